From an optimization exercise on the open Yosys and OpenROAD flow, aimed at small area, a short achievable clock period and few clock cycles; shortcuts taken in it are not production practice.
RTL that was checked went through simulation tests only; none was proved equivalent to the original.
Order is by start time. A run may have started before the one above it ended, and the first run may already hold edits.
Not every run is shown, and edits may drop behaviour that the tests do not exercise.
Function not checked in runs 3 to 5, 7 and 8: the RTL went through the layout flow alone.

`run.sh`:
```
#!/bin/bash
# synth_recipe.tcl (not shown) runs the flow's synth.tcl, then flattens the netlist and writes it again
# the make line also repeats each setting of config.mk as NAME=value (left out here)
make -C /OpenROAD-flow-scripts/flow DESIGN_CONFIG=/design/flow/config.mk WORK_HOME=/design/flow/orfs CLKGATE_MAP_FILE= SYNTH_SCRIPT=/design/flow/synth_recipe.tcl finish
```
`config.mk`:
```
export PLATFORM = sky130hd
export DESIGN_NAME = solver
export DESIGN_NICKNAME = solver
export VERILOG_FILES = /design/flow/design.v
export SDC_FILE = /design/flow/constraint.sdc
export NUM_CORES = 4
export LEC_CHECK = 0
export CAP_MARGIN = 20
export CORE_MARGIN = 2
export CORE_UTILIZATION = 40
export SLEW_MARGIN = 20
```
`constraint.sdc`:
```
create_clock -name core_clock -period 22.0 [get_ports {clk}]
set_input_delay 4.4000 -clock core_clock [delete_from_list [all_inputs] [get_ports {clk}]]
set_output_delay 4.4000 -clock core_clock [all_outputs]
set_load 0.01 [all_outputs]
```
`design.v`:
```
module solver (
    input  logic        clk,
    input  logic        resetN,
    input  logic        start_enable,
    input  logic [31:0]  seq1_in,                     
    input  logic [31:0]  seq2_in,                     
    input  logic [127:0] above_row_score,             
    input  logic [127:0] left_col_score,              
    input  logic [3:0]   tile_row,                    
    input  logic [3:0]   tile_col,
    output logic         solver_done,
    output logic [511:0] arrow_matrix,                
    output logic [127:0] last_row_score,              
    output logic [127:0] last_col_score,              
    output logic [7:0]   max_score,                   
    output logic [7:0]   max_pos,                     
    output logic [3:0]   out_tile_row,                
    output logic [3:0]   out_tile_col                 
);
    logic [2047:0] score_matrix;        
    logic [511:0]  temp_arrow_matrix;   
    logic [7:0] current_max_score;
    logic [3:0] max_score_row, max_score_col;
    logic [4:0] current_diag;
    logic [1:0] seq1_chars [15:0];
    logic [1:0] seq2_chars [15:0];
    typedef enum logic [2:0] {IDLE, INIT, PROCESS_DIAG, UPDATE_SCORES, FINALIZE} state_t;
    state_t current_state, next_state;
    always_comb begin
        for(int i = 0; i < 16; i++) begin
            seq1_chars[i] = seq1_in[2*i +: 2];
            seq2_chars[i] = seq2_in[2*i +: 2];
        end
    end
    always_ff @(posedge clk or negedge resetN) begin
        if (!resetN)
            current_state <= IDLE;
        else
            current_state <= next_state;
    end
    always_comb begin
        next_state = current_state;
        case (current_state)
            IDLE: begin
                if (start_enable)
                    next_state = INIT;
            end
            INIT: begin
                next_state = PROCESS_DIAG;
            end
            PROCESS_DIAG: begin
                if (current_diag == 30)  
                    next_state = FINALIZE;
            end
            FINALIZE: begin
                next_state = IDLE;
            end
            default: next_state = IDLE;
        endcase
    end
    logic [15:0]  cell_valid;
    logic [63:0]  cell_col;      
    logic [127:0] cell_val;      
    logic [31:0]  cell_arrow;    
    logic [7:0]   diag_max;
    logic [3:0]   diag_max_row;
    logic [135:0] ext_row [16:0];    
    always_comb begin
        ext_row[0] = {above_row_score, 8'd0};
        for (int r = 0; r < 16; r++)
            ext_row[r+1] = {score_matrix[16*8*r +: 128], left_col_score[8*r +: 8]};
    end
    logic [127:0] lvl0_v;
    logic [63:0]  lvl0_r;
    logic [63:0]  lvl1_v;
    logic [31:0]  lvl1_r;
    logic [31:0]  lvl2_v;
    logic [15:0]  lvl2_r;
    logic [15:0]  lvl3_v;
    logic [7:0]   lvl3_r;
    always_comb begin
        for (int i = 0; i < 16; i++) begin
            logic [4:0] col;
            logic [7:0] h_diag, h_up, h_left;
            logic signed [9:0] diag_score, up_score, left_score;
            logic signed [9:0] max_val;
            logic [1:0] arrow;
            col = current_diag - 5'(i);
            cell_valid[i] = (current_diag >= 5'(i)) && (col < 5'd16);
            cell_col[4*i +: 4] = col[3:0];
            h_left = ext_row[i+1][8*col[3:0] +: 8];
            h_diag = ext_row[i][8*col[3:0] +: 8];
            h_up   = ext_row[i][8*({1'b0, col[3:0]} + 5'd1) +: 8];
            diag_score = $signed({2'b00, h_diag}) + ((seq1_chars[i] == seq2_chars[col[3:0]]) ? 10'sd1 : -10'sd1);
            up_score   = $signed({2'b00, h_up})   - 10'sd2;
            left_score = $signed({2'b00, h_left}) - 10'sd2;
            if (diag_score >= up_score && diag_score >= left_score && diag_score > 0) begin
                max_val = diag_score;
                arrow = 2'b01;  
            end
            else if (up_score >= left_score && up_score > 0) begin
                max_val = up_score;
                arrow = 2'b10;  
            end
            else if (left_score > 0) begin
                max_val = left_score;
                arrow = 2'b11;  
            end
            else begin
                max_val = '0;
                arrow = 2'b00;  
            end
            if (max_val > 10'sd255)
                max_val = 10'sd255;
            cell_val[8*i +: 8] = max_val[7:0];
            cell_arrow[2*i +: 2] = arrow;
        end
        for (int i = 0; i < 16; i++) begin
            lvl0_v[8*i +: 8] = cell_valid[i] ? cell_val[8*i +: 8] : 8'd0;
            lvl0_r[4*i +: 4] = 4'(i);
        end
        for (int i = 0; i < 8; i++) begin
            if (lvl0_v[16*i+8 +: 8] > lvl0_v[16*i +: 8]) begin
                lvl1_v[8*i +: 8] = lvl0_v[16*i+8 +: 8]; lvl1_r[4*i +: 4] = lvl0_r[8*i+4 +: 4];
            end else begin
                lvl1_v[8*i +: 8] = lvl0_v[16*i +: 8];   lvl1_r[4*i +: 4] = lvl0_r[8*i +: 4];
            end
        end
        for (int i = 0; i < 4; i++) begin
            if (lvl1_v[16*i+8 +: 8] > lvl1_v[16*i +: 8]) begin
                lvl2_v[8*i +: 8] = lvl1_v[16*i+8 +: 8]; lvl2_r[4*i +: 4] = lvl1_r[8*i+4 +: 4];
            end else begin
                lvl2_v[8*i +: 8] = lvl1_v[16*i +: 8];   lvl2_r[4*i +: 4] = lvl1_r[8*i +: 4];
            end
        end
        for (int i = 0; i < 2; i++) begin
            if (lvl2_v[16*i+8 +: 8] > lvl2_v[16*i +: 8]) begin
                lvl3_v[8*i +: 8] = lvl2_v[16*i+8 +: 8]; lvl3_r[4*i +: 4] = lvl2_r[8*i+4 +: 4];
            end else begin
                lvl3_v[8*i +: 8] = lvl2_v[16*i +: 8];   lvl3_r[4*i +: 4] = lvl2_r[8*i +: 4];
            end
        end
        if (lvl3_v[15:8] > lvl3_v[7:0]) begin
            diag_max = lvl3_v[15:8]; diag_max_row = lvl3_r[7:4];
        end else begin
            diag_max = lvl3_v[7:0];  diag_max_row = lvl3_r[3:0];
        end
    end
    always_ff @(posedge clk or negedge resetN) begin
        if (!resetN) begin
            current_diag <= '0;
            solver_done <= 0;
            max_score <= '0;
            max_pos <= '0;
            current_max_score <= '0;
            max_score_row <= '0;
            max_score_col <= '0;
            out_tile_row <= '0;
            out_tile_col <= '0;
            score_matrix <= '0;
            temp_arrow_matrix <= '0;
            arrow_matrix <= '0;
            last_row_score <= '0;
            last_col_score <= '0;
        end
        else begin
            case (current_state)
                IDLE: begin
                    if (start_enable)
                        solver_done <= 0;
                end
                INIT: begin
                    current_diag <= '0;
                    current_max_score <= '0;
                    max_score_row <= '0;
                    max_score_col <= '0;
                end
                PROCESS_DIAG: begin
                    for (int i = 0; i < 16; i++) begin
                        for (int j = 0; j < 16; j++) begin
                            if (cell_valid[i] && cell_col[4*i +: 4] == 4'(j)) begin
                                score_matrix[(16*i+j)*8 +: 8] <= cell_val[8*i +: 8];
                                temp_arrow_matrix[(16*i+j)*2 +: 2] <= cell_arrow[2*i +: 2];
                            end
                        end
                    end
                    if (diag_max > current_max_score) begin
                        current_max_score <= diag_max;
                        max_score_row <= diag_max_row;
                        max_score_col <= cell_col[4*diag_max_row +: 4];
                    end
                    current_diag <= current_diag + 1;
                end
                FINALIZE: begin
                    for (int i = 0; i < 16; i++) begin
                        for (int j = 0; j < 16; j++) begin
                            arrow_matrix[32*i + 2*j +: 2] <= temp_arrow_matrix[(16*i+j)*2 +: 2];
                        end
                        last_row_score[8*i +: 8] <= score_matrix[(16*15+i)*8 +: 8];
                        last_col_score[8*i +: 8] <= score_matrix[(16*i+15)*8 +: 8];
                    end
                    max_score <= current_max_score;
                    max_pos <= {max_score_row, max_score_col};
                    out_tile_row <= tile_row;
                    out_tile_col <= tile_col;
                    solver_done <= 1;
                end
                default: ;
            endcase
        end
    end
endmodule
```
==> results by group, run 1 <==
Outcome
  – Status: timing/DRC/antenna clean

Global route
  – GRT Total Usage: a little under a third
  – GRT Residual Overflow: 0
  – Initial antenna violation count: ~150
  – First-pass GRT wire length: between 1,000,000 and 1,500,000 um
  – Pin count of the biggest net entering global routing: 178
  – Vias in the first global route: ~160k

Logic synthesis
  – Syn Inst Count: between 15k and 20k
  – Area share of the largest cell type after synthesis: around two fifths
  – Net count after synthesis: between 15k and 20k
  – Most used standard cell by instance count after synthesis: dfrtp_1
  – #FFs+latches synth: ~3.4k
  – FFs w/ async S/R, synth: 100%
  – Synth cell count leaders: dfrtp_1 (3,369), nand2_1 (2,042), mux2_2 (1,880)
  – Netlist cell types: 158
  – Leading area contributor after synthesis: dfrtp_1
  – Synth top area cells: dfrtp_1 (40%), mux4_2 (16%), mux2_2 (10%)
  – Post-synth design cell area: between 0.2 and 0.25 mm^2
  – Post-synth top flop: dfrtp_1
  – Post-synth EDFFs: 0
  – Synth warn: 4
  – Seq/Total Area, Yosys: between 40% and 50%
  – Syn avg cell area: between 10 and 15 um^2

Clock network
  – Clock tree root buffer cell: clkbuf_16
  – H-tree lvl count: 5
  – Max clock buf depth: 4
  – Clock Latency Late Sink: 1.10 ns
  – CTS Sinks: ~3.4k
  – Clk slew on worst S/H paths: roughly 0.06 ns
  – CTS tree: yes
  – Number of clock buffers inserted by TritonCTS: 380

Route
  – Wire per inst: around 31 um
  – Total routed wirelength: a little over 800,000 um
  – Met2 routed WL: 358,000 um
  – Highest routing layer actually used: met5
  – Wl on met1: approximately 330,000 um
  – Pre-antenna DRT Iters: 7
  – Routed Antenna Nets: 0
  – DRC: 0
  – Iter 0 DRT Violations: ~18k
  – DR vias: 164k
  – DR vias/cell: 6.19
  – Routed wire length on met3: roughly 80,000 um

Worst setup path
  – R2R Setup Slk: 1.93 ns
  – WP data required: about 23 ns
  – CP max FO: 18
  – Worst path top cell family by delay: compound AO/OA/AOI/OAI gates
  – Critical path arrival: between 20 and 25 ns
  – Startpoint Class: primary input
  – Worst path slowest cell: clkdlybuf4s50_1
  – Crit end category: flop
  – CP Class: in2reg
  – Crit-path most repeated cell: o21a_1
  – Critical path's largest stage delay: about 0.83 ns
  – Critical path buffers and inverters: 6

Final layout
  – Share of cells above drive strength 1: between 20% and 30%
  – Final net count: between 20k and 25k
  – Util after Layout: a little under half
  – Fillers: roughly 48k
  – Layout area overhead: 15.6%

Place
  – HPWL after DPL: 596,000 um
  – Final estimated routing congestion in global placement: approximately 0.97
  – Port Buffers: ~1.1k

STA
  – TNS Setup: 0 ns
  – Final Skew: between 0.1 and 0.15 ns
  – Max Slew Vio Count: 0
  – Final hold violation count: 0
  – Final period utilization: between 90 and 100%
  – Slew @ Worst Pin: 1.35 ns
  – Final setup vio count: 0
  – Unrepaired setup endpoints after global routing: false
  – F_max: around 0.047 GHz
  – Slew headroom: around 8.8%
  – Min Tclk post-route: 21.15 ns

Die
  – Row cnt: 266
  – I/O pins: roughly 1.1k
  – Die Width: 730 um
  – Die height: around 730 um
  – Core area: roughly 0.52 mm^2
  – Die ar.: ~0.53 mm^2
  – Starting Density: ~40%

Min path
  – Hold WC Path Type: reg2reg

Job
  – Max-cap viol count: 0
metal layers:
metal | global-route usage, % | vias up
li1 | - | 70100
met1 | 40.8 | 84000
met2 | 44.7 | 8050
met3 | 8.10 | 1604
met4 | 14.2 | 76
met5 | 0 | -
cell usage in the layout (no fill, tap or decap), types with 114 or more instances in the layout:
master	instances
a21oi_1	802
o21ai_0	1340
ha_1	779
nor2b_1	137
dfrtp_1	3364
nor3_1	159
inv_1	448
nand2b_1	116
a21o_1	142
nand2_1	2040
mux2i_1	538
buf_4	530
xnor2_1	162
mux2_2	1880
nand3_1	300
a22oi_1	114
clkdlybuf4s50_1	1122
nor2_1	1068
mux4_2	1539
clkbuf_16	382
xor2_1	114
worst reg2reg max path: cells and delay by family (launching register included):
kind,cells,cell delay [ns]
xor+xnor,2,1.12
buf+inv,9,2.90
flops,1,0.99
compound gates,39,7.27
mux,1,0.66
simple gates,19,4.00
fa+ha+maj,8,3.01
logic make-up (layout without fill, tap and decap cells):
logic type	count (synthesis)	after routing	synth area share [%]
AOI/OAI and AO/OA	3567	3567	10.6
xor gates and xnor gates	296	296	1.30
adders and majority gates	804	804	4.83
buffers and inverters	1725	2838	3.80
DFF	3369	3369	40.0
muxes	4043	4043	29.9
other	0	95	0
and+or+nand+nor	4480	4480	9.60
per-stage QoR:
step	area, um^2	hold WS (ns)	worst slack, ns	std cells
6_report	244000	0.457	0.845	26500
5_1_grt	243000	0.477	0.0216	26400
4_1_cts	243000	0.461	1.41	26400
3_5_place_dp	230000	0.458	0.402	25700
3_3_place_gp	230000	0.456	0.395	25700
2_1_floorplan	211000	0.430	1.94	18300
state kept, by name (all words and copies together), names as in the netlist:
| register | flops |
|---|---|
| max_score_col | 4 |
| solver_done | 1 |
| max_score_row | 4 |
| arrow_matrix | 512 |
| current_diag | 5 |
| max_score | 8 |
| temp_arrow_matrix | 512 |
| max_pos | 8 |
| out_tile_row | 4 |
| score_matrix | 2048 |
| last_col_score | 120 |
| out_tile_col | 4 |
| last_row_score | 128 |
| current_state | 3 |
| current_max_score | 8 |
cell type report:
cell class                      instances  area (um^2)  area share [%]
Inverter                              460         1740           0.713
Antenna cell                           95          238          0.0976
Timing Repair Buffer                 1688        15900            6.53
Multi-Input combinational cell      13200       119000            49.0
Clock inverter                        162         2380           0.977
Clock buffer                          528        11000            4.52
Tap cell                             6968         8720            3.58
Sequential cell                      3369        84300            34.6
worst paths after layout:
| path | startpoint | endpoint | depth (start not counted) |
|---|---|---|---|
| min in group asynchronous | resetN | temp_arrow_matrix[131] | 1 |
| worst max-delay path | seq2_in[24] | current_max_score[1] | 75 |
| worst min register to register | temp_arrow_matrix[425] | arrow_matrix[425] | 1 |
| worst min-delay path | temp_arrow_matrix[425] | arrow_matrix[425] | 1 |
| worst max register to register | current_diag[1] | current_max_score[1] | 78 |
| max in group asynchronous | resetN | score_matrix[898] | 6 |
timing repair:
| item | CTS | global route |
|---|---|---|
| endpoints found under the setup margin | 0 | 2 |
| buffers inserted | 0 | 2 |
| resized for setup | 0 | 4 |
| hold buffers | 0 | 0 |
Testbench counts, summed over its fixed seeds: cycles 26,112.
Power of run 1 is left out: the tool's default activity adds up to more than one toggle a clock period on the data nets, which glitch-free logic cannot reach.
==> run 2, diff against run 1 <==
==> design.v (replaced) <==
module solver (
    input  logic         clk,
    input  logic         resetN,
    input  logic         start_enable,
    input  logic [31:0]  seq1_in,
    input  logic [31:0]  seq2_in,
    input  logic [127:0] above_row_score,
    input  logic [127:0] left_col_score,
    input  logic [3:0]   tile_row,
    input  logic [3:0]   tile_col,
    output logic         solver_done,
    output logic [511:0] arrow_matrix,
    output logic [127:0] last_row_score,
    output logic [127:0] last_col_score,
    output logic [7:0]   max_score,
    output logic [7:0]   max_pos,
    output logic [3:0]   out_tile_row,
    output logic [3:0]   out_tile_col
);
    logic       busy;
    logic [3:0] tc;                      
    logic [15:0] oh;                     
    always_ff @(posedge clk or negedge resetN) begin
        if (!resetN) begin
            busy        <= 1'b0;
            tc          <= '0;
            solver_done <= 1'b0;
        end else if (!busy) begin
            if (start_enable) begin
                busy        <= 1'b1;
                solver_done <= 1'b0;
            end
        end else begin
            tc <= tc + 4'd1;
            if (tc == 4'd15) begin
                busy        <= 1'b0;
                solver_done <= 1'b1;
            end
        end
    end
    always_comb
        for (int t = 0; t < 16; t++) oh[t] = busy && (tc == 4'(t));
    always_ff @(posedge clk) begin
        if (start_enable) begin
            out_tile_row <= tile_row;
            out_tile_col <= tile_col;
        end
    end
    logic [31:0]  s1;                    
    logic [33:0]  cq;                    
    logic [23:0]  w;                     
    logic [127:0] p1;                    
    logic [127:0] p2;                    
    logic [1:0] nq_hi, nq_lo;
    logic [7:0] na_hi, na_lo;
    always_comb begin
        nq_hi = 2'b00; nq_lo = 2'b00; na_hi = 8'd0; na_lo = 8'd0;
        for (int u = 0; u < 7; u++) begin
            if (tc == 4'(u)) begin
                nq_hi = seq2_in[2*(2*u+3) +: 2];
                nq_lo = seq2_in[2*(2*u+2) +: 2];
                na_hi = above_row_score[8*(2*u+3) +: 8];
                na_lo = above_row_score[8*(2*u+2) +: 8];
            end
        end
    end
    always_ff @(posedge clk) begin
        if (!busy) begin
            s1 <= seq1_in;
            cq[3:0] <= {seq2_in[1:0], seq2_in[3:2]};
            w <= {above_row_score[15:0], 8'd0};
        end else begin
            cq[3:0] <= {nq_lo, nq_hi};
            w <= {na_hi, na_lo, w[23:16]};
        end
        cq[33:4] <= cq[29:0];
    end
    logic [255:0] hv;                    
    logic [63:0]  av;                    
    function automatic logic ge8(input logic [7:0] a, input logic [7:0] b);
        logic [7:0] g, p;
        logic [3:0] g1, p1;
        logic [1:0] g2, p2;
        g = a & ~b;
        p = a | ~b;
        for (int n = 0; n < 4; n++) begin
            g1[n] = g[2*n+1] | (p[2*n+1] & g[2*n]);
            p1[n] = p[2*n+1] & p[2*n];
        end
        for (int n = 0; n < 2; n++) begin
            g2[n] = g1[2*n+1] | (p1[2*n+1] & g1[2*n]);
            p2[n] = p1[2*n+1] & p1[2*n];
        end
        ge8 = g2[1] | (p2[1] & (g2[0] | p2[0]));
    endfunction
    function automatic logic [7:0] pand8(input logic [7:0] v);
        logic [7:0] a1, a2;
        for (int n = 0; n < 8; n++) a1[n] = (n >= 1) ? v[n] & v[n-1] : v[n];
        for (int n = 0; n < 8; n++) a2[n] = (n >= 2) ? a1[n] & a1[n-2] : a1[n];
        for (int n = 0; n < 8; n++) pand8[n] = (n >= 4) ? a2[n] & a2[n-4] : a2[n];
    endfunction
    function automatic logic [9:0] sw_cell(input logic [7:0] hd, input logic [7:0] hu,
                                           input logic [7:0] hl, input logic match);
        logic [8:0] x;
        logic [7:0] d, u, l, pd1, pd0, pu, pl, ph;
        logic       c2, dpos, upos, lpos, c_du, c_dl, c_ul, diag;
        pd1 = pand8(hd);                         
        pd0 = pand8(~hd);                        
        pu  = pand8(~{hu[7:1], 1'b0});           
        pl  = pand8(~{hl[7:1], 1'b0});
        ph  = pand8({hd[7:2], 2'b11});           
        x[0] = ~hd[0];
        x[1] = hd[1] ^ hd[0] ^ match;
        c2   = match ? (hd[1] | hd[0]) : (hd[1] & hd[0]);
        x[2] = hd[2] ^ c2;
        for (int n = 3; n < 8; n++) x[n] = hd[n] ^ (c2 & ph[n-1]);
        x[8] = c2 & ph[7];
        d[0] = ~hd[0];
        for (int n = 1; n < 8; n++) d[n] = hd[n] ^ (match ? pd1[n-1] : pd0[n-1]);
        if (match && pd1[7]) d = 8'd255;
        u[0] = hu[0];
        l[0] = hl[0];
        u[1] = ~hu[1];
        l[1] = ~hl[1];
        for (int n = 2; n < 8; n++) begin
            u[n] = hu[n] ^ pu[n-1];
            l[n] = hl[n] ^ pl[n-1];
        end
        dpos = match | (|hd[7:1]);
        upos = (|hu[7:2]) | (&hu[1:0]);
        lpos = (|hl[7:2]) | (&hl[1:0]);
        c_du = x[8] | ge8(x[7:0], hu);
        c_dl = x[8] | ge8(x[7:0], hl);
        c_ul = !lpos | ge8(hu, hl);           
        diag = dpos & c_du & c_dl;
        if (diag)              sw_cell = {2'b01, d};
        else if (!c_ul)        sw_cell = {2'b11, l};
        else if (upos)         sw_cell = {2'b10, u};
        else                   sw_cell = {2'b00, 8'd0};
    endfunction
    genvar gi, gk;
    generate
        for (gi = 0; gi < 16; gi++) begin : pe
            for (gk = 0; gk < 2; gk++) begin : ce
                logic [7:0] hl, hu, hd;
                logic       mt, force_l;
                logic [9:0] r;
                if (gk == 0) assign hl = p1[8*gi +: 8];
                else         assign hl = hv[(2*gi)*8 +: 8];
                if (gi == 0) begin
                    assign hu = w[8*(gk+1) +: 8];
                    assign hd = w[8*gk +: 8];
                end else if (gk == 0) begin
                    assign hu = p1[8*(gi-1) +: 8];
                    assign hd = p2[8*(gi-1) +: 8];
                end else begin
                    assign hu = hv[(2*gi-2)*8 +: 8];
                    assign hd = p1[8*(gi-1) +: 8];
                end
                assign mt = (s1[2*gi +: 2] == cq[2*(gi-gk+1) +: 2]);
                if (gi >= 1 && ((gi-1) % 2) == gk)
                    assign force_l = (tc == 4'((gi-1) / 2));
                else
                    assign force_l = 1'b0;
                assign r = sw_cell(hd, hu, hl, mt);
                assign hv[(2*gi+gk)*8 +: 8] = force_l ? p1[8*gi +: 8] : r[7:0];
                assign av[(2*gi+gk)*2 +: 2] = r[9:8];
            end
        end
    endgenerate
    logic [15:0] lc_02;
    always_ff @(posedge clk) begin
        for (int i = 0; i < 16; i++) begin
            if (i <= 2 ? !busy : oh[(i-1)/2 - 1])
                p1[8*i +: 8] <= left_col_score[8*i +: 8];
            else if (i % 2 == 1 || i <= 2 || (busy && tc <= 4'((15+i)/2)))
                p1[8*i +: 8] <= hv[(2*i+1)*8 +: 8];
            if (i % 2 == 0 || (busy && tc <= 4'((15+i)/2)))
                p2[8*i +: 8] <= hv[(2*i)*8 +: 8];
        end
        if (oh[7]) lc_02[7:0]  <= hv[(2*0+1)*8 +: 8];
        if (oh[8]) lc_02[15:8] <= hv[(2*2+1)*8 +: 8];
    end
    always_comb begin
        for (int i = 0; i < 16; i++) begin
            if (i == 0)          last_col_score[8*i +: 8] = lc_02[7:0];
            else if (i == 2)     last_col_score[8*i +: 8] = lc_02[15:8];
            else if (i % 2 == 1) last_col_score[8*i +: 8] = p2[8*i +: 8];
            else                 last_col_score[8*i +: 8] = p1[8*i +: 8];
        end
    end
    always_ff @(posedge clk) begin
        for (int i = 0; i < 16; i++) begin
            for (int j = 0; j < 16; j++) begin
                if (oh[(i+j) / 2])
                    arrow_matrix[32*i + 2*j +: 2] <= av[(2*i + (i+j) % 2)*2 +: 2];
            end
            if (oh[(15+i) / 2])
                last_row_score[8*i +: 8] <= hv[(2*15 + (15+i) % 2)*8 +: 8];
        end
    end
    logic [31:0] c_v;                    
    logic [15:0] c_r, c_c;               
    logic [31:0] n_v;
    logic [15:0] n_r, n_c;
    logic [31:0] cval;
    always_comb
        for (int i = 0; i < 16; i++)
            for (int k = 0; k < 2; k++) begin
                cval[2*i+k] = 1'b0;
                for (int t = 0; t < 16; t++)
                    if (2*t + k - i >= 0 && 2*t + k - i <= 15 && t + 1 < 16)
                        cval[2*i+k] = cval[2*i+k] | oh[t+1];
            end
    always_comb begin
        for (int k = 0; k < 2; k++) begin
            for (int h = 0; h < 2; h++) begin
                logic [7:0] v0 [8];
                logic [2:0] r0 [8];
                logic [7:0] v1 [4];
                logic [2:0] r1 [4];
                logic [7:0] v2 [2];
                logic [2:0] r2 [2];
                logic [7:0] v3;
                logic [2:0] r3;
                for (int q = 0; q < 8; q++) begin
                    v0[q] = cval[2*(8*h+q)+k] ? (k == 1 ? p1[8*(8*h+q) +: 8] : p2[8*(8*h+q) +: 8]) : 8'd0;
                    r0[q] = 3'(q);
                end
                for (int q = 0; q < 4; q++) begin
                    if (ge8(v0[2*q], v0[2*q+1])) begin v1[q] = v0[2*q];   r1[q] = r0[2*q];   end
                    else                         begin v1[q] = v0[2*q+1]; r1[q] = r0[2*q+1]; end
                end
                for (int q = 0; q < 2; q++) begin
                    if (ge8(v1[2*q], v1[2*q+1])) begin v2[q] = v1[2*q];   r2[q] = r1[2*q];   end
                    else                         begin v2[q] = v1[2*q+1]; r2[q] = r1[2*q+1]; end
                end
                if (ge8(v2[0], v2[1])) begin v3 = v2[0]; r3 = r2[0]; end
                else                   begin v3 = v2[1]; r3 = r2[1]; end
                n_v[(2*k+h)*8 +: 8] = v3;
                n_r[(2*k+h)*4 +: 4] = {1'(h), r3};
                n_c[(2*k+h)*4 +: 4] = {tc[2:0] - 3'd1, 1'(k)} - {1'(h), r3};
            end
        end
    end
    always_ff @(posedge clk) begin
        c_v <= n_v;
        c_r <= n_r;
        c_c <= n_c;
    end
    logic [7:0] m_v, m_p;
    always_comb begin
        logic [7:0] a_v, a_p, b_v, b_p, s_v, s_p;
        logic [7:0] t_v [5];
        logic [7:0] t_p [5];
        logic [7:0] u_v, u_p, x_v, x_p, y_v, y_p;
        if (ge8(c_v[7:0], c_v[15:8])) begin a_v = c_v[7:0];   a_p = {c_r[3:0], c_c[3:0]};   end
        else                          begin a_v = c_v[15:8];  a_p = {c_r[7:4], c_c[7:4]};   end
        if (ge8(c_v[23:16], c_v[31:24])) begin b_v = c_v[23:16]; b_p = {c_r[11:8], c_c[11:8]};   end
        else                             begin b_v = c_v[31:24]; b_p = {c_r[15:12], c_c[15:12]}; end
        if (ge8(a_v, b_v)) begin s_v = a_v; s_p = a_p; end
        else               begin s_v = b_v; s_p = b_p; end
        if (ge8(max_score, s_v)) begin m_v = max_score; m_p = max_pos; end
        else                     begin m_v = s_v;       m_p = s_p;     end
        t_v[0] = p2[8*13 +: 8]; t_p[0] = {4'd13, 4'd15};
        t_v[1] = p2[8*14 +: 8]; t_p[1] = {4'd14, 4'd14};
        t_v[2] = p2[8*15 +: 8]; t_p[2] = {4'd15, 4'd13};
        t_v[3] = p1[8*14 +: 8]; t_p[3] = {4'd14, 4'd15};
        t_v[4] = p1[8*15 +: 8]; t_p[4] = {4'd15, 4'd14};
        if (ge8(t_v[0], t_v[1])) begin u_v = t_v[0]; u_p = t_p[0]; end
        else                     begin u_v = t_v[1]; u_p = t_p[1]; end
        if (ge8(t_v[2], t_v[3])) begin x_v = t_v[2]; x_p = t_p[2]; end
        else                     begin x_v = t_v[3]; x_p = t_p[3]; end
        if (ge8(u_v, x_v)) begin y_v = u_v; y_p = u_p; end
        else               begin y_v = x_v; y_p = x_p; end
        if (!ge8(y_v, t_v[4])) begin y_v = t_v[4]; y_p = t_p[4]; end
        if (tc == 4'd15) begin
            if (!ge8(m_v, y_v)) begin m_v = y_v; m_p = y_p; end
            if (!ge8(m_v, hv[(2*15)*8 +: 8])) begin m_v = hv[(2*15)*8 +: 8]; m_p = 8'hFF; end
        end
    end
    always_ff @(posedge clk) begin
        if (busy) begin
            if (tc == 4'd0) begin
                max_score <= '0;
                max_pos   <= '0;
            end else begin
                max_score <= m_v;
                max_pos   <= m_p;
            end
        end
    end
endmodule
==> results by group, run 2 <==
Min path
  – Hold WC Path Type: reg2reg

Route
  – Iter 0 DRT Violations: 10.1k (-44%)
  – Pre-antenna DRT Iters: 9 (+2)
  – Total routed wirelength: 363,000 um (-56%)
  – DRC: 0 (unchanged)
  – Wire per inst: 27.4 um (-11%)
  – DR vias/cell: 6.29 (+1.6%)
  – Routed Antenna Nets: 0 (unchanged)
  – DR vias: 83.3k (-49%)

Final layout
  – Sequential cell area: 0.0301 mm^2 (-64%)
  – Top reg by flops: arrow_matrix
  – Most frequent cells in the layout: clkdlybuf4s50_1 (1,123), nor2_1 (935), nand2_1 (884)
  – Layout area overhead: 21.4%
  – Final net count: 10.9k (-46%)
  – Fillers: 19.6k (-59%)
  – Area occupied by multi-input gates: 0.0480 mm^2 (-60%)
  – Share of cells above drive strength 1: 8.07% (-18 points)
  – Max reg flops: 512 (-75%)
  – Commonest non-fill, non-tap cell in the layout: clkdlybuf4s50_1

STA
  – Final hold violation count: 0 (unchanged)
  – Slew @ Worst Pin: 1.12 ns (-0.228 ns)
  – Slew headroom: 23.0% (+14 points)
  – Min Tclk post-route: 9.41 ns (-11.75 ns)
  – F_max: 0.106 GHz (+120%)
  – Unrepaired setup endpoints after global routing: false
  – Final period utilization: 42.8% (-53 points)
  – Final setup vio count: 0 (unchanged)
  – Max Slew Vio Count: 0 (unchanged)
  – TNS Setup: 0 ns (unchanged)
  – Final Skew: 0.0258 ns (-0.0925 ns)

Die
  – Row cnt: 167 (-37%)
  – Core area: 0.207 mm^2 (-61%)
  – I/O pins: 1,124 (unchanged)
  – Die Width: 459 um (-37%)
  – Die height: 459 um (-37%)
  – Die ar.: 0.211 mm^2 (-60%)
  – Starting Density: 40.1% (about the same)

Worst setup path
  – Crit end category: flop
  – Reg-to-reg endpoint: c_c[3]
  – Reg-to-Reg Start: busy
  – CP Class: reg2reg
  – Critical path's largest stage delay: 0.74 ns (-0.09 ns)
  – Crit. path cell count: 26 (-65%)
  – WP data required: 22.77 ns (-0.17 ns)
  – Startpoint Class: flop
  – Worst path slowest cell: or3_1
  – Critical path buffers and inverters: 4 (-2)
  – Worst path top cell family by delay: compound AO/OA/AOI/OAI gates
  – CP max FO: 33 (+15)
  – CP endpoint: c_c[3]
  – Critical path arrival: 10.18 ns (-11.91 ns)
  – CP Launch Point: busy
  – Cells on worst reg2reg path: 26 (-67%)
  – R2R Setup Slk: 12.59 ns (+10.66 ns)

Place
  – Final estimated routing congestion in global placement: 0.982 (+1.0%)
  – Port Buffers: 1,123 (unchanged)
  – HPWL after DPL: 274,000 um (-54%)

Global route
  – Global route hottest layer: met2
  – Met2 Usage GRT: 51.4% (+6.7 points)
  – Pin count of the biggest net entering global routing: 84 (-53%)
  – Initial antenna violation count: 4 (-97%)
  – First-pass GRT wire length: 522,000 um (-55%)
  – GRT Residual Overflow: 0 (unchanged)
  – GRT Total Usage: 32.6% (+2.6 points)
  – Met1 Use GR: 43.0% (+2.2 points)
  – Met3 Usage GRT: 7.55% (-0.55 points)
  – Vias in the first global route: 78.2k (-50%)

Logic synthesis
  – Syn Inst Count: 9,646 (-47%)
  – Net count after synthesis: 10.1k (-48%)
  – #FFs+latches synth: 1,090 (-68%)
  – Netlist cell types: 142 (-10%)
  – Syn avg cell area: 8.60 um^2 (-25%)
  – Seq/Total Area, Yosys: 36.3% (-3.7 points)
  – Most used standard cell by instance count after synthesis: nor2_1
  – Synth top area cells: edfxtp_1 (30%), dfxtp_1 (6.3%), xnor2_1 (4.5%)
  – Leading area contributor after synthesis: edfxtp_1
  – Post-synth EDFFs: 824 (+824)
  – FFs w/ async S/R, synth: 0.550% (-99 points)
  – Synth cell count leaders: nor2_1 (945), nand2_1 (885), edfxtp_1 (824)
  – Post-synth top flop: edfxtp_1
  – Area share of the largest cell type after synthesis: 29.8% (-10 points)
  – Synth warn: 27 (+23)
  – Post-synth design cell area: 0.0830 mm^2 (-61%)

Clock network
  – Number of clock buffers inserted by TritonCTS: 134 (-65%)
  – H-tree lvl count: 4 (-1)
  – Clk slew on worst S/H paths: 0.06 ns (about the same)
  – Clock tree root buffer cell: clkbuf_16
  – Post CTS Setup Buffer Count: 0 (unchanged)
  – CTS Sinks: 1,090 (-68%)
  – Max clock buf depth: 3 (-1)
  – CTS resizes: 0 (unchanged)
  – CTS tree: yes
  – Clock Latency Late Sink: 0.84 ns (-0.26 ns)
  – Hold buffers post-CTS: 0 (unchanged)

Outcome
  – Status: timing/DRC/antenna clean

Job
  – Max-cap viol count: 0 (unchanged)
[run 2: cell count changes in the layout (fill, tap and decap cells not counted), sizes merged, moves of 308 or more]
cell | before | now
nand2 | 2047 | 892
mux2 | 1885 | 113
buf | 566 | 203
mux2i | 573 | 265
ha | 788 | 157
dfrtp | 3369 | 6
clkbuf | 528 | 167
edfxtp | 0 | 824
mux4 | 1585 | 0
o21ai | 1374 | 566
[run 2: worst min-delay path by stage]
stage	to	cells after the start	startpoint
2_1_floorplan	cq[4]	0	cq[0]
3_5_place_dp	cq[31]	0	cq[27]
6_report	cq[31]	0	cq[27]
3_3_place_gp	cq[4]	0	cq[0]
5_1_grt	cq[31]	0	cq[27]
4_1_cts	cq[31]	0	cq[27]
[run 2: cell families after synthesis]
group	synth area share [%]
AO/OA/AOI/OAI	23.9
XOR/XNOR	5.84
adder cells (fa/ha/maj)	4.68
buffers and inverters	6.10
flip-flops	36.3
multiplexers	4.80
AND/OR/NAND/NOR	18.4
[run 2: final cells by class]
type	count	share of cell area, %
Tap cell	2704	3.36
Clock buffer	167	3.56
Clock inverter	78	1.05
Inverter	481	1.80
Antenna cell	4	0.00994
Sequential cell	1090	29.9
Timing Repair Buffer	1326	12.7
Multi-Input combinational cell	7384	47.6
[run 2: metrics by stage]
stage	cells	hold WS [ns]	instance area [um^2]	util [%]	setup slack (ns)
after floorplan	9646	0.350	83000	-	11.98
after global placement	13000	0.400	96000	46.4	12.70
after detailed placement	13000	0.392	96000	46.5	12.75
after CTS	13200	0.403	101000	48.7	12.71
after global routing	13200	0.406	101000	48.7	11.99
final	13200	0.401	101000	48.7	12.59
[run 2: per-layer routing]
metal / wire, um / vias up
li1: - / 37600
met1: 149000 / 40300
met2: 162000 / 4664
met3: 36500 / 765
met4: 15500 / 2
met5: 13 / -
Testbench counts for the RTL of run 2, summed over its fixed seeds: cycles 13,056.
Power of run 2 is left out for the same reason.
==> run 3, diff against run 2 <==
--- a/design.v
+++ b/design.v
@@ -47,7 +47,9 @@
         end
     end
     logic [31:0]  s1;                    
-    logic [33:0]  cq;                    
+    logic [37:0]  cq;                    
+    logic [37:0]  cqn;                   
+    logic [31:0]  mr;                    
     logic [23:0]  w;                     
     logic [127:0] p1;                    
     logic [127:0] p2;                    
@@ -57,23 +59,33 @@
         nq_hi = 2'b00; nq_lo = 2'b00; na_hi = 8'd0; na_lo = 8'd0;
         for (int u = 0; u < 7; u++) begin
             if (tc == 4'(u)) begin
-                nq_hi = seq2_in[2*(2*u+3) +: 2];
-                nq_lo = seq2_in[2*(2*u+2) +: 2];
                 na_hi = above_row_score[8*(2*u+3) +: 8];
                 na_lo = above_row_score[8*(2*u+2) +: 8];
             end
+            if (tc == 4'(u) && u < 6) begin
+                nq_hi = seq2_in[2*(2*u+5) +: 2];
+                nq_lo = seq2_in[2*(2*u+4) +: 2];
+            end
         end
     end
+    always_comb begin
+        if (!busy)
+            cqn[7:0] = {seq2_in[1:0], seq2_in[3:2], seq2_in[5:4], seq2_in[7:6]};
+        else
+            cqn[7:0] = {cq[3:0], nq_lo, nq_hi};
+        cqn[37:8] = cq[33:4];
+    end
     always_ff @(posedge clk) begin
         if (!busy) begin
             s1 <= seq1_in;
-            cq[3:0] <= {seq2_in[1:0], seq2_in[3:2]};
             w <= {above_row_score[15:0], 8'd0};
         end else begin
-            cq[3:0] <= {nq_lo, nq_hi};
             w <= {na_hi, na_lo, w[23:16]};
         end
-        cq[33:4] <= cq[29:0];
+        cq <= cqn;
+        for (int i = 0; i < 16; i++)
+            for (int k = 0; k < 2; k++)
+                mr[2*i+k] <= ((busy ? s1[2*i +: 2] : seq1_in[2*i +: 2]) == cqn[2*(i-k+3) +: 2]);
     end
     logic [255:0] hv;                    
     logic [63:0]  av;                    
@@ -143,10 +155,13 @@
         for (gi = 0; gi < 16; gi++) begin : pe
             for (gk = 0; gk < 2; gk++) begin : ce
                 logic [7:0] hl, hu, hd;
-                logic       mt, force_l;
                 logic [9:0] r;
-                if (gk == 0) assign hl = p1[8*gi +: 8];
-                else         assign hl = hv[(2*gi)*8 +: 8];
+                if (gk == 0)
+                    assign hl = p1[8*gi +: 8];
+                else if (gi % 2 == 1)
+                    assign hl = (tc == 4'((gi-1) / 2)) ? p1[8*gi +: 8] : hv[(2*gi)*8 +: 8];
+                else
+                    assign hl = hv[(2*gi)*8 +: 8];
                 if (gi == 0) begin
                     assign hu = w[8*(gk+1) +: 8];
                     assign hd = w[8*gk +: 8];
@@ -157,34 +172,31 @@
                     assign hu = hv[(2*gi-2)*8 +: 8];
                     assign hd = p1[8*(gi-1) +: 8];
                 end
-                assign mt = (s1[2*gi +: 2] == cq[2*(gi-gk+1) +: 2]);
-                if (gi >= 1 && ((gi-1) % 2) == gk)
-                    assign force_l = (tc == 4'((gi-1) / 2));
-                else
-                    assign force_l = 1'b0;
-                assign r = sw_cell(hd, hu, hl, mt);
-                assign hv[(2*gi+gk)*8 +: 8] = force_l ? p1[8*gi +: 8] : r[7:0];
+                assign r = sw_cell(hd, hu, hl, mr[2*gi+gk]);
+                assign hv[(2*gi+gk)*8 +: 8] = r[7:0];
                 assign av[(2*gi+gk)*2 +: 2] = r[9:8];
             end
         end
     endgenerate
-    logic [15:0] lc_02;
+    logic [7:0] lc0;
     always_ff @(posedge clk) begin
         for (int i = 0; i < 16; i++) begin
-            if (i <= 2 ? !busy : oh[(i-1)/2 - 1])
+            if (i == 0 ? !busy :
+                i % 2 == 1 ? ((i-1)/2 == 0 ? !busy : oh[(i-1)/2 - 1]) :
+                             oh[(i-2)/2])
                 p1[8*i +: 8] <= left_col_score[8*i +: 8];
-            else if (i % 2 == 1 || i <= 2 || (busy && tc <= 4'((15+i)/2)))
+            else if (i % 2 == 1 || i == 0 || (busy && tc <= 4'((15+i)/2)))
                 p1[8*i +: 8] <= hv[(2*i+1)*8 +: 8];
-            if (i % 2 == 0 || (busy && tc <= 4'((15+i)/2)))
+            if (i % 2 == 1 && oh[(i-1)/2])
+                p2[8*i +: 8] <= p1[8*i +: 8];
+            else if (i % 2 == 0 || (busy && tc <= 4'((15+i)/2)))
                 p2[8*i +: 8] <= hv[(2*i)*8 +: 8];
         end
-        if (oh[7]) lc_02[7:0]  <= hv[(2*0+1)*8 +: 8];
-        if (oh[8]) lc_02[15:8] <= hv[(2*2+1)*8 +: 8];
+        if (oh[7]) lc0 <= hv[(2*0+1)*8 +: 8];
     end
     always_comb begin
         for (int i = 0; i < 16; i++) begin
-            if (i == 0)          last_col_score[8*i +: 8] = lc_02[7:0];
-            else if (i == 2)     last_col_score[8*i +: 8] = lc_02[15:8];
+            if (i == 0)          last_col_score[8*i +: 8] = lc0;
             else if (i % 2 == 1) last_col_score[8*i +: 8] = p2[8*i +: 8];
             else                 last_col_score[8*i +: 8] = p1[8*i +: 8];
         end
@@ -199,69 +211,91 @@
                 last_row_score[8*i +: 8] <= hv[(2*15 + (15+i) % 2)*8 +: 8];
         end
     end
-    logic [31:0] c_v;                    
-    logic [15:0] c_r, c_c;               
-    logic [31:0] n_v;
-    logic [15:0] n_r, n_c;
-    logic [31:0] cval;
-    always_comb
+    logic [31:0] vr;
+    always_ff @(posedge clk)
         for (int i = 0; i < 16; i++)
             for (int k = 0; k < 2; k++) begin
-                cval[2*i+k] = 1'b0;
+                vr[2*i+k] <= 1'b0;
                 for (int t = 0; t < 16; t++)
-                    if (2*t + k - i >= 0 && 2*t + k - i <= 15 && t + 1 < 16)
-                        cval[2*i+k] = cval[2*i+k] | oh[t+1];
+                    if (2*t + k - i >= 0 && 2*t + k - i <= 15 && oh[t])
+                        vr[2*i+k] <= 1'b1;
             end
+    logic [3:0]  c_ok;                   
+    logic [31:0] c_v;                    
+    logic [15:0] c_r;                    
+    logic [2:0]  c_b;                    
+    logic [3:0]  n_ok;
+    logic [31:0] n_v;
+    logic [15:0] n_r;
+    logic [3:0]  tcd;                    
+    always_ff @(posedge clk) tcd <= tc;
     always_comb begin
         for (int k = 0; k < 2; k++) begin
             for (int h = 0; h < 2; h++) begin
+                logic       o0 [8];
                 logic [7:0] v0 [8];
                 logic [2:0] r0 [8];
+                logic       o1 [4];
                 logic [7:0] v1 [4];
                 logic [2:0] r1 [4];
+                logic       o2 [2];
                 logic [7:0] v2 [2];
                 logic [2:0] r2 [2];
-                logic [7:0] v3;
-                logic [2:0] r3;
                 for (int q = 0; q < 8; q++) begin
-                    v0[q] = cval[2*(8*h+q)+k] ? (k == 1 ? p1[8*(8*h+q) +: 8] : p2[8*(8*h+q) +: 8]) : 8'd0;
+                    o0[q] = vr[2*(8*h+q)+k];
+                    v0[q] = (k == 1) ? p1[8*(8*h+q) +: 8] : p2[8*(8*h+q) +: 8];
                     r0[q] = 3'(q);
                 end
                 for (int q = 0; q < 4; q++) begin
-                    if (ge8(v0[2*q], v0[2*q+1])) begin v1[q] = v0[2*q];   r1[q] = r0[2*q];   end
-                    else                         begin v1[q] = v0[2*q+1]; r1[q] = r0[2*q+1]; end
+                    if (o0[2*q+1] && (!o0[2*q] || !ge8(v0[2*q], v0[2*q+1])))
+                         begin v1[q] = v0[2*q+1]; r1[q] = r0[2*q+1]; end
+                    else begin v1[q] = v0[2*q];   r1[q] = r0[2*q];   end
+                    o1[q] = o0[2*q] | o0[2*q+1];
                 end
                 for (int q = 0; q < 2; q++) begin
-                    if (ge8(v1[2*q], v1[2*q+1])) begin v2[q] = v1[2*q];   r2[q] = r1[2*q];   end
-                    else                         begin v2[q] = v1[2*q+1]; r2[q] = r1[2*q+1]; end
+                    if (o1[2*q+1] && (!o1[2*q] || !ge8(v1[2*q], v1[2*q+1])))
+                         begin v2[q] = v1[2*q+1]; r2[q] = r1[2*q+1]; end
+                    else begin v2[q] = v1[2*q];   r2[q] = r1[2*q];   end
+                    o2[q] = o1[2*q] | o1[2*q+1];
                 end
-                if (ge8(v2[0], v2[1])) begin v3 = v2[0]; r3 = r2[0]; end
-                else                   begin v3 = v2[1]; r3 = r2[1]; end
-                n_v[(2*k+h)*8 +: 8] = v3;
-                n_r[(2*k+h)*4 +: 4] = {1'(h), r3};
-                n_c[(2*k+h)*4 +: 4] = {tc[2:0] - 3'd1, 1'(k)} - {1'(h), r3};
+                if (o2[1] && (!o2[0] || !ge8(v2[0], v2[1])))
+                     begin n_v[(2*k+h)*8 +: 8] = v2[1]; n_r[(2*k+h)*4 +: 4] = {1'(h), r2[1]}; end
+                else begin n_v[(2*k+h)*8 +: 8] = v2[0]; n_r[(2*k+h)*4 +: 4] = {1'(h), r2[0]}; end
+                n_ok[2*k+h] = o2[0] | o2[1];
             end
         end
     end
     always_ff @(posedge clk) begin
+        c_ok <= n_ok;
         c_v <= n_v;
         c_r <= n_r;
-        c_c <= n_c;
+        c_b <= tcd[2:0];
     end
     logic [7:0] m_v, m_p;
     always_comb begin
         logic [7:0] a_v, a_p, b_v, b_p, s_v, s_p;
+        logic       a_ok, b_ok, s_ok;
         logic [7:0] t_v [5];
         logic [7:0] t_p [5];
-        logic [7:0] u_v, u_p, x_v, x_p, y_v, y_p;
-        if (ge8(c_v[7:0], c_v[15:8])) begin a_v = c_v[7:0];   a_p = {c_r[3:0], c_c[3:0]};   end
-        else                          begin a_v = c_v[15:8];  a_p = {c_r[7:4], c_c[7:4]};   end
-        if (ge8(c_v[23:16], c_v[31:24])) begin b_v = c_v[23:16]; b_p = {c_r[11:8], c_c[11:8]};   end
-        else                             begin b_v = c_v[31:24]; b_p = {c_r[15:12], c_c[15:12]}; end
-        if (ge8(a_v, b_v)) begin s_v = a_v; s_p = a_p; end
-        else               begin s_v = b_v; s_p = b_p; end
-        if (ge8(max_score, s_v)) begin m_v = max_score; m_p = max_pos; end
-        else                     begin m_v = s_v;       m_p = s_p;     end
+        logic [7:0] u_v, u_p, x_v, x_p, y_v, y_p, d15;
+        logic [15:0] c_c;
+        for (int c = 0; c < 4; c++)
+            c_c[4*c +: 4] = {c_b, 1'(c / 2)} - c_r[4*c +: 4];
+        if (c_ok[1] && (!c_ok[0] || !ge8(c_v[7:0], c_v[15:8])))
+             begin a_v = c_v[15:8];  a_p = {c_r[7:4], c_c[7:4]};   end
+        else begin a_v = c_v[7:0];   a_p = {c_r[3:0], c_c[3:0]};   end
+        a_ok = c_ok[0] | c_ok[1];
+        if (c_ok[3] && (!c_ok[2] || !ge8(c_v[23:16], c_v[31:24])))
+             begin b_v = c_v[31:24]; b_p = {c_r[15:12], c_c[15:12]}; end
+        else begin b_v = c_v[23:16]; b_p = {c_r[11:8], c_c[11:8]};   end
+        b_ok = c_ok[2] | c_ok[3];
+        if (b_ok && (!a_ok || !ge8(a_v, b_v)))
+             begin s_v = b_v; s_p = b_p; end
+        else begin s_v = a_v; s_p = a_p; end
+        s_ok = a_ok | b_ok;
+        if (s_ok && !ge8(max_score, s_v))
+             begin m_v = s_v;       m_p = s_p;     end
+        else begin m_v = max_score; m_p = max_pos; end
         t_v[0] = p2[8*13 +: 8]; t_p[0] = {4'd13, 4'd15};
         t_v[1] = p2[8*14 +: 8]; t_p[1] = {4'd14, 4'd14};
         t_v[2] = p2[8*15 +: 8]; t_p[2] = {4'd15, 4'd13};
@@ -274,9 +308,12 @@
         if (ge8(u_v, x_v)) begin y_v = u_v; y_p = u_p; end
         else               begin y_v = x_v; y_p = x_p; end
         if (!ge8(y_v, t_v[4])) begin y_v = t_v[4]; y_p = t_p[4]; end
+        d15 = p2[8*14 +: 8] + 8'd1;
         if (tc == 4'd15) begin
             if (!ge8(m_v, y_v)) begin m_v = y_v; m_p = y_p; end
-            if (!ge8(m_v, hv[(2*15)*8 +: 8])) begin m_v = hv[(2*15)*8 +: 8]; m_p = 8'hFF; end
+            if (mr[30] && m_v == p2[8*14 +: 8] && m_v != 8'd255) begin
+                m_v = d15; m_p = 8'hFF;
+            end
         end
     end
     always_ff @(posedge clk) begin
==> flow/run.sh (new file) <==
#!/bin/bash
# The standard layout (standard.sh, unchanged synthesis) with two
# changes to how it is optimised:
#  - timing repair after CTS and global routing aims for 16 ns of setup
#    slack at the design's clock period, so it upsizes and buffers the
#    critical paths instead of stopping at 0 ns of slack;
set -o pipefail
export SETUP_SLACK_MARGIN=16
export BUFFER_PORTS_ARGS="-buffer_cell sky130_fd_sc_hd__buf_4"
bash standard.sh finish > standard.log 2>&1
==> standard.sh (new file) <==
#!/bin/bash
# synth_recipe.tcl (not shown) runs the flow's synth.tcl, then flattens the netlist and writes it again
# the make line also repeats each setting of config.mk as NAME=value (left out here)
make -C /OpenROAD-flow-scripts/flow DESIGN_CONFIG=/design/flow/config.mk WORK_HOME=/design/flow/orfs CLKGATE_MAP_FILE= SYNTH_SCRIPT=/design/flow/synth_recipe.tcl "${@:-finish}"
removed: run.sh
==> results by group, run 3 <==
Logic synthesis
  – Syn avg cell area: 8.67 um^2 (+0.85%)
  – Seq/Total Area, Yosys: 37.3% (+1.0 points)
  – Area share of the largest cell type after synthesis: 30.1% (+0.28 points)
  – Synth cell count leaders: nor2_1 (998), nand2_1 (826), edfxtp_1 (824)
  – #FFs+latches synth: 1,119 (+2.7%)
  – Synth warn: 41 (+52%)
  – Net count after synthesis: 9,970 (-1.7%)
  – Post-synth EDFFs: 824 (unchanged)
  – Netlist cell types: 120 (-15%)
  – Most used standard cell by instance count after synthesis: nor2_1
  – Syn Inst Count: 9,477 (-1.8%)
  – Synth top area cells: edfxtp_1 (30%), dfxtp_1 (7.0%), xnor2_1 (5.2%)
  – Post-synth design cell area: 0.0822 mm^2 (-0.91%)
  – Leading area contributor after synthesis: edfxtp_1
  – Post-synth top flop: edfxtp_1
  – FFs w/ async S/R, synth: 0.536% (-0.014 points)

STA
  – TNS Setup: 0 ns (unchanged)
  – Max Slew Vio Count: 0 (unchanged)
  – Final setup vio count: 0 (unchanged)
  – Slew @ Worst Pin: 1.30 ns (+0.175 ns)
  – Final hold violation count: 0 (unchanged)
  – F_max: 0.151 GHz (+42%)
  – Slew headroom: 13.3% (-9.8 points)
  – Final period utilization: 30.2% (-13 points)
  – Worst hold slack: 0.331 ns (-0.0700 ns)
  – Final Skew: 0.0364 ns (+0.0106 ns)
  – Unrepaired setup endpoints after global routing: true
  – Min Tclk post-route: 6.64 ns (-2.77 ns)

Route
  – Routed Antenna Nets: 0 (unchanged)
  – DRC: 0 (unchanged)
  – DR vias: 86.8k (+4.2%)
  – DR vias/cell: 6.18 (-1.8%)
  – Iter 0 DRT Violations: 10.4k (+3.1%)
  – Total routed wirelength: 377,000 um (+3.9%)
  – Wire per inst: 26.9 um (-2.1%)
  – Pre-antenna DRT Iters: 10 (+1)

Place
  – Port Buffers: 1,123 (unchanged)
  – Post-Place Cells: 12.8k (-1.7%)
  – HPWL after DPL: 261,000 um (-4.5%)
  – Final estimated routing congestion in global placement: 0.990 (+0.87%)

Die
  – Starting Density: 40.2% (+0.076 points)
  – I/O pins: 1,124 (unchanged)
  – Row cnt: 166 (-0.60%)
  – Die height: 457 um (-0.45%)
  – Core area: 0.204 mm^2 (-1.1%)
  – Die ar.: 0.209 mm^2 (-0.91%)
  – Die Width: 457 um (-0.45%)

Final layout
  – Top reg by flops: arrow_matrix
  – Finished Layout Cells: 14.0k (+6.1%)
  – Util after Layout: 55.9% (+7.1 points)
  – Commonest non-fill, non-tap cell in the layout: buf_4
  – Most frequent cells in the layout: buf_4 (1,981), nor2_1 (914), edfxtp_1 (824)
  – Layout area overhead: 39.0%
  – Share of cells above drive strength 1: 35.5% (+27 points)
  – Final net count: 11.7k (+7.4%)
  – Max reg flops: 512 (unchanged)

Outcome
  – Status: timing/DRC/antenna clean

Worst setup path
  – CP Launch Point: p2[119]
  – Reg-to-Reg Start: p2[119]
  – Startpoint Class: flop
  – Reg-to-reg endpoint: max_score[4]
  – CP endpoint: max_score[4]
  – R2R Setup Slk: 15.36 ns (+2.77 ns)
  – Crit end category: flop
  – Critical path arrival: 7.15 ns (-3.03 ns)
  – CP Class: reg2reg
  – WP data required: 22.51 ns (-0.26 ns)
  – CP max FO: 16 (-52%)
  – Cells on worst reg2reg path: 25 (-3.8%)

Clock network
  – H-tree lvl count: 4 (unchanged)
  – Clock tree root buffer cell: clkbuf_16
  – Hold buffers post-CTS: 0 (unchanged)
  – CTS tree: yes
  – Number of clock buffers inserted by TritonCTS: 134 (unchanged)
  – CTS Sinks: 1,119 (+2.7%)
  – Max clock buf depth: 3 (unchanged)
  – Clock Latency Late Sink: 0.85 ns (about the same)
  – Clk slew on worst S/H paths: 0.06 ns (about the same)

Min path
  – Hold WC Path Type: reg2reg

Global route
  – Pin count of the biggest net entering global routing: 50 (-40%)
  – Vias in the first global route: 80.5k (+2.9%)
  – First-pass GRT wire length: 532,000 um (+1.9%)
  – GRT Total Usage: 33.5% (+0.89 points)
  – Initial antenna violation count: 18 (+14)
  – GRT Residual Overflow: 0 (unchanged)

Job
  – Max-cap viol count: 0 (unchanged)
run 3: changes by cell type after synthesis, sizes merged, moves of 50 or more:
cell | before | now
a21oi | 634 | 568
buf | 263 | 202
clkbuf | 428 | 506
maj3 | 181 | 249
nor2 | 949 | 999
nor3 | 292 | 227
mux2i | 265 | 325
xnor2 | 429 | 491
nand2 | 892 | 829
run 3: per-stage QoR:
step                      worst slack [ns]  area, um^2
after floorplan                      15.85       83000
after global placement               13.25       93000
after detailed placement             13.18       93000
after CTS                            15.58      108000
after global routing                 15.08      114000
final                                15.36      114000
run 3: cell type report:
class | instances | area (um^2)
well taps | 2688 | 3360
clock inverters | 76 | 982
clock buffers | 171 | 3660
multi-input cells | 7190 | 54200
diodes | 26 | 65.1
repair buffers | 2296 | 19200
flip-flops and latches | 1119 | 30800
inverters | 479 | 1970
fillers | 18100 | 90200
run 3: how the worst min path moves through the flow:
stage / depth (start not counted) / start / slack [ns] / endpoint
global placement: 0 / tcd[1] / 0.32 / c_b[1]
finish: 0 / tcd[2] / 0.33 / c_b[2]
CTS: 0 / tcd[1] / 0.33 / c_b[1]
global route: 0 / tcd[2] / 0.34 / c_b[2]
detailed placement: 0 / tcd[2] / 0.32 / c_b[2]
floorplan: 0 / tcd[0] / 0.31 / c_b[0]
run 3: repair_timing:
action | CTS | global route
pin swaps | 344 | 393
resized for setup | 1168 | 778
endpoints found under the setup margin | 638 | 557
buffers inserted | 704 | 273
gates cloned | 22 | 7
run 3: worst max-delay path, stage by stage (launching register included):
cell	delay (ns)
dfxtp_2	0.48
nand2b_1	0.26
a31oi_2	0.29
o21ai_1	0.15
o41ai_4	0.21
buf_4	0.25
mux2i_4	0.32
a31oi_2	0.15
o311a_1	0.42
or3_1	0.32
o2111a_1	0.17
a211oi_2	0.28
a22oi_2	0.10
maj3_4	0.46
mux2_4	0.36
a32o_1	0.22
o21a_1	0.21
o211a_4	0.28
a211oi_2	0.21
o211ai_1	0.18
a2111oi_4	0.21
buf_4	0.20
nand4_1	0.19
buf_6	0.21
nor2_4	0.10
a2111oi_2	0.05
run 3: logic make-up after synthesis:
| logic type | count (synthesis) | synth area share, % |
|---|---|---|
| compound gates | 2513 | 20.6 |
| flops | 1119 | 37.3 |
| fa+ha+maj | 411 | 5.53 |
| buf+inv | 1187 | 6.08 |
| mux | 469 | 5.94 |
| simple gates | 3177 | 18.1 |
| xor+xnor | 601 | 6.40 |
run 3: layer usage:
metal	share of wire [%]	routed length, um	track usage [%]	vias up
met4	5.7	21400	16.5	14
met5	0.097	366	0	-
met2	45	170000	52.8	5086
met1	39	147000	42.6	42000
li1	-	-	-	38500
met3	10	38800	8.65	1122
Power of run 3 is left out for the same reason.
==> run 4, diff against run 3 <==
==> design.v (replaced) <==
module solver (
    input  logic         clk,
    input  logic         resetN,
    input  logic         start_enable,
    input  logic [31:0]  seq1_in,
    input  logic [31:0]  seq2_in,
    input  logic [127:0] above_row_score,
    input  logic [127:0] left_col_score,
    input  logic [3:0]   tile_row,
    input  logic [3:0]   tile_col,
    output logic         solver_done,
    output logic [511:0] arrow_matrix,
    output logic [127:0] last_row_score,
    output logic [127:0] last_col_score,
    output logic [7:0]   max_score,
    output logic [7:0]   max_pos,
    output logic [3:0]   out_tile_row,
    output logic [3:0]   out_tile_col
);
    logic        busy;
    logic [4:0]  tc;                     
    logic [30:0] oh;                     
    always_ff @(posedge clk or negedge resetN) begin
        if (!resetN) begin
            busy        <= 1'b0;
            tc          <= '0;
            solver_done <= 1'b0;
        end else if (!busy) begin
            if (start_enable) begin
                busy        <= 1'b1;
                solver_done <= 1'b0;
            end
        end else if (tc == 5'd30) begin
            busy        <= 1'b0;
            tc          <= '0;
            solver_done <= 1'b1;
        end else begin
            tc <= tc + 5'd1;
        end
    end
    always_comb
        for (int t = 0; t < 31; t++) oh[t] = busy && (tc == 5'(t));
    always_ff @(posedge clk) begin
        if (start_enable) begin
            out_tile_row <= tile_row;
            out_tile_col <= tile_col;
        end
    end
    logic [31:0]  s1;                    
    logic [33:0]  cq;                    
    logic [33:0]  cqn;                   
    logic [15:0]  mr;                    
    logic [15:0]  w;                     
    logic [127:0] p1;                    
    logic [127:0] p2;                    
    logic [1:0] nq;
    logic [7:0] na;
    always_comb begin
        nq = 2'b00; na = 8'd0;
        for (int u = 0; u < 15; u++) begin
            if (tc == 5'(u)) na = above_row_score[8*(u+1) +: 8];
            if (tc == 5'(u) && u < 14) nq = seq2_in[2*(u+2) +: 2];
        end
    end
    always_comb begin
        if (!busy)
            cqn[3:0] = {seq2_in[1:0], seq2_in[3:2]};
        else
            cqn[3:0] = {cq[1:0], nq};
        cqn[33:4] = cq[31:2];
    end
    always_ff @(posedge clk) begin
        if (!busy) begin
            s1 <= seq1_in;
            w <= {above_row_score[7:0], 8'd0};
        end else begin
            w <= {na, w[15:8]};
        end
        cq <= cqn;
        for (int i = 0; i < 16; i++)
            mr[i] <= ((busy ? s1[2*i +: 2] : seq1_in[2*i +: 2]) == cqn[2*(i+1) +: 2]);
    end
    logic [127:0] hv;                    
    logic [31:0]  av;                    
    function automatic logic ge8(input logic [7:0] a, input logic [7:0] b);
        logic [7:0] g, p;
        logic [3:0] g1, p1;
        logic [1:0] g2, p2;
        g = a & ~b;
        p = a | ~b;
        for (int n = 0; n < 4; n++) begin
            g1[n] = g[2*n+1] | (p[2*n+1] & g[2*n]);
            p1[n] = p[2*n+1] & p[2*n];
        end
        for (int n = 0; n < 2; n++) begin
            g2[n] = g1[2*n+1] | (p1[2*n+1] & g1[2*n]);
            p2[n] = p1[2*n+1] & p1[2*n];
        end
        ge8 = g2[1] | (p2[1] & (g2[0] | p2[0]));
    endfunction
    function automatic logic [7:0] pand8(input logic [7:0] v);
        logic [7:0] a1, a2;
        for (int n = 0; n < 8; n++) a1[n] = (n >= 1) ? v[n] & v[n-1] : v[n];
        for (int n = 0; n < 8; n++) a2[n] = (n >= 2) ? a1[n] & a1[n-2] : a1[n];
        for (int n = 0; n < 8; n++) pand8[n] = (n >= 4) ? a2[n] & a2[n-4] : a2[n];
    endfunction
    function automatic logic [9:0] sw_cell(input logic [7:0] hd, input logic [7:0] hu,
                                           input logic [7:0] hl, input logic match);
        logic [8:0] x;
        logic [7:0] d, u, l, pd1, pd0, pu, pl, ph;
        logic       c2, dpos, upos, lpos, c_du, c_dl, c_ul, diag;
        pd1 = pand8(hd);                         
        pd0 = pand8(~hd);                        
        pu  = pand8(~{hu[7:1], 1'b0});           
        pl  = pand8(~{hl[7:1], 1'b0});
        ph  = pand8({hd[7:2], 2'b11});           
        x[0] = ~hd[0];
        x[1] = hd[1] ^ hd[0] ^ match;
        c2   = match ? (hd[1] | hd[0]) : (hd[1] & hd[0]);
        x[2] = hd[2] ^ c2;
        for (int n = 3; n < 8; n++) x[n] = hd[n] ^ (c2 & ph[n-1]);
        x[8] = c2 & ph[7];
        d[0] = ~hd[0];
        for (int n = 1; n < 8; n++) d[n] = hd[n] ^ (match ? pd1[n-1] : pd0[n-1]);
        if (match && pd1[7]) d = 8'd255;
        u[0] = hu[0];
        l[0] = hl[0];
        u[1] = ~hu[1];
        l[1] = ~hl[1];
        for (int n = 2; n < 8; n++) begin
            u[n] = hu[n] ^ pu[n-1];
            l[n] = hl[n] ^ pl[n-1];
        end
        dpos = match | (|hd[7:1]);
        upos = (|hu[7:2]) | (&hu[1:0]);
        lpos = (|hl[7:2]) | (&hl[1:0]);
        c_du = x[8] | ge8(x[7:0], hu);
        c_dl = x[8] | ge8(x[7:0], hl);
        c_ul = !lpos | ge8(hu, hl);           
        diag = dpos & c_du & c_dl;
        if (diag)              sw_cell = {2'b01, d};
        else if (!c_ul)        sw_cell = {2'b11, l};
        else if (upos)         sw_cell = {2'b10, u};
        else                   sw_cell = {2'b00, 8'd0};
    endfunction
    genvar gi;
    generate
        for (gi = 0; gi < 16; gi++) begin : pe
            logic [7:0] hl, hu, hd;
            logic [9:0] r;
            assign hl = p1[8*gi +: 8];
            if (gi == 0) begin
                assign hu = w[15:8];
                assign hd = w[7:0];
            end else begin
                assign hu = p1[8*(gi-1) +: 8];
                assign hd = p2[8*(gi-1) +: 8];
            end
            assign r = sw_cell(hd, hu, hl, mr[gi]);
            assign hv[8*gi +: 8] = r[7:0];
            assign av[2*gi +: 2] = r[9:8];
        end
    endgenerate
    logic [7:0] lc0;
    always_ff @(posedge clk) begin
        for (int i = 0; i < 16; i++) begin
            if (i == 0 ? !busy : oh[i-1])
                p1[8*i +: 8] <= left_col_score[8*i +: 8];
            else if (i == 0 || (busy && tc <= 5'(i+15)))
                p1[8*i +: 8] <= hv[8*i +: 8];
        end
        p2 <= p1;
        if (oh[15]) lc0 <= hv[7:0];
    end
    always_comb begin
        last_col_score = p1;
        last_col_score[7:0] = lc0;
    end
    always_ff @(posedge clk) begin
        for (int i = 0; i < 16; i++) begin
            for (int j = 0; j < 16; j++) begin
                if (oh[i+j])
                    arrow_matrix[32*i + 2*j +: 2] <= av[2*i +: 2];
            end
            if (oh[15+i])
                last_row_score[8*i +: 8] <= hv[8*15 +: 8];
        end
    end
    logic [15:0] vr;
    always_ff @(posedge clk)
        for (int i = 0; i < 16; i++) begin
            vr[i] <= 1'b0;
            for (int t = 0; t < 31; t++)
                if (t - i >= 0 && t - i <= 15 && oh[t]) vr[i] <= 1'b1;
        end
    logic [1:0]  c_ok;                   
    logic [15:0] c_v;                    
    logic [7:0]  c_r;                    
    logic [3:0]  c_b;                    
    logic [4:0]  tcd;                    
    logic [1:0]  n_ok;
    logic [15:0] n_v;
    logic [7:0]  n_r;
    always_ff @(posedge clk) tcd <= tc;
    always_comb begin
        for (int h = 0; h < 2; h++) begin
            logic       o0 [8];
            logic [7:0] v0 [8];
            logic [2:0] r0 [8];
            logic       o1 [4];
            logic [7:0] v1 [4];
            logic [2:0] r1 [4];
            logic       o2 [2];
            logic [7:0] v2 [2];
            logic [2:0] r2 [2];
            for (int q = 0; q < 8; q++) begin
                o0[q] = vr[8*h+q];
                v0[q] = p1[8*(8*h+q) +: 8];
                r0[q] = 3'(q);
            end
            for (int q = 0; q < 4; q++) begin
                if (o0[2*q+1] && (!o0[2*q] || !ge8(v0[2*q], v0[2*q+1])))
                     begin v1[q] = v0[2*q+1]; r1[q] = r0[2*q+1]; end
                else begin v1[q] = v0[2*q];   r1[q] = r0[2*q];   end
                o1[q] = o0[2*q] | o0[2*q+1];
            end
            for (int q = 0; q < 2; q++) begin
                if (o1[2*q+1] && (!o1[2*q] || !ge8(v1[2*q], v1[2*q+1])))
                     begin v2[q] = v1[2*q+1]; r2[q] = r1[2*q+1]; end
                else begin v2[q] = v1[2*q];   r2[q] = r1[2*q];   end
                o2[q] = o1[2*q] | o1[2*q+1];
            end
            if (o2[1] && (!o2[0] || !ge8(v2[0], v2[1])))
                 begin n_v[8*h +: 8] = v2[1]; n_r[4*h +: 4] = {1'(h), r2[1]}; end
            else begin n_v[8*h +: 8] = v2[0]; n_r[4*h +: 4] = {1'(h), r2[0]}; end
            n_ok[h] = o2[0] | o2[1];
        end
    end
    always_ff @(posedge clk) begin
        c_ok <= n_ok;
        c_v <= n_v;
        c_r <= n_r;
        c_b <= tcd[3:0];
    end
    logic [7:0] m_v, m_p;
    always_comb begin
        logic [7:0] s_v, s_p, y_v, y_p, d15;
        logic [3:0] c0, c1;
        c0 = c_b - c_r[3:0];
        c1 = c_b - c_r[7:4];
        if (c_ok[1] && (!c_ok[0] || !ge8(c_v[7:0], c_v[15:8])))
             begin s_v = c_v[15:8]; s_p = {c_r[7:4], c1}; end
        else begin s_v = c_v[7:0];  s_p = {c_r[3:0], c0}; end
        if ((c_ok[0] | c_ok[1]) && !ge8(max_score, s_v))
             begin m_v = s_v;       m_p = s_p;     end
        else begin m_v = max_score; m_p = max_pos; end
        if (ge8(p1[8*14 +: 8], p1[8*15 +: 8])) begin y_v = p1[8*14 +: 8]; y_p = {4'd14, 4'd15}; end
        else                                    begin y_v = p1[8*15 +: 8]; y_p = {4'd15, 4'd14}; end
        d15 = p2[8*14 +: 8] + 8'd1;
        if (tc == 5'd30) begin
            if (!ge8(m_v, y_v)) begin m_v = y_v; m_p = y_p; end
            if (mr[15] && m_v == p2[8*14 +: 8] && m_v != 8'd255) begin
                m_v = d15; m_p = 8'hFF;
            end
        end
    end
    always_ff @(posedge clk) begin
        if (busy) begin
            if (tc == 5'd0) begin
                max_score <= '0;
                max_pos   <= '0;
            end else begin
                max_score <= m_v;
                max_pos   <= m_p;
            end
        end
    end
endmodule
==> flow/run.sh (replaced) <==
#!/bin/bash
# The standard layout (standard.sh, unchanged synthesis) with two
# changes to how it is optimised:
#  - timing repair after CTS and global routing aims for 16.5 ns of setup
#    slack at the design's clock period, so it upsizes and buffers the
#    critical paths instead of stopping at 0 ns of slack;
set -o pipefail
export SETUP_SLACK_MARGIN=16.5
export BUFFER_PORTS_ARGS="-buffer_cell sky130_fd_sc_hd__buf_4"
bash standard.sh finish > standard.log 2>&1
==> results by group, run 4 <==
Outcome
  – Status: timing/DRC/antenna clean

Logic synthesis
  – Simple-gate area share of the yosys netlist: 13.9% (-4.3 points)
  – Syn Inst Count: 5,549 (-41%)
  – Post-synth design cell area: 0.0566 mm^2 (-31%)
  – Synth Area in XOR/XNOR: 4.51% (-1.9 points)
  – Seq/Total Area, Yosys: 52.6% (+15 points)
  – Post-synth EDFFs: 824 (unchanged)
  – Post-synth top flop: edfxtp_1
  – FFs w/ async S/R, synth: 0.654% (+0.12 points)
  – Leading area contributor after synthesis: edfxtp_1
  – Syn avg cell area: 10.2 um^2 (+18%)
  – Most used standard cell by instance count after synthesis: edfxtp_1
  – Netlist cell types: 103 (-14%)
  – Synth cell count leaders: edfxtp_1 (824), nand2_1 (542), o21ai_0 (467)
  – Largest family of logic cells by synthesized area: compound AO/OA/AOI/OAI gates
  – Compound-Gate Fraction of Synth Area: 15.6% (-5.0 points)
  – Net count after synthesis: 5,954 (-40%)
  – Area share of the largest cell type after synthesis: 43.7% (+14 points)
  – Post-synthesis mux area share: 3.42% (-2.5 points)
  – Synth top area cells: edfxtp_1 (44%), dfxtp_1 (8.5%), o21ai_0 (4.1%)
  – Synth warn: 20 (-51%)
  – #FFs+latches synth: 1,071 (-4.3%)
  – Adder-cell share of the synthesized area: 4.61% (-0.92 points)

STA
  – Max Slew Vio Count: 0 (unchanged)
  – Final period utilization: 26.7% (-3.5 points)
  – Slew headroom: 24.0% (+11 points)
  – Final Skew: 0.0409 ns (+0.00445 ns)
  – Slew @ Worst Pin: 1.14 ns (-0.158 ns)
  – F_max: 0.170 GHz (+13%)
  – TNS Setup: 0 ns (unchanged)
  – Min Tclk post-route: 5.87 ns (-0.770 ns)
  – Final setup vio count: 0 (unchanged)
  – Final hold violation count: 0 (unchanged)
  – Worst hold slack: 0.358 ns (+0.0269 ns)
  – Unrepaired setup endpoints after global routing: true

Final layout
  – Final net count: 7,134 (-39%)
  – Top reg by flops: arrow_matrix
  – Share of cells above drive strength 1: 28.8% (-6.6 points)
  – Layout area overhead: 34.3%
  – Commonest non-fill, non-tap cell in the layout: edfxtp_1
  – Top Registers: arrow_matrix: 512 flops, last_row_score: 128 flops, p1: 128 flops
  – Most frequent cells in the layout: edfxtp_1 (824), buf_4 (757), buf_6 (739)
  – Max reg flops: 512 (unchanged)

Global route
  – Vias in the first global route: 46.5k (-42%)
  – Pin count of the biggest net entering global routing: 65 (+30%)
  – First-pass GRT wire length: 328,000 um (-38%)
  – GRT Residual Overflow: 0 (unchanged)
  – GRT Total Usage: 30.7% (-2.9 points)
  – Initial antenna violation count: 18 (unchanged)

Route
  – Routed Antenna Nets: 0 (unchanged)
  – Pre-antenna DRT Iters: 6 (-4)
  – Wire per inst: 26.8 um (-0.42%)
  – Iter 0 DRT Violations: 5,324 (-49%)
  – DR vias: 49.4k (-43%)
  – Total routed wirelength: 233,000 um (-38%)
  – DRC: 0 (unchanged)
  – DR vias/cell: 5.67 (-8.2%)

Die
  – I/O pins: 1,124 (unchanged)
  – Starting Density: 40.4% (+0.22 points)
  – Core area: 0.140 mm^2 (-32%)
  – Die ar.: 0.144 mm^2 (-31%)
  – Die Width: 380 um (-17%)
  – Die height: 380 um (-17%)
  – Row cnt: 137 (-17%)

Clock network
  – Clk slew on worst S/H paths: 0.06 ns (about the same)
  – Hold buffers post-CTS: 0 (unchanged)
  – Max clock buf depth: 3 (unchanged)
  – CTS tree: yes
  – H-tree lvl count: 3 (-1)
  – Clock tree root buffer cell: clkbuf_16
  – CTS Sinks: 1,071 (-4.3%)
  – Number of clock buffers inserted by TritonCTS: 113 (-16%)
  – Clock Latency Late Sink: 0.76 ns (-0.09 ns)

Min path
  – Hold WC Path Type: reg2reg

Worst setup path
  – CP max FO: 2 (-14)
  – Worst path cell trace: buf_6
  – Startpoint Class: flop
  – Critical path's largest stage delay: 0.53 ns (+0.05 ns)
  – CP Class: reg2out
  – Worst path top cell family by delay: flip-flops
  – Critical path arrival: 1.47 ns (-5.68 ns)
  – Crit end category: output pin
  – Critical path buffers and inverters: 1 (-2)
  – WP data required: 17.60 ns (-4.91 ns)
  – Worst path slowest cell: edfxtp_1

Place
  – HPWL after DPL: 168,000 um (-36%)
  – Port Buffers: 1,123 (unchanged)
  – Final estimated routing congestion in global placement: 0.965 (-2.5%)

Job
  – Max-cap viol count: 0 (unchanged)
run 4: per-stage QoR:
step	instance area, um^2	setup WS, ns	util, %	std cells
final	76000	16.13	54.3	8712
after global routing	76000	16.05	54.3	8712
after CTS	74000	16.09	52.9	8619
after detailed placement	66000	15.17	47.2	8176
after global placement	65900	15.11	47.1	8175
after floorplan	56600	16.07	-	5549
run 4: layer usage:
metal | wire length, um | vias up | share of wire, % | GRT usage [%]
met5 | 27 | - | 0.012 | 0
met4 | 9520 | 4 | 4.1 | 12.4
met3 | 18300 | 397 | 7.9 | 5.73
met2 | 114000 | 2288 | 49 | 52.0
met1 | 91400 | 24200 | 39 | 38.4
li1 | - | 22600 | - | -
run 4: final cells by class:
cell class	count	area [um^2]
Multi-Input combinational cell	3798	24800
Clock buffer	143	3070
Clock inverter	70	825
Fill cell	12200	63900
Sequential cell	1071	29700
Tap cell	1876	2350
Inverter	232	876
Timing Repair Buffer	1513	14300
Antenna cell	9	22.5
run 4: final timing paths:
check / cells after the start / start / slack, ns / to
setup / recovery: 1 / p1[64] / 16.13 / last_col_score[64]
hold / removal: 0 / tcd[0] / 0.36 / c_b[0]
setup reg to reg: 25 / p1[68] / 16.57 / c_v[14]
hold reg to reg: 0 / tcd[0] / 0.36 / c_b[0]
max in group asynchronous: 1 / resetN / 18.30 / busy
min in group asynchronous: 1 / resetN / 3.51 / solver_done
run 4: repair_timing:
| action | CTS | global route |
|---|---|---|
| gates resized for setup | 625 | 285 |
| buffers inserted | 229 | 81 |
| pin swaps | 28 | 53 |
| endpoints found under the setup margin | 987 | 996 |
| cloned | 1 | 1 |
run 4: cell families (layout without fill, tap and decap cells):
| group | after synthesis | after routing |
|---|---|---|
| muxes | 187 | 187 |
| xor gates and xnor gates | 291 | 291 |
| other | 0 | 9 |
| adders and majority gates | 241 | 241 |
| buffers and inverters | 682 | 1958 |
| DFF | 1071 | 1071 |
| and+or+nand+nor | 1689 | 1691 |
| AOI/OAI and AO/OA | 1388 | 1388 |
Power of run 4 is not shown: the default activity estimate is doubtful for this run.
==> run 5, diff against run 4 <==
==> design.v (replaced) <==
module solver (
    input  logic         clk,
    input  logic         resetN,
    input  logic         start_enable,
    input  logic [31:0]  seq1_in,
    input  logic [31:0]  seq2_in,
    input  logic [127:0] above_row_score,
    input  logic [127:0] left_col_score,
    input  logic [3:0]   tile_row,
    input  logic [3:0]   tile_col,
    output logic         solver_done,
    output logic [511:0] arrow_matrix,
    output logic [127:0] last_row_score,
    output logic [127:0] last_col_score,
    output logic [7:0]   max_score,
    output logic [7:0]   max_pos,
    output logic [3:0]   out_tile_row,
    output logic [3:0]   out_tile_col
);
    logic        busy;
    logic [3:0]  tc;                     
    logic [14:0] oh;                     
    always_ff @(posedge clk or negedge resetN) begin
        if (!resetN) begin
            busy        <= 1'b0;
            tc          <= '0;
            solver_done <= 1'b0;
        end else if (!busy) begin
            if (start_enable) begin
                busy        <= 1'b1;
                solver_done <= 1'b0;
            end
        end else if (tc == 4'd14) begin
            busy        <= 1'b0;
            tc          <= '0;
            solver_done <= 1'b1;
        end else begin
            tc <= tc + 4'd1;
        end
    end
    always_comb
        for (int t = 0; t < 15; t++) oh[t] = busy && (tc == 4'(t));
    always_ff @(posedge clk) begin
        if (start_enable) begin
            out_tile_row <= tile_row;
            out_tile_col <= tile_col;
        end
    end
    function automatic logic ge8(input logic [7:0] a, input logic [7:0] b);
        logic [7:0] g, p;
        logic [3:0] g1, p1;
        logic [1:0] g2, p2;
        g = a & ~b;
        p = a | ~b;
        for (int n = 0; n < 4; n++) begin
            g1[n] = g[2*n+1] | (p[2*n+1] & g[2*n]);
            p1[n] = p[2*n+1] & p[2*n];
        end
        for (int n = 0; n < 2; n++) begin
            g2[n] = g1[2*n+1] | (p1[2*n+1] & g1[2*n]);
            p2[n] = p1[2*n+1] & p1[2*n];
        end
        ge8 = g2[1] | (p2[1] & (g2[0] | p2[0]));
    endfunction
    function automatic logic [7:0] pand8(input logic [7:0] v);
        logic [7:0] a1, a2;
        for (int n = 0; n < 8; n++) a1[n] = (n >= 1) ? v[n] & v[n-1] : v[n];
        for (int n = 0; n < 8; n++) a2[n] = (n >= 2) ? a1[n] & a1[n-2] : a1[n];
        for (int n = 0; n < 8; n++) pand8[n] = (n >= 4) ? a2[n] & a2[n-4] : a2[n];
    endfunction
    function automatic logic [9:0] sw_cell(input logic [7:0] hd, input logic [7:0] hu,
                                           input logic [7:0] hl, input logic match);
        logic [8:0] x;
        logic [7:0] d, u, l, pd1, pd0, pu, pl, ph;
        logic       c2, dpos, upos, lpos, c_du, c_dl, c_ul, diag;
        pd1 = pand8(hd);                         
        pd0 = pand8(~hd);                        
        pu  = pand8(~{hu[7:1], 1'b0});           
        pl  = pand8(~{hl[7:1], 1'b0});
        ph  = pand8({hd[7:2], 2'b11});           
        x[0] = ~hd[0];
        x[1] = hd[1] ^ hd[0] ^ match;
        c2   = match ? (hd[1] | hd[0]) : (hd[1] & hd[0]);
        x[2] = hd[2] ^ c2;
        for (int n = 3; n < 8; n++) x[n] = hd[n] ^ (c2 & ph[n-1]);
        x[8] = c2 & ph[7];
        d[0] = ~hd[0];
        for (int n = 1; n < 8; n++) d[n] = hd[n] ^ (match ? pd1[n-1] : pd0[n-1]);
        if (match && pd1[7]) d = 8'd255;
        u[0] = hu[0];
        l[0] = hl[0];
        u[1] = ~hu[1];
        l[1] = ~hl[1];
        for (int n = 2; n < 8; n++) begin
            u[n] = hu[n] ^ pu[n-1];
            l[n] = hl[n] ^ pl[n-1];
        end
        dpos = match | (|hd[7:1]);
        upos = (|hu[7:2]) | (&hu[1:0]);
        lpos = (|hl[7:2]) | (&hl[1:0]);
        c_du = x[8] | ge8(x[7:0], hu);
        c_dl = x[8] | ge8(x[7:0], hl);
        c_ul = !lpos | ge8(hu, hl);           
        diag = dpos & c_du & c_dl;
        if (diag)              sw_cell = {2'b01, d};
        else if (!c_ul)        sw_cell = {2'b11, l};
        else if (upos)         sw_cell = {2'b10, u};
        else                   sw_cell = {2'b00, 8'd0};
    endfunction
    function automatic logic [8:0] xinc(input logic [7:0] h, input logic match);
        logic [7:0] ph;
        logic       c2;
        ph = pand8({h[7:2], 2'b11});           
        xinc[0] = ~h[0];
        xinc[1] = h[1] ^ h[0] ^ match;
        c2 = match ? (h[1] | h[0]) : (h[1] & h[0]);
        xinc[2] = h[2] ^ c2;
        for (int n = 3; n < 8; n++) xinc[n] = h[n] ^ (c2 & ph[n-1]);
        xinc[8] = c2 & ph[7];
    endfunction
    function automatic logic [9:0] sw_cell_x(input logic [8:0] x, input logic [7:0] hu,
                                             input logic [7:0] hl);
        logic [7:0] d, u, l, px, pu, pl;
        logic       dpos, upos, lpos, c_du, c_dl, c_ul, diag;
        px = pand8(~{x[7:1], 1'b0});             
        d[0] = x[0];
        d[1] = ~x[1];
        for (int n = 2; n < 8; n++) d[n] = x[n] ^ px[n-1];
        if (x[8] && x[1]) d = 8'd255;
        pu = pand8(~{hu[7:1], 1'b0});
        pl = pand8(~{hl[7:1], 1'b0});
        u[0] = hu[0];
        l[0] = hl[0];
        u[1] = ~hu[1];
        l[1] = ~hl[1];
        for (int n = 2; n < 8; n++) begin
            u[n] = hu[n] ^ pu[n-1];
            l[n] = hl[n] ^ pl[n-1];
        end
        dpos = (|x[8:2]) | (&x[1:0]);
        upos = (|hu[7:2]) | (&hu[1:0]);
        lpos = (|hl[7:2]) | (&hl[1:0]);
        c_du = x[8] | ge8(x[7:0], hu);
        c_dl = x[8] | ge8(x[7:0], hl);
        c_ul = !lpos | ge8(hu, hl);
        diag = dpos & c_du & c_dl;
        if (diag)              sw_cell_x = {2'b01, d};
        else if (!c_ul)        sw_cell_x = {2'b11, l};
        else if (upos)         sw_cell_x = {2'b10, u};
        else                   sw_cell_x = {2'b00, 8'd0};
    endfunction
    logic [37:0]  cq;                    
    logic [37:0]  cqn;                   
    logic [31:0]  mr;                    
    logic [23:0]  w;                     
    logic [127:0] p1;                    
    logic [127:0] p2;                    
    logic [143:0] xr;                    
    logic [31:0]  mrn;                   
    logic [23:0]  wn;                    
    logic [127:0] p2n;                   
    logic [7:0]   h00;                   
    logic [1:0]   a00;                   
    logic [1:0] nq_hi, nq_lo;
    logic [7:0] na_hi, na_lo;
    always_comb begin
        nq_hi = 2'b00; nq_lo = 2'b00; na_hi = 8'd0; na_lo = 8'd0;
        for (int u = 0; u < 7; u++) begin
            if (2*u+4 < 16) na_hi = na_hi | ({8{tc == 4'(u)}} & above_row_score[8*(2*u+4) +: 8]);
            na_lo = na_lo | ({8{tc == 4'(u)}} & above_row_score[8*(2*u+3) +: 8]);
            if (2*u+6 < 16) nq_hi = nq_hi | ({2{tc == 4'(u)}} & seq2_in[2*(2*u+6) +: 2]);
            if (2*u+5 < 16) nq_lo = nq_lo | ({2{tc == 4'(u)}} & seq2_in[2*(2*u+5) +: 2]);
        end
    end
    always_comb begin
        if (!busy)
            cqn[9:0] = {seq2_in[1:0], seq2_in[3:2], seq2_in[5:4], seq2_in[7:6], seq2_in[9:8]};
        else
            cqn[9:0] = {cq[5:0], nq_lo, nq_hi};
        cqn[37:10] = cq[33:6];
    end
    logic [9:0] r00;
    assign r00 = sw_cell(8'd0, above_row_score[7:0], left_col_score[7:0],
                         seq1_in[1:0] == seq2_in[1:0]);
    always_comb begin
        wn = busy ? {na_hi, na_lo, w[23:16]} : above_row_score[23:0];
        for (int i = 0; i < 16; i++)
            for (int k = 0; k < 2; k++)
                mrn[2*i+k] = (seq1_in[2*i +: 2] == cqn[2*(i-k+3) +: 2]);
    end
    always_ff @(posedge clk) begin
        if (!busy) begin
            h00 <= r00[7:0];
            a00 <= r00[9:8];
        end
        w  <= wn;
        cq <= cqn;
        mr <= mrn;
        xr[8:0] <= xinc(wn[7:0], mrn[0]);
        for (int i = 1; i < 16; i++)
            xr[9*i +: 9] <= xinc(p2n[8*(i-1) +: 8], mrn[2*i]);
    end
    logic [255:0] hv;                    
    logic [63:0]  av;                    
    genvar gi, gk;
    generate
        for (gi = 0; gi < 16; gi++) begin : pe
            for (gk = 0; gk < 2; gk++) begin : ce
                logic [7:0] hl, hu, hd;
                logic [9:0] r;
                if (gk == 0) begin
                    if (gi == 0)
                        assign hl = (tc == 4'd0) ? h00 : p1[8*gi +: 8];
                    else if (gi % 2 == 1)
                        assign hl = (tc == 4'((gi-1) / 2)) ? p2[8*gi +: 8] : p1[8*gi +: 8];
                    else
                        assign hl = p1[8*gi +: 8];
                end else begin
                    if (gi % 2 == 0 && gi >= 2)
                        assign hl = (tc == 4'((gi-2) / 2)) ? p2[8*gi +: 8] : hv[(2*gi)*8 +: 8];
                    else
                        assign hl = hv[(2*gi)*8 +: 8];
                end
                if (gi == 0) begin
                    assign hu = w[8*(gk+1) +: 8];
                    assign hd = w[8*gk +: 8];
                end else if (gk == 0) begin
                    if (gi == 1)
                        assign hu = (tc == 4'd0) ? h00 : p1[8*(gi-1) +: 8];
                    else
                        assign hu = p1[8*(gi-1) +: 8];
                    assign hd = p2[8*(gi-1) +: 8];
                end else begin
                    assign hu = hv[(2*gi-2)*8 +: 8];
                    if (gi == 1)
                        assign hd = (tc == 4'd0) ? h00 : p1[8*(gi-1) +: 8];
                    else if ((gi-1) % 2 == 1)
                        assign hd = (tc == 4'((gi-2) / 2)) ? p2[8*(gi-1) +: 8] : p1[8*(gi-1) +: 8];
                    else
                        assign hd = p1[8*(gi-1) +: 8];
                end
                if (gk == 0) assign r = sw_cell_x(xr[9*gi +: 9], hu, hl);
                else         assign r = sw_cell(hd, hu, hl, mr[2*gi+gk]);
                assign hv[(2*gi+gk)*8 +: 8] = r[7:0];
                assign av[(2*gi+gk)*2 +: 2] = r[9:8];
            end
        end
    endgenerate
    logic [23:0] lc;
    always_comb begin
        for (int i = 0; i < 16; i++) begin
            p2n[8*i +: 8] = p2[8*i +: 8];
            if (i == 0 ? !busy :
                i % 2 == 1 ? (i == 1 ? !busy : oh[(i-3)/2]) :
                             ((i == 2 ? !busy : oh[(i-4)/2]) || oh[(i-2)/2]))
                p2n[8*i +: 8] = left_col_score[8*i +: 8];
            else if (i <= 2 || (busy && tc <= 4'((14+i)/2)))
                p2n[8*i +: 8] = hv[(2*i)*8 +: 8];
            else if (i % 2 == 1 && busy && tc == 4'((14+i)/2 + 1))
                p2n[8*i +: 8] = p1[8*i +: 8];
        end
    end
    always_ff @(posedge clk) begin
        p1 <= {hv[255:248], hv[239:232], hv[223:216], hv[207:200], hv[191:184], hv[175:168], hv[159:152], hv[143:136],
               hv[127:120], hv[111:104], hv[95:88], hv[79:72], hv[63:56], hv[47:40], hv[31:24], hv[15:8]};
        p2 <= p2n;
        if (oh[7]) lc[7:0]   <= hv[(2*0)*8 +: 8];
        if (oh[7]) lc[15:8]  <= hv[(2*1+1)*8 +: 8];
        if (oh[8]) lc[23:16] <= hv[(2*2)*8 +: 8];
    end
    always_comb begin
        last_col_score = p2;
        last_col_score[23:0] = lc;
        last_col_score[127:120] = last_row_score[127:120];
    end
    always_ff @(posedge clk) begin
        if (oh[0]) arrow_matrix[1:0] <= a00;
        for (int i = 0; i < 16; i++) begin
            for (int j = 0; j < 16; j++) begin
                if (i + j >= 1 && oh[(i+j-1) / 2])
                    arrow_matrix[32*i + 2*j +: 2] <= av[(2*i + (i+j-1) % 2)*2 +: 2];
            end
            if (oh[(14+i) / 2])
                last_row_score[8*i +: 8] <= hv[(2*15 + i % 2)*8 +: 8];
        end
    end
    logic [31:0] vr;
    always_ff @(posedge clk)
        for (int i = 0; i < 16; i++)
            for (int k = 0; k < 2; k++) begin
                vr[2*i+k] <= 1'b0;
                for (int t = 0; t < 15; t++)
                    if (2*t + 1 + k - i >= 0 && 2*t + 1 + k - i <= 15 && oh[t])
                        vr[2*i+k] <= 1'b1;
            end
    logic [3:0]  c_ok;                   
    logic [31:0] c_v;                    
    logic [15:0] c_r;                    
    logic [3:0]  c_b;                    
    logic [3:0]  n_ok;
    logic [31:0] n_v;
    logic [15:0] n_r;
    always_comb begin
        for (int k = 0; k < 2; k++) begin
            for (int h = 0; h < 2; h++) begin
                logic       o0 [8];
                logic [7:0] v0 [8];
                logic [2:0] r0 [8];
                logic       o1 [4];
                logic [7:0] v1 [4];
                logic [2:0] r1 [4];
                logic       o2 [2];
                logic [7:0] v2 [2];
                logic [2:0] r2 [2];
                for (int q = 0; q < 8; q++) begin
                    o0[q] = vr[2*(8*h+q)+k];
                    v0[q] = (k == 1) ? p1[8*(8*h+q) +: 8] : p2[8*(8*h+q) +: 8];
                    r0[q] = 3'(q);
                end
                for (int q = 0; q < 4; q++) begin
                    if (o0[2*q+1] && (!o0[2*q] || !ge8(v0[2*q], v0[2*q+1])))
                         begin v1[q] = v0[2*q+1]; r1[q] = r0[2*q+1]; end
                    else begin v1[q] = v0[2*q];   r1[q] = r0[2*q];   end
                    o1[q] = o0[2*q] | o0[2*q+1];
                end
                for (int q = 0; q < 2; q++) begin
                    if (o1[2*q+1] && (!o1[2*q] || !ge8(v1[2*q], v1[2*q+1])))
                         begin v2[q] = v1[2*q+1]; r2[q] = r1[2*q+1]; end
                    else begin v2[q] = v1[2*q];   r2[q] = r1[2*q];   end
                    o2[q] = o1[2*q] | o1[2*q+1];
                end
                if (o2[1] && (!o2[0] || !ge8(v2[0], v2[1])))
                     begin n_v[(2*k+h)*8 +: 8] = v2[1]; n_r[(2*k+h)*4 +: 4] = {1'(h), r2[1]}; end
                else begin n_v[(2*k+h)*8 +: 8] = v2[0]; n_r[(2*k+h)*4 +: 4] = {1'(h), r2[0]}; end
                n_ok[2*k+h] = o2[0] | o2[1];
            end
        end
    end
    always_ff @(posedge clk) begin
        c_ok <= n_ok;
        c_v <= n_v;
        c_r <= n_r;
        c_b <= {tc[2:0] - 3'd1, 1'b1};       
    end
    logic [7:0] m_v, m_p;
    always_comb begin
        logic [7:0] a_v, a_p, b_v, b_p, s_v, s_p;
        logic       a_ok, b_ok, s_ok;
        logic [7:0] t_v [7];
        logic [7:0] t_p [7];
        logic [7:0] u_v [4];
        logic [7:0] u_p [4];
        logic [7:0] x_v, x_p, y_v, y_p, z_v, z_p;
        logic [15:0] c_c;
        logic q1, q2, q3;
        q1 = 1'b0; q2 = 1'b0; q3 = 1'b0;
        for (int c = 0; c < 4; c++)
            c_c[4*c +: 4] = c_b + 4'(c / 2) - c_r[4*c +: 4];
        if (c_ok[1] && (!c_ok[0] || !ge8(c_v[7:0], c_v[15:8])))
             begin a_v = c_v[15:8];  a_p = {c_r[7:4], c_c[7:4]};   end
        else begin a_v = c_v[7:0];   a_p = {c_r[3:0], c_c[3:0]};   end
        a_ok = c_ok[0] | c_ok[1];
        if (c_ok[3] && (!c_ok[2] || !ge8(c_v[23:16], c_v[31:24])))
             begin b_v = c_v[31:24]; b_p = {c_r[15:12], c_c[15:12]}; end
        else begin b_v = c_v[23:16]; b_p = {c_r[11:8], c_c[11:8]};   end
        b_ok = c_ok[2] | c_ok[3];
        if (b_ok && (!a_ok || !ge8(a_v, b_v)))
             begin s_v = b_v; s_p = b_p; end
        else begin s_v = a_v; s_p = a_p; end
        s_ok = a_ok | b_ok;
        if (s_ok && !ge8(max_score, s_v))
             begin m_v = s_v;       m_p = s_p;     end
        else begin m_v = max_score; m_p = max_pos; end
        t_v[0] = p2[8*12 +: 8]; t_p[0] = {4'd12, 4'd15};
        t_v[1] = p2[8*13 +: 8]; t_p[1] = {4'd13, 4'd14};
        t_v[2] = p2[8*14 +: 8]; t_p[2] = {4'd14, 4'd13};
        t_v[3] = p2[8*15 +: 8]; t_p[3] = {4'd15, 4'd12};
        t_v[4] = p1[8*13 +: 8]; t_p[4] = {4'd13, 4'd15};
        t_v[5] = p1[8*14 +: 8]; t_p[5] = {4'd14, 4'd14};
        t_v[6] = p1[8*15 +: 8]; t_p[6] = {4'd15, 4'd13};
        for (int q = 0; q < 3; q++) begin
            if (ge8(t_v[2*q], t_v[2*q+1])) begin u_v[q] = t_v[2*q];   u_p[q] = t_p[2*q];   end
            else                           begin u_v[q] = t_v[2*q+1]; u_p[q] = t_p[2*q+1]; end
        end
        u_v[3] = t_v[6]; u_p[3] = t_p[6];
        if (ge8(u_v[0], u_v[1])) begin x_v = u_v[0]; x_p = u_p[0]; end
        else                     begin x_v = u_v[1]; x_p = u_p[1]; end
        if (ge8(u_v[2], u_v[3])) begin y_v = u_v[2]; y_p = u_p[2]; end
        else                     begin y_v = u_v[3]; y_p = u_p[3]; end
        if (ge8(x_v, y_v)) begin z_v = x_v; z_p = x_p; end
        else               begin z_v = y_v; z_p = y_p; end
        if (tc == 4'd14) begin
            if (!ge8(m_v, z_v)) begin m_v = z_v; m_p = z_p; end
            q1 = mr[2*14] && m_v == p2[8*13 +: 8] && m_v != 8'd255;       
            q2 = mr[2*15] && m_v == p2[8*14 +: 8] && m_v != 8'd255;       
            q3 = mr[2*15+1] && m_v == p1[8*14 +: 8] && m_v != 8'd255;     
            if (q1)      begin m_v = p2[8*13 +: 8] + 8'd1; m_p = {4'd14, 4'd15}; end
            else if (q2) begin m_v = p2[8*14 +: 8] + 8'd1; m_p = {4'd15, 4'd14}; end
            else if (q3) begin m_v = p1[8*14 +: 8] + 8'd1; m_p = 8'hFF;         end
        end
    end
    always_ff @(posedge clk) begin
        if (busy) begin
            if (tc == 4'd0) begin
                max_score <= h00;
                max_pos   <= '0;
            end else begin
                max_score <= m_v;
                max_pos   <= m_p;
            end
        end
    end
endmodule
==> flow/run.sh (replaced) <==
#!/bin/bash
# The standard layout (standard.sh, unchanged synthesis) with two
# changes to how it is optimised:
#  - timing repair after CTS and global routing aims for 16 ns of setup
#    slack at the design's clock period, so it upsizes and buffers the
#    critical paths instead of stopping at 0 ns of slack;
set -o pipefail
export SETUP_SLACK_MARGIN=16
export BUFFER_PORTS_ARGS="-buffer_cell sky130_fd_sc_hd__buf_4"
bash standard.sh finish > standard.log 2>&1
==> results by group, run 5 <==
STA
  – Max Slew Vio Count: 0 (unchanged)
  – Slew headroom: 21.0% (-3.0 points)
  – Slew @ Worst Pin: 1.15 ns (+0.0119 ns)
  – Final Skew: 0.0595 ns (+0.0187 ns)
  – Final period utilization: 32.4% (+5.7 points)
  – Final hold violation count: 0 (unchanged)
  – Unrepaired setup endpoints after global routing: true
  – F_max: 0.140 GHz (-18%)
  – Min Tclk post-route: 7.13 ns (+1.26 ns)
  – Final setup vio count: 0 (unchanged)
  – TNS Setup: 0 ns (unchanged)

Final layout
  – Finished Layout Cells: 14.5k (+66%)
  – Top Registers: arrow_matrix: 512 flops, xr: 144 flops
  – Commonest non-fill, non-tap cell in the layout: buf_4
  – Top reg by flops: arrow_matrix
  – Share of cells above drive strength 1: 35.5% (+6.6 points)
  – Final net count: 12.1k (+69%)
  – Util after Layout: 56.2% (+1.9 points)
  – Layout area overhead: 39.5%
  – Most frequent cells in the layout: buf_4 (1,930), nor2_1 (922), nand2_1 (874)
  – Max reg flops: 512 (unchanged)

Worst setup path
  – Startpoint Class: flop
  – Worst path slowest cell: a222oi_1
  – Crit end category: flop
  – WP data required: 22.57 ns (+4.97 ns)
  – Cells on worst reg2reg path: 29 (+16%)
  – CP Launch Point: p1[116]
  – CP endpoint: max_pos[1]
  – Critical path arrival: 7.69 ns (+6.22 ns)
  – CP Class: reg2reg
  – R2R Setup Slk: 14.87 ns (-1.70 ns)
  – Crit-path most repeated cell: buf_4
  – Critical path's largest stage delay: 0.40 ns (-0.13 ns)
  – CP max FO: 11 (+9)
  – Reg-to-Reg Start: p1[116]
  – Reg-to-reg endpoint: max_pos[1]

Clock network
  – CTS Sinks: 1,232 (+15%)
  – Clock Latency Late Sink: 0.86 ns (+0.10 ns)
  – Clk slew on worst S/H paths: 0.07 ns (about the same)
  – Max clock buf depth: 3 (unchanged)
  – Number of clock buffers inserted by TritonCTS: 145 (+28%)
  – H-tree lvl count: 4 (+1)
  – Clock tree root buffer cell: clkbuf_16
  – CTS tree: yes

Die
  – Core area: 0.210 mm^2 (+50%)
  – Die height: 463 um (+22%)
  – Row cnt: 168 (+23%)
  – Starting Density: 40.3% (-0.19 points)
  – I/O pins: 1,124 (unchanged)
  – Die ar.: 0.215 mm^2 (+49%)
  – Die Width: 463 um (+22%)

Logic synthesis
  – Syn avg cell area: 8.73 um^2 (-14%)
  – Most used standard cell by instance count after synthesis: nor2_1
  – Synth cell count leaders: nor2_1 (989), nand2_1 (931), edfxtp_1 (706)
  – Netlist cell types: 143 (+39%)
  – Net count after synthesis: 10.2k (+71%)
  – FFs w/ async S/R, synth: 0.487% (-0.17 points)
  – Leading area contributor after synthesis: edfxtp_1
  – Area share of the largest cell type after synthesis: 25.1% (-19 points)
  – Post-synth EDFFs: 706 (-14%)
  – Syn Inst Count: 9,667 (+74%)
  – Synth top area cells: edfxtp_1 (25%), dfxtp_1 (12%), mux2i_1 (4.6%)
  – Post-synth top flop: edfxtp_1
  – Seq/Total Area, Yosys: 37.6% (-15 points)
  – Post-synth design cell area: 0.0844 mm^2 (+49%)
  – #FFs+latches synth: 1,232 (+15%)
  – Synth warn: 42 (+110%)

Route
  – Total routed wirelength: 412,000 um (+77%)
  – Iter 0 DRT Violations: 9,737 (+83%)
  – Pre-antenna DRT Iters: 10 (+4)
  – DR vias: 88.2k (+78%)
  – Wire per inst: 28.4 um (+6.2%)
  – DR vias/cell: 6.08 (+7.2%)
  – DRC: 0 (unchanged)
  – Routed Antenna Nets: 0 (unchanged)

Place
  – HPWL after DPL: 292,000 um (+74%)
  – Final estimated routing congestion in global placement: 1.02 (+5.7%)
  – Post-Place Cells: 13.2k (+62%)
  – Port Buffers: 1,123 (unchanged)

Global route
  – GRT Residual Overflow: 0 (unchanged)
  – Vias in the first global route: 83.7k (+80%)
  – GRT Total Usage: 36.1% (+5.4 points)
  – Initial antenna violation count: 27 (+9)
  – First-pass GRT wire length: 579,000 um (+76%)
  – Pin count of the biggest net entering global routing: 97 (+49%)

Min path
  – Hold depth: 0 (unchanged)
  – Hold WC Path Type: reg2reg

Job
  – Max-cap viol count: 0 (unchanged)

Outcome
  – Status: timing/DRC/antenna clean
## run 5: cell types whose count changed in the layout (fill, tap and decap cells not counted), moves of 147 or more
cell,previous run,this run
nand2_1,538,874
buf_6,739,249
nor2_1,428,922
maj3_2,6,169
buf_4,757,1930
mux2i_1,117,268
a21oi_1,278,454
inv_1,224,494
dfxtp_1,237,384
xnor2_1,209,432
## run 5: worst min-delay path by stage
| stage | from | end | slack (ns) |
|---|---|---|---|
| final | cq[28] | cq[32] | 0.39 |
| after global routing | cq[28] | cq[32] | 0.40 |
| after CTS | cq[28] | cq[32] | 0.39 |
| after detailed placement | cq[28] | cq[32] | 0.38 |
| after global placement | cq[28] | cq[32] | 0.38 |
| after floorplan | cq[12] | cq[16] | 0.37 |
## run 5: worst max-delay path, delay by kind of cell (launching register included)
| kind | cells | cell delay [ns] |
|---|---|---|
| flops | 1 | 0.39 |
| xor+xnor | 1 | 0.18 |
| buf+inv | 7 | 1.05 |
| mux | 2 | 0.56 |
| simple gates | 7 | 1.61 |
| compound gates | 12 | 3.06 |
## run 5: layout make-up
class | instances | area (um^2)
fillers | 18600 | 91900
multi-input cells | 7274 | 54900
flip-flops and latches | 1232 | 32000
repair buffers | 2297 | 19800
clock buffers | 175 | 3910
well taps | 2805 | 3510
inverters | 611 | 2530
clock inverters | 92 | 1080
diodes | 10 | 25.0
## run 5: what timing repair did
action,in CTS,in global routing
buffers inserted,726,239
resized for setup,1417,652
hold buffers,0,0
endpoints found under the setup margin,673,555
pin swaps,430,405
gates cloned,41,2
## run 5: stage by stage
step                      setup slack [ns]  hold slack, ns  area [um^2]
after detailed placement             12.84           0.382        95700
after global routing                 14.63           0.401       118000
final                                14.87           0.388       118000
after floorplan                      15.27           0.373        85200
after CTS                            14.97           0.387       113000
after global placement               13.09           0.381        95700
## run 5: logic make-up (layout without fill, tap and decap cells)
logic type | Yosys count | in the layout | share of synthesized area (%)
AO/OA/AOI/OAI | 2502 | 2518 | 19.8
XOR/XNOR | 639 | 639 | 6.63
adder cells (fa/ha/maj) | 517 | 518 | 6.77
buffers and inverters | 1181 | 3175 | 6.13
flip-flops | 1232 | 1232 | 37.6
multiplexers | 503 | 504 | 6.17
other | 0 | 10 | 0
AND/OR/NAND/NOR | 3093 | 3095 | 16.9
## run 5: routing by layer
layer	up-vias	wire length, um	track usage, %
met4	12	23000	17.0
met3	1098	39000	8.27
met1	43000	165000	46.6
met2	5054	184000	57.0
met5	-	78	0
li1	39000	-	-
Power of run 5 is not shown: default switching activity piles up to over one toggle a cycle in this logic, so the estimate is an artifact.
==> run 6, diff against run 5 <==
--- a/design.v
+++ b/design.v
@@ -149,6 +149,7 @@
         else if (upos)         sw_cell_x = {2'b10, u};
         else                   sw_cell_x = {2'b00, 8'd0};
     endfunction
+    logic [31:0]  s1;                    
     logic [37:0]  cq;                    
     logic [37:0]  cqn;                   
     logic [31:0]  mr;                    
@@ -166,10 +167,14 @@
     always_comb begin
         nq_hi = 2'b00; nq_lo = 2'b00; na_hi = 8'd0; na_lo = 8'd0;
         for (int u = 0; u < 7; u++) begin
-            if (2*u+4 < 16) na_hi = na_hi | ({8{tc == 4'(u)}} & above_row_score[8*(2*u+4) +: 8]);
-            na_lo = na_lo | ({8{tc == 4'(u)}} & above_row_score[8*(2*u+3) +: 8]);
-            if (2*u+6 < 16) nq_hi = nq_hi | ({2{tc == 4'(u)}} & seq2_in[2*(2*u+6) +: 2]);
-            if (2*u+5 < 16) nq_lo = nq_lo | ({2{tc == 4'(u)}} & seq2_in[2*(2*u+5) +: 2]);
+            if (tc == 4'(u)) begin
+                if (2*u+4 < 16) na_hi = above_row_score[8*(2*u+4) +: 8];
+                na_lo = above_row_score[8*(2*u+3) +: 8];
+            end
+            if (tc == 4'(u) && u < 6) begin
+                if (2*u+6 < 16) nq_hi = seq2_in[2*(2*u+6) +: 2];
+                nq_lo = seq2_in[2*(2*u+5) +: 2];
+            end
         end
     end
     always_comb begin
@@ -186,10 +191,11 @@
         wn = busy ? {na_hi, na_lo, w[23:16]} : above_row_score[23:0];
         for (int i = 0; i < 16; i++)
             for (int k = 0; k < 2; k++)
-                mrn[2*i+k] = (seq1_in[2*i +: 2] == cqn[2*(i-k+3) +: 2]);
+                mrn[2*i+k] = ((busy ? s1[2*i +: 2] : seq1_in[2*i +: 2]) == cqn[2*(i-k+3) +: 2]);
     end
     always_ff @(posedge clk) begin
         if (!busy) begin
+            s1  <= seq1_in;
             h00 <= r00[7:0];
             a00 <= r00[9:8];
         end
==> results by group, run 6 <==
Worst setup path
  – Worst path slowest cell: or4b_4
  – Startpoint Class: flop
  – CP Launch Point: p2[123]
  – CP Class: reg2reg
  – CP max FO: 8 (-3)
  – Critical path buffers and inverters: 4 (-3)
  – Critical path's largest stage delay: 0.57 ns (+0.17 ns)
  – Crit end category: flop
  – Reg-to-Reg Start: p2[123]
  – R2R Setup Slk: 15.26 ns (+0.38 ns)
  – WP data required: 22.54 ns (-0.03 ns)
  – Critical path arrival: 7.28 ns (-0.41 ns)
  – Worst path top cell family by delay: compound AO/OA/AOI/OAI gates

STA
  – Final setup vio count: 0 (unchanged)
  – F_max: 0.148 GHz (+5.7%)
  – TNS Setup: 0 ns (unchanged)
  – Final Skew: 0.0365 ns (-0.0231 ns)
  – Final period utilization: 30.6% (-1.7 points)
  – Max Slew Vio Count: 0 (unchanged)
  – Final hold violation count: 0 (unchanged)
  – Unrepaired setup endpoints after global routing: true
  – Min Tclk post-route: 6.74 ns (-0.385 ns)
  – Slew headroom: 15.6% (-5.4 points)
  – Slew @ Worst Pin: 1.26 ns (+0.109 ns)

Clock network
  – CTS tree: yes
  – Max clock buf depth: 3 (unchanged)
  – Clock tree root buffer cell: clkbuf_16
  – Number of clock buffers inserted by TritonCTS: 146 (+0.69%)
  – Clk slew on worst S/H paths: 0.07 ns (about the same)
  – Hold buffers post-CTS: 0 (unchanged)
  – H-tree lvl count: 4 (unchanged)
  – Clock Latency Late Sink: 0.82 ns (-0.04 ns)
  – CTS Sinks: 1,264 (+2.6%)

Die
  – Starting Density: 40.2% (-0.041 points)
  – I/O pins: 1,124 (unchanged)
  – Die ar.: 0.219 mm^2 (+2.3%)
  – Core area: 0.215 mm^2 (+2.4%)
  – Die height: 468 um (+1.1%)
  – Die Width: 468 um (+1.1%)
  – Row cnt: 170 (+1.2%)

Logic synthesis
  – Post-synth EDFFs: 738 (+4.5%)
  – Synth cell count leaders: nor2_1 (1,024), nand2_1 (899), edfxtp_1 (738)
  – Syn avg cell area: 8.81 um^2 (+0.94%)
  – Syn Inst Count: 9,798 (+1.4%)
  – Netlist cell types: 140 (-2.1%)
  – Post-synth design cell area: 0.0863 mm^2 (+2.3%)
  – Area share of the largest cell type after synthesis: 25.7% (+0.55 points)
  – #FFs+latches synth: 1,264 (+2.6%)
  – FFs w/ async S/R, synth: 0.475% (-0.012 points)
  – Synth top area cells: edfxtp_1 (26%), dfxtp_1 (12%), mux2i_1 (5.3%)
  – Net count after synthesis: 10.3k (+1.3%)
  – Synth warn: 43 (+2.4%)
  – Leading area contributor after synthesis: edfxtp_1
  – Most used standard cell by instance count after synthesis: nor2_1
  – Seq/Total Area, Yosys: 37.9% (+0.27 points)
  – Post-synth top flop: edfxtp_1

Global route
  – GRT Total Usage: 35.5% (-0.53 points)
  – Initial antenna violation count: 20 (-26%)
  – First-pass GRT wire length: 579,000 um (about the same)
  – Vias in the first global route: 83.2k (-0.60%)
  – GRT Residual Overflow: 0 (unchanged)
  – Pin count of the biggest net entering global routing: 61 (-37%)

Final layout
  – Finished Layout Cells: 14.5k (+0.24%)
  – Final net count: 12.1k (-0.13%)
  – Max reg flops: 512 (unchanged)
  – Fillers: 19.2k (+3.2%)
  – Top reg by flops: arrow_matrix
  – Layout area overhead: 36.7%
  – Top Registers: arrow_matrix: 512 flops, xr: 144 flops
  – Share of cells above drive strength 1: 33.9% (-1.5 points)
  – Commonest non-fill, non-tap cell in the layout: buf_4
  – Most frequent cells in the layout: buf_4 (1,903), nor2_1 (970), nand2_1 (856)

Place
  – Final estimated routing congestion in global placement: 1.02 (-0.43%)
  – Post-Place Cells: 13.4k (+1.2%)
  – HPWL after DPL: 297,000 um (+1.8%)
  – Port Buffers: 1,123 (unchanged)

Route
  – DR vias: 88.8k (+0.73%)
  – Routed Antenna Nets: 0 (unchanged)
  – Wire per inst: 28.5 um (+0.32%)
  – DR vias/cell: 6.11 (+0.49%)
  – Highest routing layer actually used: met5
  – Total routed wirelength: 414,000 um (+0.57%)
  – Iter 0 DRT Violations: 10.5k (+7.4%)
  – Pre-antenna DRT Iters: 19 (+9)
  – Routed wire length on met3: 42,500 um (+9.1%)
  – Wl on met1: 167,000 um (+0.89%)
  – Met2 routed WL: 183,000 um (-1.0%)
  – DRC: 0 (unchanged)

Outcome
  – Status: timing/DRC/antenna clean

Min path
  – Min-delay src: cq[29]
  – Hold WC Path Type: reg2reg

Job
  – Max-cap viol count: 0 (unchanged)
run 6: cell types whose count changed after synthesis, sizes merged, moves of 32 or more:
cell,previous run,this run
edfxtp,706,738
mux2,108,156
xor2,205,153
mux2i,395,471
nand2,935,903
xnor2,434,477
nor2,992,1030
a221oi,72,105
run 6: path summary, 6_finish.rpt:
path,to,depth (start not counted)
min,cq[33],0
max,max_score[5],26
max in group asynchronous,busy,1
min in group asynchronous,tc[1],1
min reg2reg,cq[33],0
max reg2reg,max_score[5],26
run 6: stage by stage:
step	area [um^2]	hold slack [ns]	util (%)	setup WS, ns
floorplan	87100	0.375	-	15.07
global placement	97700	0.385	45.5	13.68
detailed placement	97800	0.383	45.6	13.62
CTS	114000	0.390	53.1	15.42
global route	118000	0.402	55.0	15.02
finish	118000	0.393	55.0	15.26
run 6: worst register-to-register path: cells and delay by family (launching register included):
kind	cells	cell delay [ns]
flip-flops	1	0.45
AO/OA/AOI/OAI	11	2.50
buffers and inverters	4	0.69
multiplexers	1	0.32
AND/OR/NAND/NOR	9	2.18
adder cells (fa/ha/maj)	1	0.33
run 6: timing repair:
action | in CTS | in global routing
pin swaps | 340 | 367
resized for setup | 1286 | 546
buffers inserted | 623 | 208
gates cloned | 36 | 3
endpoints found under the setup margin | 648 | 539
run 6: cell families after synthesis:
| group | share of synthesized area (%) |
|---|---|
| XOR/XNOR | 6.39 |
| multiplexers | 7.58 |
| flip-flops | 37.9 |
| buffers and inverters | 5.80 |
| AND/OR/NAND/NOR | 16.9 |
| adder cells (fa/ha/maj) | 6.52 |
| AO/OA/AOI/OAI | 18.9 |
run 6: routing by layer:
layer / vias up / track usage [%]
met1: 43400 / 46.9
met4: 12 / 15.9
met5: - / 0
met3: 1098 / 8.66
met2: 5176 / 54.9
li1: 39200 / -
run 6: cell type report:
cell class	count	area, um^2	area share (%)
flip-flops and latches	1264	33000	28.0
repair buffers	2173	18300	15.5
clock buffers	199	4300	3.65
well taps	2838	3550	3.01
clock inverters	70	772	0.654
diodes	27	67.6	0.0573
multi-input cells	7377	55600	47.2
inverters	583	2370	2.01
Testbench counts for the RTL of run 6, summed over its fixed seeds: cycles 12,288.
Power of run 6 is left out for the same reason.
==> run 7, diff against run 6 <==
--- a/design.v
+++ b/design.v
@@ -40,6 +40,10 @@
     end
     always_comb
         for (int t = 0; t < 15; t++) oh[t] = busy && (tc == 4'(t));
+    logic [7:0] sel;
+    always_ff @(posedge clk)
+        for (int u = 0; u < 8; u++)
+            sel[u] <= busy ? (tc + 4'd1 == 4'(u)) : (u == 0);
     always_ff @(posedge clk) begin
         if (start_enable) begin
             out_tile_row <= tile_row;
@@ -149,7 +153,6 @@
         else if (upos)         sw_cell_x = {2'b10, u};
         else                   sw_cell_x = {2'b00, 8'd0};
     endfunction
-    logic [31:0]  s1;                    
     logic [37:0]  cq;                    
     logic [37:0]  cqn;                   
     logic [31:0]  mr;                    
@@ -167,14 +170,10 @@
     always_comb begin
         nq_hi = 2'b00; nq_lo = 2'b00; na_hi = 8'd0; na_lo = 8'd0;
         for (int u = 0; u < 7; u++) begin
-            if (tc == 4'(u)) begin
-                if (2*u+4 < 16) na_hi = above_row_score[8*(2*u+4) +: 8];
-                na_lo = above_row_score[8*(2*u+3) +: 8];
-            end
-            if (tc == 4'(u) && u < 6) begin
-                if (2*u+6 < 16) nq_hi = seq2_in[2*(2*u+6) +: 2];
-                nq_lo = seq2_in[2*(2*u+5) +: 2];
-            end
+            if (2*u+4 < 16) na_hi = na_hi | ({8{tc == 4'(u)}} & above_row_score[8*(2*u+4) +: 8]);
+            na_lo = na_lo | ({8{tc == 4'(u)}} & above_row_score[8*(2*u+3) +: 8]);
+            if (2*u+6 < 16) nq_hi = nq_hi | ({2{tc == 4'(u)}} & seq2_in[2*(2*u+6) +: 2]);
+            if (2*u+5 < 16) nq_lo = nq_lo | ({2{tc == 4'(u)}} & seq2_in[2*(2*u+5) +: 2]);
         end
     end
     always_comb begin
@@ -191,11 +190,10 @@
         wn = busy ? {na_hi, na_lo, w[23:16]} : above_row_score[23:0];
         for (int i = 0; i < 16; i++)
             for (int k = 0; k < 2; k++)
-                mrn[2*i+k] = ((busy ? s1[2*i +: 2] : seq1_in[2*i +: 2]) == cqn[2*(i-k+3) +: 2]);
+                mrn[2*i+k] = (seq1_in[2*i +: 2] == cqn[2*(i-k+3) +: 2]);
     end
     always_ff @(posedge clk) begin
         if (!busy) begin
-            s1  <= seq1_in;
             h00 <= r00[7:0];
             a00 <= r00[9:8];
         end
@@ -216,14 +214,14 @@
                 logic [9:0] r;
                 if (gk == 0) begin
                     if (gi == 0)
-                        assign hl = (tc == 4'd0) ? h00 : p1[8*gi +: 8];
+                        assign hl = sel[0] ? h00 : p1[8*gi +: 8];
                     else if (gi % 2 == 1)
-                        assign hl = (tc == 4'((gi-1) / 2)) ? p2[8*gi +: 8] : p1[8*gi +: 8];
+                        assign hl = sel[(gi-1) / 2] ? p2[8*gi +: 8] : p1[8*gi +: 8];
                     else
                         assign hl = p1[8*gi +: 8];
                 end else begin
                     if (gi % 2 == 0 && gi >= 2)
-                        assign hl = (tc == 4'((gi-2) / 2)) ? p2[8*gi +: 8] : hv[(2*gi)*8 +: 8];
+                        assign hl = sel[(gi-2) / 2] ? p2[8*gi +: 8] : hv[(2*gi)*8 +: 8];
                     else
                         assign hl = hv[(2*gi)*8 +: 8];
                 end
@@ -232,21 +230,21 @@
                     assign hd = w[8*gk +: 8];
                 end else if (gk == 0) begin
                     if (gi == 1)
-                        assign hu = (tc == 4'd0) ? h00 : p1[8*(gi-1) +: 8];
+                        assign hu = sel[0] ? h00 : p1[8*(gi-1) +: 8];
                     else
                         assign hu = p1[8*(gi-1) +: 8];
                     assign hd = p2[8*(gi-1) +: 8];
                 end else begin
                     assign hu = hv[(2*gi-2)*8 +: 8];
                     if (gi == 1)
-                        assign hd = (tc == 4'd0) ? h00 : p1[8*(gi-1) +: 8];
+                        assign hd = sel[0] ? h00 : p1[8*(gi-1) +: 8];
                     else if ((gi-1) % 2 == 1)
-                        assign hd = (tc == 4'((gi-2) / 2)) ? p2[8*(gi-1) +: 8] : p1[8*(gi-1) +: 8];
+                        assign hd = sel[(gi-2) / 2] ? p2[8*(gi-1) +: 8] : p1[8*(gi-1) +: 8];
                     else
                         assign hd = p1[8*(gi-1) +: 8];
                 end
-                if (gk == 0) assign r = sw_cell_x(xr[9*gi +: 9], hu, hl);
-                else         assign r = sw_cell(hd, hu, hl, mr[2*gi+gk]);
+                if (gk == 0) sw_pe_cell_x u_cell (.x(xr[9*gi +: 9]), .hu(hu), .hl(hl), .r(r));
+                else         sw_pe_cell   u_cell (.hd(hd), .hu(hu), .hl(hl), .match(mr[2*gi+gk]), .r(r));
                 assign hv[(2*gi+gk)*8 +: 8] = r[7:0];
                 assign av[(2*gi+gk)*2 +: 2] = r[9:8];
             end
@@ -417,3 +415,226 @@
         end
     end
 endmodule
+module sw_pe_cell (
+    input  logic [7:0] hd,
+    input  logic [7:0] hu,
+    input  logic [7:0] hl,
+    input  logic       match,
+    output logic [9:0] r
+);
+    function automatic logic ge8(input logic [7:0] a, input logic [7:0] b);
+        logic [7:0] g, p;
+        logic [3:0] g1, p1;
+        logic [1:0] g2, p2;
+        g = a & ~b;
+        p = a | ~b;
+        for (int n = 0; n < 4; n++) begin
+            g1[n] = g[2*n+1] | (p[2*n+1] & g[2*n]);
+            p1[n] = p[2*n+1] & p[2*n];
+        end
+        for (int n = 0; n < 2; n++) begin
+            g2[n] = g1[2*n+1] | (p1[2*n+1] & g1[2*n]);
+            p2[n] = p1[2*n+1] & p1[2*n];
+        end
+        ge8 = g2[1] | (p2[1] & (g2[0] | p2[0]));
+    endfunction
+    function automatic logic [7:0] pand8(input logic [7:0] v);
+        logic [7:0] a1, a2;
+        for (int n = 0; n < 8; n++) a1[n] = (n >= 1) ? v[n] & v[n-1] : v[n];
+        for (int n = 0; n < 8; n++) a2[n] = (n >= 2) ? a1[n] & a1[n-2] : a1[n];
+        for (int n = 0; n < 8; n++) pand8[n] = (n >= 4) ? a2[n] & a2[n-4] : a2[n];
+    endfunction
+    function automatic logic [9:0] sw_cell(input logic [7:0] hd, input logic [7:0] hu,
+                                           input logic [7:0] hl, input logic match);
+        logic [8:0] x;
+        logic [7:0] d, u, l, pd1, pd0, pu, pl, ph;
+        logic       c2, dpos, upos, lpos, c_du, c_dl, c_ul, diag;
+        pd1 = pand8(hd);                         
+        pd0 = pand8(~hd);                        
+        pu  = pand8(~{hu[7:1], 1'b0});           
+        pl  = pand8(~{hl[7:1], 1'b0});
+        ph  = pand8({hd[7:2], 2'b11});           
+        x[0] = ~hd[0];
+        x[1] = hd[1] ^ hd[0] ^ match;
+        c2   = match ? (hd[1] | hd[0]) : (hd[1] & hd[0]);
+        x[2] = hd[2] ^ c2;
+        for (int n = 3; n < 8; n++) x[n] = hd[n] ^ (c2 & ph[n-1]);
+        x[8] = c2 & ph[7];
+        d[0] = ~hd[0];
+        for (int n = 1; n < 8; n++) d[n] = hd[n] ^ (match ? pd1[n-1] : pd0[n-1]);
+        if (match && pd1[7]) d = 8'd255;
+        u[0] = hu[0];
+        l[0] = hl[0];
+        u[1] = ~hu[1];
+        l[1] = ~hl[1];
+        for (int n = 2; n < 8; n++) begin
+            u[n] = hu[n] ^ pu[n-1];
+            l[n] = hl[n] ^ pl[n-1];
+        end
+        dpos = match | (|hd[7:1]);
+        upos = (|hu[7:2]) | (&hu[1:0]);
+        lpos = (|hl[7:2]) | (&hl[1:0]);
+        c_du = x[8] | ge8(x[7:0], hu);
+        c_dl = x[8] | ge8(x[7:0], hl);
+        c_ul = !lpos | ge8(hu, hl);           
+        diag = dpos & c_du & c_dl;
+        if (diag)              sw_cell = {2'b01, d};
+        else if (!c_ul)        sw_cell = {2'b11, l};
+        else if (upos)         sw_cell = {2'b10, u};
+        else                   sw_cell = {2'b00, 8'd0};
+    endfunction
+    function automatic logic [8:0] xinc(input logic [7:0] h, input logic match);
+        logic [7:0] ph;
+        logic       c2;
+        ph = pand8({h[7:2], 2'b11});           
+        xinc[0] = ~h[0];
+        xinc[1] = h[1] ^ h[0] ^ match;
+        c2 = match ? (h[1] | h[0]) : (h[1] & h[0]);
+        xinc[2] = h[2] ^ c2;
+        for (int n = 3; n < 8; n++) xinc[n] = h[n] ^ (c2 & ph[n-1]);
+        xinc[8] = c2 & ph[7];
+    endfunction
+    function automatic logic [9:0] sw_cell_x(input logic [8:0] x, input logic [7:0] hu,
+                                             input logic [7:0] hl);
+        logic [7:0] d, u, l, px, pu, pl;
+        logic       dpos, upos, lpos, c_du, c_dl, c_ul, diag;
+        px = pand8(~{x[7:1], 1'b0});             
+        d[0] = x[0];
+        d[1] = ~x[1];
+        for (int n = 2; n < 8; n++) d[n] = x[n] ^ px[n-1];
+        if (x[8] && x[1]) d = 8'd255;
+        pu = pand8(~{hu[7:1], 1'b0});
+        pl = pand8(~{hl[7:1], 1'b0});
+        u[0] = hu[0];
+        l[0] = hl[0];
+        u[1] = ~hu[1];
+        l[1] = ~hl[1];
+        for (int n = 2; n < 8; n++) begin
+            u[n] = hu[n] ^ pu[n-1];
+            l[n] = hl[n] ^ pl[n-1];
+        end
+        dpos = (|x[8:2]) | (&x[1:0]);
+        upos = (|hu[7:2]) | (&hu[1:0]);
+        lpos = (|hl[7:2]) | (&hl[1:0]);
+        c_du = x[8] | ge8(x[7:0], hu);
+        c_dl = x[8] | ge8(x[7:0], hl);
+        c_ul = !lpos | ge8(hu, hl);
+        diag = dpos & c_du & c_dl;
+        if (diag)              sw_cell_x = {2'b01, d};
+        else if (!c_ul)        sw_cell_x = {2'b11, l};
+        else if (upos)         sw_cell_x = {2'b10, u};
+        else                   sw_cell_x = {2'b00, 8'd0};
+    endfunction
+    assign r = sw_cell(hd, hu, hl, match);
+endmodule
+module sw_pe_cell_x (
+    input  logic [8:0] x,
+    input  logic [7:0] hu,
+    input  logic [7:0] hl,
+    output logic [9:0] r
+);
+    function automatic logic ge8(input logic [7:0] a, input logic [7:0] b);
+        logic [7:0] g, p;
+        logic [3:0] g1, p1;
+        logic [1:0] g2, p2;
+        g = a & ~b;
+        p = a | ~b;
+        for (int n = 0; n < 4; n++) begin
+            g1[n] = g[2*n+1] | (p[2*n+1] & g[2*n]);
+            p1[n] = p[2*n+1] & p[2*n];
+        end
+        for (int n = 0; n < 2; n++) begin
+            g2[n] = g1[2*n+1] | (p1[2*n+1] & g1[2*n]);
+            p2[n] = p1[2*n+1] & p1[2*n];
+        end
+        ge8 = g2[1] | (p2[1] & (g2[0] | p2[0]));
+    endfunction
+    function automatic logic [7:0] pand8(input logic [7:0] v);
+        logic [7:0] a1, a2;
+        for (int n = 0; n < 8; n++) a1[n] = (n >= 1) ? v[n] & v[n-1] : v[n];
+        for (int n = 0; n < 8; n++) a2[n] = (n >= 2) ? a1[n] & a1[n-2] : a1[n];
+        for (int n = 0; n < 8; n++) pand8[n] = (n >= 4) ? a2[n] & a2[n-4] : a2[n];
+    endfunction
+    function automatic logic [9:0] sw_cell(input logic [7:0] hd, input logic [7:0] hu,
+                                           input logic [7:0] hl, input logic match);
+        logic [8:0] x;
+        logic [7:0] d, u, l, pd1, pd0, pu, pl, ph;
+        logic       c2, dpos, upos, lpos, c_du, c_dl, c_ul, diag;
+        pd1 = pand8(hd);                         
+        pd0 = pand8(~hd);                        
+        pu  = pand8(~{hu[7:1], 1'b0});           
+        pl  = pand8(~{hl[7:1], 1'b0});
+        ph  = pand8({hd[7:2], 2'b11});           
+        x[0] = ~hd[0];
+        x[1] = hd[1] ^ hd[0] ^ match;
+        c2   = match ? (hd[1] | hd[0]) : (hd[1] & hd[0]);
+        x[2] = hd[2] ^ c2;
+        for (int n = 3; n < 8; n++) x[n] = hd[n] ^ (c2 & ph[n-1]);
+        x[8] = c2 & ph[7];
+        d[0] = ~hd[0];
+        for (int n = 1; n < 8; n++) d[n] = hd[n] ^ (match ? pd1[n-1] : pd0[n-1]);
+        if (match && pd1[7]) d = 8'd255;
+        u[0] = hu[0];
+        l[0] = hl[0];
+        u[1] = ~hu[1];
+        l[1] = ~hl[1];
+        for (int n = 2; n < 8; n++) begin
+            u[n] = hu[n] ^ pu[n-1];
+            l[n] = hl[n] ^ pl[n-1];
+        end
+        dpos = match | (|hd[7:1]);
+        upos = (|hu[7:2]) | (&hu[1:0]);
+        lpos = (|hl[7:2]) | (&hl[1:0]);
+        c_du = x[8] | ge8(x[7:0], hu);
+        c_dl = x[8] | ge8(x[7:0], hl);
+        c_ul = !lpos | ge8(hu, hl);           
+        diag = dpos & c_du & c_dl;
+        if (diag)              sw_cell = {2'b01, d};
+        else if (!c_ul)        sw_cell = {2'b11, l};
+        else if (upos)         sw_cell = {2'b10, u};
+        else                   sw_cell = {2'b00, 8'd0};
+    endfunction
+    function automatic logic [8:0] xinc(input logic [7:0] h, input logic match);
+        logic [7:0] ph;
+        logic       c2;
+        ph = pand8({h[7:2], 2'b11});           
+        xinc[0] = ~h[0];
+        xinc[1] = h[1] ^ h[0] ^ match;
+        c2 = match ? (h[1] | h[0]) : (h[1] & h[0]);
+        xinc[2] = h[2] ^ c2;
+        for (int n = 3; n < 8; n++) xinc[n] = h[n] ^ (c2 & ph[n-1]);
+        xinc[8] = c2 & ph[7];
+    endfunction
+    function automatic logic [9:0] sw_cell_x(input logic [8:0] x, input logic [7:0] hu,
+                                             input logic [7:0] hl);
+        logic [7:0] d, u, l, px, pu, pl;
+        logic       dpos, upos, lpos, c_du, c_dl, c_ul, diag;
+        px = pand8(~{x[7:1], 1'b0});             
+        d[0] = x[0];
+        d[1] = ~x[1];
+        for (int n = 2; n < 8; n++) d[n] = x[n] ^ px[n-1];
+        if (x[8] && x[1]) d = 8'd255;
+        pu = pand8(~{hu[7:1], 1'b0});
+        pl = pand8(~{hl[7:1], 1'b0});
+        u[0] = hu[0];
+        l[0] = hl[0];
+        u[1] = ~hu[1];
+        l[1] = ~hl[1];
+        for (int n = 2; n < 8; n++) begin
+            u[n] = hu[n] ^ pu[n-1];
+            l[n] = hl[n] ^ pl[n-1];
+        end
+        dpos = (|x[8:2]) | (&x[1:0]);
+        upos = (|hu[7:2]) | (&hu[1:0]);
+        lpos = (|hl[7:2]) | (&hl[1:0]);
+        c_du = x[8] | ge8(x[7:0], hu);
+        c_dl = x[8] | ge8(x[7:0], hl);
+        c_ul = !lpos | ge8(hu, hl);
+        diag = dpos & c_du & c_dl;
+        if (diag)              sw_cell_x = {2'b01, d};
+        else if (!c_ul)        sw_cell_x = {2'b11, l};
+        else if (upos)         sw_cell_x = {2'b10, u};
+        else                   sw_cell_x = {2'b00, 8'd0};
+    endfunction
+    assign r = sw_cell_x(x, hu, hl);
+endmodule
--- a/config.mk
+++ b/config.mk
@@ -9,3 +9,4 @@
 export CORE_MARGIN = 2
 export CORE_UTILIZATION = 40
 export SLEW_MARGIN = 20
+export SYNTH_HIERARCHICAL = 1
==> results by group, run 7 <==
Final layout
  – Area occupied by multi-input gates: 0.0575 mm^2 (+3.3%)
  – Sequential cell area: 0.0321 mm^2 (-2.6%)
  – Finished Layout Cells: 14.8k (+2.0%)
  – Top reg by flops: arrow_matrix
  – Fillers: 21.4k (+11%)
  – Layout area overhead: 24.1%
  – Final net count: 12.2k (+1.2%)
  – Most frequent cells in the layout: buf_4 (1,582), nor2_1 (905), edfxtp_1 (706)
  – Top Registers: arrow_matrix: 512 flops, xr: 144 flops
  – Commonest non-fill, non-tap cell in the layout: buf_4
  – Max reg flops: 512 (unchanged)
  – Share of cells above drive strength 1: 26.0% (-7.9 points)

Place
  – Worst slack, placed: 12.74 ns (-0.885 ns)
  – Final estimated routing congestion in global placement: 0.967 (-4.8%)
  – Post-Place Cells: 14.2k (+6.5%)
  – HPWL after DPL: 289,000 um (-2.6%)
  – Port Buffers: 1,123 (unchanged)

Route
  – Wire per inst: 26.4 um (-7.3%)
  – DRC: 0 (unchanged)
  – Total routed wirelength: 391,000 um (-5.5%)
  – Routed Antenna Nets: 0 (unchanged)
  – Pre-antenna DRT Iters: 7 (-12)
  – DR vias/cell: 5.94 (-2.8%)
  – Iter 0 DRT Violations: 8,444 (-19%)
  – DR vias: 88.1k (-0.83%)

Global route
  – GRT Total Usage: 31.7% (-3.9 points)
  – First-pass GRT wire length: 562,000 um (-3.0%)
  – GRT Residual Overflow: 0 (unchanged)
  – Vias in the first global route: 84.0k (+0.98%)
  – Pin count of the biggest net entering global routing: 61 (unchanged)
  – Initial antenna violation count: 29 (+45%)

Logic synthesis
  – Seq/Total Area, Yosys: 34.6% (-3.3 points)
  – Post-synth top flop: edfxtp_1
  – Netlist cell types: 114 (-19%)
  – Synth top area cells: edfxtp_1 (23%), dfxtp_1 (11%), mux2i_1 (6.8%)
  – Leading area contributor after synthesis: edfxtp_1
  – Synth cell count leaders: nor2_1 (920), a21oi_1 (747), edfxtp_1 (706)
  – Net count after synthesis: 11.0k (+6.2%)
  – Syn avg cell area: 8.87 um^2 (+0.71%)
  – Synth warn: 50 (+16%)
  – #FFs+latches synth: 1,240 (-1.9%)
  – FFs w/ async S/R, synth: 0.484% (+0.0092 points)
  – Post-synth design cell area: 0.0923 mm^2 (+6.9%)
  – Syn Inst Count: 10.4k (+6.1%)
  – Area share of the largest cell type after synthesis: 23.0% (-2.7 points)
  – Most used standard cell by instance count after synthesis: nor2_1
  – Post-synth EDFFs: 706 (-4.3%)

Worst setup path
  – CP Class: reg2reg
  – Startpoint Class: flop
  – CP max FO: 8 (unchanged)
  – Crit-path most repeated cell: buf_12
  – Cells on worst reg2reg path: 30 (+15%)
  – Worst path slowest cell: or4_4
  – WP data required: 22.56 ns (+0.02 ns)
  – Critical path's largest stage delay: 0.54 ns (-0.03 ns)
  – Crit end category: flop
  – Critical path arrival: 7.55 ns (+0.27 ns)

Die
  – Die Width: 484 um (+3.4%)
  – Die height: 484 um (+3.4%)
  – Starting Density: 40.2% (-0.047 points)
  – Row cnt: 176 (+3.5%)
  – Die ar.: 0.234 mm^2 (+6.8%)
  – I/O pins: 1,124 (unchanged)
  – Core area: 0.230 mm^2 (+7.0%)

STA
  – Slew @ Worst Pin: 1.15 ns (-0.112 ns)
  – Final period utilization: 31.8% (+1.1 points)
  – F_max: 0.143 GHz (-3.5%)
  – Unrepaired setup endpoints after global routing: true
  – Final setup vio count: 0 (unchanged)
  – Worst hold slack: 0.399 ns (+0.00557 ns)
  – Final worst setup slack: 15.01 ns (-0.247 ns)
  – Final hold violation count: 0 (unchanged)
  – Final Skew: 0.0376 ns (+0.00111 ns)
  – Slew headroom: 23.4% (+7.7 points)
  – Max Slew Vio Count: 0 (unchanged)
  – Min Tclk post-route: 6.99 ns (+0.247 ns)
  – TNS Setup: 0 ns (unchanged)

Clock network
  – Max clock buf depth: 3 (unchanged)
  – CTS tree: yes
  – H-tree lvl count: 4 (unchanged)
  – Number of clock buffers inserted by TritonCTS: 146 (unchanged)
  – Clock Latency Late Sink: 0.84 ns (+0.02 ns)
  – Hold buffers post-CTS: 0 (unchanged)
  – Clk slew on worst S/H paths: 0.07 ns (about the same)
  – Clock tree root buffer cell: clkbuf_16
  – CTS Sinks: 1,240 (-1.9%)

Outcome
  – Status: timing/DRC/antenna clean

Min path
  – Hold depth: 0 (unchanged)
  – Hold WC Path Type: reg2reg

Job
  – Max-cap viol count: 0 (unchanged)
[run 7: critical path, delay by kind of cell (launching register included)]
family	cells	cell delay, ns
buffers and inverters	8	0.99
multiplexers	3	0.82
AND/OR/NAND/NOR	5	1.42
AO/OA/AOI/OAI	13	2.98
XOR/XNOR	1	0.15
flip-flops	1	0.34
[run 7: what timing repair did]
item                       CTS  global route
buffers inserted           210            69
setup endpoints to repair  359           321
resized for setup          467           207
pin swaps                  120           119
cloned                       8             2
[run 7: final timing paths]
path | endpoint | startpoint | slack [ns]
worst max register to register | max_score[6] | c_v[13] | 15.01
max in group asynchronous | busy | resetN | 18.43
min in group asynchronous | tc[3] | resetN | 3.39
worst max-delay path | max_score[6] | c_v[13] | 15.01
worst min-delay path | cq[14] | cq[10] | 0.40
worst min register to register | cq[14] | cq[10] | 0.40
[run 7: layout make-up]
class	count	share of cell area, %
clock inverters	79	0.895
multi-input cells	7859	50.2
repair buffers	1677	11.6
well taps	3026	3.31
diodes	23	0.0503
inverters	726	2.40
clock buffers	190	3.48
flip-flops and latches	1240	28.1
[run 7: Yosys stat by module (local to each module, per instance)]
module        flops+latches  cell area [um^2]  cells
solver                 1240             53000   4480
sw_pe_cell                0              1370    207
sw_pe_cell_x              0              1090    163
[run 7: kinds of logic after synthesis]
| group | synth area share (%) |
|---|---|
| fa+ha+maj | 5.21 |
| flops | 34.6 |
| mux | 9.87 |
| compound gates | 19.6 |
| simple gates | 18.0 |
| xor+xnor | 6.57 |
| buf+inv | 6.10 |
[run 7: routing by layer]
metal / up-vias / GRT usage (%) / part of all wire [%]
met2: 4326 / 51.9 / 46
met4: 10 / 19.2 / 6.7
met5: - / 0 / 0.018
li1: 40300 / - / -
met3: 887 / 6.26 / 7.6
met1: 42500 / 38.3 / 39
[run 7: metrics by stage]
step,instance area [um^2],utilization (%)
after floorplan,92700,-
after global placement,104000,45.4
after detailed placement,104000,45.4
after CTS,113000,49.2
after global routing,114000,49.8
final,114000,49.8
Power of run 7 is left out for the same reason.
==> run 8, diff against run 7 <==
--- a/design.v
+++ b/design.v
@@ -356,7 +356,7 @@
         logic [7:0] u_p [4];
         logic [7:0] x_v, x_p, y_v, y_p, z_v, z_p;
         logic [15:0] c_c;
-        logic q1, q2, q3;
+        logic q1, q2, q3, ga, gb, gc;
         q1 = 1'b0; q2 = 1'b0; q3 = 1'b0;
         for (int c = 0; c < 4; c++)
             c_c[4*c +: 4] = c_b + 4'(c / 2) - c_r[4*c +: 4];
@@ -393,14 +393,25 @@
         else                     begin y_v = u_v[3]; y_p = u_p[3]; end
         if (ge8(x_v, y_v)) begin z_v = x_v; z_p = x_p; end
         else               begin z_v = y_v; z_p = y_p; end
+        ga = 1'b1; gb = 1'b1; gc = 1'b1;
+        for (int c = 0; c < 4; c++) begin
+            ga = ga & (!c_ok[c] | ge8(t_v[1], c_v[8*c +: 8]));
+            gb = gb & (!c_ok[c] | ge8(t_v[2], c_v[8*c +: 8]));
+            gc = gc & (!c_ok[c] | ge8(t_v[5], c_v[8*c +: 8]));
+        end
+        for (int j = 0; j < 7; j++) begin
+            if (j != 1) ga = ga & ge8(t_v[1], t_v[j]);
+            if (j != 2) gb = gb & ge8(t_v[2], t_v[j]);
+            if (j != 5) gc = gc & ge8(t_v[5], t_v[j]);
+        end
+        q1 = mr[2*14]   && ga && ge8(t_v[1], max_score) && t_v[1] != 8'd255;    
+        q2 = mr[2*15]   && gb && ge8(t_v[2], max_score) && t_v[2] != 8'd255;    
+        q3 = mr[2*15+1] && gc && ge8(t_v[5], max_score) && t_v[5] != 8'd255;    
         if (tc == 4'd14) begin
             if (!ge8(m_v, z_v)) begin m_v = z_v; m_p = z_p; end
-            q1 = mr[2*14] && m_v == p2[8*13 +: 8] && m_v != 8'd255;       
-            q2 = mr[2*15] && m_v == p2[8*14 +: 8] && m_v != 8'd255;       
-            q3 = mr[2*15+1] && m_v == p1[8*14 +: 8] && m_v != 8'd255;     
-            if (q1)      begin m_v = p2[8*13 +: 8] + 8'd1; m_p = {4'd14, 4'd15}; end
-            else if (q2) begin m_v = p2[8*14 +: 8] + 8'd1; m_p = {4'd15, 4'd14}; end
-            else if (q3) begin m_v = p1[8*14 +: 8] + 8'd1; m_p = 8'hFF;         end
+            if (q1)      begin m_v = t_v[1] + 8'd1; m_p = {4'd14, 4'd15}; end
+            else if (q2) begin m_v = t_v[2] + 8'd1; m_p = {4'd15, 4'd14}; end
+            else if (q3) begin m_v = t_v[5] + 8'd1; m_p = 8'hFF;         end
         end
     end
     always_ff @(posedge clk) begin
==> results by group, run 8 <==
Logic synthesis
  – Most used standard cell by instance count after synthesis: nor2_1
  – Seq/Total Area, Yosys: 33.8% (-0.85 points)
  – Netlist cell types: 112 (-1.8%)
  – Post-synth top flop: edfxtp_1
  – Synth cell count leaders: nor2_1 (946), a21oi_1 (856), nand2_1 (718)
  – #FFs+latches synth: 1,240 (unchanged)
  – Net count after synthesis: 11.4k (+4.1%)
  – Leading area contributor after synthesis: edfxtp_1
  – Syn avg cell area: 8.71 um^2 (-1.8%)
  – Area share of the largest cell type after synthesis: 22.4% (-0.56 points)
  – Post-synth EDFFs: 706 (unchanged)
  – Post-synth design cell area: 0.0946 mm^2 (+2.5%)
  – Synth warn: 50 (unchanged)
  – Syn Inst Count: 10.9k (+4.3%)
  – FFs w/ async S/R, synth: 0.484% (unchanged)
  – Synth top area cells: edfxtp_1 (22%), dfxtp_1 (11%), mux2i_1 (6.2%)

Die
  – Row cnt: 178 (+1.1%)
  – Starting Density: 40.2% (+0.043 points)
  – Die Width: 490 um (+1.2%)
  – Core area: 0.235 mm^2 (+2.4%)
  – Die height: 490 um (+1.2%)
  – Die ar.: 0.240 mm^2 (+2.5%)
  – I/O pins: 1,124 (unchanged)

Outcome
  – Status: timing/DRC/antenna clean

Worst setup path
  – Worst path cell trace: buf_12, nand2b_4, maj3_2, o21ai_1, o21ai_1, maj3_2, maj3_2, maj3_2, o21ai_2, a21oi_4, and3b_1, or3_1
  – Critical path's largest stage delay: 0.30 ns (-0.24 ns)
  – WP data required: 22.57 ns (about the same)
  – CP Class: in2reg
  – Crit-path most repeated cell: maj3_2
  – Startpoint Class: primary input
  – Critical path arrival: 6.63 ns (-0.92 ns)
  – CP max FO: 4 (-4)
  – Crit end category: flop
  – Worst path slowest cell: maj3_2
  – R2R Setup Slk: 16.03 ns (+1.02 ns)

Place
  – HPWL after DPL: 308,000 um (+6.6%)
  – Port Buffers: 1,123 (unchanged)
  – Final estimated routing congestion in global placement: 1.00 (+3.6%)
  – Post-DP Area: 0.106 mm^2 (+2.0%)

Final layout
  – Most frequent cells in the layout: buf_4 (1,526), nor2_1 (934), a21oi_1 (824)
  – Final net count: 12.5k (+2.7%)
  – Layout area overhead: 22.0%
  – Design area: 0.115 mm^2 (+0.80%)
  – Share of cells above drive strength 1: 23.3% (-2.7 points)
  – Commonest non-fill, non-tap cell in the layout: buf_4
  – Top Registers: arrow_matrix: 512 flops, xr: 144 flops
  – Max reg flops: 512 (unchanged)
  – Top reg by flops: arrow_matrix

STA
  – F_max: 0.165 GHz (+15%)
  – Min Tclk post-route: 6.06 ns (-0.925 ns)
  – Final Skew: 0.0365 ns (-0.00108 ns)
  – Unrepaired setup endpoints after global routing: true
  – Final setup vio count: 0 (unchanged)
  – Slew headroom: 16.3% (-7.1 points)
  – Slew @ Worst Pin: 1.26 ns (+0.106 ns)
  – Final period utilization: 27.6% (-4.2 points)
  – Final hold violation count: 0 (unchanged)
  – TNS Setup: 0 ns (unchanged)
  – Max Slew Vio Count: 0 (unchanged)

Clock network
  – Clock tree root buffer cell: clkbuf_16
  – Max clock buf depth: 3 (unchanged)
  – Hold buffers post-CTS: 0 (unchanged)
  – Clk slew on worst S/H paths: 0.06 ns (about the same)
  – Clock Latency Late Sink: 0.85 ns (about the same)
  – H-tree lvl count: 4 (unchanged)
  – CTS tree: yes
  – Number of clock buffers inserted by TritonCTS: 146 (unchanged)
  – CTS Sinks: 1,240 (unchanged)

Global route
  – Initial antenna violation count: 17 (-41%)
  – First-pass GRT wire length: 599,000 um (+6.5%)
  – GRT Residual Overflow: 0 (unchanged)
  – GRT Total Usage: 32.9% (+1.3 points)
  – Pin count of the biggest net entering global routing: 80 (+31%)
  – Vias in the first global route: 87.0k (+3.5%)

Route
  – Wire per inst: 27.5 um (+4.3%)
  – Total routed wirelength: 420,000 um (+7.3%)
  – DR vias/cell: 6.06 (+2.0%)
  – Routed Antenna Nets: 0 (unchanged)
  – Iter 0 DRT Violations: 10.1k (+20%)
  – Pre-antenna DRT Iters: 9 (+2)
  – DR vias: 92.4k (+4.9%)
  – DRC: 0 (unchanged)

Min path
  – Hold WC Path Type: reg2reg

Job
  – Max-cap viol count: 0 (unchanged)
## run 8: changes by cell type after synthesis, sizes merged, moves of 25 or more
| cell | change |
|---|---|
| a21oi | +108 |
| o21ai | +106 |
| maj3 | +85 |
| nand2 | +50 |
| clkbuf | +46 |
| mux2i | -44 |
| nor2 | +27 |
| o22ai | +25 |
## run 8: final timing paths
path	from	endpoint	depth (start not counted)
worst max-delay path	above_row_score[0]	h00[0]	12
worst max register to register	p1[96]	c_v[25]	23
min in group asynchronous	resetN	solver_done	1
worst min register to register	cq[20]	cq[24]	0
max in group asynchronous	resetN	busy	1
worst min-delay path	cq[20]	cq[24]	0
## run 8: metrics by stage
stage               hold WS, ns  setup WS, ns  utilization [%]  instances
finish                    0.392         15.94             49.0      15300
detailed placement        0.394         14.43             45.2      14800
global route              0.397         15.86             49.0      15300
global placement          0.386         14.43             45.2      14800
CTS                       0.393         15.95             48.3      15200
floorplan                 0.373         15.30                -      10900
## run 8: per-layer routing
layer | track usage [%] | wire length, um
met5 | 0 | 64
met4 | 16.3 | 24700
met3 | 6.78 | 36800
met2 | 53.5 | 192000
met1 | 41.4 | 167000
## run 8: logic make-up (layout without fill, tap and decap cells)
kind of cell	count (synthesis)	count (layout)	share of synthesized area, %
compound gates	2860	2863	20.8
xor+xnor	672	672	6.22
other cells	0	5	0
fa+ha+maj	501	501	5.99
flops	1240	1240	33.8
mux	802	802	8.90
buf+inv	1361	2603	6.16
simple gates	3416	3418	18.2
## run 8: layout make-up
cell class                 instances  area, um^2
fill                           22300      120000
multi-input combinational       8256       58700
sequential                      1240       32100
timing repair buffer            1605       12800
tap                             3150        3940
clock buffer                     183        3930
inverter                         730        2790
clock inverter                    85        1080
antenna                            5        12.5
## run 8: Yosys stat by module (local to each module, per instance)
module / times used / cells inside / cell area [um^2]
solver: 1 / 4932 / 55300
sw_pe_cell: 16 / 207 / 1370
sw_pe_cell_x: 16 / 163 / 1090
## run 8: what timing repair did
item                       in CTS  in global routing
gates resized for setup       287                251
pin swaps                      46                 84
setup endpoints to repair     279                328
buffers inserted              108                 79
cloned                         11                  8
## run 8: worst max-delay path, delay by kind of cell
kind	cells	cell delay (ns)
AO/OA/AOI/OAI	4	0.33
AND/OR/NAND/NOR	3	0.60
buffers and inverters	1	0.11
adder cells (fa/ha/maj)	4	1.16
Power of run 8 is left out for the same reason.
==> run 9, diff against run 8 <==
--- a/design.v
+++ b/design.v
@@ -184,8 +184,8 @@
         cqn[37:10] = cq[33:6];
     end
     logic [9:0] r00;
-    assign r00 = sw_cell(8'd0, above_row_score[7:0], left_col_score[7:0],
-                         seq1_in[1:0] == seq2_in[1:0]);
+    sw_pe_cell00 u_cell00 (.hu(above_row_score[7:0]), .hl(left_col_score[7:0]),
+                           .match(seq1_in[1:0] == seq2_in[1:0]), .r(r00));
     always_comb begin
         wn = busy ? {na_hi, na_lo, w[23:16]} : above_row_score[23:0];
         for (int i = 0; i < 16; i++)
@@ -304,42 +304,24 @@
     logic [3:0]  n_ok;
     logic [31:0] n_v;
     logic [15:0] n_r;
-    always_comb begin
-        for (int k = 0; k < 2; k++) begin
-            for (int h = 0; h < 2; h++) begin
-                logic       o0 [8];
-                logic [7:0] v0 [8];
-                logic [2:0] r0 [8];
-                logic       o1 [4];
-                logic [7:0] v1 [4];
-                logic [2:0] r1 [4];
-                logic       o2 [2];
-                logic [7:0] v2 [2];
-                logic [2:0] r2 [2];
-                for (int q = 0; q < 8; q++) begin
-                    o0[q] = vr[2*(8*h+q)+k];
-                    v0[q] = (k == 1) ? p1[8*(8*h+q) +: 8] : p2[8*(8*h+q) +: 8];
-                    r0[q] = 3'(q);
-                end
-                for (int q = 0; q < 4; q++) begin
-                    if (o0[2*q+1] && (!o0[2*q] || !ge8(v0[2*q], v0[2*q+1])))
-                         begin v1[q] = v0[2*q+1]; r1[q] = r0[2*q+1]; end
-                    else begin v1[q] = v0[2*q];   r1[q] = r0[2*q];   end
-                    o1[q] = o0[2*q] | o0[2*q+1];
-                end
-                for (int q = 0; q < 2; q++) begin
-                    if (o1[2*q+1] && (!o1[2*q] || !ge8(v1[2*q], v1[2*q+1])))
-                         begin v2[q] = v1[2*q+1]; r2[q] = r1[2*q+1]; end
-                    else begin v2[q] = v1[2*q];   r2[q] = r1[2*q];   end
-                    o2[q] = o1[2*q] | o1[2*q+1];
+    genvar gk2, gh2;
+    generate
+        for (gk2 = 0; gk2 < 2; gk2++) begin : s1k
+            for (gh2 = 0; gh2 < 2; gh2++) begin : s1h
+                logic [63:0] vals;
+                logic [7:0]  oks;
+                for (genvar q = 0; q < 8; q++) begin : lf
+                    assign oks[q] = vr[2*(8*gh2+q)+gk2];
+                    if (gk2 == 1) assign vals[8*q +: 8] = p1[8*(8*gh2+q) +: 8];
+                    else          assign vals[8*q +: 8] = p2[8*(8*gh2+q) +: 8];
                 end
-                if (o2[1] && (!o2[0] || !ge8(v2[0], v2[1])))
-                     begin n_v[(2*k+h)*8 +: 8] = v2[1]; n_r[(2*k+h)*4 +: 4] = {1'(h), r2[1]}; end
-                else begin n_v[(2*k+h)*8 +: 8] = v2[0]; n_r[(2*k+h)*4 +: 4] = {1'(h), r2[0]}; end
-                n_ok[2*k+h] = o2[0] | o2[1];
+                sw_max8 u_max (.ok(oks), .v(vals),
+                               .best_ok(n_ok[2*gk2+gh2]), .best_v(n_v[(2*gk2+gh2)*8 +: 8]),
+                               .best_r(n_r[(2*gk2+gh2)*4 +: 3]));
+                assign n_r[(2*gk2+gh2)*4 + 3] = 1'(gh2);
             end
         end
-    end
+    endgenerate
     always_ff @(posedge clk) begin
         c_ok <= n_ok;
         c_v <= n_v;
@@ -649,3 +631,249 @@
     endfunction
     assign r = sw_cell_x(x, hu, hl);
 endmodule
+module sw_pe_cell00 (
+    input  logic [7:0] hu,
+    input  logic [7:0] hl,
+    input  logic       match,
+    output logic [9:0] r
+);
+    function automatic logic ge8(input logic [7:0] a, input logic [7:0] b);
+        logic [7:0] g, p;
+        logic [3:0] g1, p1;
+        logic [1:0] g2, p2;
+        g = a & ~b;
+        p = a | ~b;
+        for (int n = 0; n < 4; n++) begin
+            g1[n] = g[2*n+1] | (p[2*n+1] & g[2*n]);
+            p1[n] = p[2*n+1] & p[2*n];
+        end
+        for (int n = 0; n < 2; n++) begin
+            g2[n] = g1[2*n+1] | (p1[2*n+1] & g1[2*n]);
+            p2[n] = p1[2*n+1] & p1[2*n];
+        end
+        ge8 = g2[1] | (p2[1] & (g2[0] | p2[0]));
+    endfunction
+    function automatic logic [7:0] pand8(input logic [7:0] v);
+        logic [7:0] a1, a2;
+        for (int n = 0; n < 8; n++) a1[n] = (n >= 1) ? v[n] & v[n-1] : v[n];
+        for (int n = 0; n < 8; n++) a2[n] = (n >= 2) ? a1[n] & a1[n-2] : a1[n];
+        for (int n = 0; n < 8; n++) pand8[n] = (n >= 4) ? a2[n] & a2[n-4] : a2[n];
+    endfunction
+    function automatic logic [9:0] sw_cell(input logic [7:0] hd, input logic [7:0] hu,
+                                           input logic [7:0] hl, input logic match);
+        logic [8:0] x;
+        logic [7:0] d, u, l, pd1, pd0, pu, pl, ph;
+        logic       c2, dpos, upos, lpos, c_du, c_dl, c_ul, diag;
+        pd1 = pand8(hd);                         
+        pd0 = pand8(~hd);                        
+        pu  = pand8(~{hu[7:1], 1'b0});           
+        pl  = pand8(~{hl[7:1], 1'b0});
+        ph  = pand8({hd[7:2], 2'b11});           
+        x[0] = ~hd[0];
+        x[1] = hd[1] ^ hd[0] ^ match;
+        c2   = match ? (hd[1] | hd[0]) : (hd[1] & hd[0]);
+        x[2] = hd[2] ^ c2;
+        for (int n = 3; n < 8; n++) x[n] = hd[n] ^ (c2 & ph[n-1]);
+        x[8] = c2 & ph[7];
+        d[0] = ~hd[0];
+        for (int n = 1; n < 8; n++) d[n] = hd[n] ^ (match ? pd1[n-1] : pd0[n-1]);
+        if (match && pd1[7]) d = 8'd255;
+        u[0] = hu[0];
+        l[0] = hl[0];
+        u[1] = ~hu[1];
+        l[1] = ~hl[1];
+        for (int n = 2; n < 8; n++) begin
+            u[n] = hu[n] ^ pu[n-1];
+            l[n] = hl[n] ^ pl[n-1];
+        end
+        dpos = match | (|hd[7:1]);
+        upos = (|hu[7:2]) | (&hu[1:0]);
+        lpos = (|hl[7:2]) | (&hl[1:0]);
+        c_du = x[8] | ge8(x[7:0], hu);
+        c_dl = x[8] | ge8(x[7:0], hl);
+        c_ul = !lpos | ge8(hu, hl);           
+        diag = dpos & c_du & c_dl;
+        if (diag)              sw_cell = {2'b01, d};
+        else if (!c_ul)        sw_cell = {2'b11, l};
+        else if (upos)         sw_cell = {2'b10, u};
+        else                   sw_cell = {2'b00, 8'd0};
+    endfunction
+    function automatic logic [8:0] xinc(input logic [7:0] h, input logic match);
+        logic [7:0] ph;
+        logic       c2;
+        ph = pand8({h[7:2], 2'b11});           
+        xinc[0] = ~h[0];
+        xinc[1] = h[1] ^ h[0] ^ match;
+        c2 = match ? (h[1] | h[0]) : (h[1] & h[0]);
+        xinc[2] = h[2] ^ c2;
+        for (int n = 3; n < 8; n++) xinc[n] = h[n] ^ (c2 & ph[n-1]);
+        xinc[8] = c2 & ph[7];
+    endfunction
+    function automatic logic [9:0] sw_cell_x(input logic [8:0] x, input logic [7:0] hu,
+                                             input logic [7:0] hl);
+        logic [7:0] d, u, l, px, pu, pl;
+        logic       dpos, upos, lpos, c_du, c_dl, c_ul, diag;
+        px = pand8(~{x[7:1], 1'b0});             
+        d[0] = x[0];
+        d[1] = ~x[1];
+        for (int n = 2; n < 8; n++) d[n] = x[n] ^ px[n-1];
+        if (x[8] && x[1]) d = 8'd255;
+        pu = pand8(~{hu[7:1], 1'b0});
+        pl = pand8(~{hl[7:1], 1'b0});
+        u[0] = hu[0];
+        l[0] = hl[0];
+        u[1] = ~hu[1];
+        l[1] = ~hl[1];
+        for (int n = 2; n < 8; n++) begin
+            u[n] = hu[n] ^ pu[n-1];
+            l[n] = hl[n] ^ pl[n-1];
+        end
+        dpos = (|x[8:2]) | (&x[1:0]);
+        upos = (|hu[7:2]) | (&hu[1:0]);
+        lpos = (|hl[7:2]) | (&hl[1:0]);
+        c_du = x[8] | ge8(x[7:0], hu);
+        c_dl = x[8] | ge8(x[7:0], hl);
+        c_ul = !lpos | ge8(hu, hl);
+        diag = dpos & c_du & c_dl;
+        if (diag)              sw_cell_x = {2'b01, d};
+        else if (!c_ul)        sw_cell_x = {2'b11, l};
+        else if (upos)         sw_cell_x = {2'b10, u};
+        else                   sw_cell_x = {2'b00, 8'd0};
+    endfunction
+    assign r = sw_cell(8'd0, hu, hl, match);
+endmodule
+module sw_max8 (
+    input  logic [7:0]  ok,
+    input  logic [63:0] v,
+    output logic        best_ok,
+    output logic [7:0]  best_v,
+    output logic [2:0]  best_r
+);
+    function automatic logic ge8(input logic [7:0] a, input logic [7:0] b);
+        logic [7:0] g, p;
+        logic [3:0] g1, p1;
+        logic [1:0] g2, p2;
+        g = a & ~b;
+        p = a | ~b;
+        for (int n = 0; n < 4; n++) begin
+            g1[n] = g[2*n+1] | (p[2*n+1] & g[2*n]);
+            p1[n] = p[2*n+1] & p[2*n];
+        end
+        for (int n = 0; n < 2; n++) begin
+            g2[n] = g1[2*n+1] | (p1[2*n+1] & g1[2*n]);
+            p2[n] = p1[2*n+1] & p1[2*n];
+        end
+        ge8 = g2[1] | (p2[1] & (g2[0] | p2[0]));
+    endfunction
+    function automatic logic [7:0] pand8(input logic [7:0] v);
+        logic [7:0] a1, a2;
+        for (int n = 0; n < 8; n++) a1[n] = (n >= 1) ? v[n] & v[n-1] : v[n];
+        for (int n = 0; n < 8; n++) a2[n] = (n >= 2) ? a1[n] & a1[n-2] : a1[n];
+        for (int n = 0; n < 8; n++) pand8[n] = (n >= 4) ? a2[n] & a2[n-4] : a2[n];
+    endfunction
+    function automatic logic [9:0] sw_cell(input logic [7:0] hd, input logic [7:0] hu,
+                                           input logic [7:0] hl, input logic match);
+        logic [8:0] x;
+        logic [7:0] d, u, l, pd1, pd0, pu, pl, ph;
+        logic       c2, dpos, upos, lpos, c_du, c_dl, c_ul, diag;
+        pd1 = pand8(hd);                         
+        pd0 = pand8(~hd);                        
+        pu  = pand8(~{hu[7:1], 1'b0});           
+        pl  = pand8(~{hl[7:1], 1'b0});
+        ph  = pand8({hd[7:2], 2'b11});           
+        x[0] = ~hd[0];
+        x[1] = hd[1] ^ hd[0] ^ match;
+        c2   = match ? (hd[1] | hd[0]) : (hd[1] & hd[0]);
+        x[2] = hd[2] ^ c2;
+        for (int n = 3; n < 8; n++) x[n] = hd[n] ^ (c2 & ph[n-1]);
+        x[8] = c2 & ph[7];
+        d[0] = ~hd[0];
+        for (int n = 1; n < 8; n++) d[n] = hd[n] ^ (match ? pd1[n-1] : pd0[n-1]);
+        if (match && pd1[7]) d = 8'd255;
+        u[0] = hu[0];
+        l[0] = hl[0];
+        u[1] = ~hu[1];
+        l[1] = ~hl[1];
+        for (int n = 2; n < 8; n++) begin
+            u[n] = hu[n] ^ pu[n-1];
+            l[n] = hl[n] ^ pl[n-1];
+        end
+        dpos = match | (|hd[7:1]);
+        upos = (|hu[7:2]) | (&hu[1:0]);
+        lpos = (|hl[7:2]) | (&hl[1:0]);
+        c_du = x[8] | ge8(x[7:0], hu);
+        c_dl = x[8] | ge8(x[7:0], hl);
+        c_ul = !lpos | ge8(hu, hl);           
+        diag = dpos & c_du & c_dl;
+        if (diag)              sw_cell = {2'b01, d};
+        else if (!c_ul)        sw_cell = {2'b11, l};
+        else if (upos)         sw_cell = {2'b10, u};
+        else                   sw_cell = {2'b00, 8'd0};
+    endfunction
+    function automatic logic [8:0] xinc(input logic [7:0] h, input logic match);
+        logic [7:0] ph;
+        logic       c2;
+        ph = pand8({h[7:2], 2'b11});           
+        xinc[0] = ~h[0];
+        xinc[1] = h[1] ^ h[0] ^ match;
+        c2 = match ? (h[1] | h[0]) : (h[1] & h[0]);
+        xinc[2] = h[2] ^ c2;
+        for (int n = 3; n < 8; n++) xinc[n] = h[n] ^ (c2 & ph[n-1]);
+        xinc[8] = c2 & ph[7];
+    endfunction
+    function automatic logic [9:0] sw_cell_x(input logic [8:0] x, input logic [7:0] hu,
+                                             input logic [7:0] hl);
+        logic [7:0] d, u, l, px, pu, pl;
+        logic       dpos, upos, lpos, c_du, c_dl, c_ul, diag;
+        px = pand8(~{x[7:1], 1'b0});             
+        d[0] = x[0];
+        d[1] = ~x[1];
+        for (int n = 2; n < 8; n++) d[n] = x[n] ^ px[n-1];
+        if (x[8] && x[1]) d = 8'd255;
+        pu = pand8(~{hu[7:1], 1'b0});
+        pl = pand8(~{hl[7:1], 1'b0});
+        u[0] = hu[0];
+        l[0] = hl[0];
+        u[1] = ~hu[1];
+        l[1] = ~hl[1];
+        for (int n = 2; n < 8; n++) begin
+            u[n] = hu[n] ^ pu[n-1];
+            l[n] = hl[n] ^ pl[n-1];
+        end
+        dpos = (|x[8:2]) | (&x[1:0]);
+        upos = (|hu[7:2]) | (&hu[1:0]);
+        lpos = (|hl[7:2]) | (&hl[1:0]);
+        c_du = x[8] | ge8(x[7:0], hu);
+        c_dl = x[8] | ge8(x[7:0], hl);
+        c_ul = !lpos | ge8(hu, hl);
+        diag = dpos & c_du & c_dl;
+        if (diag)              sw_cell_x = {2'b01, d};
+        else if (!c_ul)        sw_cell_x = {2'b11, l};
+        else if (upos)         sw_cell_x = {2'b10, u};
+        else                   sw_cell_x = {2'b00, 8'd0};
+    endfunction
+    always_comb begin
+        logic       o1 [4];
+        logic [7:0] v1 [4];
+        logic [2:0] r1 [4];
+        logic       o2 [2];
+        logic [7:0] v2 [2];
+        logic [2:0] r2 [2];
+        for (int q = 0; q < 4; q++) begin
+            if (ok[2*q+1] && (!ok[2*q] || !ge8(v[16*q +: 8], v[16*q+8 +: 8])))
+                 begin v1[q] = v[16*q+8 +: 8]; r1[q] = 3'(2*q+1); end
+            else begin v1[q] = v[16*q +: 8];   r1[q] = 3'(2*q);   end
+            o1[q] = ok[2*q] | ok[2*q+1];
+        end
+        for (int q = 0; q < 2; q++) begin
+            if (o1[2*q+1] && (!o1[2*q] || !ge8(v1[2*q], v1[2*q+1])))
+                 begin v2[q] = v1[2*q+1]; r2[q] = r1[2*q+1]; end
+            else begin v2[q] = v1[2*q];   r2[q] = r1[2*q];   end
+            o2[q] = o1[2*q] | o1[2*q+1];
+        end
+        if (o2[1] && (!o2[0] || !ge8(v2[0], v2[1])))
+             begin best_v = v2[1]; best_r = r2[1]; end
+        else begin best_v = v2[0]; best_r = r2[0]; end
+        best_ok = o2[0] | o2[1];
+    end
+endmodule
==> results by group, run 9 <==
Place
  – Port Buffers: 1,123 (unchanged)
  – Post-DP Area: 0.108 mm^2 (+1.7%)
  – HPWL after DPL: 299,000 um (-3.1%)
  – Final estimated routing congestion in global placement: 0.994 (-0.74%)

Worst setup path
  – Cells on worst reg2reg path: 24 (+4.3%)
  – Reg-to-reg endpoint: max_pos[4]
  – CP Class: reg2out
  – R2R Setup Slk: 16.04 ns (about the same)
  – CP max FO: 2 (-2)
  – Startpoint Class: flop
  – CP Launch Point: max_score[1]
  – Critical path's largest stage delay: 0.54 ns (+0.24 ns)
  – Crit end category: output pin
  – CP endpoint: max_score[1]
  – Crit. path cell count: 1 (-11)
  – WP data required: 17.60 ns (-4.97 ns)
  – Worst path slowest cell: edfxtp_1
  – Critical path buffers and inverters: 1 (unchanged)
  – Critical path arrival: 1.61 ns (-5.02 ns)
  – Reg-to-Reg Start: p1[108]
  – Worst path top cell family by delay: flip-flops
  – Worst path cell trace: buf_6

Final layout
  – Max reg flops: 512 (unchanged)
  – Most frequent cells in the layout: buf_4 (1,445), nor2_1 (909), a21oi_1 (799)
  – Share of cells above drive strength 1: 22.3% (-0.94 points)
  – Layout area overhead: 20.1%
  – Final net count: 12.5k (-0.22%)
  – Util after Layout: 48.3% (-0.79 points)
  – Commonest non-fill, non-tap cell in the layout: buf_4
  – Design area: 0.116 mm^2 (+0.53%)
  – Top Registers: arrow_matrix: 512 flops, xr: 144 flops
  – Top reg by flops: arrow_matrix

Clock network
  – Clk slew on worst S/H paths: 0.06 ns (about the same)
  – Clock tree root buffer cell: clkbuf_16
  – Clock Latency Late Sink: 0.86 ns (about the same)
  – Hold buffers post-CTS: 0 (unchanged)
  – Number of clock buffers inserted by TritonCTS: 147 (+0.68%)
  – Max clock buf depth: 3 (unchanged)
  – CTS tree: yes
  – H-tree lvl count: 4 (unchanged)
  – CTS Sinks: 1,240 (unchanged)

STA
  – Final hold violation count: 0 (unchanged)
  – Unrepaired setup endpoints after global routing: true
  – Final Skew: 0.0463 ns (+0.00984 ns)
  – F_max: 0.166 GHz (+0.87%)
  – Max Slew Vio Count: 0 (unchanged)
  – Final period utilization: 27.3% (-0.24 points)
  – Slew @ Worst Pin: 1.13 ns (-0.129 ns)
  – Final setup vio count: 0 (unchanged)
  – Slew headroom: 24.5% (+8.2 points)
  – Min Tclk post-route: 6.01 ns (-0.0520 ns)
  – Worst hold slack: 0.405 ns (+0.0131 ns)
  – TNS Setup: 0 ns (unchanged)

Die
  – I/O pins: 1,124 (unchanged)
  – Die ar.: 0.245 mm^2 (+2.1%)
  – Starting Density: 40.2% (about the same)
  – Die Width: 495 um (+1.1%)
  – Core area: 0.240 mm^2 (+2.2%)
  – Die height: 495 um (+1.1%)
  – Row cnt: 180 (+1.1%)

Logic synthesis
  – Area share of the largest cell type after synthesis: 21.9% (-0.47 points)
  – Syn Inst Count: 10.9k (+0.61%)
  – Largest family of logic cells by synthesized area: compound AO/OA/AOI/OAI gates
  – Syn avg cell area: 8.85 um^2 (+1.5%)
  – Simple-gate area share of the yosys netlist: 18.0% (-0.22 points)
  – Post-synth EDFFs: 706 (unchanged)
  – Synth top area cells: edfxtp_1 (22%), dfxtp_1 (11%), mux2i_1 (6.7%)
  – FFs w/ async S/R, synth: 0.484% (unchanged)
  – Compound-Gate Fraction of Synth Area: 20.8% (+0.048 points)
  – #FFs+latches synth: 1,240 (unchanged)
  – Synth cell count leaders: nor2_1 (917), a21oi_1 (813), inv_1 (720)
  – Most used standard cell by instance count after synthesis: nor2_1
  – Post-synthesis mux area share: 10.2% (+1.3 points)
  – Leading area contributor after synthesis: edfxtp_1
  – Net count after synthesis: 11.5k (+0.57%)
  – Post-synth top flop: edfxtp_1
  – Synth Area in XOR/XNOR: 6.07% (-0.15 points)
  – Netlist cell types: 115 (+2.7%)
  – Synth warn: 22 (-56%)
  – Seq/Total Area, Yosys: 33.0% (-0.71 points)
  – Post-synth design cell area: 0.0966 mm^2 (+2.2%)
  – Adder-cell share of the synthesized area: 5.57% (-0.42 points)

Route
  – DR vias/cell: 6.07 (+0.20%)
  – Wl on met1: 160,000 um (-3.9%)
  – DRC: 0 (unchanged)
  – Routed wire length on met3: 33,600 um (-8.7%)
  – Met2 routed WL: 189,000 um (-1.3%)
  – Pre-antenna DRT Iters: 9 (unchanged)
  – Total routed wirelength: 407,000 um (-3.0%)
  – Routed Antenna Nets: 0 (unchanged)
  – Highest routing layer actually used: met5
  – DR vias: 92.7k (+0.33%)
  – Iter 0 DRT Violations: 9,902 (-2.4%)
  – Wire per inst: 26.7 um (-3.1%)

Job
  – Max-cap viol count: 0 (unchanged)

Global route
  – First-pass GRT wire length: 583,000 um (-2.5%)
  – GRT Total Usage: 31.4% (-1.5 points)
  – Vias in the first global route: 87.4k (+0.54%)
  – Pin count of the biggest net entering global routing: 98 (+23%)
  – Initial antenna violation count: 30 (+13)
  – GRT Residual Overflow: 0 (unchanged)

Outcome
  – Status: timing/DRC/antenna clean

Min path
  – Hold WC Path Type: reg2reg
==> run 9: changes by cell type after synthesis, moves of 34 or more <==
cell	change
a21oi_1	-43
nand2_1	-81
mux2i_1	+60
o21ai_0	-130
maj3_1	-34
nand2b_1	+43
==> run 9: logic make-up after synthesis <==
kind of cell / count (synthesis)
AND/OR/NAND/NOR: 3388
AO/OA/AOI/OAI: 2829
buffers and inverters: 1385
XOR/XNOR: 670
multiplexers: 934
adder cells (fa/ha/maj): 472
flip-flops: 1240
==> run 9: repair_timing <==
action	in CTS	in global routing
pin swaps	5	32
resized for setup	216	159
cloned	4	5
endpoints found under the setup margin	334	306
setup buffers	39	64
==> run 9: layout make-up <==
cell class,instances,area (um^2)
fillers,22700,124000
multi-input cells,8296,59700
flip-flops and latches,1240,32100
repair buffers,1515,11900
well taps,3185,3990
clock buffers,174,3970
inverters,752,2880
clock inverters,101,1400
diodes,10,25.0
==> run 9: layer usage <==
| metal | GRT usage [%] | up-vias |
|---|---|---|
| met5 | 0 | - |
| li1 | - | 42000 |
| met3 | 5.85 | 974 |
| met4 | 16.8 | 20 |
| met1 | 38.9 | 44900 |
| met2 | 51.7 | 4814 |
==> run 9: how the worst min path moves through the flow <==
stage           start  endpoint  cells after the start
2_1_floorplan   cq[6]    cq[10]                      0
3_3_place_gp   cq[23]    cq[27]                      0
3_5_place_dp   cq[22]    cq[26]                      0
4_1_cts        cq[22]    cq[26]                      0
5_1_grt        cq[23]    cq[27]                      0
6_report       cq[22]    cq[26]                      0
==> run 9: per-module statistics from Yosys, one instance, submodules excluded <==
module        cells  cell area, um^2
sw_pe_cell00     87              587
sw_pe_cell_x    163             1090
solver         3743            48500
sw_max8         292             2070
sw_pe_cell      207             1370
==> run 9: per-stage QoR <==
stage,worst slack (ns),instances
after CTS,15.94,15200
after global placement,14.63,14900
final,15.99,15300
after detailed placement,14.60,14900
after floorplan,16.01,10900
after global routing,15.90,15300
Testbench counts for the RTL of run 9, summed over its fixed seeds: cycles 12,288.
Power of run 9 is left out for the same reason.
==> run 10, diff against run 9 <==
--- a/config.mk
+++ b/config.mk
@@ -7,6 +7,6 @@
 export LEC_CHECK = 0
 export CAP_MARGIN = 20
 export CORE_MARGIN = 2
-export CORE_UTILIZATION = 40
+export CORE_UTILIZATION = 55
 export SLEW_MARGIN = 20
 export SYNTH_HIERARCHICAL = 1
==> results by group, run 10 <==
Clock network
  – CTS tree: yes
  – Clock Latency Late Sink: 0.83 ns (-0.03 ns)
  – Clock tree root buffer cell: clkbuf_16
  – Clk slew on worst S/H paths: 0.07 ns (about the same)
  – H-tree lvl count: 4 (unchanged)
  – Number of clock buffers inserted by TritonCTS: 139 (-5.4%)
  – Hold buffers post-CTS: 0 (unchanged)
  – Max clock buf depth: 3 (unchanged)
  – CTS Sinks: 1,240 (unchanged)

Worst setup path
  – Critical path's largest stage delay: 0.58 ns (+0.04 ns)
  – Critical path buffers and inverters: 1 (unchanged)
  – Worst path top cell family by delay: flip-flops
  – Worst path cell trace: buf_6
  – Crit end category: output pin
  – Startpoint Class: flop
  – WP data required: 17.60 ns (about the same)
  – CP Class: reg2out
  – Critical path arrival: 1.63 ns (+0.02 ns)
  – Worst path slowest cell: edfxtp_1
  – CP max FO: 2 (unchanged)

Logic synthesis
  – Post-synth top flop: edfxtp_1
  – Synth top area cells: edfxtp_1 (22%), dfxtp_1 (11%), mux2i_1 (6.7%)
  – Net count after synthesis: 11.5k (unchanged)
  – Largest family of logic cells by synthesized area: compound AO/OA/AOI/OAI gates
  – Syn Inst Count: 10.9k (unchanged)
  – Post-synthesis mux area share: 10.2% (unchanged)
  – Seq/Total Area, Yosys: 33.0% (unchanged)
  – Adder-cell share of the synthesized area: 5.57% (unchanged)
  – Simple-gate area share of the yosys netlist: 18.0% (unchanged)
  – Compound-Gate Fraction of Synth Area: 20.8% (unchanged)
  – Most used standard cell by instance count after synthesis: nor2_1
  – FFs w/ async S/R, synth: 0.484% (unchanged)
  – Post-synth EDFFs: 706 (unchanged)
  – Syn avg cell area: 8.85 um^2 (unchanged)
  – #FFs+latches synth: 1,240 (unchanged)
  – Post-synth design cell area: 0.0966 mm^2 (unchanged)
  – Synth warn: 22 (unchanged)
  – Area share of the largest cell type after synthesis: 21.9% (unchanged)
  – Netlist cell types: 115 (unchanged)
  – Leading area contributor after synthesis: edfxtp_1
  – Synth cell count leaders: nor2_1 (917), a21oi_1 (813), inv_1 (720)
  – Synth Area in XOR/XNOR: 6.07% (unchanged)

Job
  – Max-cap viol count: 0 (unchanged)

Route
  – DR vias: 93.3k (+0.64%)
  – DRC: 0 (unchanged)
  – Pre-antenna DRT Iters: 8 (-1)
  – Wire per inst: 26.6 um (-0.27%)
  – Iter 0 DRT Violations: 11.3k (+14%)
  – Total routed wirelength: 381,000 um (-6.4%)
  – Routed Antenna Nets: 0 (unchanged)
  – DR vias/cell: 6.51 (+7.2%)

STA
  – Final period utilization: 27.4% (+0.085 points)
  – Min Tclk post-route: 6.03 ns (+0.0188 ns)
  – Slew headroom: 13.9% (-11 points)
  – F_max: 0.166 GHz (-0.31%)
  – Unrepaired setup endpoints after global routing: true
  – Final Skew: 0.0347 ns (-0.0116 ns)
  – Final hold violation count: 0 (unchanged)
  – Max Slew Vio Count: 0 (unchanged)
  – Final setup vio count: 0 (unchanged)
  – Slew @ Worst Pin: 1.29 ns (+0.161 ns)
  – TNS Setup: 0 ns (unchanged)

Final layout
  – Share of cells above drive strength 1: 21.4% (-0.92 points)
  – Top reg by flops: arrow_matrix
  – Top Registers: arrow_matrix: 512 flops, xr: 144 flops
  – Max reg flops: 512 (unchanged)
  – Final net count: 12.4k (-0.53%)
  – Fillers: 14.7k (-35%)
  – Most frequent cells in the layout: buf_4 (1,421), nor2_1 (912), a21oi_1 (802)
  – Layout area overhead: 17.1%
  – Commonest non-fill, non-tap cell in the layout: buf_4

Die
  – I/O pins: 1,124 (unchanged)
  – Die ar.: 0.179 mm^2 (-27%)
  – Starting Density: 55.5% (+15 points)
  – Die height: 423 um (-15%)
  – Core area: 0.174 mm^2 (-28%)
  – Row cnt: 153 (-15%)
  – Die Width: 423 um (-15%)

Place
  – HPWL after DPL: 281,000 um (-6.1%)
  – Final estimated routing congestion in global placement: 1.06 (+6.4%)
  – Port Buffers: 1,123 (unchanged)

Global route
  – First-pass GRT wire length: 556,000 um (-4.7%)
  – Pin count of the biggest net entering global routing: 66 (-33%)
  – Vias in the first global route: 87.4k (-0.010%)
  – GRT Total Usage: 40.4% (+8.9 points)
  – Initial antenna violation count: 28 (-6.7%)
  – GRT Residual Overflow: 0 (unchanged)

Min path
  – Hold WC Path Type: reg2reg

Outcome
  – Status: timing/DRC/antenna clean
## run 10: per-stage QoR
step / area, um^2 / worst slack [ns] / hold slack, ns / instances / util (%)
floorplan: 96600 / 16.01 / 0.373 / 10900 / -
global placement: 107000 / 14.97 / 0.389 / 14000 / 61.3
detailed placement: 107000 / 14.88 / 0.389 / 14000 / 61.3
CTS: 112000 / 16.00 / 0.399 / 14300 / 64.4
global route: 113000 / 15.90 / 0.409 / 14300 / 64.9
finish: 113000 / 15.97 / 0.400 / 14300 / 64.9
## run 10: logic make-up (layout without fill, tap and decap cells)
kind of cell               after synthesis  after routing
AOI/OAI and AO/OA                     2829           2830
xor gates and xnor gates               670            670
adders and majority gates              472            472
buffers and inverters                 1385           2470
DFF                                   1240           1240
muxes                                  934            934
other                                    0             12
and+or+nand+nor                       3388           3388
## run 10: area by class of cell
| type | instances | area, um^2 | area share [%] |
|---|---|---|---|
| Tap cell | 2325 | 2910 | 2.57 |
| Sequential cell | 1240 | 32100 | 28.4 |
| Timing Repair Buffer | 1459 | 11200 | 9.92 |
| Antenna cell | 12 | 30.0 | 0.0266 |
| Clock inverter | 73 | 792 | 0.700 |
| Multi-Input combinational cell | 8294 | 59300 | 52.4 |
| Inverter | 752 | 2870 | 2.53 |
| Clock buffer | 186 | 3900 | 3.45 |
## run 10: worst reg2reg max path, delay by kind of cell (launching register included)
family | cells | cell delay (ns)
AO/OA/AOI/OAI | 8 | 2.48
buffers and inverters | 1 | 0.26
flip-flops | 1 | 0.84
multiplexers | 2 | 0.86
AND/OR/NAND/NOR | 5 | 1.34
## run 10: final timing paths
| kind | from | endpoint | slack (ns) | depth (start not counted) |
|---|---|---|---|---|
| max in group asynchronous | resetN | tc[2] | 18.39 | 1 |
| min reg2reg | cq[11] | cq[15] | 0.40 | 0 |
| max | max_pos[1] | max_pos[1] | 15.97 | 1 |
| max reg2reg | p1[58] | arrow_matrix[257] | 16.09 | 16 |
| min | cq[11] | cq[15] | 0.40 | 0 |
| min in group asynchronous | resetN | busy | 3.41 | 1 |
## run 10: layer usage
layer,share of wire (%),track usage (%)
met5,0.028,0
met4,7.3,25.2
met3,9.6,8.30
met2,45,64.6
met1,38,49.7
## run 10: per-module statistics from Yosys, one instance, submodules excluded
module / cell area [um^2] / cells inside / times used / flip-flops and latches
sw_pe_cell00: 587 / 87 / 1 / 0
sw_pe_cell: 1370 / 207 / 16 / 0
solver: 48500 / 3743 / 1 / 1240
sw_max8: 2070 / 292 / 4 / 0
sw_pe_cell_x: 1090 / 163 / 16 / 0
## run 10: repair_timing
action	4_1_cts	5_1_grt
gates cloned	1	2
gates resized for setup	135	144
buffers inserted	29	39
pin swaps	5	23
endpoints found under the setup margin	264	340
Power of run 10 is left out for the same reason.
==> run 11, diff against run 10 <==
--- a/config.mk
+++ b/config.mk
@@ -8,5 +8,7 @@
 export CAP_MARGIN = 20
 export CORE_MARGIN = 2
 export CORE_UTILIZATION = 55
+export CTS_CLUSTER_DIAMETER = 100
+export CTS_CLUSTER_SIZE = 20
 export SLEW_MARGIN = 20
 export SYNTH_HIERARCHICAL = 1
==> results by group, run 11 <==
Die
  – Die ar.: 0.179 mm^2 (unchanged)
  – Row cnt: 153 (unchanged)
  – I/O pins: 1,124 (unchanged)
  – Starting Density: 55.5% (unchanged)
  – Die height: 423 um (unchanged)
  – Die Width: 423 um (unchanged)
  – Core area: 0.174 mm^2 (unchanged)

Clock network
  – Number of clock buffers inserted by TritonCTS: 77 (-45%)
  – Clk slew on worst S/H paths: 0.08 ns (about the same)
  – H-tree lvl count: 3 (-1)
  – Clock Latency Late Sink: 0.76 ns (-0.07 ns)
  – CTS tree: yes
  – Clock tree root buffer cell: clkbuf_16
  – Max clock buf depth: 3 (unchanged)
  – Hold buffers post-CTS: 0 (unchanged)
  – CTS Sinks: 1,240 (unchanged)

Worst setup path
  – Worst path slowest cell: dfxtp_1
  – Worst path cell trace: buf_4, buf_4
  – R2R Setup Slk: 16.10 ns (about the same)
  – CP max FO: 13 (+11)
  – Crit end category: output pin
  – Startpoint Class: flop
  – Critical path arrival: 1.60 ns (-0.03 ns)
  – Reg-to-reg endpoint: max_score[0]
  – Cells on worst reg2reg path: 20 (+4)
  – Crit-path most repeated cell: buf_4
  – WP data required: 17.60 ns (about the same)
  – CP Launch Point: p2[102]
  – Critical path's largest stage delay: 0.32 ns (-0.26 ns)
  – CP Class: reg2out
  – Reg-to-Reg Start: p1[112]

Global route
  – First-pass GRT wire length: 552,000 um (-0.67%)
  – Initial antenna violation count: 21 (-25%)
  – Vias in the first global route: 86.5k (-1.1%)
  – GRT Total Usage: 40.0% (-0.31 points)
  – Pin count of the biggest net entering global routing: 66 (unchanged)
  – GRT Residual Overflow: 0 (unchanged)

Logic synthesis
  – Area share of the largest cell type after synthesis: 21.9% (unchanged)
  – Seq/Total Area, Yosys: 33.0% (unchanged)
  – Syn Inst Count: 10.9k (unchanged)
  – Leading area contributor after synthesis: edfxtp_1
  – Post-synth top flop: edfxtp_1
  – Most used standard cell by instance count after synthesis: nor2_1
  – #FFs+latches synth: 1,240 (unchanged)
  – Net count after synthesis: 11.5k (unchanged)
  – Synth cell count leaders: nor2_1 (917), a21oi_1 (813), inv_1 (720)
  – Post-synth EDFFs: 706 (unchanged)
  – Netlist cell types: 115 (unchanged)
  – Post-synth design cell area: 0.0966 mm^2 (unchanged)
  – Synth top area cells: edfxtp_1 (22%), dfxtp_1 (11%), mux2i_1 (6.7%)
  – Syn avg cell area: 8.85 um^2 (unchanged)
  – FFs w/ async S/R, synth: 0.484% (unchanged)
  – Synth warn: 22 (unchanged)

Min path
  – Min-delay src: cq[11]
  – Hold WC Path Type: reg2reg
  – Min-Delay Endpoint: cq[15]
  – Hold depth: 0 (unchanged)

Final layout
  – Most frequent cells in the layout: buf_4 (1,433), nor2_1 (912), a21oi_1 (801)
  – Top Registers: arrow_matrix: 512 flops, xr: 144 flops
  – Final net count: 12.4k (-0.52%)
  – Area occupied by multi-input gates: 0.0594 mm^2 (about the same)
  – Fillers: 15.0k (+2.1%)
  – Commonest non-fill, non-tap cell in the layout: buf_4
  – Layout area overhead: 14.6%
  – Top reg by flops: arrow_matrix
  – Share of cells above drive strength 1: 20.5% (-0.94 points)
  – Max reg flops: 512 (unchanged)
  – Sequential cell area: 0.0320 mm^2 (-0.14%)
  – Util after Layout: 63.5% (-1.4 points)

STA
  – Final worst setup slack: 16.00 ns (+0.0343 ns)
  – Worst hold slack: 0.400 ns (-0.000107 ns)
  – Final setup vio count: 0 (unchanged)
  – Min Tclk post-route: 6.00 ns (-0.0343 ns)
  – Final hold violation count: 0 (unchanged)
  – Max Slew Vio Count: 0 (unchanged)
  – Slew headroom: 15.0% (+1.1 points)
  – TNS Setup: 0 ns (unchanged)
  – Final period utilization: 27.3% (-0.16 points)
  – Final Skew: 0.0273 ns (-0.00740 ns)
  – F_max: 0.167 GHz (+0.57%)
  – Slew @ Worst Pin: 1.26 ns (-0.0257 ns)
  – Unrepaired setup endpoints after global routing: true

Outcome
  – Status: timing/DRC/antenna clean

Route
  – DR vias: 92.6k (-0.79%)
  – Iter 0 DRT Violations: 11.0k (-2.4%)
  – Pre-antenna DRT Iters: 8 (unchanged)
  – Routed Antenna Nets: 0 (unchanged)
  – Total routed wirelength: 379,000 um (-0.71%)
  – Wire per inst: 26.6 um (+0.14%)
  – DRC: 0 (unchanged)
  – DR vias/cell: 6.51 (about the same)

Place
  – Port Buffers: 1,123 (unchanged)
  – Final estimated routing congestion in global placement: 1.06 (unchanged)
  – Worst slack, placed: 14.88 ns (unchanged)
  – HPWL after DPL: 281,000 um (unchanged)

Job
  – Max-cap viol count: 0 (unchanged)
## run 11: worst max-delay path by stage
stage	end	slack, ns
after floorplan	xr[7]	16.01
final	last_col_score[102]	16.00
after detailed placement	max_pos[1]	14.88
after global placement	max_pos[1]	14.97
after global routing	max_pos[4]	15.96
after CTS	last_col_score[103]	16.00
## run 11: layer usage
metal  global-route usage [%]  vias to the layer above  routed length (um)
li1                         -                    41700                   -
met1                     49.8                    44600              144000
met2                     64.1                     5214              172000
met3                     7.92                     1138               35800
met4                     24.4                       14               26800
met5                        0                        -                  94
## run 11: layout make-up
type / count / share of cell area [%]
Clock inverter: 16 / 0.180
Tap cell: 2325 / 2.63
Multi-Input combinational cell: 8294 / 53.6
Sequential cell: 1240 / 28.9
Clock buffer: 123 / 1.95
Timing Repair Buffer: 1456 / 10.0
Antenna cell: 13 / 0.0294
Inverter: 752 / 2.59
## run 11: what timing repair did
item	in CTS	in global routing
pin swaps	5	26
gates resized for setup	87	154
cloned	1	2
endpoints found under the setup margin	238	342
setup buffers	26	39
## run 11: critical path, delay by kind of cell (launching register included)
| kind | cells | cell delay (ns) |
|---|---|---|
| buffers and inverters | 2 | 0.53 |
| DFF | 1 | 0.32 |
## run 11: cells by family (layout without fill, tap and decap cells)
family	count (synthesis)	in the layout	share of synthesized area, %
adders and majority gates	472	472	5.57
xor gates and xnor gates	670	670	6.07
muxes	934	934	10.2
AOI/OAI and AO/OA	2829	2830	20.8
buffers and inverters	1385	2347	6.27
other	0	13	0
DFF	1240	1240	33.0
and+or+nand+nor	3388	3388	18.0
## run 11: metrics by stage
stage                     std cells  cell area (um^2)
final                         14200            111000
after global routing          14200            111000
after CTS                     14200            110000
after detailed placement      14000            107000
after global placement        14000            107000
after floorplan               10900             96600
## run 11: per-module statistics from Yosys, one instance, submodules excluded
module / cells / flip-flops and latches / cell area [um^2] / times used
sw_pe_cell: 207 / 0 / 1370 / 16
sw_pe_cell_x: 163 / 0 / 1090 / 16
solver: 3743 / 1240 / 48500 / 1
sw_max8: 292 / 0 / 2070 / 4
sw_pe_cell00: 87 / 0 / 587 / 1
Power of run 11 is left out for the same reason.
==> run 12, diff against run 11 <==
--- a/config.mk
+++ b/config.mk
@@ -7,7 +7,7 @@
 export LEC_CHECK = 0
 export CAP_MARGIN = 20
 export CORE_MARGIN = 2
-export CORE_UTILIZATION = 55
+export CORE_UTILIZATION = 65
 export CTS_CLUSTER_DIAMETER = 100
 export CTS_CLUSTER_SIZE = 20
 export SLEW_MARGIN = 20
==> results by group, run 12 <==
STA
  – Final setup vio count: 0 (unchanged)
  – TNS Setup: 0 ns (unchanged)
  – Slew @ Worst Pin: 1.19 ns (-0.0713 ns)
  – F_max: 0.166 GHz (-0.27%)
  – Max Slew Vio Count: 0 (unchanged)
  – Final period utilization: 27.3% (+0.073 points)
  – Unrepaired setup endpoints after global routing: true
  – Final hold violation count: 0 (unchanged)
  – Worst hold slack: 0.414 ns (+0.0145 ns)
  – Min Tclk post-route: 6.01 ns (+0.0161 ns)
  – Final Skew: 0.0415 ns (+0.0142 ns)
  – Slew headroom: 20.7% (+5.6 points)

Logic synthesis
  – Area share of the largest cell type after synthesis: 21.9% (unchanged)
  – Seq/Total Area, Yosys: 33.0% (unchanged)
  – Leading area contributor after synthesis: edfxtp_1
  – FFs w/ async S/R, synth: 0.484% (unchanged)
  – Netlist cell types: 115 (unchanged)
  – Post-synth design cell area: 0.0966 mm^2 (unchanged)
  – Post-synth top flop: edfxtp_1
  – Net count after synthesis: 11.5k (unchanged)
  – Most used standard cell by instance count after synthesis: nor2_1
  – Synth top area cells: edfxtp_1 (22%), dfxtp_1 (11%), mux2i_1 (6.7%)
  – Synth warn: 22 (unchanged)
  – Post-synth EDFFs: 706 (unchanged)
  – Syn Inst Count: 10.9k (unchanged)
  – #FFs+latches synth: 1,240 (unchanged)
  – Synth cell count leaders: nor2_1 (917), a21oi_1 (813), inv_1 (720)
  – Syn avg cell area: 8.85 um^2 (unchanged)

Worst setup path
  – CP max FO: 6 (-7)
  – Critical path's largest stage delay: 0.64 ns (+0.32 ns)
  – Worst path slowest cell: dfxtp_1
  – Worst path cell trace: buf_4
  – R2R Setup Slk: 16.06 ns (-0.04 ns)
  – Critical path arrival: 1.61 ns (about the same)
  – Cells on worst reg2reg path: 23 (+15%)
  – WP data required: 17.60 ns (about the same)
  – Critical path buffers and inverters: 1 (-1)
  – Startpoint Class: flop
  – Crit end category: output pin
  – Reg-to-Reg Start: p1[112]
  – CP Class: reg2out
  – Worst path top cell family by delay: flip-flops
  – Reg-to-reg endpoint: max_pos[4]

Place
  – Final estimated routing congestion in global placement: 1.07 (+1.3%)
  – HPWL after DPL: 268,000 um (-4.4%)
  – Port Buffers: 1,123 (unchanged)

Route
  – Total routed wirelength: 368,000 um (-2.7%)
  – Wire per inst: 26.7 um (+0.23%)
  – DR vias/cell: 6.89 (+5.8%)
  – DR vias: 95.0k (+2.6%)
  – Pre-antenna DRT Iters: 10 (+2)
  – DRC: 0 (unchanged)
  – Iter 0 DRT Violations: 14.0k (+27%)
  – Routed Antenna Nets: 0 (unchanged)

Die
  – Row cnt: 141 (-7.8%)
  – Die height: 390 um (-7.9%)
  – Core area: 0.148 mm^2 (-15%)
  – I/O pins: 1,124 (unchanged)
  – Die Width: 390 um (-7.9%)
  – Starting Density: 65.4% (+10 points)
  – Die ar.: 0.152 mm^2 (-15%)

Global route
  – Met1 Use GR: 56.3% (+6.6 points)
  – Pin count of the biggest net entering global routing: 63 (-4.5%)
  – Initial antenna violation count: 20 (-4.8%)
  – Vias in the first global route: 89.5k (+3.5%)
  – Met2 Usage GRT: 71.2% (+7.2 points)
  – GRT Residual Overflow: 0 (unchanged)
  – Global route hottest layer: met2
  – First-pass GRT wire length: 543,000 um (-1.8%)
  – Met3 Usage GRT: 13.5% (+5.6 points)
  – GRT Total Usage: 46.0% (+5.9 points)

Min path
  – Hold WC Path Type: reg2reg
  – Hold depth: 0 (unchanged)
  – Min-Delay Endpoint: cq[29]
  – Min-delay src: cq[25]

Final layout
  – Most frequent cells in the layout: buf_4 (1,421), nor2_1 (910), a21oi_1 (800)
  – Commonest non-fill, non-tap cell in the layout: buf_4
  – Max reg flops: 512 (unchanged)
  – Top Registers: arrow_matrix: 512 flops, xr: 144 flops
  – Fillers: 10.7k (-29%)
  – Layout area overhead: 13.8%
  – Top reg by flops: arrow_matrix
  – Final net count: 12.4k (-0.12%)
  – Share of cells above drive strength 1: 20.2% (-0.27 points)

Clock network
  – Clock tree root buffer cell: clkbuf_16
  – H-tree lvl count: 3 (unchanged)
  – Clock Latency Late Sink: 0.73 ns (-0.03 ns)
  – Number of clock buffers inserted by TritonCTS: 75 (-2.6%)
  – CTS tree: yes
  – Clk slew on worst S/H paths: 0.09 ns (about the same)
  – CTS Sinks: 1,240 (unchanged)
  – Max clock buf depth: 3 (unchanged)
  – Hold buffers post-CTS: 0 (unchanged)

Job
  – Max-cap viol count: 0 (unchanged)

Outcome
  – Status: timing/DRC/antenna clean
[run 12: worst max-delay path by stage]
| stage | start | to | cells after the start |
|---|---|---|---|
| 2_1_floorplan | seq2_in[3] | xr[7] | 11 |
| 3_3_place_gp | p1[117] | max_pos[7] | 20 |
| 3_5_place_dp | p1[117] | max_pos[6] | 20 |
| 4_1_cts | p2[99] | max_pos[1] | 23 |
| 5_1_grt | c_v[28] | max_pos[1] | 21 |
| 6_report | p2[48] | last_col_score[48] | 1 |
[run 12: per-module statistics from Yosys, one instance, submodules excluded]
module | flops+latches | cells
sw_max8 | 0 | 292
sw_pe_cell00 | 0 | 87
sw_pe_cell_x | 0 | 163
solver | 1240 | 3743
sw_pe_cell | 0 | 207
[run 12: logic make-up after synthesis]
logic type | after synthesis | share of synthesized area [%]
adders and majority gates | 472 | 5.57
DFF | 1240 | 33.0
muxes | 934 | 10.2
AOI/OAI and AO/OA | 2829 | 20.8
and+or+nand+nor | 3388 | 18.0
xor gates and xnor gates | 670 | 6.07
buffers and inverters | 1385 | 6.27
[run 12: layout make-up]
type | instances | area (um^2) | share of cell area (%)
antenna | 5 | 12.5 | 0.0114
clock buffer | 124 | 2150 | 1.95
clock inverter | 11 | 129 | 0.117
inverter | 752 | 2870 | 2.61
multi-input combinational | 8299 | 59500 | 54.1
sequential | 1240 | 32000 | 29.1
tap | 1930 | 2410 | 2.20
timing repair buffer | 1438 | 10900 | 9.92
[run 12: repair_timing]
item	4_1_cts	5_1_grt
setup endpoints to repair	284	313
gates resized for setup	88	126
pin swaps	7	24
cloned	2	5
buffers inserted	28	42
[run 12: layer usage]
layer	part of all wire, %	vias up	wire [um]
met2	44	6949	161000
met1	36	44800	131000
met3	13	1621	48300
met5	0.034	-	127
li1	-	41600	-
met4	7.5	22	27500
[run 12: metrics by stage]
| stage | setup slack, ns | util (%) | area (um^2) | cells |
|---|---|---|---|---|
| after detailed placement | 14.59 | 71.9 | 106000 | 13600 |
| after global routing | 15.95 | 74.4 | 110000 | 13800 |
| after CTS | 16.00 | 73.8 | 109000 | 13700 |
| after global placement | 14.74 | 71.9 | 106000 | 13600 |
| final | 15.99 | 74.4 | 110000 | 13800 |
| after floorplan | 16.01 | - | 96600 | 10900 |
Power of run 12 is left out for the same reason.

-- what the ideal ports hide --
The flow's constraints put no driver on any port. The routed layouts listed below were extracted and timed again, unchanged, in two steps.
Step 1 sets driving cells, clkbuf_16 on the clock port and buf_2 on the other inputs (assumed; they add their load-dependent delay and slew).
Step 2 adds t to the input delays and takes it off the output delays; t is the mean of the earliest and latest rising clock arrival at the registers after step 1. Input paths then give back, and output paths get back, about the clock's delay inside the block.
a / b / c = no drivers / after step 1 / after step 2; a / b = the first two.
run | shift t [ns] | slack for setup (ns) | clock arrival spread, ns | slew at the worst register clock pin (ns) | cell pins on the clock port's net
run 1 | 1.148 | 0.845 / 0.948 / -0.200 | 0.142 / 0.142 | 0.07 / 0.07 | 1
run 2 | 0.936 | 12.593 / 12.593 / 12.593 | 0.028 / 0.028 | 0.07 / 0.07 | 1
run 3 | 0.923 | 15.364 / 15.364 / 15.364 | 0.038 / 0.038 | 0.07 / 0.07 | 1
run 4 | 0.815 | 16.133 / 16.052 / 15.407 | 0.042 / 0.042 | 0.07 / 0.07 | 1
run 5 | 0.937 | 14.874 / 14.874 / 14.822 | 0.060 / 0.060 | 0.07 / 0.07 | 1
run 6 | 0.899 | 15.259 / 15.259 / 14.741 | 0.037 / 0.036 | 0.07 / 0.07 | 1
run 7 | 0.929 | 15.012 / 15.012 / 14.838 | 0.052 / 0.052 | 0.07 / 0.07 | 1
run 8 | 0.924 | 15.937 / 15.877 / 15.056 | 0.040 / 0.040 | 0.07 / 0.07 | 1
run 9 | 0.943 | 15.989 / 15.881 / 15.401 | 0.051 / 0.051 | 0.07 / 0.07 | 1
run 10 | 0.914 | 15.971 / 15.871 / 15.309 | 0.037 / 0.038 | 0.07 / 0.07 | 1
run 11 | 0.843 | 16.005 / 15.905 / 15.352 | 0.030 / 0.030 | 0.09 / 0.09 | 1
run 12 | 0.813 | 15.989 / 15.891 / 15.326 | 0.044 / 0.044 | 0.10 / 0.10 | 1
Met with ideal ports but missed after step 2: setup timing in run 1. The setup slack of run 1, which loses most, moves by +0.103 ns with the drivers and by -1.045 ns with both steps.
